Source: an optimization exercise on an open RTL-to-GDS flow (aim: small area). Production flows keep margins and buffers that such runs may drop.
Where RTL was checked, it was by simulation tests only, not by an equivalence proof against the original.
The runs stand in the order in which they began. Some may have run side by side, so a run need not build on the results above it, and the first need not be the original design.
The series may have gaps, and a smaller design here may also do less where the tests do not look.
Function not checked in runs 3, 4, 9, 10, 12 and 13: the RTL went through the layout flow alone.
The clock port is modelled as an ideal driver, which makes a skipped or thinned clock tree look cheaper than it is; a real chip needs a root buffer or a tree.
Power figures rest on the tool's default switching activity, not on a simulated workload.

<file path="design/flow/run.sh">
#!/bin/bash
# synth_recipe.tcl (not shown) runs the flow's synth.tcl, then flattens the netlist and writes it again
# the make line also repeats each setting of config.mk as NAME=value (left out here)
make -C /OpenROAD-flow-scripts/flow DESIGN_CONFIG=/design/flow/config.mk WORK_HOME=/design/flow/orfs CLKGATE_MAP_FILE= SYNTH_SCRIPT=/design/flow/synth_recipe.tcl finish
</file>
<file path="design/flow/config.mk">
export PLATFORM = sky130hd
export DESIGN_NAME = HRALM4
export DESIGN_NICKNAME = HRALM4
export VERILOG_FILES = /design/flow/design.v
export SDC_FILE = /design/flow/constraint.sdc
export NUM_CORES = 4
export LEC_CHECK = 0
export CAP_MARGIN = 20
export CORE_MARGIN = 2
export CORE_UTILIZATION = 40
export PLACE_DENSITY_LB_ADDON = 0.2
export SLEW_MARGIN = 20
</file>
<file path="design/flow/constraint.sdc">
create_clock -name core_clock -period 12.0 [get_ports {clk}]
set_input_delay 2.4000 -clock core_clock [delete_from_list [all_inputs] [get_ports {clk}]]
set_output_delay 2.4000 -clock core_clock [all_outputs]
set_load 0.01 [all_outputs]
</file>
<file path="design/flow/design.v">
module HRALM4(
    input [15:0] x,
    input [15:0] y,
    input clk,
    input rst,
    output reg [31:0] p
    );
    wire  sign_factor;
    wire [16:0] PP_1;
    wire [29:0] PP_0;
    PP_1_gen High(
        .x1(x[15:13]),
        .y(y),
        .sign_factor(sign_factor),
        .PP(PP_1)
        );
    PP_0_gen Low(
        .x0(x[13:0]),
        .y0(y),
        .PP(PP_0)
        );
    wire [17:0] tmp1_add;
    wire [17:0] tmp2_add;
    wire [17:0] tmp_sum;
    assign tmp1_add = {PP_0[29],PP_0[29],PP_0[29:14]};
    assign tmp2_add = {PP_1[16],PP_1};
    wire [1:0] carry_adder;
    wire [1:0] sum_adder;
    FAd add0(tmp1_add[0],tmp2_add[0],sign_factor,carry_adder[0],tmp_sum[0]);
    FAd add1(tmp1_add[1],tmp2_add[1],carry_adder[0],carry_adder[1],tmp_sum[1]);
    adder16 ADDER(tmp1_add[17:2],tmp2_add[17:2],carry_adder[1],tmp_sum[17:2]);
    always @(posedge clk)
    begin
    if(rst)
      p = 32'd0;
    else
     p = {tmp_sum,PP_0[13:0]};
    end
endmodule
module PP_1_gen(
    input [2:0] x1,
    input [15:0] y,
    output sign_factor,
    output [16:0] PP
    );
    wire one, two, sign;
    code encode_block(
        .one(one),
        .two(two),
        .sign(sign),
        .y2(x1[2]),
        .y1(x1[1]),
        .y0(x1[0])
        );
    wire [16:0] tmp1_pp; 
    assign tmp1_pp = {y[15],y};  
    wire [17:0] out1;
    assign out1[0] = sign;
    genvar i;
    generate
        for ( i = 0; i < 17; i = i+1 )
            begin : pp_rad4_first 
            product pp_pr(tmp1_pp[i],out1[i],one,two,sign,PP[i],out1[i+1]);
            end
    endgenerate
    sgn_gen sign_gen(one,two,sign,sign_factor);
endmodule
module code(one,two,sign,y2,y1,y0);  
	input y2,y1,y0;                     
	output one,two,sign;                
	wire [1:0]k;                        
	xor x1(one,y0,y1);                  
	xor x2(k[1],y2,y1);                 
	not n1(k[0],one);                   
	and a1(two,k[0],k[1]);              
	assign sign=y2;                     
endmodule       
module product(x1,x0,one,two,sign,p,i);
	input x1,x0,sign,one,two;
	output p,i;
	wire [1:0] k;
	xor xo1(i,x1,sign);
	and a1(k[1],i,one);
	and a0(k[0],x0,two);
	or o1(p,k[1],k[0]);
endmodule
module sgn_gen(one,two,sign,sign_factor);
    input sign,one,two;
    output sign_factor;
    wire k;
    or o1(k,one,two);
    and a1(sign_factor,sign,k);
endmodule
module PP_0_gen(
    input signed [13:0] x0,
    input signed [15:0] y0,
    output signed [29:0] PP
    );
    wire [13:0] x0_abs;
    assign x0_abs = x0 ^ {14{x0[13]}};
    wire [15:0] k_x0;
    wire [15:0] tmp_abs;
    wire zero_x0;
    wire [3:0] k_x0_enc;
    assign tmp_abs = {2'b0,x0_abs};
    LOD16 lod_x0(
        .data_i(tmp_abs),
        .zero_o(zero_x0),
        .data_o(k_x0),
        .data_enc(k_x0_enc));
    wire [3:0] x_shift;
    wire [3:0] neg_kx;
    assign neg_kx = ~ k_x0_enc;
    LBarrel Lshift_x0(
        .data_i(tmp_abs),
        .shift_i(neg_kx),
        .data_o(x_shift));
    wire [15:0] y0_abs;
    assign y0_abs = y0 ^ {16{y0[15]}};
    wire [15:0] k_y0;
    wire zero_y0;
    wire [3:0] k_y0_enc;
    LOD16 lod_y0(
        .data_i(y0_abs),
        .zero_o(zero_y0),
        .data_o(k_y0),
        .data_enc(k_y0_enc));
    wire [3:0] y_shift;
    wire [3:0] neg_ky;
    assign neg_ky = ~ k_y0_enc;
    LBarrel Lshift_y0(
        .data_i(y0_abs),
        .shift_i(neg_ky),
        .data_o(y_shift));
    wire [8:0] x_log;
    wire [8:0] y_log;
    wire [8:0] p_log;
    assign x_log = {1'b0,k_x0_enc,x_shift};
    assign y_log = {1'b0,k_y0_enc,y_shift};
    assign p_log = x_log + y_log;
    wire [20:0] p_l1b;
    wire [4:0] l1_input;
    assign l1_input = {1'b1,p_log[3:0]};
    L1Barrel L1shift_plog(
        .data_i(l1_input),
        .shift_i(p_log[7:4]),
        .data_o(p_l1b));
    wire [29:0] PP_abs;
    assign PP_abs = p_log[8] ? p_l1b[20:4] << 16 :  p_l1b[20:4];
    wire p_sign;
    wire [29:0] PP_temp;
    assign p_sign = x0[13] ^ y0[15];
    assign PP_temp = PP_abs ^ {30{p_sign}};
    wire notZeroA, notZeroB, notZeroD;
    assign notZeroA = ~zero_x0;
    assign notZeroB = ~zero_y0;
    assign notZeroD = notZeroA & notZeroB;
    assign PP = notZeroD? PP_temp : 30'b0;
endmodule
module LOD16(
    input [15:0] data_i,
    output zero_o,
    output [15:0] data_o,
    output [3:0] data_enc
    );
    wire [15:0] z;
	wire [3:0] zdet;
	wire [3:0] select;
	assign zdet[3] = |(data_i[15:12]);
	assign zdet[2] = |(data_i[11:8]);
	assign zdet[1] = |(data_i[7:4]);
	assign zdet[0] = |(data_i[3:0]);
	assign zero_o =  ~(|zdet);
	LOD4 lod4_1 (
		.data_i(data_i[3:0]), 
		.data_o(z[3:0])
	);
    LOD4 lod4_2 (
        .data_i(data_i[7:4]), 
        .data_o(z[7:4])
        );
    LOD4 lod4_3 (
        .data_i(data_i[11:8]), 
        .data_o(z[11:8])
    );
    LOD4 lod2_4 (
        .data_i(data_i[15:12]), 
        .data_o(z[15:12])
    );
    LOD4 lod4_5 (
            .data_i(zdet), 
            .data_o(select)
        );
	wire [15:0] tmp_out;
	Muxes2in1Array4 Inst_MUX214_3 (
         .data_i(z[15:12]), 
         .select_i(select[3]), 
         .data_o(tmp_out[15:12])
     );
	Muxes2in1Array4 Inst_MUX214_2 (
        .data_i(z[11:8]), 
        .select_i(select[2]), 
        .data_o(tmp_out[11:8])
    );
	 Muxes2in1Array4 Inst_MUX214_1 (
        .data_i(z[7:4]), 
        .select_i(select[1]), 
        .data_o(tmp_out[7:4])
    );
	 Muxes2in1Array4 Inst_MUX214_0 (
		.data_i(z[3:0]), 
		.select_i(select[0]), 
		.data_o(tmp_out[3:0])
    );
    wire [2:0] low_enc; 
    assign low_enc = tmp_out[3:1] | tmp_out[7:5] | tmp_out[11:9] | tmp_out[15: 13];
    assign data_enc[3] = select[3] | select[2];
    assign data_enc[2] = select[3] | select[1];
    assign data_enc[1] = low_enc[2] | low_enc[1];
    assign data_enc[0] = low_enc[2] | low_enc[0];
    assign data_o = tmp_out;
endmodule
module LOD4(
    input [3:0] data_i,
    output [3:0] data_o
    );
	 wire mux0;
	 wire mux1;
	 wire mux2;
	 assign mux2 = (data_i[3]==1) ? 1'b0 : 1'b1;
	 assign mux1 = (data_i[2]==1) ? 1'b0 : mux2;
	 assign mux0 = (data_i[1]==1) ? 1'b0 : mux1;
	 assign data_o[3] = data_i[3];
	 assign data_o[2] =(mux2 & data_i[2]);
	 assign data_o[1] =(mux1 & data_i[1]);
	 assign data_o[0] =(mux0 & data_i[0]);
endmodule
module LOD2(
    input [1:0] data_i,
    output [1:0] data_o
    );
	 assign data_o[1] = data_i[1];
	 assign data_o[0] =(~data_i[1] & data_i[0]);
endmodule
module Muxes2in1Array4(
    input [3:0] data_i,
    input select_i,
    output [3:0] data_o
    );
	assign data_o[3] = select_i ? data_i[3] : 1'b0;
	assign data_o[2] = select_i ? data_i[2] : 1'b0;
	assign data_o[1] = select_i ? data_i[1] : 1'b0;
	assign data_o[0] = select_i ? data_i[0] : 1'b0;
endmodule
module Muxes2in1Array2(
    input [1:0] data_i,
    input select_i,
    output [1:0] data_o
    );
	assign data_o[1] = select_i ? data_i[1] : 1'b0;
	assign data_o[0] = select_i ? data_i[0] : 1'b0;
endmodule
module LBarrel(
    input [15:0] data_i,
    input [3:0] shift_i,
    output [3:0] data_o);
    reg [15:0] tmp;
    always @*
        case (shift_i)
           4'b0000: tmp = data_i;
           4'b0001: tmp = data_i << 1;
           4'b0010: tmp = data_i << 2;
           4'b0011: tmp = data_i << 3;
           4'b0100: tmp = data_i << 4;
           4'b0101: tmp = data_i << 5;
           4'b0110: tmp = data_i << 6;
           4'b0111: tmp = data_i << 7;
           4'b1000: tmp = data_i << 8;
           4'b1001: tmp = data_i << 9;
           4'b1010: tmp = data_i << 10;
           4'b1011: tmp = data_i << 11;
           4'b1100: tmp = data_i << 12;
           4'b1101: tmp = data_i << 13;
           4'b1110: tmp = data_i << 14;
           default: tmp = data_i << 15;
        endcase
    assign data_o[3:1] = tmp[14:12];
    assign data_o[0] = 1'b1;
endmodule
module L1Barrel(
    input [4:0] data_i,
    input [3:0] shift_i,
    output reg [20:0] data_o);
    always @*
        case (shift_i)
           4'b0000: data_o = data_i;
           4'b0001: data_o = data_i << 1;
           4'b0010: data_o = data_i << 2;
           4'b0011: data_o = data_i << 3;
           4'b0100: data_o = data_i << 4;
           4'b0101: data_o = data_i << 5;
           4'b0110: data_o = data_i << 6;
           4'b0111: data_o = data_i << 7;
           4'b1000: data_o = data_i << 8;
           4'b1001: data_o = data_i << 9;
           4'b1010: data_o = data_i << 10;
           4'b1011: data_o = data_i << 11;
           4'b1100: data_o = data_i << 12;
           4'b1101: data_o = data_i << 13;
           4'b1110: data_o = data_i << 14;
           default: data_o = data_i << 15;
        endcase
endmodule
module RBarell(
    input [1:0] data_i,
    input [1:0] shift_i,
    output [2:0] data_o);
    assign data_o[2] = ~(shift_i[0] | shift_i[1]);
    assign data_o[1] = ~shift_i[1] | (data_i[1] & ~shift_i[0]);
    assign data_o[0] = (~shift_i[0] & data_i[0]) | (~shift_i[0] & shift_i[1]) | (~shift_i[1] & shift_i[0] & data_i[1]);
endmodule
module FAd(a,b,c,cy,sm);
	input a,b,c;
	output cy,sm;
	wire x,y,z;
	xor x1(x,a,b);
	xor x2(sm,x,c);
	and a1(y,a,b);
	and a2(z,x,c);
	or o1(cy,y,z);
endmodule 
module HAd(a,b,cy,sm);
	input a,b;
	output cy,sm;
	assign cy = a & b;
	assign sm = a ^ b;
endmodule 
module adder16(X,Y,carry_in,Z);
	input [15:0]X;
	input [15:0]Y;
	input carry_in;
	output [15:0]Z;
	wire c[3:1];
	adder4 A1(Z[3:0],c[1],X[3:0],Y[3:0],carry_in);
	adder4 A2(Z[7:4],c[2],X[7:4],Y[7:4],c[1]);
	adder4 A3(Z[11:8],c[3],X[11:8],Y[11:8],c[2]);
	adder4 A4(Z[15:12],Carry,X[15:12],Y[15:12],c[3]);
endmodule
module adder4(Sum,Cout,A,B,Cin);
	input [3:0]A,B;
	input Cin;
	output [3:0]Sum;
	output Cout;
	wire c[3:1], p[3:0], g[3:0];
	assign p[0]=A[0]^B[0], p[1]=A[1]^B[1], p[2]=A[2]^B[2], p[3]=A[3]^B[3];
	assign g[0]=A[0]&B[0], g[1]=A[1]&B[1], g[2]=A[2]&B[2], g[3]=A[3]&B[3];
	assign c[1]=g[0] | (p[0]&Cin);
	assign c[2]=g[1] | (p[1]&g[0]) | (p[1]&p[0]&Cin);
	assign c[3]=g[2] | (p[2]&g[1]) | (p[2]&p[1]&g[0]) | (p[2]&p[1]&p[0]&Cin);
	assign Cout=g[3] | (p[3]&g[2]) | (p[3]&p[2]&g[1]) | (p[3]&p[2]&p[1]&g[0]) | (p[3]&p[2]&p[1]&p[0]&Cin);
	assign Sum[0]=p[0]^Cin, Sum[1]=p[1]^c[1], Sum[2]=p[2]^c[2], Sum[3]=p[3]^c[3];
endmodule
</file>
==> results.txt, run 1 <==
Most frequent cell after synthesis: nor2_1
Synth top area share: 13.2%
Final Core Density: 46.8%
Resize count post-CTS: 0
Area Growth Syn to Fin: 14.9%
Vias in the first global route: 4817
Vias/cell: 6.16
Worst Path Buf+Inv: 3
Setup crit end kind: flop
Pre-antenna DRT Iters: 7
Max Clk Rate: 0.0944 GHz
Vias: 5117
PD cells: 129 nW/µm²
Post-route minimum period: 10590 ps
IO Pins: 66
Die height: 114 µm
Post-Syn Nets: 730
Initial antenna violation count: 0
CP Max Fanout: 18
Final Hold Vio Count: 0
Synth unique cells: 85
Total gr overflow: 0
Hold path depth: 2
DRC viols: 0
Cell types with the highest counts after synthesis: nor2_1 (73), nand2_1 (52), clkbuf_1 (48)
Clock share of power: 15.0%
Max_slew headroom: 34.5%
Core area: 12000 µm²
Multiplexer share of the synthesized area: 7.48%
Final std cells w/o fill: 831
Hpwl dp: 11200 µm
Port bufs: 65
Synth area leaders: dfxtp_1 (13%), mux2i_1 (6.8%), nor2_1 (5.6%), ha_1 (5.1%), a21oi_1 (4.1%)
Startpoint types: input port
CP Data Required Time: 12130 ps
Met1 WL: 6430 µm
Slew Limit Fails: 0
Number of synthesized flops with an enable pin: 0
Largest family of logic cells by synthesized area: compound AO/OA/AOI/OAI gates
ANT cells: 0
DR iter-0 viols: 431
Setup bufs post-CTS: 0
Crit-path leading delay family: compound AO/OA/AOI/OAI gates
Longest Clk Path Bufs: 2
Placed insts: 825
Syn Std Cell Area: 4870 µm²
Logic pwr share: 65.3%
Instance count of the mapped netlist: 669
Top Layer Used: met4
Routability cong.: 0.896
WL met3: 741 µm
Sink of the worst hold path: p[18]
Post-route setup TNS: 0 ps
Die area: 13100 µm²
Htree depth: 2
Area share of fa/ha/maj cells after synthesis: 8.02%
First-pass GRT wire length: 23600 µm
Initial Utilization: 40.7%
Share of synthesized registers carrying an async set or reset: 0%
Peak supply drop: 0.0526 mV
Fill cells: 1222
CTS root buf: clkbuf_16
RSZ-0062 raised after global routing: no
Total GRT Usage: 21.9%
Clk sinks: 32
Chip width: 114 µm
Internal power: 0.000420 W
Proportion of layout cells with a drive suffix above 1: 6.73%
Number of synthesized register bits: 32
Seq pwr share: 19.7%
# rows: 40
Largest register FFs: 32
Count of maximum capacitance violations: 0
Psw: 0.000300 W
Avg Synthesized Cell Area: 7.27 µm²
Synth Area in Compound Gates: 31.9%
Sequential fraction of the synthesis area: 13.2%
Worst EP arrival: 10720 ps
Crit path top cell by count: a21oi_1
Final setup vio count: 0
Crit-path max cell delay: 740 ps
Worst slew pin tran: 979 ps
Cell taking the most area after synthesis: dfxtp_1
Number of buffers created by CTS: 5
Slowest CP cell: clkdlybuf4s50_1
Nets@finish: 747
Routed len/inst: 17.2 µm
Clock transition at path regs: 40 ps
Setup CP Type: in2reg
Total leakage power: 2.18 nW
Primary FF master, synth: dfxtp_1
Switching Fraction: 41.6%
Post-synthesis simple-gate area fraction: 25.1%
XOR/XNOR Fraction of Synth Area: 7.69%
DRT Wirelength: 14300 µm
HP Class: in2reg
Hold_buf cts: 0
Largest net degree at the start of global routing: 57
HP Start: rst
Met2 routed wirelength: 6850 µm
Final Cycle Share: 88.3%
CTS tree: yes
Status: no timing/DRC/antenna violations
Yosys warns: 7
Antenna Nets Post-Route: 0
## worst max path at each step
stage	startpoint	end	slack [ps]	cells after the start
floorplan	y[10]	p[29]	2760	36
global placement	y[10]	p[29]	1420	35
detailed placement	y[10]	p[29]	1180	35
CTS	y[10]	p[29]	1450	35
global route	y[10]	p[29]	680	35
finish	y[10]	p[29]	1410	35
## power by group through the flow
stage,Sequential [W],Clock (W),Combinational (W)
after global placement,0.000143,0,0.000461
after detailed placement,0.000144,0,0.000466
after global routing,0.000144,0.000115,0.000522
final,0.000142,0.000108,0.000470
after floorplan,0.000159,0,0.000312
after CTS,0.000142,0.000111,0.000468
## final cells by class
| cell class | instances | area, µm² | share of cell area, % |
|---|---|---|---|
| Tap cell | 147 | 184 | 3.29 |
| Multi-Input combinational cell | 560 | 3900 | 69.7 |
| Clock buffer | 5 | 125 | 2.24 |
| Timing Repair Buffer | 69 | 676 | 12.1 |
| Sequential cell | 32 | 641 | 11.5 |
| Inverter | 18 | 67.6 | 1.21 |
## per-stage QoR
stage | hold WS [ps] | setup slack, ps | cell area, µm² | power (W)
6_report | 3100 | 1410 | 5590 | 0.000720
5_1_grt | 3190 | 679 | 5590 | 0.000781
4_1_cts | 3120 | 1450 | 5590 | 0.000721
3_5_place_dp | 3130 | 1180 | 5460 | 0.000610
3_3_place_gp | 3140 | 1420 | 5460 | 0.000604
2_1_floorplan | 2600 | 2760 | 4870 | 0.000472
## routing by layer
layer | vias to the layer above | global-route usage, %
met1 | 2374 | 28.4
li1 | 2522 | -
met4 | 0 | 6.18
met3 | 22 | 1.85
met5 | - | 0
met2 | 199 | 38.8
## cells in the final DEF, fill, tap and decap left out, types with 8 or more instances in the layout
cell type / Yosys / final
nor2_1: 73 / 73
clkdlybuf4s50_1: 0 / 64
nand2_1: 52 / 52
a21oi_1: 40 / 40
o21ai_0: 35 / 35
mux2i_1: 33 / 33
dfxtp_1: 32 / 32
xnor2_1: 20 / 20
nor3_1: 20 / 20
xor2_1: 20 / 20
ha_1: 20 / 20
nand3_1: 18 / 18
o22ai_1: 18 / 18
inv_1: 17 / 17
a22oi_1: 15 / 15
nand2b_1: 11 / 11
a221oi_1: 11 / 11
nor2b_1: 11 / 11
o221ai_1: 10 / 10
and3_1: 9 / 9
or3_1: 8 / 8
a21o_1: 8 / 8
## kinds of logic after synthesis
group           Yosys count
compound gates          213
xor+xnor                 41
fa+ha+maj                27
buf+inv                  77
flops                    32
mux                      36
simple gates            243
==> inputs of run 2 (changes only) <==
==> design/flow/design.v (replaced) <==
module HRALM4(
    input  [15:0] x,
    input  [15:0] y,
    input         clk,
    input         rst,
    output reg [31:0] p
    );
    wire one = ~rst & (x[13] ^ x[14]);
    wire two = ~rst & ~(x[13] ^ x[14]) & (x[15] ^ x[14]);
    wire sf  = x[15] & (one | two);
    wire [16:0] mag = ({17{one}} & {y[15], y}) | ({17{two}} & {y, 1'b0});
    wire [16:0] pp1 = mag ^ {17{sf}};
    wire [15:0] ax = {3'b0, x[12:0] ^ {13{x[13]}}};
    wire zx8 = ~|ax[15:8];
    wire [15:0] bx = zx8 ? {ax[7:0], 8'd0} : ax;
    wire zx4 = ~|bx[15:12];
    wire [15:0] cx = zx4 ? {bx[11:0], 4'd0} : bx;
    wire zx2 = ~|cx[15:14];
    wire [15:0] dx = zx2 ? {cx[13:0], 2'd0} : cx;
    wire zx1 = ~dx[15];
    wire [2:0] fx = zx1 ? dx[13:11] : dx[14:12];
    wire [3:0] kx = ~{zx8, zx4, zx2, zx1};
    wire nzx = dx[15] | dx[14];
    wire [15:0] ay = {1'b0, y[14:0] ^ {15{y[15]}}};
    wire zy8 = ~|ay[15:8];
    wire [15:0] by = zy8 ? {ay[7:0], 8'd0} : ay;
    wire zy4 = ~|by[15:12];
    wire [15:0] cy = zy4 ? {by[11:0], 4'd0} : by;
    wire zy2 = ~|cy[15:14];
    wire [15:0] dy = zy2 ? {cy[13:0], 2'd0} : cy;
    wire zy1 = ~dy[15];
    wire [2:0] fy = zy1 ? dy[13:11] : dy[14:12];
    wire [3:0] ky = ~{zy8, zy4, zy2, zy1};
    wire nzy = dy[15] | dy[14];
    wire [7:0] L = {1'b0, kx, fx} + {1'b0, ky, fy} + 8'd1;
    wire [3:0]  t  = L[6:3];
    wire [3:0]  w0 = {1'b1, L[2:0]};
    wire [4:0]  u1 = t[0] ? {w0, 1'b0} : {1'b0, w0};
    wire [6:0]  u2 = t[1] ? {u1, 2'b0} : {2'b0, u1};
    wire [10:0] u3 = t[2] ? {u2, 4'b0} : {4'b0, u2};
    wire [18:0] u4 = t[3] ? {u3, 8'b0} : {8'b0, u3};
    wire [15:0] v  = u4[18:3];
    wire nz   = ~rst & nzx & nzy;
    wire s    = x[13] ^ y[15];
    wire h0   = nz & s;
    wire h1lo = nz & (s ^ ~L[7]);
    wire h1hi = nz & (s ^ L[7]);
    wire [29:0] pp0;
    genvar i;
    for (i = 0; i < 16; i = i + 1) begin : g_lo
        assign pp0[i] = v[i] ? h1lo : h0;
    end
    for (i = 0; i < 12; i = i + 1) begin : g_hi
        assign pp0[16+i] = v[i] ? h1hi : h0;
    end
    assign pp0[29:28] = {h0, h0};
    wire [17:0] hi = {pp0[29], pp0[29], pp0[29:14]} + {pp1[16], pp1} + {17'd0, sf};
    always @(posedge clk)
        p <= {hi, pp0[13:0]};
endmodule
==> design/flow/flow/run.sh (new file) <==
#!/bin/bash
# Own layout flow: the standard ORFS flow, with
#  - synthesis as synth_recipe.tcl, but ABC mapping with an area-oriented script
#    (flow/area.abc) instead of the ORFS one, without adder extraction;
#  - port buffers of the smallest buffer cell.
set -euo pipefail
W=$PWD
export MY_WORK=$W
export MY_ABC_SCRIPT=$W/flow/area.abc
SYN="SYNTH_SCRIPT=$W/flow/synth.tcl"
bash standard.sh "$SYN" ADDER_MAP_FILE= synth > $W/log_synth.txt 2>&1
bash standard.sh "$SYN" ADDER_MAP_FILE= "BUFFER_PORTS_ARGS=-buffer_cell sky130_fd_sc_hd__buf_1" finish > $W/log_layout.txt 2>&1
==> design/flow/flow/area.abc (new file) <==
strash; &get -n; &deepsyn -T 30; &put; &get -n; &dch -f; &nf -R 1000; &put
==> design/flow/flow/synth.tcl (new file) <==
# synth_recipe.tcl with ABC run on an area-oriented script, without the
# ORFS delay constraints (-D, -constr).
proc abc {args} {
  set out {}
  set i 0
  while {$i < [llength $args]} {
    set a [lindex $args $i]
    if {$a in {-script -constr -D}} { incr i 2; continue }
    lappend out $a
    incr i
  }
  yosys abc -script $::env(MY_ABC_SCRIPT) {*}$out
}
source $::env(MY_WORK)/synth_recipe.tcl
==> design/flow/standard.sh (new file) <==
#!/bin/bash
# synth_recipe.tcl (not shown) runs the flow's synth.tcl, then flattens the netlist and writes it again
# the make line also repeats each setting of config.mk as NAME=value (left out here)
make -C /OpenROAD-flow-scripts/flow DESIGN_CONFIG=/design/flow/config.mk WORK_HOME=/design/flow/orfs CLKGATE_MAP_FILE= SYNTH_SCRIPT=/design/flow/synth_recipe.tcl "${@:-finish}"
--- a/design/flow/config.mk
+++ b/design/flow/config.mk
@@ -7,6 +7,8 @@
 export LEC_CHECK = 0
 export CAP_MARGIN = 20
 export CORE_MARGIN = 2
-export CORE_UTILIZATION = 40
+export CORE_UTILIZATION = 60
+export CTS_BUF_LIST = sky130_fd_sc_hd__clkbuf_4
+export GPL_TIMING_DRIVEN = 0
 export PLACE_DENSITY_LB_ADDON = 0.2
 export SLEW_MARGIN = 20
removed: design/flow/run.sh
==> run 2 against run 1 <==
Effect of this change: global-route usage is 4.1 points higher; critical path depth is 7 higher; via count is 43% lower; routed wire length is 48% lower; clock power is 49% lower; utilization is 35 points higher; design area is 36% lower; first-iteration DRC count is 60% lower; critical endpoint is now p[31]; largest power group unchanged.
==> results.txt, run 2 <==
Largest register FFs: 32 (unchanged)
Primary FF master, synth: dfxtp_1 (unchanged)
Cell taking the most area after synthesis: dfxtp_1 (unchanged)
Worst EP arrival: 11930 ps (was 10720 ps)
Post-route setup TNS: 0 ps (unchanged)
Antenna Nets Post-Route: 0 (unchanged)
Slowest CP cell: o41a_1 (was clkdlybuf4s50_1)
Worst slew pin tran: 820 ps (was 979 ps)
CP Data Required Time: 12240 ps (was 12130 ps)
Core area: 4410 µm² (was 12000 µm²)
CTS tree: yes (unchanged)
Max Clk Rate: 0.0855 GHz (was 0.0944 GHz)
Most frequent cell after synthesis: xnor2_1 (was nor2_1)
Share of synthesized registers carrying an async set or reset: 0% (unchanged)
Most frequent cells in the layout: buf_1 (63), xnor2_1 (52), dfxtp_1 (32), nand2_1 (27), a21oi_1 (26) (was nor2_1 (73), clkdlybuf4s50_1 (64), nand2_1 (52), a21oi_1 (40), o21ai_0 (35))
Die height: 72.0 µm (was 114 µm)
CTS root buf: clkbuf_4 (was clkbuf_16)
Proportion of layout cells with a drive suffix above 1: 16.1% (was 6.73%)
Total GRT Usage: 26.0% (was 21.9%)
DRC viols: 0 (unchanged)
Yosys warns: 1 (was 7)
Port bufs: 65 (unchanged)
Post-route minimum period: 11690 ps (was 10590 ps)
Total gr overflow: 0 (unchanged)
Peak supply drop: 0.103 mV (was 0.0526 mV)
Avg Synthesized Cell Area: 7.95 µm² (was 7.27 µm²)
Synth area leaders: dfxtp_1 (23%), xnor2_1 (18%), mux2i_1 (7.9%), xor2_1 (7.3%), o21ai_0 (5.4%) (was dfxtp_1 (13%), mux2i_1 (6.8%), nor2_1 (5.6%), ha_1 (5.1%), a21oi_1 (4.1%))
Hold_buf cts: 0 (unchanged)
Final setup vio count: 0 (unchanged)
PD cells: 195 nW/µm² (was 129 nW/µm²)
Routed len/inst: 14.9 µm (was 17.2 µm)
Initial Utilization: 62.9% (was 40.7%)
Fill cells: 283 (was 1222)
Vias in the first global route: 2459 (was 4817)
First-pass GRT wire length: 10800 µm (was 23600 µm)
Largest net degree at the start of global routing: 24 (was 57)
Hpwl dp: 5010 µm (was 11200 µm)
Vias/cell: 5.88 (was 6.16)
Clock transition at path regs: 120 ps (was 40 ps)
Commonest non-fill, non-tap cell in the layout: buf_1 (was nor2_1)
Crit-path max cell delay: 400 ps (was 740 ps)
Instance count of the mapped netlist: 349 (was 669)
Sequential fraction of the synthesis area: 23.1% (was 13.2%)
Setup crit end kind: flop (unchanged)
Pre-antenna DRT Iters: 5 (was 7)
Number of buffers created by CTS: 5 (unchanged)
Slew Limit Fails: 0 (unchanged)
Routability cong.: 0.899 (was 0.896)
Area Growth Syn to Fin: 29.7% (was 14.9%)
Die area: 5190 µm² (was 13100 µm²)
Clk sinks: 32 (unchanged)
Status: no timing/DRC/antenna violations (unchanged)
IO Pins: 66 (unchanged)
HP Class: in2reg (unchanged)
Post-Syn Nets: 383 (was 730)
Number of synthesized register bits: 32 (unchanged)
Setup CP Type: in2reg (unchanged)
Syn Std Cell Area: 2780 µm² (was 4870 µm²)
CP Max Fanout: 15 (was 18)
DR iter-0 viols: 173 (was 431)
Vias: 2930 (was 5117)
Max_slew headroom: 45.4% (was 34.5%)
Htree depth: 2 (unchanged)
DRT Wirelength: 7440 µm (was 14300 µm)
Total leakage power: 1.30 nW (was 2.18 nW)
Final Hold Vio Count: 0 (unchanged)
# rows: 24 (was 40)
Final Cycle Share: 97.4% (was 88.3%)
Crit path top cell by count: maj3_1 (was a21oi_1)
Hold slack final: 2530 ps (was 3100 ps)
Synth top area share: 23.1% (was 13.2%)
ANT cells: 0 (unchanged)
Initial antenna violation count: 0 (unchanged)
Cell types with the highest counts after synthesis: xnor2_1 (56), dfxtp_1 (32), nand2_1 (32) (was nor2_1 (73), nand2_1 (52), clkbuf_1 (48))
Nets@finish: 480 (was 747)
Startpoint types: input port (unchanged)
Chip width: 72.0 µm (was 114 µm)
Count of maximum capacitance violations: 0 (unchanged)
Longest Clk Path Bufs: 2 (unchanged)
Number of synthesized flops with an enable pin: 0 (unchanged)
Synth unique cells: 33 (was 85)
-- run 2: stage by stage --
step | power, W | instance area, µm² | setup slack, ps | instances | utilization [%]
after floorplan | 0.000508 | 2850 | 19.1 | 349 | -
after global placement | 0.000590 | 3160 | -1470 | 466 | 71.6
after detailed placement | 0.000599 | 3170 | -1670 | 467 | 71.9
after CTS | 0.000666 | 3380 | 6.79 | 484 | 76.5
after global routing | 0.000757 | 3600 | -74.7 | 498 | 81.5
final | 0.000703 | 3600 | 308 | 498 | 81.5
-- run 2: power breakdown --
group	internal, W	leakage, nW	switching [W]
combinational	0.000200	1.01	0.000285
sequential	0.000153	0.267	0.00000995
clock	0.0000204	0.0261	0.0000347
total	0.000373	1.30	0.000330
-- run 2: repair_timing --
| action | in CTS | in global routing |
|---|---|---|
| resized for setup | 22 | 26 |
| setup endpoints to repair | 8 | 6 |
| pin swaps | 5 | 18 |
| buffers inserted | 10 | 14 |
| hold endpoints to repair | 0 | 0 |
-- run 2: path summary, 6_finish.rpt --
path,from,to,slack [ps],cells past startpoint
worst max-delay path,y[15],p[31],310,42
worst min-delay path,y[0],p[14],2530,3
-- run 2: cell type report --
class | instances | area, µm² | share of cell area [%]
well taps | 52 | 65.1 | 1.81
flip-flops and latches | 32 | 641 | 17.8
inverters | 14 | 52.6 | 1.46
clock buffers | 5 | 37.5 | 1.04
repair buffers | 90 | 447 | 12.4
multi-input cells | 303 | 2350 | 65.3
clock inverters | 2 | 7.51 | 0.209
-- run 2: critical path, delay by kind of cell --
family / cells / cell delay [ps]
compound gates: 11 / 1990
xor+xnor: 3 / 590
fa+ha+maj: 12 / 4550
buf+inv: 2 / 340
simple gates: 14 / 2040
-- run 2: kinds of logic (layout without fill, tap and decap cells) --
kind of cell / Yosys count / in the layout / share of synthesized area [%]
adders and majority gates: 12 / 12 / 4.33
and+or+nand+nor: 85 / 85 / 13.8
AOI/OAI and AO/OA: 98 / 98 / 21.1
muxes: 29 / 29 / 10.8
buffers and inverters: 14 / 111 / 1.89
xor gates and xnor gates: 79 / 79 / 24.9
DFF: 32 / 32 / 23.1
-- run 2: routing by layer --
layer | track usage (%) | wire [µm]
met1 | 30.8 | 2870
met2 | 48.5 | 3810
met3 | 3.61 | 557
met4 | 7.55 | 197
met5 | 0 | 0
==> inputs of run 3 (changes only) <==
==> design/flow/design.v (replaced) <==
module HRALM4(
    input  [15:0] x,
    input  [15:0] y,
    input         clk,
    input         rst,
    output [31:0] p
    );
    wire [15:0] ax = {3'b0, x[12:0] ^ {13{x[13]}}};
    wire zx8 = ~|ax[15:8];
    wire [15:0] bx = zx8 ? {ax[7:0], 8'd0} : ax;
    wire zx4 = ~|bx[15:12];
    wire [15:0] cx = zx4 ? {bx[11:0], 4'd0} : bx;
    wire zx2 = ~|cx[15:14];
    wire [15:0] dx = zx2 ? {cx[13:0], 2'd0} : cx;
    wire zx1 = ~dx[15];
    wire [2:0] fx = zx1 ? dx[13:11] : dx[14:12];
    wire [3:0] kx = ~{zx8, zx4, zx2, zx1};
    wire nzx = dx[15] | dx[14];
    wire [15:0] ay = {1'b0, y[14:0] ^ {15{y[15]}}};
    wire zy8 = ~|ay[15:8];
    wire [15:0] by = zy8 ? {ay[7:0], 8'd0} : ay;
    wire zy4 = ~|by[15:12];
    wire [15:0] cy = zy4 ? {by[11:0], 4'd0} : by;
    wire zy2 = ~|cy[15:14];
    wire [15:0] dy = zy2 ? {cy[13:0], 2'd0} : cy;
    wire zy1 = ~dy[15];
    wire [2:0] fy = zy1 ? dy[13:11] : dy[14:12];
    wire [3:0] ky = ~{zy8, zy4, zy2, zy1};
    wire nzy = dy[15] | dy[14];
    wire [7:0] lc;
    wire [7:0] ls;
    assign ls[0] = ~(fx[0] ^ fy[0]);
    assign lc[1] = fx[0] | fy[0];
    wire [6:1] la = {kx, fx[2:1]};
    wire [6:1] lb = {ky, fy[2:1]};
    genvar i;
    for (i = 1; i < 7; i = i + 1) begin : g_la
        FA la_fa(.a(la[i]), .b(lb[i]), .c(lc[i]), .s(ls[i]), .co(lc[i+1]));
    end
    assign ls[7] = lc[7];
    wire xo = x[13] ^ x[14];
    reg  [15:0] ry;
    reg         one, two, sf;
    reg  [7:0]  L;
    reg         s, nz;
    always @(posedge clk) begin
        ry  <= y;
        one <= ~rst & xo;
        two <= ~rst & ~xo & (x[15] ^ x[14]);
        sf  <= ~rst & x[15] & (xo | x[14] ^ x[15]);
        L   <= ls;
        s   <= x[13] ^ y[15];
        nz  <= ~rst & nzx & nzy;
    end
    wire [16:0] mag = ({17{one}} & {ry[15], ry}) | ({17{two}} & {ry, 1'b0});
    wire [16:0] pp1 = mag ^ {17{sf}};
    wire [3:0]  t  = L[6:3];
    wire [3:0]  w0 = {1'b1, L[2:0]};
    wire [4:0]  u1 = t[0] ? {w0, 1'b0} : {1'b0, w0};
    wire [6:0]  u2 = t[1] ? {u1, 2'b0} : {2'b0, u1};
    wire [10:0] u3 = t[2] ? {u2, 4'b0} : {4'b0, u2};
    wire [18:0] u4 = t[3] ? {u3, 8'b0} : {8'b0, u3};
    wire [15:0] v  = u4[18:3];
    wire h0   = nz & s;
    wire h1lo = nz & (s ^ ~L[7]);
    wire h1hi = nz & (s ^ L[7]);
    wire [29:0] pp0;
    for (i = 0; i < 16; i = i + 1) begin : g_lo
        assign pp0[i] = v[i] ? h1lo : h0;
    end
    for (i = 0; i < 12; i = i + 1) begin : g_hi
        assign pp0[16+i] = v[i] ? h1hi : h0;
    end
    assign pp0[29:28] = {h0, h0};
    wire [17:0] ha = {pp0[29], pp0[29], pp0[29:14]};
    wire [17:0] hb = {pp1[16], pp1};
    wire [17:0] hi;
    wire [17:0] hc;
    assign hc[0] = sf;
    for (i = 0; i < 17; i = i + 1) begin : g_ha
        FA ha_fa(.a(ha[i]), .b(hb[i]), .c(hc[i]), .s(hi[i]), .co(hc[i+1]));
    end
    assign hi[17] = ha[17] ^ hb[17] ^ hc[17];
    assign p = {hi, pp0[13:0]};
endmodule
module FA(
    input  a,
    input  b,
    input  c,
    output s,
    output co
    );
    assign s  = a ^ b ^ c;
    assign co = (a & b) | (c & (a ^ b));
endmodule
==> design/flow/flow/run.sh (replaced) <==
#!/bin/bash
# Own layout flow: the standard ORFS flow, with
#  - synthesis as synth_recipe.tcl, but module FA kept apart and mapped onto
#    the library's full-adder cell, and ABC mapping with an area-oriented
#    script (flow/area.abc) instead of the ORFS one, without adder extraction;
#  - port buffers of the smallest buffer cell.
# Each make run writes its output to a log file of its own here; ORFS keeps
# each tool's log under orfs/logs.
set -euo pipefail
W=$PWD
export MY_WORK=$W
export MY_ABC_SCRIPT=$W/flow/area.abc
export MY_FA_MAP=$W/flow/fa_map.v
ARGS=("SYNTH_SCRIPT=$W/flow/synth.tcl" "ADDER_MAP_FILE=" "SYNTH_KEEP_MODULES=FA"
      "BUFFER_PORTS_ARGS=-buffer_cell sky130_fd_sc_hd__buf_1")
bash standard.sh "${ARGS[@]}" synth > $W/log_synth.txt 2>&1
bash standard.sh "${ARGS[@]}" finish > $W/log_layout.txt 2>&1
==> design/flow/flow/fa_map.v (new file) <==
(* techmap_celltype = "FA" *)
module _map_FA(input a, input b, input c, output s, output co);
  sky130_fd_sc_hd__fa_1 _TECHMAP_REPLACE_ (.A(a), .B(b), .CIN(c), .SUM(s), .COUT(co));
endmodule
==> design/flow/flow/synth.tcl (replaced) <==
# synth_recipe.tcl, except that ABC maps with an area-oriented script and
# without the ORFS delay constraints (-D, -constr), and that instances of
# module FA become the library's full-adder cell before ABC runs.
proc abc {args} {
  set out {}
  set i 0
  while {$i < [llength $args]} {
    set a [lindex $args $i]
    if {$a in {-script -constr -D}} { incr i 2; continue }
    lappend out $a
    incr i
  }
  yosys techmap -map $::env(MY_FA_MAP)
  yosys delete FA
  yosys abc -script $::env(MY_ABC_SCRIPT) {*}$out
}
source $::env(MY_WORK)/synth_recipe.tcl
--- a/design/flow/config.mk
+++ b/design/flow/config.mk
@@ -7,8 +7,7 @@
 export LEC_CHECK = 0
 export CAP_MARGIN = 20
 export CORE_MARGIN = 2
-export CORE_UTILIZATION = 60
-export CTS_BUF_LIST = sky130_fd_sc_hd__clkbuf_4
+export CORE_UTILIZATION = 40
 export GPL_TIMING_DRIVEN = 0
 export PLACE_DENSITY_LB_ADDON = 0.2
 export SLEW_MARGIN = 20
==> run 3 against run 2 <==
Effect of this change: routed wire length shrank 25%; still clean on timing, DRC and antenna; power shrank 27%; global-route usage shrank 9.5 points; clock power grew 77%; cell count shrank 14%; setup slack gained 630 ps; highest routed layer unchanged.
==> results.txt, run 3 <==
Status: no timing/DRC/antenna violations (unchanged)
Primary FF master, synth: dfxtp_1 (unchanged)
Worst EP arrival: 8660 ps (was 11930 ps)
Slew Limit Fails: 0 (unchanged)
Instance count of the mapped netlist: 279 (was 349)
CTS tree: yes (unchanged)
Most frequent cells in the layout: buf_1 (65), xnor2_1 (33), o21ai_0 (33), dfxtp_1 (29), nand2_1 (28) (was buf_1 (63), xnor2_1 (52), dfxtp_1 (32), nand2_1 (27), a21oi_1 (26))
PD cells: 175 nW/µm² (was 195 nW/µm²)
Final std cells w/o fill: 427 (was 498)
Count of maximum capacitance violations: 0 (unchanged)
Slowest CP cell: dfxtp_1 (was o41a_1)
Area Growth Syn to Fin: 18.2% (was 29.7%)
Yosys warns: 1 (unchanged)
HP Class: in2reg (unchanged)
Pre-antenna DRT Iters: 4 (was 5)
Commonest non-fill, non-tap cell in the layout: buf_1 (unchanged)
DRC viols: 0 (unchanged)
ANT cells: 0 (unchanged)
Vias in the first global route: 2041 (was 2459)
Die area: 6880 µm² (was 5190 µm²)
Cell taking the most area after synthesis: dfxtp_1 (unchanged)
Resize count post-CTS: 0 (was 22)
Crit path top cell by count: fa_1 (was maj3_1)
Proportion of layout cells with a drive suffix above 1: 2.27% (was 16.1%)
Hold_buf cts: 0 (unchanged)
Nets@finish: 408 (was 480)
Final setup vio count: 0 (unchanged)
Synth top area share: 23.3% (was 23.1%)
Max_slew headroom: 39.3% (was 45.4%)
Die height: 83.0 µm (was 72.0 µm)
HP Start: y[14] (was y[0])
Longest Clk Path Bufs: 2 (unchanged)
Avg Synthesized Cell Area: 8.94 µm² (was 7.95 µm²)
Sink of the worst hold path: ry[14] (was p[14])
Sequential fraction of the synthesis area: 23.3% (was 23.1%)
DRT Wirelength: 5580 µm (was 7440 µm)
Synth area leaders: dfxtp_1 (23%), fa_1 (18%), xnor2_1 (12%), mux2i_1 (7.2%), o21ai_0 (6.6%) (was dfxtp_1 (23%), xnor2_1 (18%), mux2i_1 (7.9%), xor2_1 (7.3%), o21ai_0 (5.4%))
Initial Utilization: 41.6% (was 62.9%)
Hold slack final: 2260 ps (was 2530 ps)
Worst Path Buf+Inv: 1 (was 2)
Hold path depth: 1 (was 3)
Hpwl dp: 4690 µm (was 5010 µm)
Total GRT Usage: 16.5% (was 26.0%)
Core area: 5990 µm² (was 4410 µm²)
Total leakage power: 1.07 nW (was 1.30 nW)
Setup bufs post-CTS: 0 (was 10)
Worst slew pin tran: 909 ps (was 820 ps)
Final Cycle Share: 92.2% (was 97.4%)
DR iter-0 viols: 55 (was 173)
Chip width: 83.0 µm (was 72.0 µm)
Largest net degree at the start of global routing: 19 (was 24)
RSZ-0062 raised after global routing: no
Antenna Nets Post-Route: 0 (unchanged)
Syn Std Cell Area: 2490 µm² (was 2780 µm²)
CP Data Required Time: 9600 ps (was 12240 ps)
Cell types with the highest counts after synthesis: o21ai_0 (33), xnor2_1 (33), dfxtp_1 (29) (was xnor2_1 (56), dfxtp_1 (32), nand2_1 (32))
Initial antenna violation count: 0 (unchanged)
Post-route setup TNS: 0 ps (unchanged)
Peak supply drop: 0.0951 mV (was 0.103 mV)
Post-Syn Nets: 336 (was 383)
Number of buffers created by CTS: 5 (unchanged)
First-pass GRT wire length: 9480 µm (was 10800 µm)
Total gr overflow: 0 (unchanged)
Share of synthesized registers carrying an async set or reset: 0% (unchanged)
# rows: 28 (was 24)
CTS root buf: clkbuf_8 (was clkbuf_4)
Final Hold Vio Count: 0 (unchanged)
Port bufs: 65 (unchanged)
Crit path depth: 21 (was 42)
Post-route minimum period: 11060 ps (was 11690 ps)
Synth unique cells: 32 (was 33)
Clk sinks: 29 (was 32)
CP Max Fanout: 18 (was 15)
Largest register FFs: 16 (was 32)
IO Pins: 66 (unchanged)
Crit-path max cell delay: 910 ps (was 400 ps)
Startpoint types: flop (was input port)
Vias/cell: 5.12 (was 5.88)
Crit-path leading delay family: adder cells (unchanged)
Routed len/inst: 13.1 µm (was 14.9 µm)
Setup crit end kind: output port (was flop)
Routability cong.: 0.948 (was 0.899)
Setup CP Type: reg2out (was in2reg)
Critical-path cell list: xnor2_1 > fa_1 > fa_1 > fa_1 > fa_1 > fa_1 > fa_1 > fa_1 > fa_1 > fa_1 > fa_1 > fa_1 > fa_1 > fa_1 > fa_1 > fa_1 > fa_1 > fa_1 > xnor2_1 > xnor2_1 > buf_1
Placed insts: 419 (was 467)
Max Clk Rate: 0.0904 GHz (was 0.0855 GHz)
Clock transition at path regs: 70 ps (was 120 ps)
Htree depth: 2 (unchanged)
Number of synthesized flops with an enable pin: 0 (unchanged)
Vias: 2186 (was 2930)
Number of synthesized register bits: 29 (was 32)
run 3: final cells by class:
type	instances	area [µm²]
fillers	585	3040
multi-input cells	239	1870
flip-flops and latches	29	581
repair buffers	65	244
well taps	75	93.8
clock buffers	5	68.8
clock inverters	3	46.3
inverters	11	41.3
run 3: power by group:
part | switching, W | total (W) | leakage [nW] | internal [W]
sequential | 0.0000271 | 0.000141 | 0.244 | 0.000114
combinational | 0.000168 | 0.000277 | 0.775 | 0.000109
clock | 0.0000357 | 0.0000977 | 0.0543 | 0.0000620
run 3: logic make-up (layout without fill, tap and decap cells):
kind of cell	count (synthesis)	after routing	synth area share [%]
compound gates	91	91	22.5
simple gates	64	64	11.5
xor+xnor	40	40	14.0
flops	29	29	23.3
fa+ha+maj	23	23	18.5
mux	21	21	8.58
buf+inv	11	84	1.65
run 3: how the worst max path moves through the flow:
stage	start	endpoint	slack, ps
2_1_floorplan	sf	p[31]	1700
3_3_place_gp	sf	p[31]	1320
3_5_place_dp	sf	p[31]	1200
4_1_cts	sf	p[31]	900
5_1_grt	sf	p[31]	600
6_report	sf	p[31]	940
run 3: per-layer routing:
layer / wire [µm] / track usage, % / vias to the layer above
met2: 2440 / 25.7 / 69
met5: 0 / 0 / -
li1: - / - / 1141
met3: 288 / 2.58 / 8
met1: 2750 / 23.0 / 968
met4: 101 / 6.26 / 0
run 3: metrics by stage:
stage,setup slack [ps],area (µm²),power (W),util (%)
2_1_floorplan,1700,2490,0.000345,-
3_3_place_gp,1320,2830,0.000416,47.3
3_5_place_dp,1200,2830,0.000420,47.3
4_1_cts,904,2950,0.000520,49.2
5_1_grt,600,2950,0.000562,49.2
6_report,939,2950,0.000516,49.2
==> inputs of run 4 (changes only) <==
--- a/design/flow/design.v
+++ b/design/flow/design.v
@@ -3,8 +3,13 @@
     input  [15:0] y,
     input         clk,
     input         rst,
-    output [31:0] p
+    output reg [31:0] p
     );
+    wire one = ~rst & (x[13] ^ x[14]);
+    wire two = ~rst & ~(x[13] ^ x[14]) & (x[15] ^ x[14]);
+    wire sf  = x[15] & (one | two);
+    wire [16:0] mag = ({17{one}} & {y[15], y}) | ({17{two}} & {y, 1'b0});
+    wire [16:0] pp1 = mag ^ {17{sf}};
     wire [15:0] ax = {3'b0, x[12:0] ^ {13{x[13]}}};
     wire zx8 = ~|ax[15:8];
     wire [15:0] bx = zx8 ? {ax[7:0], 8'd0} : ax;
@@ -27,33 +32,17 @@
     wire [2:0] fy = zy1 ? dy[13:11] : dy[14:12];
     wire [3:0] ky = ~{zy8, zy4, zy2, zy1};
     wire nzy = dy[15] | dy[14];
+    wire [7:0] L;
     wire [7:0] lc;
-    wire [7:0] ls;
-    assign ls[0] = ~(fx[0] ^ fy[0]);
+    assign L[0]  = ~(fx[0] ^ fy[0]);
     assign lc[1] = fx[0] | fy[0];
     wire [6:1] la = {kx, fx[2:1]};
     wire [6:1] lb = {ky, fy[2:1]};
     genvar i;
     for (i = 1; i < 7; i = i + 1) begin : g_la
-        FA la_fa(.a(la[i]), .b(lb[i]), .c(lc[i]), .s(ls[i]), .co(lc[i+1]));
+        FA la_fa(.a(la[i]), .b(lb[i]), .c(lc[i]), .s(L[i]), .co(lc[i+1]));
     end
-    assign ls[7] = lc[7];
-    wire xo = x[13] ^ x[14];
-    reg  [15:0] ry;
-    reg         one, two, sf;
-    reg  [7:0]  L;
-    reg         s, nz;
-    always @(posedge clk) begin
-        ry  <= y;
-        one <= ~rst & xo;
-        two <= ~rst & ~xo & (x[15] ^ x[14]);
-        sf  <= ~rst & x[15] & (xo | x[14] ^ x[15]);
-        L   <= ls;
-        s   <= x[13] ^ y[15];
-        nz  <= ~rst & nzx & nzy;
-    end
-    wire [16:0] mag = ({17{one}} & {ry[15], ry}) | ({17{two}} & {ry, 1'b0});
-    wire [16:0] pp1 = mag ^ {17{sf}};
+    assign L[7] = lc[7];
     wire [3:0]  t  = L[6:3];
     wire [3:0]  w0 = {1'b1, L[2:0]};
     wire [4:0]  u1 = t[0] ? {w0, 1'b0} : {1'b0, w0};
@@ -61,6 +50,8 @@
     wire [10:0] u3 = t[2] ? {u2, 4'b0} : {4'b0, u2};
     wire [18:0] u4 = t[3] ? {u3, 8'b0} : {8'b0, u3};
     wire [15:0] v  = u4[18:3];
+    wire nz   = ~rst & nzx & nzy;
+    wire s    = x[13] ^ y[15];
     wire h0   = nz & s;
     wire h1lo = nz & (s ^ ~L[7]);
     wire h1hi = nz & (s ^ L[7]);
@@ -75,13 +66,14 @@
     wire [17:0] ha = {pp0[29], pp0[29], pp0[29:14]};
     wire [17:0] hb = {pp1[16], pp1};
     wire [17:0] hi;
-    wire [17:0] hc;
+    wire [18:0] hc;
     assign hc[0] = sf;
     for (i = 0; i < 17; i = i + 1) begin : g_ha
         FA ha_fa(.a(ha[i]), .b(hb[i]), .c(hc[i]), .s(hi[i]), .co(hc[i+1]));
     end
     assign hi[17] = ha[17] ^ hb[17] ^ hc[17];
-    assign p = {hi, pp0[13:0]};
+    always @(posedge clk)
+        p <= {hi, pp0[13:0]};
 endmodule
 module FA(
     input  a,
==> run 4 against run 3 <==
Effect of this change: sequential power rose by 14%; first-iteration DRC count rose by 67%; highest routed layer unchanged; cell count rose by 4.4%; largest power group unchanged; critical path type is now in2reg; count of clock-buffer cells in the layout rose by 2; the layout now fails its checks (setup timing).
==> results.txt, run 4 <==
Status: failed layout checks (was no timing/DRC/antenna violations)
SO Viols: setup timing
Psw: 0.000287 W (was 0.000231 W)
Commonest non-fill, non-tap cell in the layout: buf_1 (unchanged)
Total GRT Usage: 18.4% (was 16.5%)
Setup slack after layout: -1490 ps (was 939 ps)
Max_slew headroom: 35.7% (was 39.3%)
Antenna Nets Post-Route: 0 (unchanged)
Die height: 84.9 µm (was 83.0 µm)
Most frequent cells in the layout: buf_1 (59), mux2i_1 (34), dfxtp_1 (32), xnor2_1 (24), fa_2 (23) (was buf_1 (65), xnor2_1 (33), o21ai_0 (33), dfxtp_1 (29), nand2_1 (28))
Logic pwr share: 60.3% (was 53.7%)
Avg Synthesized Cell Area: 9.51 µm² (was 8.94 µm²)
Vias/cell: 5.17 (was 5.12)
Synth area leaders: dfxtp_1 (24%), fa_1 (18%), mux2i_1 (13%), xnor2_1 (9.4%), a22oi_1 (4.3%) (was dfxtp_1 (23%), fa_1 (18%), xnor2_1 (12%), mux2i_1 (7.2%), o21ai_0 (6.6%))
Synth unique cells: 34 (was 32)
Internal power: 0.000396 W (was 0.000285 W)
Clock transition at path regs: 70 ps (about the same)
Post-route setup TNS: -4510 ps (was 0 ps)
Setup crit end kind: flop (was output port)
ANT cells: 0 (unchanged)
Number of buffers created by CTS: 5 (unchanged)
Hpwl dp: 4910 µm (was 4690 µm)
Total leakage power: 1.37 nW (was 1.07 nW)
Final Hold Vio Count: 0 (unchanged)
Largest net degree at the start of global routing: 29 (was 19)
DRT Wirelength: 6310 µm (was 5580 µm)
Vias in the first global route: 2214 (was 2041)
Largest register FFs: 32 (was 16)
Pre-antenna DRT Iters: 4 (unchanged)
Primary FF master, synth: dfxtp_1 (unchanged)
Cell taking the most area after synthesis: dfxtp_1 (unchanged)
Crit path top cell by count: fa_2 (was fa_1)
Synth top area share: 24.5% (was 23.3%)
Worst Setup SP: y[15] (was sf)
Worst setup endpoint: p[31] (unchanged)
# rows: 29 (was 28)
DRC viols: 0 (unchanged)
Final Cycle Share: 112% (was 92.2%)
Cell types with the highest counts after synthesis: mux2i_1 (35), dfxtp_1 (32), xnor2_1 (28) (was o21ai_0 (33), xnor2_1 (33), dfxtp_1 (29))
Placed insts: 417 (was 419)
Switching Fraction: 42.0% (was 44.7%)
Post-Syn Nets: 332 (was 336)
Instance count of the mapped netlist: 275 (was 279)
Post-route minimum period: 13490 ps (was 11060 ps)
Worst EP arrival: 13660 ps (was 8660 ps)
Number of synthesized register bits: 32 (was 29)
Htree depth: 2 (unchanged)
RSZ-0062 raised after global routing: yes (was no)
Core area: 6350 µm² (was 5990 µm²)
Vias: 2306 (was 2186)
IO Pins: 66 (unchanged)
Yosys warns: 1 (unchanged)
Final Core Density: 56.4% (was 49.2%)
PD cells: 191 nW/µm² (was 175 nW/µm²)
Proportion of layout cells with a drive suffix above 1: 24.1% (was 2.27%)
Peak supply drop: 0.170 mV (was 0.0951 mV)
CP Max Fanout: 5 (was 18)
Nets@finish: 425 (was 408)
Max Clk Rate: 0.0741 GHz (was 0.0904 GHz)
Final setup vio count: 5 (was 0)
Slowest CP cell: fa_2 (was dfxtp_1)
Initial antenna violation count: 0 (unchanged)
Clock share of power: 16.1% (was 18.9%)
Hold_buf cts: 0 (unchanged)
Seq pwr share: 23.5% (was 27.3%)
First-pass GRT wire length: 10600 µm (was 9480 µm)
Total gr overflow: 0 (unchanged)
Count of maximum capacitance violations: 0 (unchanged)
CTS root buf: clkbuf_8 (unchanged)
Area Growth Syn to Fin: 36.9% (was 18.2%)
Startpoint types: input port (was flop)
Die area: 7200 µm² (was 6880 µm²)
Final std cells w/o fill: 446 (was 427)
DR iter-0 viols: 92 (was 55)
Chip width: 84.9 µm (was 83.0 µm)
HP Class: in2reg (unchanged)
Number of synthesized flops with an enable pin: 0 (unchanged)
Initial Utilization: 41.2% (was 41.6%)
Most frequent cell after synthesis: mux2i_1
Clk sinks: 32 (was 29)
Sequential fraction of the synthesis area: 24.5% (was 23.3%)
Port bufs: 65 (unchanged)
Slew Limit Fails: 0 (unchanged)
Worst slew pin tran: 962 ps (was 909 ps)
Routability cong.: 0.921 (was 0.948)
CP Data Required Time: 12170 ps (was 9600 ps)
Hold slack final: 2690 ps (was 2260 ps)
Longest Clk Path Bufs: 2 (unchanged)
Crit-path max cell delay: 560 ps (was 910 ps)
CTS tree: yes (unchanged)
Setup CP Type: in2reg (was reg2out)
Pre-CTS setup slack: -2640 ps (was 1200 ps)
Routed len/inst: 14.1 µm (was 13.1 µm)
Syn Std Cell Area: 2620 µm² (was 2490 µm²)
Share of synthesized registers carrying an async set or reset: 0% (unchanged)
## run 4: through the flow
stage	power, W	area, µm²
floorplan	0.000457	2800
global placement	0.000554	3140
detailed placement	0.000559	3150
CTS	0.000686	3530
global route	0.000741	3580
finish	0.000684	3580
## run 4: how the worst min path moves through the flow
| stage | depth (start not counted) | slack, ps | from | endpoint |
|---|---|---|---|---|
| 2_1_floorplan | 3 | 2700 | x[15] | p[31] |
| 3_3_place_gp | 1 | 2790 | p[6] | p[6] |
| 3_5_place_dp | 1 | 2790 | p[29] | p[29] |
| 4_1_cts | 4 | 2650 | x[15] | p[31] |
| 5_1_grt | 4 | 2780 | x[15] | p[31] |
| 6_report | 4 | 2690 | x[15] | p[31] |
## run 4: area by class of cell
| type | count | area, µm² |
|---|---|---|
| clock inverter | 1 | 30.0 |
| tap | 77 | 96.3 |
| fill | 564 | 2770 |
| sequential | 32 | 641 |
| multi-input combinational | 235 | 2210 |
| inverter | 8 | 37.5 |
| timing repair buffer | 86 | 469 |
| clock buffer | 7 | 96.3 |
## run 4: power by group through the flow
stage / Combinational (W) / Clock, W / Sequential, W
2_1_floorplan: 0.000269 / 0 / 0.000188
6_report: 0.000412 / 0.000110 / 0.000161
4_1_cts: 0.000412 / 0.000112 / 0.000162
3_5_place_dp: 0.000395 / 0 / 0.000164
5_1_grt: 0.000459 / 0.000117 / 0.000165
3_3_place_gp: 0.000392 / 0 / 0.000162
## run 4: routing by layer
layer  global-route usage (%)  part of all wire [%]
met5                        0                     0
met4                     6.06                   2.0
met3                     3.21                   4.7
met2                     29.7                    46
met1                     25.2                    47
## run 4: worst max-delay path: cells and delay by family
kind,cells,cell delay (ps)
AO/OA/AOI/OAI,3,430
XOR/XNOR,3,500
adder cells (fa/ha/maj),23,8270
buffers and inverters,2,320
multiplexers,2,490
AND/OR/NAND/NOR,6,1270
## run 4: cells by family (layout without fill, tap and decap cells)
kind of cell               count (synthesis)  count (layout)  share of synthesized area, %
xor gates and xnor gates                  39              39                          13.1
muxes                                     38              38                          14.7
buffers and inverters                      8             102                          1.15
DFF                                       32              32                          24.5
and+or+nand+nor                           60              60                          10.5
AOI/OAI and AO/OA                         75              75                          18.5
adders and majority gates                 23              23                          17.6
## run 4: timing repair
action	in CTS	in global routing
setup buffers	15	5
gates cloned	1	0
resized for setup	31	8
endpoints found under the setup margin	8	6
pin swaps	8	6
==> inputs of run 5 (changes only) <==
--- a/design/flow/design.v
+++ b/design/flow/design.v
@@ -3,13 +3,8 @@
     input  [15:0] y,
     input         clk,
     input         rst,
-    output reg [31:0] p
+    output [31:0] p
     );
-    wire one = ~rst & (x[13] ^ x[14]);
-    wire two = ~rst & ~(x[13] ^ x[14]) & (x[15] ^ x[14]);
-    wire sf  = x[15] & (one | two);
-    wire [16:0] mag = ({17{one}} & {y[15], y}) | ({17{two}} & {y, 1'b0});
-    wire [16:0] pp1 = mag ^ {17{sf}};
     wire [15:0] ax = {3'b0, x[12:0] ^ {13{x[13]}}};
     wire zx8 = ~|ax[15:8];
     wire [15:0] bx = zx8 ? {ax[7:0], 8'd0} : ax;
@@ -32,17 +27,33 @@
     wire [2:0] fy = zy1 ? dy[13:11] : dy[14:12];
     wire [3:0] ky = ~{zy8, zy4, zy2, zy1};
     wire nzy = dy[15] | dy[14];
-    wire [7:0] L;
     wire [7:0] lc;
-    assign L[0]  = ~(fx[0] ^ fy[0]);
+    wire [7:0] ls;
+    assign ls[0] = ~(fx[0] ^ fy[0]);
     assign lc[1] = fx[0] | fy[0];
     wire [6:1] la = {kx, fx[2:1]};
     wire [6:1] lb = {ky, fy[2:1]};
     genvar i;
     for (i = 1; i < 7; i = i + 1) begin : g_la
-        FA la_fa(.a(la[i]), .b(lb[i]), .c(lc[i]), .s(L[i]), .co(lc[i+1]));
+        FA la_fa(.a(la[i]), .b(lb[i]), .c(lc[i]), .s(ls[i]), .co(lc[i+1]));
     end
-    assign L[7] = lc[7];
+    assign ls[7] = lc[7];
+    wire xo  = x[13] ^ x[14];
+    wire one = ~rst & xo;
+    wire two = ~rst & ~xo & (x[15] ^ x[14]);
+    wire neg = x[15] & (one | two);
+    wire [16:0] mag = ({17{one}} & {y[15], y}) | ({17{two}} & {y, 1'b0});
+    reg  [16:0] pp1;
+    reg         sf;
+    reg  [7:0]  L;
+    reg         s, nz;
+    always @(posedge clk) begin
+        pp1 <= mag ^ {17{neg}};
+        sf  <= neg;
+        L   <= ls;
+        s   <= x[13] ^ y[15];
+        nz  <= ~rst & nzx & nzy;
+    end
     wire [3:0]  t  = L[6:3];
     wire [3:0]  w0 = {1'b1, L[2:0]};
     wire [4:0]  u1 = t[0] ? {w0, 1'b0} : {1'b0, w0};
@@ -50,8 +61,6 @@
     wire [10:0] u3 = t[2] ? {u2, 4'b0} : {4'b0, u2};
     wire [18:0] u4 = t[3] ? {u3, 8'b0} : {8'b0, u3};
     wire [15:0] v  = u4[18:3];
-    wire nz   = ~rst & nzx & nzy;
-    wire s    = x[13] ^ y[15];
     wire h0   = nz & s;
     wire h1lo = nz & (s ^ ~L[7]);
     wire h1hi = nz & (s ^ L[7]);
@@ -66,14 +75,13 @@
     wire [17:0] ha = {pp0[29], pp0[29], pp0[29:14]};
     wire [17:0] hb = {pp1[16], pp1};
     wire [17:0] hi;
-    wire [18:0] hc;
+    wire [17:0] hc;
     assign hc[0] = sf;
     for (i = 0; i < 17; i = i + 1) begin : g_ha
         FA ha_fa(.a(ha[i]), .b(hb[i]), .c(hc[i]), .s(hi[i]), .co(hc[i+1]));
     end
     assign hi[17] = ha[17] ^ hb[17] ^ hc[17];
-    always @(posedge clk)
-        p <= {hi, pp0[13:0]};
+    assign p = {hi, pp0[13:0]};
 endmodule
 module FA(
     input  a,
==> design/flow/flow/run.sh (replaced) <==
#!/bin/bash
# Own layout flow: the standard ORFS flow, with
#  - synthesis as synth_recipe.tcl, but module FA kept apart and mapped onto
#    the library's full-adder cell, and ABC mapping with an area-oriented
#    script (flow/area.abc) instead of the ORFS one, without adder extraction;
#  - port buffers of the smallest buffer cell;
#  - clock tree options from flow/cts_args (no dummy loads).
# Each make run writes its output to a log file of its own here; ORFS keeps
# each tool's log under orfs/logs.
set -euo pipefail
W=$PWD
export MY_WORK=$W
export MY_ABC_SCRIPT=$W/flow/area.abc
export MY_FA_MAP=$W/flow/fa_map.v
ARGS=("SYNTH_SCRIPT=$W/flow/synth.tcl" "ADDER_MAP_FILE=" "SYNTH_KEEP_MODULES=FA"
      "BUFFER_PORTS_ARGS=-buffer_cell sky130_fd_sc_hd__buf_1"
      "CTS_ARGS=$(cat $W/flow/cts_args)")
bash standard.sh "${ARGS[@]}" synth > $W/log_synth.txt 2>&1
bash standard.sh "${ARGS[@]}" finish > $W/log_layout.txt 2>&1
==> design/flow/flow/cts_args (new file) <==
-sink_clustering_enable -repair_clock_nets -dont_use_dummy_load -buf_list sky130_fd_sc_hd__clkbuf_4 -sink_clustering_size 10
==> run 5 against run 4 <==
Effect of this change: the run now finishes clean; via count decreased by 1.7%; area after synthesis decreased by 5.3%; sequential share of layout area is 1.8 points higher; combinational power decreased by 34%; clock power decreased by 69%; sequential power fell by 11%; synthesized cell count up 1.8%; first-iteration DRC count down 9.8%; critical path depth fell by 15; setup slack gained 2000 ps; cell count is 4.9% lower; largest cell class unchanged.
==> results.txt, run 5 <==
Slew Limit Fails: 0 (unchanged)
DR iter-0 viols: 83 (was 92)
Psw: 0.000218 W (was 0.000287 W)
Peak supply drop: 0.0733 mV (was 0.170 mV)
Die height: 82.7 µm (was 84.9 µm)
Total GRT Usage: 17.3% (was 18.4%)
Proportion of layout cells with a drive suffix above 1: 1.43% (was 24.1%)
Chip width: 82.7 µm (was 84.9 µm)
Count of maximum capacitance violations: 0 (unchanged)
Synth area leaders: dfxtp_1 (23%), fa_1 (19%), xnor2_1 (11%), mux2i_1 (7.7%), o21ai_0 (6.7%) (was dfxtp_1 (24%), fa_1 (18%), mux2i_1 (13%), xnor2_1 (9.4%), a22oi_1 (4.3%))
Longest Clk Path Bufs: 2 (unchanged)
Syn Std Cell Area: 2480 µm² (was 2620 µm²)
Final Cycle Share: 95.8% (was 112%)
DRC viols: 0 (unchanged)
Setup crit end kind: output port (was flop)
Worst EP arrival: 9090 ps (was 13660 ps)
Logic pwr share: 60.6% (was 60.3%)
Clock transition at path regs: 120 ps (was 70 ps)
CTS tree: yes (unchanged)
Initial Utilization: 41.6% (was 41.2%)
Setup bufs post-CTS: 0 (was 15)
Max_slew headroom: 41.6% (was 35.7%)
Yosys warns: 1 (unchanged)
ANT cells: 0 (unchanged)
Setup CP Type: reg2out (was in2reg)
Number of synthesized register bits: 28 (was 32)
Post-route setup TNS: 0 ps (was -4510 ps)
XOR/XNOR Fraction of Synth Area: 13.4% (was 13.1%)
Vias: 2266 (was 2306)
Synth top area share: 22.6% (was 24.5%)
CTS root buf: clkbuf_4 (was clkbuf_8)
Most frequent cell after synthesis: o21ai_0 (was mux2i_1)
Htree depth: 1 (was 2)
Cell types with the highest counts after synthesis: o21ai_0 (33), xnor2_1 (31), dfxtp_1 (28), nand2_1 (28), fa_1 (23) (was mux2i_1 (35), dfxtp_1 (32), xnor2_1 (28))
Largest net degree at the start of global routing: 21 (was 29)
Finished Cell Area: 2850 µm² (was 3580 µm²)
IO Pins: 66 (unchanged)
Area share of fa/ha/maj cells after synthesis: 18.6% (was 17.6%)
Synth unique cells: 31 (was 34)
Status: no timing/DRC/antenna violations (was failed layout checks)
Final Total Pwr: 0.000451 W (was 0.000684 W)
Final setup vio count: 0 (was 5)
Share of synthesized registers carrying an async set or reset: 0% (unchanged)
Core area: 5960 µm² (was 6350 µm²)
Largest register FFs: 17 (was 32)
Synth Area in Compound Gates: 22.3% (was 18.5%)
DRT Wirelength: 5690 µm (was 6310 µm)
Largest family of logic cells by synthesized area: compound AO/OA/AOI/OAI gates (unchanged)
Pre-antenna DRT Iters: 4 (unchanged)
Primary FF master, synth: dfxtp_1 (unchanged)
Total gr overflow: 0 (unchanged)
Most frequent cells in the layout: buf_1 (65), o21ai_0 (33), xnor2_1 (31), dfxtp_1 (28), nand2_1 (28) (was buf_1 (59), mux2i_1 (34), dfxtp_1 (32), xnor2_1 (24), fa_2 (23))
Post-synthesis simple-gate area fraction: 11.8% (was 10.5%)
Number of synthesized flops with an enable pin: 0 (unchanged)
Final Hold Vio Count: 0 (unchanged)
Antenna Nets Post-Route: 0 (unchanged)
PD cells: 158 nW/µm² (was 191 nW/µm²)
Routed len/inst: 13.4 µm (was 14.1 µm)
Hold slack final: 2370 ps (was 2690 ps)
Switching Fraction: 48.3% (was 42.0%)
Cell taking the most area after synthesis: dfxtp_1 (unchanged)
Vias/cell: 5.34 (was 5.17)
Post-Syn Nets: 337 (was 332)
Number of buffers created by CTS: 3 (was 5)
Avg Synthesized Cell Area: 8.84 µm² (was 9.51 µm²)
Hpwl dp: 4750 µm (was 4910 µm)
HP Class: in2reg (unchanged)
Multiplexer share of the synthesized area: 9.50% (was 14.7%)
RSZ-0062 raised after global routing: no (was yes)
Port bufs: 65 (unchanged)
Post-route minimum period: 11490 ps (was 13490 ps)
Initial antenna violation count: 0 (unchanged)
Max Clk Rate: 0.0870 GHz (was 0.0741 GHz)
Resize count post-CTS: 0 (was 31)
Internal power: 0.000233 W (was 0.000396 W)
Die area: 6840 µm² (was 7200 µm²)
Clock share of power: 7.5% (was 16.1%)
Area Growth Syn to Fin: 15.1% (was 36.9%)
Instance count of the mapped netlist: 280 (was 275)
# rows: 28 (was 29)
First-pass GRT wire length: 9250 µm (was 10600 µm)
Commonest non-fill, non-tap cell in the layout: buf_1 (unchanged)
Hold_buf cts: 0 (unchanged)
Worst slew pin tran: 875 ps (was 962 ps)
Hold path depth: 2 (was 4)
Routability cong.: 0.898 (was 0.921)
Nets@finish: 408 (was 425)
Total leakage power: 1.02 nW (was 1.37 nW)
Vias in the first global route: 1939 (was 2214)
Startpoint types: flop (was input port)
Placed Area: 2830 µm² (was 3150 µm²)
CP Data Required Time: 9600 ps (was 12170 ps)
Pre-CTS setup slack: 835 ps (was -2640 ps)
Sequential fraction of the synthesis area: 22.6% (was 24.5%)
Setup slack after layout: 507 ps (was -1490 ps)
Clk sinks: 28 (was 32)
Seq pwr share: 31.9% (was 23.5%)
CP Max Fanout: 13 (was 5)
## run 5: cell types whose count changed after synthesis, moves of 2 or more
cell / change
a211oi_1: +2
a21boi_0: -6
a21oi_1: +2
clkinv_1: +3
dfxtp_1: -4
mux2i_1: -16
nand2_1: +12
nand2b_1: -3
nor2_1: -7
nor2b_1: +3
o21ai_0: +20
o31ai_1: +3
xnor2_1: +3
xor2_1: -4
## run 5: logic make-up (layout without fill, tap and decap cells)
group,after synthesis,count (layout)
DFF,28,28
xor gates and xnor gates,38,38
muxes,23,23
buffers and inverters,11,80
and+or+nand+nor,65,65
adders and majority gates,23,23
AOI/OAI and AO/OA,92,92
## run 5: metal layers
layer	part of all wire (%)	vias to the layer above	track usage (%)
met3	5.6	8	0.870
li1	-	1147	-
met2	45	88	27.6
met4	1.0	0	3.44
met5	0	-	0
met1	49	1023	26.2
## run 5: cell type report
class                      instances  area, µm²
clock buffer                       3       22.5
fill                             611       3110
inverter                          11       41.3
multi-input combinational        241       1880
sequential                        28        561
tap                               75       93.8
timing repair buffer              66        251
## run 5: worst paths after layout
kind / start / end / slack (ps)
hold / removal: rst / nz / 2370
setup / recovery: nz / p[31] / 510
## run 5: critical path, cell delays in order, from the launching register on
cell	delay, ps
dfxtp_1	350
nand2_1	370
clkinv_1	540
o21ai_0	210
o31ai_1	120
fa_1	450
fa_1	410
fa_1	390
fa_1	390
fa_1	400
fa_1	390
fa_1	390
fa_1	420
fa_1	400
fa_1	390
fa_1	390
fa_1	390
fa_1	390
fa_1	380
fa_1	390
fa_1	380
fa_1	390
xor2_1	170
xnor2_1	130
buf_1	170
## run 5: stage by stage
| step | util, % | std cells |
|---|---|---|
| floorplan | - | 280 |
| global placement | 47.2 | 420 |
| detailed placement | 47.5 | 421 |
| CTS | 47.8 | 424 |
| global route | 47.8 | 424 |
| finish | 47.8 | 424 |
## run 5: power by group through the flow
stage	sequential [W]	combinational [W]	clock [W]
after global routing	0.000149	0.000317	0.0000395
after detailed placement	0.000146	0.000275	0
after global placement	0.000145	0.000272	0
after floorplan	0.000139	0.000207	0
after CTS	0.000144	0.000276	0.0000358
final	0.000144	0.000273	0.0000340
==> inputs of run 6 (changes only) <==
==> design/flow/flow/cts_args (replaced) <==
-sink_clustering_enable -repair_clock_nets -dont_use_dummy_load -buf_list sky130_fd_sc_hd__clkbuf_8 -sink_clustering_size 30 -sink_clustering_max_diameter 200
==> run 6 against run 5 <==
Effect of this change: still clean; worst hold slack improved by 54 ps; fmax increased by 0.23%; critical path depth stayed put; non-clock buffer count did not move; clock power is 35% higher; sequential share of layout area fell by 0.13 points; critical endpoint unchanged; largest cell class unchanged.
==> results.txt, run 6 <==
Status: no timing/DRC/antenna violations (unchanged)
DRC viols: 0 (unchanged)
Yosys warns: 1 (unchanged)
Placed insts: 421 (unchanged)
Area Growth Syn to Fin: 15.8% (was 15.1%)
Fill cells: 610 (was 611)
CP Max Fanout: 13 (unchanged)
Primary FF master, synth: dfxtp_1 (unchanged)
Hold slack final: 2420 ps (was 2370 ps)
Synth area leaders: dfxtp_1 (23%), fa_1 (19%), xnor2_1 (11%), mux2i_1 (7.7%), o21ai_0 (6.7%) (unchanged)
PD cells: 162 nW/µm² (was 158 nW/µm²)
Worst slew pin tran: 888 ps (was 875 ps)
DR iter-0 viols: 66 (was 83)
Synth top area share: 22.6% (unchanged)
Hold_buf cts: 0 (unchanged)
# rows: 28 (unchanged)
Finished Cell Area: 2870 µm² (was 2850 µm²)
Most frequent cell after synthesis: o21ai_0 (unchanged)
Slew Limit Fails: 0 (unchanged)
Antenna Nets Post-Route: 0 (unchanged)
Nets@finish: 408 (unchanged)
Longest Clk Path Bufs: 2 (unchanged)
Cell taking the most area after synthesis: dfxtp_1 (unchanged)
Vias: 2247 (was 2266)
Clock transition at path regs: 80 ps (was 120 ps)
Total GRT Usage: 17.3% (about the same)
Final Core Density: 48.2% (was 47.8%)
Multi-input logic area: 1880 µm² (unchanged)
Sequential fraction of the synthesis area: 22.6% (unchanged)
DRT Wirelength: 5720 µm (was 5690 µm)
Die area: 6840 µm² (unchanged)
Synth unique cells: 31 (unchanged)
ANT cells: 0 (unchanged)
Core area: 5960 µm² (unchanged)
CP Data Required Time: 9600 ps (about the same)
Chip width: 82.7 µm (unchanged)
Setup bufs post-CTS: 0 (unchanged)
Pre-antenna DRT Iters: 6 (was 4)
Vias in the first global route: 1945 (was 1939)
Number of synthesized flops with an enable pin: 0 (unchanged)
Htree depth: 1 (unchanged)
Worst EP arrival: 9070 ps (was 9090 ps)
Placed Area: 2830 µm² (unchanged)
Total leakage power: 1.03 nW (was 1.02 nW)
Vias/cell: 5.30 (was 5.34)
HP Class: in2reg (unchanged)
Port bufs: 65 (unchanged)
Count of maximum capacitance violations: 0 (unchanged)
IO Pins: 66 (unchanged)
Final Hold Vio Count: 0 (unchanged)
Final Cycle Share: 95.5% (was 95.8%)
Number of buffers created by CTS: 3 (unchanged)
Routed len/inst: 13.5 µm (was 13.4 µm)
Initial Utilization: 41.6% (unchanged)
Number of synthesized register bits: 28 (unchanged)
Clk sinks: 28 (unchanged)
Setup CP Type: reg2out (unchanged)
Die height: 82.7 µm (unchanged)
Post-route setup TNS: 0 ps (unchanged)
Hpwl dp: 4750 µm (unchanged)
Proportion of layout cells with a drive suffix above 1: 1.43% (unchanged)
Largest register FFs: 17 (unchanged)
Syn Std Cell Area: 2480 µm² (unchanged)
Routability cong.: 0.898 (unchanged)
RSZ-0062 raised after global routing: no (unchanged)
Share of synthesized registers carrying an async set or reset: 0% (unchanged)
Max_slew headroom: 40.8% (was 41.6%)
Most frequent cells in the layout: buf_1 (65), o21ai_0 (33), xnor2_1 (31), dfxtp_1 (28), nand2_1 (28) (unchanged)
Cell types with the highest counts after synthesis: o21ai_0 (33), xnor2_1 (31), dfxtp_1 (28), nand2_1 (28), fa_1 (23) (unchanged)
Avg Synthesized Cell Area: 8.84 µm² (unchanged)
Max Clk Rate: 0.0872 GHz (was 0.0870 GHz)
Post-Syn Nets: 337 (unchanged)
Peak supply drop: 0.0739 mV (was 0.0733 mV)
Reg area: 561 µm² (unchanged)
Initial antenna violation count: 0 (unchanged)
Startpoint types: flop (unchanged)
Resize count post-CTS: 0 (unchanged)
CTS tree: yes (unchanged)
Final setup vio count: 0 (unchanged)
Commonest non-fill, non-tap cell in the layout: buf_1 (unchanged)
Instance count of the mapped netlist: 280 (unchanged)
Final std cells w/o fill: 424 (unchanged)
Post-route minimum period: 11470 ps (was 11490 ps)
Setup crit end kind: output port (unchanged)
Largest net degree at the start of global routing: 21 (unchanged)
CTS root buf: clkbuf_8 (was clkbuf_4)
First-pass GRT wire length: 9220 µm (was 9250 µm)
Total gr overflow: 0 (unchanged)
==> run 6: cells by family (layout without fill, tap and decap cells) <==
group / after synthesis / after routing / synth area share (%)
and+or+nand+nor: 65 / 65 / 11.8
DFF: 28 / 28 / 22.6
AOI/OAI and AO/OA: 92 / 92 / 22.3
xor gates and xnor gates: 38 / 38 / 13.4
buffers and inverters: 11 / 80 / 1.67
adders and majority gates: 23 / 23 / 18.6
muxes: 23 / 23 / 9.50
==> run 6: critical path, cell delays in order, from the launching register on <==
cell and delay [ps]:
dfxtp_1 330, nand2_1 380, clkinv_1 540, o21ai_0 220
o31ai_1 120, fa_1 450, fa_1 420, fa_1 390
fa_1 390, fa_1 400, fa_1 390, fa_1 390
fa_1 420, fa_1 400, fa_1 390, fa_1 390
fa_1 390, fa_1 390, fa_1 380, fa_1 390
fa_1 380, fa_1 390, xor2_1 170, xnor2_1 130
buf_1 170
==> run 6: stage by stage <==
step	setup slack, ps	power, W
2_1_floorplan	1530	0.000345
3_3_place_gp	919	0.000417
3_5_place_dp	835	0.000422
4_1_cts	551	0.000468
5_1_grt	116	0.000517
6_report	534	0.000464
==> run 6: cell type report <==
| type | instances | area share [%] |
|---|---|---|
| multi-input cells | 241 | 65.5 |
| flip-flops and latches | 28 | 19.5 |
| repair buffers | 66 | 8.77 |
| well taps | 75 | 3.27 |
| clock buffers | 3 | 1.44 |
| inverters | 11 | 1.44 |
==> run 6: final timing paths <==
path	from	end	slack, ps	depth (start not counted)
max	nz	p[31]	530	24
min	rst	nz	2420	2
==> run 6: power by group <==
part,switching [W],leakage [nW],total [W],internal (W)
Sequential,0.0000297,0.235,0.000144,0.000114
Clock,0.0000236,0.0216,0.0000460,0.0000224
Combinational,0.000167,0.775,0.000274,0.000107
==> run 6: per-layer routing <==
layer  GRT usage (%)  up-vias  part of all wire (%)
met5               0        -                     0
met4            3.44        0                  0.84
met3           0.870        6                   6.3
met2            27.4       81                    44
met1            26.2     1013                    49
li1                -     1147                     -
==> inputs of run 7 (changes only) <==
==> design/flow/flow/cts_args (replaced) <==
-sink_clustering_enable -repair_clock_nets -dont_use_dummy_load -buf_list sky130_fd_sc_hd__clkbuf_8 -root_buf sky130_fd_sc_hd__clkbuf_8 -sink_clustering_size 50 -sink_clustering_max_diameter 500 -sink_clustering_levels 1
==> run 7 against run 6 <==
Effect of this change: still clean on timing, DRC and antenna; sequential share of layout area unchanged; global-route usage unchanged; first-iteration DRC count unchanged; worst hold slack unchanged; sequential cell count unchanged; combinational power about the same; count of clock-buffer cells in the layout unchanged; critical path depth unchanged; critical path type unchanged; critical endpoint unchanged; largest cell class unchanged.
==> results.txt, run 7 <==
Critical-path cell list: nand2_1 > clkinv_1 > o21ai_0 > o31ai_1 > fa_1 > fa_1 > fa_1 > fa_1 > fa_1 > fa_1 > fa_1 > fa_1 > fa_1 > fa_1 > fa_1 > fa_1 > fa_1 > fa_1 > fa_1 > fa_1 > fa_1 > xor2_1 > xnor2_1 > buf_1 (unchanged)
Initial antenna violation count: 0 (unchanged)
ANT cells: 0 (unchanged)
Worst Setup SP: nz (unchanged)
Total gr overflow: 0 (unchanged)
CTS tree: yes (unchanged)
Vias in the first global route: 1945 (unchanged)
Vias: 2247 (unchanged)
Resize count post-CTS: 0 (unchanged)
Routability cong.: 0.898 (unchanged)
First-pass GRT wire length: 9220 µm (unchanged)
Instance count of the mapped netlist: 280 (unchanged)
Final Cycle Share: 95.5% (unchanged)
Synth area leaders: dfxtp_1 (23%), fa_1 (19%), xnor2_1 (11%), mux2i_1 (7.7%), o21ai_0 (6.7%) (unchanged)
Post-route setup TNS: 0 ps (unchanged)
Worst Path Buf+Inv: 2 (unchanged)
Number of buffers created by CTS: 3 (unchanged)
Yosys warns: 1 (unchanged)
Slew Limit Fails: 0 (unchanged)
Number of synthesized flops with an enable pin: 0 (unchanged)
Vias/cell: 5.30 (unchanged)
Largest net degree at the start of global routing: 21 (unchanged)
Count of maximum capacitance violations: 0 (unchanged)
Worst setup endpoint: p[31] (unchanged)
Crit path depth: 24 (unchanged)
Worst EP arrival: 9070 ps (about the same)
Hpwl dp: 4750 µm (unchanged)
Nets@finish: 408 (unchanged)
Pre-antenna DRT Iters: 6 (unchanged)
Post-route minimum period: 11470 ps (unchanged)
Final setup vio count: 0 (unchanged)
Fill cells: 610 (unchanged)
# rows: 28 (unchanged)
Synth unique cells: 31 (unchanged)
Area share of fa/ha/maj cells after synthesis: 18.6% (unchanged)
Primary FF master, synth: dfxtp_1 (unchanged)
Core area: 5960 µm² (unchanged)
Final Hold Vio Count: 0 (unchanged)
PD cells: 162 nW/µm² (unchanged)
Synth Area in Compound Gates: 22.3% (unchanged)
Startpoint types: flop (unchanged)
Die area: 6840 µm² (unchanged)
Total leakage power: 1.03 nW (unchanged)
Slowest CP cell: clkinv_1 (unchanged)
DRT Wirelength: 5720 µm (unchanged)
DR iter-0 viols: 66 (unchanged)
Hold slack final: 2420 ps (unchanged)
Crit-path max cell delay: 540 ps (about the same)
Max Clk Rate: 0.0872 GHz (unchanged)
Commonest non-fill, non-tap cell in the layout: buf_1 (unchanged)
Port bufs: 65 (unchanged)
Proportion of layout cells with a drive suffix above 1: 1.43% (unchanged)
Longest Clk Path Bufs: 2 (unchanged)
Sequential fraction of the synthesis area: 22.6% (unchanged)
Setup crit end kind: output port (unchanged)
Cell taking the most area after synthesis: dfxtp_1 (unchanged)
Multiplexer share of the synthesized area: 9.50% (unchanged)
Peak supply drop: 0.0739 mV (unchanged)
Worst slew pin tran: 888 ps (unchanged)
Post-Syn Nets: 337 (unchanged)
Syn Std Cell Area: 2480 µm² (unchanged)
RSZ-0062 raised after global routing: no (unchanged)
Max_slew headroom: 40.8% (unchanged)
HP Class: in2reg (unchanged)
Avg Synthesized Cell Area: 8.84 µm² (unchanged)
Cell types with the highest counts after synthesis: o21ai_0 (33), xnor2_1 (31), dfxtp_1 (28), nand2_1 (28), fa_1 (23) (unchanged)
Most frequent cells in the layout: buf_1 (65), o21ai_0 (33), xnor2_1 (31), dfxtp_1 (28), nand2_1 (28) (unchanged)
IO Pins: 66 (unchanged)
Routed len/inst: 13.5 µm (unchanged)
Hold_buf cts: 0 (unchanged)
Largest register FFs: 17 (unchanged)
Most frequent cell after synthesis: o21ai_0 (unchanged)
Clock transition at path regs: 80 ps (about the same)
Clk sinks: 28 (unchanged)
Area Growth Syn to Fin: 15.8% (unchanged)
CTS root buf: clkbuf_8 (unchanged)
Crit path top cell by count: fa_1 (unchanged)
CP Data Required Time: 9600 ps (about the same)
Synth top area share: 22.6% (unchanged)
Post-synthesis simple-gate area fraction: 11.8% (unchanged)
Htree depth: 1 (unchanged)
Largest family of logic cells by synthesized area: compound AO/OA/AOI/OAI gates (unchanged)
Die height: 82.7 µm (unchanged)
Status: no timing/DRC/antenna violations (unchanged)
Setup CP Type: reg2out (unchanged)
Setup bufs post-CTS: 0 (unchanged)
Chip width: 82.7 µm (unchanged)
DRC viols: 0 (unchanged)
CP Max Fanout: 13 (unchanged)
Initial Utilization: 41.6% (unchanged)
Number of synthesized register bits: 28 (unchanged)
XOR/XNOR Fraction of Synth Area: 13.4% (unchanged)
Crit-path leading delay family: adder cells (unchanged)
Share of synthesized registers carrying an async set or reset: 0% (unchanged)
Antenna Nets Post-Route: 0 (unchanged)
Total GRT Usage: 17.3% (unchanged)
[run 7: cell counts after synthesis]
Identical to the previous run, type by type.
[run 7: stage by stage]
step | area [µm²] | utilization [%] | std cells | total power, W | worst slack [ps]
after global placement | 2810 | 47.2 | 420 | 0.000417 | 919
after floorplan | 2480 | - | 280 | 0.000345 | 1530
after detailed placement | 2830 | 47.5 | 421 | 0.000422 | 835
after CTS | 2870 | 48.2 | 424 | 0.000468 | 551
after global routing | 2870 | 48.2 | 424 | 0.000517 | 116
final | 2870 | 48.2 | 424 | 0.000464 | 534
[run 7: layout make-up]
cell class	instances	area, µm²	area share [%]
Tap cell	75	93.8	3.27
Multi-Input combinational cell	241	1880	65.5
Clock buffer	3	41.3	1.44
Inverter	11	41.3	1.44
Sequential cell	28	561	19.5
Timing Repair Buffer	66	251	8.77
[run 7: worst min path at each step]
stage	start	endpoint	slack (ps)	depth (start not counted)
2_1_floorplan	rst	nz	2480	1
3_3_place_gp	rst	nz	2680	2
3_5_place_dp	rst	nz	2700	2
4_1_cts	rst	nz	2420	2
5_1_grt	rst	nz	2450	2
6_report	rst	nz	2420	2
[run 7: logic make-up (layout without fill, tap and decap cells)]
kind of cell | Yosys count | in the layout
adders and majority gates | 23 | 23
muxes | 23 | 23
buffers and inverters | 11 | 80
AOI/OAI and AO/OA | 92 | 92
DFF | 28 | 28
xor gates and xnor gates | 38 | 38
and+or+nand+nor | 65 | 65
[run 7: power by group]
| group | leakage, nW | internal, W | switching, W |
|---|---|---|---|
| clock network | 0.0216 | 0.0000224 | 0.0000236 |
| logic | 0.775 | 0.000107 | 0.000167 |
| registers | 0.235 | 0.000114 | 0.0000297 |
| total | 1.03 | 0.000244 | 0.000220 |
[run 7: per-layer routing]
layer / GRT usage, % / part of all wire (%) / vias up
met5: 0 / 0 / -
met4: 3.44 / 0.84 / 0
met3: 0.870 / 6.3 / 6
met2: 27.4 / 44 / 81
met1: 26.2 / 49 / 1013
li1: - / - / 1147
==> inputs of run 8 (changes only) <==
==> design/flow/flow/cts_args (replaced) <==
-repair_clock_nets -dont_use_dummy_load -buf_list sky130_fd_sc_hd__clkbuf_16 -root_buf sky130_fd_sc_hd__clkbuf_16
==> run 8 against run 7 <==
Effect of this change: still clean on timing, DRC and antenna; power up 5.4%; cell count unchanged; die area unchanged; critical path depth unchanged; count of clock-buffer cells in the layout unchanged; first-iteration DRC count up 47%; fmax about the same; clock power up 55%; critical endpoint unchanged; largest power group unchanged.
==> results.txt, run 8 <==
Number of synthesized flops with an enable pin: 0 (unchanged)
Pre-CTS setup slack: 835 ps (unchanged)
Crit path top cell by count: fa_1 (unchanged)
Setup CP Type: reg2out (unchanged)
Vias in the first global route: 1960 (was 1945)
Pre-antenna DRT Iters: 5 (was 6)
Cell types with the highest counts after synthesis: o21ai_0 (33), xnor2_1 (31), dfxtp_1 (28), nand2_1 (28), fa_1 (23) (unchanged)
Slowest CP cell: clkinv_1 (unchanged)
Total gr overflow: 0 (unchanged)
Most frequent cell after synthesis: o21ai_0 (unchanged)
Setup crit end kind: output port (unchanged)
Port bufs: 65 (unchanged)
Final setup vio count: 0 (unchanged)
Fill cells: 603 (was 610)
Clock transition at path regs: 60 ps (was 80 ps)
Synth unique cells: 31 (unchanged)
IO Pins: 66 (unchanged)
Synth top area share: 22.6% (unchanged)
RSZ-0062 raised after global routing: no (unchanged)
Vias: 2255 (was 2247)
Final Cycle Share: 95.5% (about the same)
HP Class: in2reg (unchanged)
Vias/cell: 5.32 (was 5.30)
# rows: 28 (unchanged)
Setup bufs post-CTS: 0 (unchanged)
Sink of the worst hold path: nz (unchanged)
CTS tree: yes (unchanged)
Multi-input logic area: 1880 µm² (unchanged)
Hold path depth: 2 (unchanged)
Core area: 5960 µm² (unchanged)
PD cells: 169 nW/µm² (was 162 nW/µm²)
Number of synthesized register bits: 28 (unchanged)
Syn Std Cell Area: 2480 µm² (unchanged)
Initial antenna violation count: 0 (unchanged)
Area Growth Syn to Fin: 17.2% (was 15.8%)
Sequential fraction of the synthesis area: 22.6% (unchanged)
Share of synthesized registers carrying an async set or reset: 0% (unchanged)
Die area: 6840 µm² (unchanged)
Critical-path cell list: nand2_1 > clkinv_1 > o21ai_0 > o31ai_1 > fa_1 > fa_1 > fa_1 > fa_1 > fa_1 > fa_1 > fa_1 > fa_1 > fa_1 > fa_1 > fa_1 > fa_1 > fa_1 > fa_1 > fa_1 > fa_1 > fa_1 > xor2_1 > xnor2_1 > buf_1 (unchanged)
CP Data Required Time: 9600 ps (about the same)
DR iter-0 viols: 97 (was 66)
Total GRT Usage: 17.5% (was 17.3%)
Primary FF master, synth: dfxtp_1 (unchanged)
HP Start: rst (unchanged)
Avg Synthesized Cell Area: 8.84 µm² (unchanged)
Nets@finish: 408 (unchanged)
Worst EP arrival: 9060 ps (was 9070 ps)
Instance count of the mapped netlist: 280 (unchanged)
Largest net degree at the start of global routing: 21 (unchanged)
Htree depth: 1 (unchanged)
First-pass GRT wire length: 9310 µm (was 9220 µm)
Worst slew pin tran: 887 ps (was 888 ps)
DRC viols: 0 (unchanged)
Most frequent cells in the layout: buf_1 (65), o21ai_0 (33), xnor2_1 (31), dfxtp_1 (28), nand2_1 (28) (unchanged)
Startpoint types: flop (unchanged)
Hold_buf cts: 0 (unchanged)
Yosys warns: 1 (unchanged)
CTS root buf: clkbuf_16 (was clkbuf_8)
CP Max Fanout: 13 (unchanged)
Reg area: 561 µm² (unchanged)
Slew Limit Fails: 0 (unchanged)
Peak supply drop: 0.0901 mV (was 0.0739 mV)
Resize count post-CTS: 0 (unchanged)
DRT Wirelength: 5800 µm (was 5720 µm)
Setup slack after layout: 542 ps (was 534 ps)
Routability cong.: 0.898 (unchanged)
Number of buffers created by CTS: 3 (unchanged)
Status: no timing/DRC/antenna violations (unchanged)
Max_slew headroom: 40.9% (was 40.8%)
Max Clk Rate: 0.0873 GHz (was 0.0872 GHz)
Proportion of layout cells with a drive suffix above 1: 1.43% (unchanged)
Post-route setup TNS: 0 ps (unchanged)
Post-route minimum period: 11460 ps (was 11470 ps)
Hpwl dp: 4750 µm (unchanged)
Synth area leaders: dfxtp_1 (23%), fa_1 (19%), xnor2_1 (11%), mux2i_1 (7.7%), o21ai_0 (6.7%) (unchanged)
Chip width: 82.7 µm (unchanged)
ANT cells: 0 (unchanged)
Final Hold Vio Count: 0 (unchanged)
Crit-path max cell delay: 550 ps (was 540 ps)
Initial Utilization: 41.6% (unchanged)
Hold slack final: 2440 ps (was 2420 ps)
Post-Syn Nets: 337 (unchanged)
Final Total Pwr: 0.000490 W (was 0.000464 W)
Largest register FFs: 17 (unchanged)
Total leakage power: 1.05 nW (was 1.03 nW)
Cell taking the most area after synthesis: dfxtp_1 (unchanged)
Count of maximum capacitance violations: 0 (unchanged)
Clk sinks: 28 (unchanged)
Longest Clk Path Bufs: 2 (unchanged)
Routed len/inst: 13.7 µm (was 13.5 µm)
Die height: 82.7 µm (unchanged)
Antenna Nets Post-Route: 0 (unchanged)
Commonest non-fill, non-tap cell in the layout: buf_1 (unchanged)
[run 8: cell types whose count changed in the layout (fill, tap and decap cells not counted)]
cell       previous run  this run
clkbuf_16             0         3
clkbuf_8              3         0
[run 8: cells by family (layout without fill, tap and decap cells)]
| group | count (synthesis) | in the layout | share of synthesized area [%] |
|---|---|---|---|
| xor gates and xnor gates | 38 | 38 | 13.4 |
| muxes | 23 | 23 | 9.50 |
| DFF | 28 | 28 | 22.6 |
| buffers and inverters | 11 | 80 | 1.67 |
| AOI/OAI and AO/OA | 92 | 92 | 22.3 |
| adders and majority gates | 23 | 23 | 18.6 |
| and+or+nand+nor | 65 | 65 | 11.8 |
[run 8: critical path, delay by kind of cell (launching register included)]
kind	cells	cell delay (ps)
xor+xnor	2	300
simple gates	1	370
compound gates	2	330
buf+inv	2	720
flops	1	320
fa+ha+maj	17	6780
[run 8: per-layer routing]
layer	track usage, %	up-vias	share of wire (%)
met5	0	-	0
met4	4.43	0	1.2
met3	0.870	7	5.5
met2	27.6	80	44
met1	26.3	1024	50
li1	-	1144	-
[run 8: through the flow]
stage                     area (µm²)  std cells  util [%]
after floorplan                 2480        280         -
after global placement          2810        420      47.2
after detailed placement        2830        421      47.5
after CTS                       2900        424      48.7
after global routing            2900        424      48.7
final                           2900        424      48.7
[run 8: worst max path at each step]
stage          start     to
3_3_place_gp      nz  p[31]
5_1_grt           nz  p[31]
6_report          nz  p[31]
2_1_floorplan     nz  p[31]
3_5_place_dp      nz  p[31]
4_1_cts           nz  p[31]
[run 8: layout make-up]
class | count | area share (%)
multi-input cells | 241 | 64.8
flip-flops and latches | 28 | 19.3
repair buffers | 66 | 8.67
well taps | 75 | 3.23
clock buffers | 3 | 2.59
inverters | 11 | 1.42
[run 8: power by group]
part,switching (W),leakage [nW],internal [W]
Combinational,0.000167,0.775,0.000107
Clock,0.0000270,0.0370,0.0000441
Sequential,0.0000297,0.235,0.000115
==> inputs of run 9 (changes only) <==
--- a/design/flow/design.v
+++ b/design/flow/design.v
@@ -3,8 +3,13 @@
     input  [15:0] y,
     input         clk,
     input         rst,
-    output [31:0] p
+    output reg [31:0] p
     );
+    wire one = ~rst & (x[13] ^ x[14]);
+    wire two = ~rst & ~(x[13] ^ x[14]) & (x[15] ^ x[14]);
+    wire sf  = x[15] & (one | two);
+    wire [16:0] mag = ({17{one}} & {y[15], y}) | ({17{two}} & {y, 1'b0});
+    wire [16:0] pp1 = mag ^ {17{sf}};
     wire [15:0] ax = {3'b0, x[12:0] ^ {13{x[13]}}};
     wire zx8 = ~|ax[15:8];
     wire [15:0] bx = zx8 ? {ax[7:0], 8'd0} : ax;
@@ -27,33 +32,17 @@
     wire [2:0] fy = zy1 ? dy[13:11] : dy[14:12];
     wire [3:0] ky = ~{zy8, zy4, zy2, zy1};
     wire nzy = dy[15] | dy[14];
+    wire [7:0] L;
     wire [7:0] lc;
-    wire [7:0] ls;
-    assign ls[0] = ~(fx[0] ^ fy[0]);
+    assign L[0]  = ~(fx[0] ^ fy[0]);
     assign lc[1] = fx[0] | fy[0];
     wire [6:1] la = {kx, fx[2:1]};
     wire [6:1] lb = {ky, fy[2:1]};
     genvar i;
     for (i = 1; i < 7; i = i + 1) begin : g_la
-        FA la_fa(.a(la[i]), .b(lb[i]), .c(lc[i]), .s(ls[i]), .co(lc[i+1]));
+        FA la_fa(.a(la[i]), .b(lb[i]), .c(lc[i]), .s(L[i]), .co(lc[i+1]));
     end
-    assign ls[7] = lc[7];
-    wire xo  = x[13] ^ x[14];
-    wire one = ~rst & xo;
-    wire two = ~rst & ~xo & (x[15] ^ x[14]);
-    wire neg = x[15] & (one | two);
-    wire [16:0] mag = ({17{one}} & {y[15], y}) | ({17{two}} & {y, 1'b0});
-    reg  [16:0] pp1;
-    reg         sf;
-    reg  [7:0]  L;
-    reg         s, nz;
-    always @(posedge clk) begin
-        pp1 <= mag ^ {17{neg}};
-        sf  <= neg;
-        L   <= ls;
-        s   <= x[13] ^ y[15];
-        nz  <= ~rst & nzx & nzy;
-    end
+    assign L[7] = lc[7];
     wire [3:0]  t  = L[6:3];
     wire [3:0]  w0 = {1'b1, L[2:0]};
     wire [4:0]  u1 = t[0] ? {w0, 1'b0} : {1'b0, w0};
@@ -61,6 +50,8 @@
     wire [10:0] u3 = t[2] ? {u2, 4'b0} : {4'b0, u2};
     wire [18:0] u4 = t[3] ? {u3, 8'b0} : {8'b0, u3};
     wire [15:0] v  = u4[18:3];
+    wire nz   = ~rst & nzx & nzy;
+    wire s    = x[13] ^ y[15];
     wire h0   = nz & s;
     wire h1lo = nz & (s ^ ~L[7]);
     wire h1hi = nz & (s ^ L[7]);
@@ -81,7 +72,8 @@
         FA ha_fa(.a(ha[i]), .b(hb[i]), .c(hc[i]), .s(hi[i]), .co(hc[i+1]));
     end
     assign hi[17] = ha[17] ^ hb[17] ^ hc[17];
-    assign p = {hi, pp0[13:0]};
+    always @(posedge clk)
+        p <= {hi, pp0[13:0]};
 endmodule
 module FA(
     input  a,
==> design/flow/flow/cts_args (replaced) <==
-sink_clustering_enable -repair_clock_nets -dont_use_dummy_load -buf_list sky130_fd_sc_hd__clkbuf_8 -sink_clustering_size 30 -sink_clustering_max_diameter 200
--- a/design/flow/config.mk
+++ b/design/flow/config.mk
@@ -8,6 +8,5 @@
 export CAP_MARGIN = 20
 export CORE_MARGIN = 2
 export CORE_UTILIZATION = 40
-export GPL_TIMING_DRIVEN = 0
 export PLACE_DENSITY_LB_ADDON = 0.2
 export SLEW_MARGIN = 20
==> run 9 against run 8 <==
Effect of this change: now fails the layout checks on setup timing; global-route usage rose by 1.3 points; fmax fell by 14%; setup slack got worse by 1900 ps; routed wire length rose by 16%; non-clock buffer count rose by 97; count of clock-buffer cells in the layout rose by 2; worst hold slack improved by 240 ps; critical path type is now in2reg.
==> results.txt, run 9 <==
Primary FF master, synth: dfxtp_1 (unchanged)
Routability cong.: 0.909 (was 0.898)
Cell taking the most area after synthesis: dfxtp_1 (unchanged)
Hold slack final: 2680 ps (was 2440 ps)
Switching Fraction: 40.8% (was 45.7%)
Final Hold Vio Count: 0 (unchanged)
CP Data Required Time: 12160 ps (was 9600 ps)
Port bufs: 65 (unchanged)
Core area: 6350 µm² (was 5960 µm²)
Number of synthesized register bits: 32 (was 28)
Reg area: 641 µm² (was 561 µm²)
Final Cycle Share: 111% (was 95.5%)
Antenna Nets Post-Route: 0 (unchanged)
Crit path top cell by count: fa_2 (was fa_1)
DRT Wirelength: 6700 µm (was 5800 µm)
Instance count of the mapped netlist: 275 (was 280)
CTS root buf: clkbuf_8 (was clkbuf_16)
Syn Std Cell Area: 2620 µm² (was 2480 µm²)
Initial antenna violation count: 0 (unchanged)
Proportion of layout cells with a drive suffix above 1: 35.7% (was 1.43%)
Worst slew pin tran: 557 ps (was 887 ps)
Longest Clk Path Bufs: 2 (unchanged)
Synth area leaders: dfxtp_1 (24%), fa_1 (18%), mux2i_1 (13%), xnor2_1 (9.4%), a22oi_1 (4.3%) (was dfxtp_1 (23%), fa_1 (19%), xnor2_1 (11%), mux2i_1 (7.7%), o21ai_0 (6.7%))
Setup slack after layout: -1360 ps (was 542 ps)
Logic pwr share: 69.0% (was 56.0%)
RSZ-0062 raised after global routing: yes (was no)
IO Pins: 66 (unchanged)
# rows: 29 (was 28)
Hpwl dp: 5630 µm (was 4750 µm)
Total leakage power: 1.69 nW (was 1.05 nW)
Sink of the worst hold path: p[31] (was nz)
Slew Limit Fails: 0 (unchanged)
Hold path depth: 4 (was 2)
Clock share of power: 9.5% (was 14.5%)
Avg Synthesized Cell Area: 9.51 µm² (was 8.84 µm²)
Vias/cell: 4.86 (was 5.32)
Vias in the first global route: 2347 (was 1960)
Setup crit end kind: flop (was output port)
Most frequent cells in the layout: buf_4 (95), buf_1 (62), mux2i_1 (34), dfxtp_1 (32), xnor2_1 (24) (was buf_1 (65), o21ai_0 (33), xnor2_1 (31), dfxtp_1 (28), nand2_1 (28))
Chip width: 84.9 µm (was 82.7 µm)
Largest register FFs: 32 (was 17)
Commonest non-fill, non-tap cell in the layout: buf_4 (was buf_1)
Post-route setup TNS: -3870 ps (was 0 ps)
Die height: 84.9 µm (was 82.7 µm)
Post-route minimum period: 13360 ps (was 11460 ps)
DR iter-0 viols: 52 (was 97)
Crit-path max cell delay: 560 ps (was 550 ps)
Status: failed layout checks (was no timing/DRC/antenna violations)
Routed len/inst: 12.9 µm (was 13.7 µm)
Most frequent cell after synthesis: mux2i_1 (was o21ai_0)
Cell types with the highest counts after synthesis: mux2i_1 (35), dfxtp_1 (32), xnor2_1 (28) (was o21ai_0 (33), xnor2_1 (31), dfxtp_1 (28), nand2_1 (28), fa_1 (23))
Yosys warns: 1 (unchanged)
Post-Syn Nets: 332 (was 337)
Fill cells: 571 (was 603)
Clk sinks: 32 (was 28)
Startpoint types: input port (was flop)
CP Max Fanout: 6 (was 13)
Number of synthesized flops with an enable pin: 0 (unchanged)
Final setup vio count: 5 (was 0)
Sequential fraction of the synthesis area: 24.5% (was 22.6%)
Htree depth: 2 (was 1)
Die area: 7200 µm² (was 6840 µm²)
Pre-CTS setup slack: -1730 ps (was 835 ps)
Seq pwr share: 21.5% (was 29.5%)
Clock transition at path regs: 60 ps (about the same)
Slowest CP cell: fa_2 (was clkinv_1)
Pre-antenna DRT Iters: 4 (was 5)
Total GRT Usage: 18.9% (was 17.5%)
Initial Utilization: 41.2% (was 41.6%)
Vias: 2526 (was 2255)
Synth unique cells: 34 (was 31)
CTS tree: yes (unchanged)
HP Class: in2reg (unchanged)
Finished Cell Area: 4090 µm² (was 2900 µm²)
Internal power: 0.000443 W (was 0.000266 W)
Count of maximum capacitance violations: 0 (unchanged)
First-pass GRT wire length: 10900 µm (was 9310 µm)
Total gr overflow: 0 (unchanged)
Placed Area: 3830 µm² (was 2830 µm²)
Share of synthesized registers carrying an async set or reset: 0% (unchanged)
Synth top area share: 24.5% (was 22.6%)
Hold_buf cts: 0 (unchanged)
Peak supply drop: 0.130 mV (was 0.0901 mV)
HP Start: x[15] (was rst)
Largest net degree at the start of global routing: 28 (was 21)
ANT cells: 0 (unchanged)
Max_slew headroom: 62.9% (was 40.9%)
Nets@finish: 502 (was 408)
DRC viols: 0 (unchanged)
Area Growth Syn to Fin: 56.2% (was 17.2%)
Max Clk Rate: 0.0749 GHz (was 0.0873 GHz)
Setup CP Type: in2reg (was reg2out)
Worst EP arrival: 13520 ps (was 9060 ps)
Psw: 0.000305 W (was 0.000224 W)
Multi-input logic area: 2200 µm² (was 1880 µm²)
PD cells: 183 nW/µm² (was 169 nW/µm²)
SO Viols: setup timing
Number of buffers created by CTS: 5 (was 3)
[run 9: cell types whose count changed after synthesis, sizes merged, moves of 4 or more]
cell / change
nand2: -12
mux2i: +16
a21boi: +6
dfxtp: +4
xor2: +4
nor2: +7
o21ai: -20
[run 9: power by group through the flow]
stage | Clock [W] | Sequential, W | Combinational, W
global placement | 0 | 0.000162 | 0.000496
finish | 0.0000710 | 0.000161 | 0.000517
global route | 0.0000756 | 0.000164 | 0.000570
detailed placement | 0 | 0.000164 | 0.000505
floorplan | 0 | 0.000188 | 0.000269
CTS | 0.0000731 | 0.000161 | 0.000515
[run 9: worst max path at each step]
stage,from,endpoint,slack [ps],cells after the start
after floorplan,y[8],p[31],-1290,38
after global placement,y[15],p[31],-1610,40
after detailed placement,y[15],p[31],-1730,40
after CTS,y[15],p[31],-1320,40
after global routing,y[15],p[31],-1660,40
final,y[15],p[31],-1360,40
[run 9: final cells by class]
cell class,instances,share of cell area (%)
Multi-Input combinational cell,235,53.9
Timing Repair Buffer,163,25.4
Sequential cell,32,15.7
Tap cell,77,2.36
Clock buffer,5,1.68
Inverter,8,0.919
[run 9: kinds of logic (layout without fill, tap and decap cells)]
family	count (synthesis)	after routing	share of synthesized area [%]
XOR/XNOR	39	39	13.1
AND/OR/NAND/NOR	60	60	10.5
AO/OA/AOI/OAI	75	75	18.5
adder cells (fa/ha/maj)	23	23	17.6
flip-flops	32	32	24.5
multiplexers	38	38	14.7
buffers and inverters	8	176	1.15
[run 9: metrics by stage]
step / cells / utilization [%] / total power, W
after floorplan: 275 / - / 0.000457
after global placement: 505 / 60.3 / 0.000658
after detailed placement: 505 / 60.3 / 0.000668
after CTS: 516 / 63.4 / 0.000749
after global routing: 520 / 64.3 / 0.000809
final: 520 / 64.3 / 0.000748
[run 9: per-layer routing]
metal,vias up,part of all wire (%),GRT usage (%)
li1,1325,-,-
met1,1133,48,25.4
met2,61,48,32.1
met3,7,3.5,2.53
met4,0,1.4,4.91
met5,-,0,0
[run 9: timing repair]
| item | 4_1_cts | 5_1_grt |
|---|---|---|
| gates cloned | 1 | 0 |
| gates resized for setup | 13 | 7 |
| endpoints found under the setup margin | 5 | 6 |
| pin swaps | 2 | 0 |
| endpoints found under the hold margin | 0 | 0 |
| setup buffers | 5 | 4 |
[run 9: worst max-delay path: cells and delay by family]
family / cells / cell delay [ps]
AO/OA/AOI/OAI: 3 / 420
XOR/XNOR: 3 / 490
adder cells (fa/ha/maj): 23 / 8200
buffers and inverters: 3 / 410
multiplexers: 2 / 480
AND/OR/NAND/NOR: 6 / 1100
==> inputs of run 10 (changes only) <==
--- a/design/flow/design.v
+++ b/design/flow/design.v
@@ -3,13 +3,8 @@
     input  [15:0] y,
     input         clk,
     input         rst,
-    output reg [31:0] p
+    output [31:0] p
     );
-    wire one = ~rst & (x[13] ^ x[14]);
-    wire two = ~rst & ~(x[13] ^ x[14]) & (x[15] ^ x[14]);
-    wire sf  = x[15] & (one | two);
-    wire [16:0] mag = ({17{one}} & {y[15], y}) | ({17{two}} & {y, 1'b0});
-    wire [16:0] pp1 = mag ^ {17{sf}};
     wire [15:0] ax = {3'b0, x[12:0] ^ {13{x[13]}}};
     wire zx8 = ~|ax[15:8];
     wire [15:0] bx = zx8 ? {ax[7:0], 8'd0} : ax;
@@ -32,17 +27,33 @@
     wire [2:0] fy = zy1 ? dy[13:11] : dy[14:12];
     wire [3:0] ky = ~{zy8, zy4, zy2, zy1};
     wire nzy = dy[15] | dy[14];
-    wire [7:0] L;
     wire [7:0] lc;
-    assign L[0]  = ~(fx[0] ^ fy[0]);
+    wire [7:0] ls;
+    assign ls[0] = ~(fx[0] ^ fy[0]);
     assign lc[1] = fx[0] | fy[0];
     wire [6:1] la = {kx, fx[2:1]};
     wire [6:1] lb = {ky, fy[2:1]};
     genvar i;
     for (i = 1; i < 7; i = i + 1) begin : g_la
-        FA la_fa(.a(la[i]), .b(lb[i]), .c(lc[i]), .s(L[i]), .co(lc[i+1]));
+        FA la_fa(.a(la[i]), .b(lb[i]), .c(lc[i]), .s(ls[i]), .co(lc[i+1]));
     end
-    assign L[7] = lc[7];
+    assign ls[7] = lc[7];
+    wire xo  = x[13] ^ x[14];
+    wire one = ~rst & xo;
+    wire two = ~rst & ~xo & (x[15] ^ x[14]);
+    wire neg = x[15] & (one | two);
+    wire [16:0] mag = ({17{one}} & {y[15], y}) | ({17{two}} & {y, 1'b0});
+    reg  [16:0] pp1;
+    reg         sf;
+    reg  [7:0]  L;
+    reg         s, nz;
+    always @(posedge clk) begin
+        pp1 <= mag ^ {17{neg}};
+        sf  <= neg;
+        L   <= ls;
+        s   <= x[13] ^ y[15];
+        nz  <= ~rst & nzx & nzy;
+    end
     wire [3:0]  t  = L[6:3];
     wire [3:0]  w0 = {1'b1, L[2:0]};
     wire [4:0]  u1 = t[0] ? {w0, 1'b0} : {1'b0, w0};
@@ -50,8 +61,6 @@
     wire [10:0] u3 = t[2] ? {u2, 4'b0} : {4'b0, u2};
     wire [18:0] u4 = t[3] ? {u3, 8'b0} : {8'b0, u3};
     wire [15:0] v  = u4[18:3];
-    wire nz   = ~rst & nzx & nzy;
-    wire s    = x[13] ^ y[15];
     wire h0   = nz & s;
     wire h1lo = nz & (s ^ ~L[7]);
     wire h1hi = nz & (s ^ L[7]);
@@ -68,12 +77,13 @@
     wire [17:0] hi;
     wire [17:0] hc;
     assign hc[0] = sf;
-    for (i = 0; i < 17; i = i + 1) begin : g_ha
+    for (i = 0; i < 16; i = i + 1) begin : g_ha
         FA ha_fa(.a(ha[i]), .b(hb[i]), .c(hc[i]), .s(hi[i]), .co(hc[i+1]));
     end
-    assign hi[17] = ha[17] ^ hb[17] ^ hc[17];
-    always @(posedge clk)
-        p <= {hi, pp0[13:0]};
+    wire hx = ha[16] ^ hb[16];
+    assign hi[16] = hx ^ hc[16];
+    assign hi[17] = hx ? hi[16] : ha[16];
+    assign p = {hi, pp0[13:0]};
 endmodule
 module FA(
     input  a,
==> design/flow/flow/area.abc (replaced) <==
strash; &get -n; &deepsyn -T 30; &put; dch -f; amap; 
--- a/design/flow/config.mk
+++ b/design/flow/config.mk
@@ -8,5 +8,6 @@
 export CAP_MARGIN = 20
 export CORE_MARGIN = 2
 export CORE_UTILIZATION = 40
+export GPL_TIMING_DRIVEN = 0
 export PLACE_DENSITY_LB_ADDON = 0.2
 export SLEW_MARGIN = 20
==> run 10 against run 9 <==
Effect of this change: the run now finishes clean; routed wire length fell by 13%; fmax is 23% higher; worst hold slack worse by 220 ps; power decreased by 43%; largest power group unchanged.
==> results.txt, run 10 <==
ANT cells: 0 (unchanged)
Total GRT Usage: 17.8% (was 18.9%)
Vias in the first global route: 2046 (was 2347)
Peak supply drop: 0.0698 mV (was 0.130 mV)
HP Class: in2reg (unchanged)
Worst EP arrival: 8440 ps (was 13520 ps)
Final setup vio count: 0 (was 5)
Largest net degree at the start of global routing: 20 (was 28)
Met3 usage: 0.543% (was 2.53%)
Setup CP Type: reg2out (was in2reg)
PD cells: 149 nW/µm² (was 183 nW/µm²)
Vias: 2504 (was 2526)
Busiest layer in global routing: met2 (unchanged)
Hpwl dp: 4920 µm (was 5630 µm)
RSZ-0062 raised after global routing: no (was yes)
Chip width: 82.2 µm (was 84.9 µm)
Yosys warns: 1 (unchanged)
Count of maximum capacitance violations: 0 (unchanged)
Setup crit end kind: output port (was flop)
Clock transition at path regs: 70 ps (was 60 ps)
# rows: 28 (was 29)
Most frequent cells in the layout: buf_1 (65), nor2_1 (55), o22ai_1 (42), o21ai_0 (41), clkinv_1 (37) (was buf_4 (95), buf_1 (62), mux2i_1 (34), dfxtp_1 (32), xnor2_1 (24))
Post-synthesis simple-gate area fraction: 21.5% (was 10.5%)
Antenna Nets Post-Route: 0 (unchanged)
Post-route minimum period: 10840 ps (was 13360 ps)
Met2 usage in global routing: 28.1% (was 32.1%)
DRC viols: 0 (unchanged)
Port bufs: 65 (unchanged)
Startpoint types: flop (was input port)
Share of synthesized registers carrying an async set or reset: 0% (unchanged)
Largest family of logic cells by synthesized area: compound AO/OA/AOI/OAI gates (unchanged)
Crit path top cell by count: fa_1 (was fa_2)
Nets@finish: 467 (was 502)
Most frequent cell after synthesis: nor2_1 (was mux2i_1)
Syn Std Cell Area: 2450 µm² (was 2620 µm²)
Resize count post-CTS: 0 (was 13)
Max_slew headroom: 45.5% (was 62.9%)
CTS tree: yes (unchanged)
Area Growth Syn to Fin: 16.4% (was 56.2%)
Clk sinks: 28 (was 32)
First-pass GRT wire length: 9450 µm (was 10900 µm)
Worst slew pin tran: 813 ps (was 557 ps)
Synth top area share: 22.9% (was 24.5%)
Number of synthesized register bits: 28 (was 32)
CP Data Required Time: 9600 ps (was 12160 ps)
Initial Utilization: 41.4% (was 41.2%)
Area share of fa/ha/maj cells after synthesis: 18.0% (was 17.6%)
Final Core Density: 48.1% (was 64.3%)
Post-Syn Nets: 396 (was 332)
Vias/cell: 5.17 (was 4.86)
Sequential fraction of the synthesis area: 22.9% (was 24.5%)
Slowest CP cell: fa_1 (was fa_2)
Crit-path leading delay family: adder cells (unchanged)
Number of synthesized flops with an enable pin: 0 (unchanged)
DR iter-0 viols: 81 (was 52)
Die height: 82.2 µm (was 84.9 µm)
Final Hold Vio Count: 0 (unchanged)
CTS root buf: clkbuf_8 (unchanged)
Synth area leaders: dfxtp_1 (23%), fa_1 (18%), o22ai_1 (11%), nor2_1 (8.6%), o21ai_0 (8.4%) (was dfxtp_1 (24%), fa_1 (18%), mux2i_1 (13%), xnor2_1 (9.4%), a22oi_1 (4.3%))
Max Clk Rate: 0.0923 GHz (was 0.0749 GHz)
Crit-path max cell delay: 460 ps (was 560 ps)
Longest Clk Path Bufs: 2 (unchanged)
Total gr overflow: 0 (unchanged)
Cell taking the most area after synthesis: dfxtp_1 (unchanged)
Fill cells: 583 (was 571)
Final Total Pwr: 0.000424 W (was 0.000748 W)
Initial antenna violation count: 0 (unchanged)
Worst Path Buf+Inv: 2 (was 3)
DRT Wirelength: 5820 µm (was 6700 µm)
Status: no timing/DRC/antenna violations (was failed layout checks)
XOR/XNOR Fraction of Synth Area: 0% (was 13.1%)
GR Util met1: 27.0% (was 25.4%)
Cell types with the highest counts after synthesis: nor2_1 (56), o22ai_1 (42), o21ai_0 (41) (was mux2i_1 (35), dfxtp_1 (32), xnor2_1 (28))
Routability cong.: 0.857 (was 0.909)
Hold_buf cts: 0 (unchanged)
Primary FF master, synth: dfxtp_1 (unchanged)
Total leakage power: 1.01 nW (was 1.69 nW)
Synth unique cells: 25 (was 34)
Die area: 6760 µm² (was 7200 µm²)
Htree depth: 1 (was 2)
Routed len/inst: 12.0 µm (was 12.9 µm)
CP Max Fanout: 5 (was 6)
Setup bufs post-CTS: 0 (was 5)
Final Cycle Share: 90.3% (was 111%)
Slew Limit Fails: 0 (unchanged)
Synth Area in Compound Gates: 31.9% (was 18.5%)
Proportion of layout cells with a drive suffix above 1: 1.71% (was 35.7%)
Multiplexer share of the synthesized area: 0% (was 14.7%)
Core area: 5920 µm² (was 6350 µm²)
Post-route setup TNS: 0 ps (was -3870 ps)
Largest register FFs: 17 (was 32)
Commonest non-fill, non-tap cell in the layout: buf_1 (was buf_4)
IO Pins: 66 (unchanged)
Number of buffers created by CTS: 3 (was 5)
Avg Synthesized Cell Area: 7.20 µm² (was 9.51 µm²)
Pre-antenna DRT Iters: 4 (unchanged)
Instance count of the mapped netlist: 340 (was 275)
==> run 10: cell count changes after synthesis, sizes merged, moves of 28 or more <==
cell,delta
mux2i,-35
xnor2,-28
o22ai,+39
clkinv,+29
o21ai,+28
nor2,+33
==> run 10: per-layer routing <==
metal	up-vias	wire length [µm]
li1	1368	-
met1	1061	3010
met2	75	2490
met3	0	328
met4	0	0
met5	-	0
==> run 10: metrics by stage <==
step                      hold WS [ps]  std cells  setup WS, ps  area [µm²]
after floorplan                   2480        340          1980        2450
after detailed placement          2690        481          1500        2800
final                             2460        484          1160        2850
after global placement            2700        480          1580        2790
after CTS                         2430        484          1180        2840
after global routing              2470        484           657        2850
==> run 10: layout make-up <==
class                           count  area (µm²)  area share (%)
Clock buffer                        3        41.3            1.45
Inverter                           37         139            4.87
Multi-Input combinational cell    275        1760            61.9
Sequential cell                    28         561            19.7
Tap cell                           75        93.8            3.29
Timing Repair Buffer               66         251            8.83
==> run 10: path summary, 6_finish.rpt <==
path,from,to,depth (start not counted)
max,L[3],p[30],25
min,x[15],pp1[0],2
==> run 10: logic make-up after synthesis <==
| group | count (synthesis) |
|---|---|
| buffers and inverters | 37 |
| flip-flops | 28 |
| AND/OR/NAND/NOR | 121 |
| adder cells (fa/ha/maj) | 22 |
| AO/OA/AOI/OAI | 132 |
==> run 10: power breakdown <==
part / total (W) / switching, W / internal [W]
registers: 0.000129 / 0.0000166 / 0.000112
clock network: 0.0000456 / 0.0000232 / 0.0000224
logic: 0.000249 / 0.000158 / 0.0000918
total: 0.000424 / 0.000197 / 0.000226
==> inputs of run 11 (changes only) <==
==> design/flow/design.v (replaced) <==
module HRALM4(
    input  [15:0] x,
    input  [15:0] y,
    input         clk,
    input         rst,
    output reg [31:0] p
    );
    wire one = ~rst & (x[13] ^ x[14]);
    wire two = ~rst & ~(x[13] ^ x[14]) & (x[15] ^ x[14]);
    wire sf  = x[15] & (one | two);
    wire [16:0] mag = ({17{one}} & {y[15], y}) | ({17{two}} & {y, 1'b0});
    wire [16:0] pp1 = mag ^ {17{sf}};
    wire [15:0] ax = {3'b0, x[12:0] ^ {13{x[13]}}};
    wire zx8 = ~|ax[15:8];
    wire [15:0] bx = zx8 ? {ax[7:0], 8'd0} : ax;
    wire zx4 = ~|bx[15:12];
    wire [15:0] cx = zx4 ? {bx[11:0], 4'd0} : bx;
    wire zx2 = ~|cx[15:14];
    wire [15:0] dx = zx2 ? {cx[13:0], 2'd0} : cx;
    wire zx1 = ~dx[15];
    wire [2:0] fx = zx1 ? dx[13:11] : dx[14:12];
    wire [3:0] kx = ~{zx8, zx4, zx2, zx1};
    wire nzx = dx[15] | dx[14];
    wire [15:0] ay = {1'b0, y[14:0] ^ {15{y[15]}}};
    wire zy8 = ~|ay[15:8];
    wire [15:0] by = zy8 ? {ay[7:0], 8'd0} : ay;
    wire zy4 = ~|by[15:12];
    wire [15:0] cy = zy4 ? {by[11:0], 4'd0} : by;
    wire zy2 = ~|cy[15:14];
    wire [15:0] dy = zy2 ? {cy[13:0], 2'd0} : cy;
    wire zy1 = ~dy[15];
    wire [2:0] fy = zy1 ? dy[13:11] : dy[14:12];
    wire [3:0] ky = ~{zy8, zy4, zy2, zy1};
    wire nzy = dy[15] | dy[14];
    wire [7:0] L = {1'b0, kx, fx} + {1'b0, ky, fy} + 8'd1;
    wire [3:0]  t  = L[6:3];
    wire [3:0]  w0 = {1'b1, L[2:0]};
    wire [4:0]  u1 = t[0] ? {w0, 1'b0} : {1'b0, w0};
    wire [6:0]  u2 = t[1] ? {u1, 2'b0} : {2'b0, u1};
    wire [10:0] u3 = t[2] ? {u2, 4'b0} : {4'b0, u2};
    wire [18:0] u4 = t[3] ? {u3, 8'b0} : {8'b0, u3};
    wire [15:0] v  = u4[18:3];
    wire nz   = ~rst & nzx & nzy;
    wire s    = x[13] ^ y[15];
    wire h0   = nz & s;
    wire h1lo = nz & (s ^ ~L[7]);
    wire h1hi = nz & (s ^ L[7]);
    wire [29:0] pp0;
    genvar i;
    for (i = 0; i < 16; i = i + 1) begin : g_lo
        assign pp0[i] = v[i] ? h1lo : h0;
    end
    for (i = 0; i < 12; i = i + 1) begin : g_hi
        assign pp0[16+i] = v[i] ? h1hi : h0;
    end
    assign pp0[29:28] = {h0, h0};
    wire [17:0] hi = {pp0[29], pp0[29], pp0[29:14]} + {pp1[16], pp1} + {17'd0, sf};
    always @(posedge clk)
        p <= {hi, pp0[13:0]};
endmodule
==> design/flow/flow/run.sh (replaced) <==
#!/bin/bash
# Own layout flow: the standard ORFS flow, with
#  - synthesis as synth_recipe.tcl, but ABC mapping with an area-oriented script
#    (flow/area.abc) instead of the ORFS one, without adder extraction;
#  - port buffers of the smallest buffer cell.
set -euo pipefail
W=$PWD
export MY_WORK=$W
export MY_ABC_SCRIPT=$W/flow/area.abc
SYN="SYNTH_SCRIPT=$W/flow/synth.tcl"
bash standard.sh "$SYN" ADDER_MAP_FILE= synth > $W/log_synth.txt 2>&1
bash standard.sh "$SYN" ADDER_MAP_FILE= "BUFFER_PORTS_ARGS=-buffer_cell sky130_fd_sc_hd__buf_1" finish > $W/log_layout.txt 2>&1
==> design/flow/flow/area.abc (replaced) <==
strash; &get -n; &deepsyn -T 30; &put; &get -n; &dch -f; &nf -R 1000; &put
==> design/flow/flow/synth.tcl (replaced) <==
# synth_recipe.tcl with ABC run on an area-oriented script, without the
# ORFS delay constraints (-D, -constr).
proc abc {args} {
  set out {}
  set i 0
  while {$i < [llength $args]} {
    set a [lindex $args $i]
    if {$a in {-script -constr -D}} { incr i 2; continue }
    lappend out $a
    incr i
  }
  yosys abc -script $::env(MY_ABC_SCRIPT) {*}$out
}
source $::env(MY_WORK)/synth_recipe.tcl
removed: design/flow/flow/cts_args
removed: design/flow/flow/fa_map.v
==> run 11 against run 10 <==
Effect of this change: still clean; area after synthesis is 13% higher; clock power is 120% higher; power increased by 75%; first-iteration DRC count up 56%; sequential power rose by 26%; utilization increased by 5.9 points; count of clock-buffer cells in the layout grew 3; sequential cell count increased by 4; design area grew 28%; die area grew 13%; combinational power increased by 93%; fmax is 6.4% lower; highest routed layer is now met4.
==> results.txt, run 11 <==
Proportion of layout cells with a drive suffix above 1: 15.6% (was 1.71%)
Commonest non-fill, non-tap cell in the layout: buf_1 (unchanged)
Max_slew headroom: 39.1% (was 45.5%)
Crit-path max cell delay: 410 ps (was 460 ps)
Share of synthesized registers carrying an async set or reset: 0% (unchanged)
Die area: 7620 µm² (was 6760 µm²)
CP Data Required Time: 12170 ps (was 9600 ps)
Setup crit end kind: flop (was output port)
Primary FF master, synth: dfxtp_1 (unchanged)
Largest register FFs: 32 (was 17)
Nets@finish: 475 (was 467)
ANT cells: 0 (unchanged)
Final Total Pwr: 0.000742 W (was 0.000424 W)
Worst EP arrival: 11740 ps (was 8440 ps)
Logic pwr share: 64.6% (was 58.9%)
Cell types with the highest counts after synthesis: xnor2_1 (56), dfxtp_1 (32), nand2_1 (32) (was nor2_1 (56), o22ai_1 (42), o21ai_0 (41))
Slowest CP cell: maj3_2 (was fa_1)
HP Class: in2reg (unchanged)
Number of synthesized flops with an enable pin: 0 (unchanged)
Sink of the worst hold path: p[14] (was pp1[0])
Total leakage power: 1.30 nW (was 1.01 nW)
Initial antenna violation count: 0 (unchanged)
Final Core Density: 54.1% (was 48.1%)
Final Cycle Share: 96.5% (was 90.3%)
Internal power: 0.000411 W (was 0.000226 W)
Max Clk Rate: 0.0864 GHz (was 0.0923 GHz)
Most frequent cells in the layout: buf_1 (63), xnor2_1 (53), dfxtp_1 (32), nand2_1 (26), a21oi_1 (26) (was buf_1 (65), nor2_1 (55), o22ai_1 (42), o21ai_0 (41), clkinv_1 (37))
Seq pwr share: 22.0% (was 30.4%)
Count of maximum capacitance violations: 0 (unchanged)
DRC viols: 0 (unchanged)
Post-Syn Nets: 383 (was 396)
DR iter-0 viols: 126 (was 81)
Sequential fraction of the synthesis area: 23.1% (was 22.9%)
PD cells: 203 nW/µm² (was 149 nW/µm²)
Avg Synthesized Cell Area: 7.95 µm² (was 7.20 µm²)
IO Pins: 66 (unchanged)
Chip width: 87.3 µm (was 82.2 µm)
Syn Std Cell Area: 2780 µm² (was 2450 µm²)
Slew Limit Fails: 0 (unchanged)
Switching Fraction: 44.7% (was 46.6%)
Status: no timing/DRC/antenna violations (unchanged)
Pre-CTS setup slack: -1650 ps (was 1500 ps)
Longest Clk Path Bufs: 2 (unchanged)
Die height: 87.3 µm (was 82.2 µm)
Clk sinks: 32 (was 28)
Routability cong.: 0.877 (was 0.857)
HP Start: y[0] (was x[15])
Vias in the first global route: 2369 (was 2046)
Yosys warns: 1 (unchanged)
Most frequent cell after synthesis: xnor2_1 (was nor2_1)
CTS tree: yes (unchanged)
Core area: 6760 µm² (was 5920 µm²)
Total gr overflow: 0 (unchanged)
Worst slew pin tran: 907 ps (was 813 ps)
Cell taking the most area after synthesis: dfxtp_1 (unchanged)
Area Growth Syn to Fin: 31.6% (was 16.4%)
DRT Wirelength: 6930 µm (was 5820 µm)
Vias/cell: 5.23 (was 5.17)
Post-route minimum period: 11580 ps (was 10840 ps)
Hpwl dp: 5290 µm (was 4920 µm)
Pre-antenna DRT Iters: 4 (unchanged)
Instance count of the mapped netlist: 349 (was 340)
Port bufs: 65 (unchanged)
Synth top area share: 23.1% (was 22.9%)
Vias: 2728 (was 2504)
# rows: 30 (was 28)
Hold path depth: 3 (was 2)
Setup CP Type: in2reg (was reg2out)
Clock share of power: 13.4% (was 10.8%)
CP Max Fanout: 7 (was 5)
Synth unique cells: 33 (was 25)
Antenna Nets Post-Route: 0 (unchanged)
Final setup vio count: 0 (unchanged)
Clock transition at path regs: 60 ps (was 70 ps)
First-pass GRT wire length: 10900 µm (was 9450 µm)
Final Hold Vio Count: 0 (unchanged)
Routed len/inst: 13.3 µm (was 12.0 µm)
Startpoint types: input port (was flop)
Htree depth: 2 (was 1)
Number of synthesized register bits: 32 (was 28)
Initial Utilization: 41.1% (was 41.4%)
Synth area leaders: dfxtp_1 (23%), xnor2_1 (18%), mux2i_1 (7.9%), xor2_1 (7.3%), o21ai_0 (5.4%) (was dfxtp_1 (23%), fa_1 (18%), o22ai_1 (11%), nor2_1 (8.6%), o21ai_0 (8.4%))
Psw: 0.000332 W (was 0.000197 W)
Number of buffers created by CTS: 5 (was 3)
CTS root buf: clkbuf_8 (unchanged)
Total GRT Usage: 17.8% (about the same)
Largest net degree at the start of global routing: 24 (was 20)
Peak supply drop: 0.0553 mV (was 0.0698 mV)
Setup slack after layout: 420 ps (was 1160 ps)
-- run 11: what timing repair did --
action                                 in CTS  in global routing
pin swaps                                  10                 14
cloned                                      0                  0
setup endpoints to repair                   8                  5
gates resized for setup                    25                 23
hold buffers                                0                  0
endpoints found under the hold margin       0                  0
buffers inserted                           13                  6
-- run 11: how the worst max path moves through the flow --
stage,slack [ps],start,to
finish,420,y[9],p[31]
global route,-60,x[13],p[31]
CTS,10,y[15],p[31]
detailed placement,-1650,y[15],p[31]
global placement,-1540,y[15],p[31]
floorplan,20,y[15],p[31]
-- run 11: area by class of cell --
type | instances | area (µm²)
tap | 80 | 100
sequential | 32 | 641
clock buffer | 6 | 72.6
inverter | 14 | 52.6
fill | 664 | 3100
clock inverter | 2 | 35.0
timing repair buffer | 85 | 405
multi-input combinational | 303 | 2350
-- run 11: logic make-up (layout without fill, tap and decap cells) --
family | after synthesis | after routing | share of synthesized area, %
AOI/OAI and AO/OA | 98 | 98 | 21.1
buffers and inverters | 14 | 107 | 1.89
and+or+nand+nor | 85 | 85 | 13.8
DFF | 32 | 32 | 23.1
xor gates and xnor gates | 79 | 79 | 24.9
adders and majority gates | 12 | 12 | 4.33
muxes | 29 | 29 | 10.8
-- run 11: through the flow --
stage,cells,hold slack (ps),setup TNS (ps),area [µm²]
after floorplan,349,2610,0,2850
after global placement,494,2790,-7550,3200
after detailed placement,495,2780,-8490,3210
after CTS,516,2550,0,3520
after global routing,522,2590,-83.3,3650
final,522,2570,0,3650
-- run 11: worst max-delay path: cells and delay by family --
kind	cells	cell delay [ps]
XOR/XNOR	3	560
adder cells (fa/ha/maj)	12	4480
buffers and inverters	2	390
AO/OA/AOI/OAI	11	1940
AND/OR/NAND/NOR	15	1970
-- run 11: power groups by stage --
| stage | Clock, W | Sequential (W) | Combinational, W |
|---|---|---|---|
| after CTS | 0.000102 | 0.000164 | 0.000459 |
| after detailed placement | 0 | 0.000166 | 0.000442 |
| after global routing | 0.000107 | 0.000168 | 0.000530 |
| final | 0.0000996 | 0.000163 | 0.000480 |
| after global placement | 0 | 0.000166 | 0.000437 |
| after floorplan | 0 | 0.000192 | 0.000316 |
-- run 11: per-layer routing --
metal  wire length [µm]  track usage (%)  part of all wire, %  vias to the layer above
li1                   -                -                    -                     1411
met1               3020             22.9                   44                     1226
met2               3450             30.6                   50                       82
met3                375             3.22                  5.4                        9
met4                 91             4.48                  1.3                        0
met5                  0                0                    0                        -
==> inputs of run 12 (changes only) <==
==> design/flow/design.v: back to that of run 10 <==
==> design/flow/flow/run.sh (replaced) <==
#!/bin/bash
# Own layout flow: the standard ORFS flow, with
#  - synthesis as synth_recipe.tcl, but module FA kept apart and mapped onto
#    the library's full-adder cell, and ABC mapping with an area-oriented
#    script (flow/area.abc) instead of the ORFS one, without adder extraction;
#  - port buffers of the smallest buffer cell;
#  - clock tree options from flow/cts_args (no dummy loads), and the
#    clock tree's second level folded into its root buffer (clk_merge.tcl).
# Each make run writes its output to a log file of its own here; ORFS keeps
# each tool's log under orfs/logs.
set -euo pipefail
W=$PWD
export MY_WORK=$W
export MY_ABC_SCRIPT=$W/flow/area.abc
export MY_FA_MAP=$W/flow/fa_map.v
ARGS=("SYNTH_SCRIPT=$W/flow/synth.tcl" "ADDER_MAP_FILE=" "SYNTH_KEEP_MODULES=FA"
      "BUFFER_PORTS_ARGS=-buffer_cell sky130_fd_sc_hd__buf_1"
      "CTS_ARGS=$(cat $W/flow/cts_args)")
bash standard.sh "${ARGS[@]}" synth > $W/log_synth.txt 2>&1
bash standard.sh "${ARGS[@]}" cts > $W/log_cts.txt 2>&1
export MY_RES=$W/orfs/results/$FLOW_PLATFORM/HRALM4/base
openroad -no_init -exit $W/flow/clk_merge.tcl > $W/log_clk_merge.txt 2>&1
bash standard.sh "${ARGS[@]}" finish > $W/log_layout.txt 2>&1
==> design/flow/flow/area.abc (replaced) <==
strash; &get -n; &deepsyn -T 30; &put; dch -f; amap; 
==> design/flow/flow/clk_merge.tcl (new file) <==
# After clock tree synthesis: the design has no register-to-register path,
# so one buffer can drive every register clock pin. Fold the clock tree's
# second-level buffers into the root buffer: their sinks move to the root
# buffer's output net, the buffers and their nets are removed, and the root
# buffer becomes a clkbuf_16 to drive them all (then placed legally again).
read_db $::env(MY_RES)/4_cts.odb
set block [ord::get_db_block]
set clkport [$block findBTerm clk]
set cnet [$clkport getNet]
set roots {}
foreach it [$cnet getITerms] { lappend roots [$it getInst] }
if {[llength $roots] != 1} { error "clock port drives [llength $roots] cells" }
set root [lindex $roots 0]
set rootout {}
foreach it [$root getITerms] {
  if {[$it isOutputSignal]} { set rootout [$it getNet] }
}
set n 0
foreach it [$rootout getITerms] {
  set inst [$it getInst]
  if {$inst eq $root} { continue }
  set m [[$inst getMaster] getName]
  if {![string match "sky130_fd_sc_hd__clkbuf_*" $m]} { continue }
  set onet {}
  foreach jt [$inst getITerms] {
    if {[$jt isOutputSignal]} { set onet [$jt getNet] }
  }
  foreach jt [$onet getITerms] {
    if {[$jt getInst] eq $inst} { continue }
    $jt disconnect
    $jt connect $rootout
  }
  odb::dbInst_destroy $inst
  odb::dbNet_destroy $onet
  incr n
}
set db [ord::get_db]
if {$n > 0} { $root swapMaster [$db findMaster sky130_fd_sc_hd__clkbuf_16] }
puts "clk_merge: folded $n buffers into [$root getName] ([[$root getMaster] getName])"
detailed_placement
check_placement -verbose
write_db $::env(MY_RES)/4_cts.odb
==> design/flow/flow/cts_args (new file) <==
-sink_clustering_enable -repair_clock_nets -dont_use_dummy_load -buf_list sky130_fd_sc_hd__clkbuf_8 -sink_clustering_size 30 -sink_clustering_max_diameter 200
==> design/flow/flow/fa_map.v (new file) <==
(* techmap_celltype = "FA" *)
module _map_FA(input a, input b, input c, output s, output co);
  sky130_fd_sc_hd__fa_1 _TECHMAP_REPLACE_ (.A(a), .B(b), .CIN(c), .SUM(s), .COUT(co));
endmodule
==> design/flow/flow/synth.tcl (replaced) <==
# synth_recipe.tcl, except that ABC maps with an area-oriented script and
# without the ORFS delay constraints (-D, -constr), and that instances of
# module FA become the library's full-adder cell before ABC runs.
proc abc {args} {
  set out {}
  set i 0
  while {$i < [llength $args]} {
    set a [lindex $args $i]
    if {$a in {-script -constr -D}} { incr i 2; continue }
    lappend out $a
    incr i
  }
  yosys techmap -map $::env(MY_FA_MAP)
  yosys delete FA
  yosys abc -script $::env(MY_ABC_SCRIPT) {*}$out
}
source $::env(MY_WORK)/synth_recipe.tcl
==> run 12 against run 11 <==
Effect of this change: routed wire length down 16%; clock power down 64%; count of clock-buffer cells in the layout down 5; sequential share of layout area up 2.2 points; still clean on timing, DRC and antenna; setup slack better by 830 ps.
==> results.txt, run 12 <==
Clk sinks: 28 (was 32)
Vias in the first global route: 2024 (was 2369)
Core area: 5920 µm² (was 6760 µm²)
Fill cells: 583 (was 664)
Nets@finish: 465 (was 475)
RSZ-0062 raised after global routing: no
Cell taking the most area after synthesis: dfxtp_1 (unchanged)
Slowest CP cell: fa_1 (was maj3_2)
Proportion of layout cells with a drive suffix above 1: 1.23% (was 15.6%)
Antenna Nets Post-Route: 0 (unchanged)
Chip width: 82.2 µm (was 87.3 µm)
Peak supply drop: 0.0760 mV (was 0.0553 mV)
Die area: 6760 µm² (was 7620 µm²)
Max_slew headroom: 45.8% (was 39.1%)
Die height: 82.2 µm (was 87.3 µm)
Largest register FFs: 17 (was 32)
Total gr overflow: 0 (unchanged)
Number of synthesized flops with an enable pin: 0 (unchanged)
Instance count of the mapped netlist: 340 (was 349)
Hold_buf cts: 0 (unchanged)
Primary FF master, synth: dfxtp_1 (unchanged)
Yosys warns: 1 (unchanged)
HP Start: rst (was y[0])
DRC viols: 0 (unchanged)
Routed len/inst: 12.1 µm (was 13.3 µm)
DRT Wirelength: 5830 µm (was 6930 µm)
Clock transition at path regs: 90 ps (was 60 ps)
Setup bufs post-CTS: 0 (was 13)
Final Cycle Share: 89.6% (was 96.5%)
Pre-antenna DRT Iters: 7 (was 4)
DR iter-0 viols: 154 (was 126)
IO Pins: 66 (unchanged)
Placed Area: 2800 µm² (was 3210 µm²)
HP Class: in2reg (unchanged)
Post-route minimum period: 10750 ps (was 11580 ps)
Finished Cell Area: 2830 µm² (was 3650 µm²)
ANT cells: 0 (unchanged)
Resize count post-CTS: 0 (was 25)
Max Clk Rate: 0.0930 GHz (was 0.0864 GHz)
# rows: 28 (was 30)
Synth area leaders: dfxtp_1 (23%), fa_1 (18%), o22ai_1 (11%), nor2_1 (8.6%), o21ai_0 (8.4%) (was dfxtp_1 (23%), xnor2_1 (18%), mux2i_1 (7.9%), xor2_1 (7.3%), o21ai_0 (5.4%))
Routability cong.: 0.857 (was 0.877)
Area Growth Syn to Fin: 15.7% (was 31.6%)
Count of maximum capacitance violations: 0 (unchanged)
Hpwl dp: 4920 µm (was 5290 µm)
Vias/cell: 5.25 (was 5.23)
Final Core Density: 47.8% (was 54.1%)
Crit path top cell by count: fa_1
Port bufs: 65 (unchanged)
Most frequent cell after synthesis: nor2_1 (was xnor2_1)
Cell types with the highest counts after synthesis: nor2_1 (56), o22ai_1 (42), o21ai_0 (41) (was xnor2_1 (56), dfxtp_1 (32), nand2_1 (32))
Most frequent cells in the layout: buf_1 (65), nor2_1 (55), o22ai_1 (42), o21ai_0 (41), clkinv_1 (37) (was buf_1 (63), xnor2_1 (53), dfxtp_1 (32), nand2_1 (26), a21oi_1 (26))
Syn Std Cell Area: 2450 µm² (was 2780 µm²)
Status: no timing/DRC/antenna violations (unchanged)
Largest net degree at the start of global routing: 29 (was 24)
Final Total Pwr: 0.000414 W (was 0.000742 W)
Final Hold Vio Count: 0 (unchanged)
Worst slew pin tran: 809 ps (was 907 ps)
Crit-path leading delay family: adder cells (unchanged)
Commonest non-fill, non-tap cell in the layout: buf_1 (unchanged)
Crit-path max cell delay: 460 ps (was 410 ps)
Vias: 2532 (was 2728)
Initial antenna violation count: 0 (unchanged)
Final setup vio count: 0 (unchanged)
Total leakage power: 0.997 nW (was 1.30 nW)
PD cells: 146 nW/µm² (was 203 nW/µm²)
Worst Path Buf+Inv: 2 (unchanged)
Worst EP arrival: 8350 ps (was 11740 ps)
Share of synthesized registers carrying an async set or reset: 0% (unchanged)
Startpoint types: flop (was input port)
Avg Synthesized Cell Area: 7.20 µm² (was 7.95 µm²)
Total GRT Usage: 18.6% (was 17.8%)
Initial Utilization: 41.4% (was 41.1%)
Synth unique cells: 25 (was 33)
First-pass GRT wire length: 9450 µm (was 10900 µm)
Setup CP Type: reg2out (was in2reg)
CP Data Required Time: 9600 ps (was 12170 ps)
Worst Setup SP: L[3] (was y[9])
Slew Limit Fails: 0 (unchanged)
Post-route setup TNS: 0 ps (unchanged)
Synth top area share: 22.9% (was 23.1%)
Post-Syn Nets: 396 (was 383)
Sequential fraction of the synthesis area: 22.9% (was 23.1%)
Setup crit end kind: output port (was flop)
Number of synthesized register bits: 28 (was 32)
CP Max Fanout: 5 (was 7)
run 12: cell count changes in the layout (fill, tap and decap cells not counted), moves of 7 or more:
cell	change
xnor2_1	-53
a22oi_1	-15
or2_0	+14
xor2_1	-18
mux2i_1	-21
buf_4	-20
mux2_1	-7
o21ai_0	+18
fa_1	+22
nand2_1	+8
nor2_1	+33
clkinv_1	+23
o22ai_1	+41
run 12: power breakdown:
| group | internal, W | leakage, nW | total [W] | switching, W |
|---|---|---|---|---|
| registers | 0.000112 | 0.235 | 0.000129 | 0.0000166 |
| clock network | 0.0000153 | 0.0123 | 0.0000359 | 0.0000206 |
| logic | 0.0000919 | 0.750 | 0.000250 | 0.000158 |
run 12: through the flow:
| step | instances | hold WS, ps | setup WS (ps) |
|---|---|---|---|
| global placement | 480 | 2700 | 1580 |
| detailed placement | 481 | 2690 | 1500 |
| floorplan | 340 | 2480 | 1980 |
| global route | 482 | 2560 | 752 |
| finish | 482 | 2550 | 1250 |
| CTS | 484 | 2430 | 1180 |
run 12: worst paths after layout:
check | endpoint | slack (ps) | depth (start not counted)
max | p[30] | 1250 | 25
min | nz | 2550 | 2
run 12: area by class of cell:
cell class                      count  area [µm²]  area share, %
Multi-Input combinational cell    275        1760           62.2
Clock buffer                        1        25.0          0.883
Timing Repair Buffer               66         251           8.88
Tap cell                           75        93.8           3.31
Sequential cell                    28         561           19.8
Inverter                           37         139           4.90
run 12: cell families (layout without fill, tap and decap cells):
logic type | Yosys count | count (layout) | synth area share (%)
AND/OR/NAND/NOR | 121 | 121 | 21.5
AO/OA/AOI/OAI | 132 | 132 | 31.9
buffers and inverters | 37 | 104 | 5.67
adder cells (fa/ha/maj) | 22 | 22 | 18.0
flip-flops | 28 | 28 | 22.9
run 12: per-layer routing:
| metal | GRT usage (%) | wire (µm) | vias to the layer above |
|---|---|---|---|
| met5 | 0 | 0 | - |
| met4 | 2.00 | 36 | 0 |
| met3 | 0.543 | 423 | 2 |
| met2 | 29.7 | 2480 | 97 |
| met1 | 28.9 | 2900 | 1071 |
| li1 | - | - | 1362 |
==> inputs of run 13 (changes only) <==
--- a/design/flow/flow/run.sh
+++ b/design/flow/flow/run.sh
@@ -1,8 +1,9 @@
 #!/bin/bash
 # Own layout flow: the standard ORFS flow, with
 #  - synthesis as synth_recipe.tcl, but module FA kept apart and mapped onto
-#    the library's full-adder cell, and ABC mapping with an area-oriented
-#    script (flow/area.abc) instead of the ORFS one, without adder extraction;
+#    the library's full-adder cell, and ABC mapping with area-oriented
+#    scripts (flow/abc/*.abc, the smallest result kept) instead of the ORFS
+#    one, without adder extraction;
 #  - port buffers of the smallest buffer cell;
 #  - clock tree options from flow/cts_args (no dummy loads), and the
 #    clock tree's second level folded into its root buffer (clk_merge.tcl).
@@ -11,7 +12,7 @@
 set -euo pipefail
 W=$PWD
 export MY_WORK=$W
-export MY_ABC_SCRIPT=$W/flow/area.abc
+export MY_ABC_DIR=$W/flow/abc
 export MY_FA_MAP=$W/flow/fa_map.v
 ARGS=("SYNTH_SCRIPT=$W/flow/synth.tcl" "ADDER_MAP_FILE=" "SYNTH_KEEP_MODULES=FA"
       "BUFFER_PORTS_ARGS=-buffer_cell sky130_fd_sc_hd__buf_1"
==> design/flow/flow/abc/a1.abc (new file) <==
strash; &get -n; &deepsyn -T 30; &put; &get -n; &dch -f; &nf -R 1000; &put
==> design/flow/flow/abc/a2.abc (new file) <==
strash; &get -n; &deepsyn -T 30; &put; dch -f; amap; 
==> design/flow/flow/abc/a3.abc (new file) <==
strash; &get -n; &deepsyn -T 30; &put; dch -f; amap -m
==> design/flow/flow/abc/a4.abc (new file) <==
strash; &get -n; &deepsyn -T 30; &put; dch -f; amap -A 10 -F 3
==> design/flow/flow/synth.tcl (replaced) <==
# synth_recipe.tcl, except that instances of module FA become the library's
# full-adder cell before ABC runs, and that ABC maps with area-oriented
# scripts (flow/abc/*.abc) instead of the ORFS one, without the ORFS delay
# constraints (-D, -constr): each script maps the same netlist, and the
# mapping with the smallest cell area is kept.
proc abc {args} {
  set out {}
  set lib {}
  set i 0
  while {$i < [llength $args]} {
    set a [lindex $args $i]
    if {$a in {-script -constr -D}} { incr i 2; continue }
    if {$a eq "-liberty"} { set lib [lindex $args [expr {$i + 1}]] }
    lappend out $a
    incr i
  }
  yosys techmap -map $::env(MY_FA_MAP)
  yosys delete FA
  yosys design -save my_pre_abc
  set best {}
  set best_area 0
  set k 0
  foreach scr [lsort [glob $::env(MY_ABC_DIR)/*.abc]] {
    yosys design -load my_pre_abc
    yosys abc -script $scr {*}$out
    set f $::env(MY_WORK)/abc_stat_$k.txt
    yosys tee -q -o $f stat -liberty $lib
    set fh [open $f r]
    set txt [read $fh]
    close $fh
    if {![regexp {Chip area for module '\\HRALM4': ([0-9.]+)} $txt -> area]} {
      error "no area for ABC script $scr"
    }
    puts "ABC script [file tail $scr]: cell area $area"
    if {$best eq {} || $area < $best_area} {
      set best $scr
      set best_area $area
      yosys design -save my_best_abc
    }
    incr k
  }
  puts "ABC script kept: [file tail $best] (cell area $best_area)"
  yosys design -load my_best_abc
}
source $::env(MY_WORK)/synth_recipe.tcl
removed: design/flow/flow/area.abc
==> run 13 against run 12 <==
Effect of this change: still clean on timing, DRC and antenna; non-clock buffer count is 1 higher; worst hold slack worse by 62 ps; utilization unchanged; sequential share of layout area unchanged; critical endpoint unchanged; highest routed layer unchanged.
==> results.txt, run 13 <==
Status: no timing/DRC/antenna violations (unchanged)
Post-Syn Nets: 392 (was 396)
Total gr overflow: 0 (unchanged)
Count of maximum capacitance violations: 0 (unchanged)
Sink of the worst hold path: nz (unchanged)
Synth Area in Compound Gates: 34.3% (was 31.9%)
Fill cells: 601 (was 583)
Max Clk Rate: 0.0923 GHz (was 0.0930 GHz)
Startpoint types: flop (unchanged)
Routed len/inst: 12.8 µm (was 12.1 µm)
Post-synthesis simple-gate area fraction: 18.6% (was 21.5%)
Antenna Nets Post-Route: 0 (unchanged)
Number of synthesized register bits: 28 (unchanged)
HP Start: rst (unchanged)
Vias/cell: 5.37 (was 5.25)
Multiplexer share of the synthesized area: 0% (unchanged)
IO Pins: 66 (unchanged)
Peak supply drop: 0.0631 mV (was 0.0760 mV)
Avg Synthesized Cell Area: 7.27 µm² (was 7.20 µm²)
PD cells: 144 nW/µm² (was 146 nW/µm²)
Final Cycle Share: 90.2% (was 89.6%)
Commonest non-fill, non-tap cell in the layout: buf_1 (unchanged)
Sequential fraction of the synthesis area: 23.0% (was 22.9%)
ANT cells: 0 (unchanged)
Placed Area: 2800 µm² (about the same)
Vias in the first global route: 2273 (was 2024)
Share of synthesized registers carrying an async set or reset: 0% (unchanged)
Hold_buf cts: 0 (unchanged)
Largest register FFs: 17 (unchanged)
Most frequent cell after synthesis: nor2_1 (unchanged)
Clock transition at path regs: 100 ps (was 90 ps)
Slew Limit Fails: 0 (unchanged)
DRC viols: 0 (unchanged)
Primary FF master, synth: dfxtp_1 (unchanged)
Instance count of the mapped netlist: 336 (was 340)
Final setup vio count: 0 (unchanged)
Initial Utilization: 41.3% (was 41.4%)
Clk sinks: 28 (unchanged)
Resize count post-CTS: 0 (unchanged)
Crit path top cell by count: fa_1 (unchanged)
Cell types with the highest counts after synthesis: nor2_1 (49), o21ai_0 (45), o22ai_1 (41) (was nor2_1 (56), o22ai_1 (42), o21ai_0 (41))
Die area: 6750 µm² (was 6760 µm²)
Post-route setup TNS: 0 ps (unchanged)
Total leakage power: 0.981 nW (was 0.997 nW)
Hold path depth: 2 (unchanged)
# rows: 28 (unchanged)
Total GRT Usage: 19.3% (was 18.6%)
DRT Wirelength: 6110 µm (was 5830 µm)
Largest net degree at the start of global routing: 29 (unchanged)
Area Growth Syn to Fin: 16.0% (was 15.7%)
Proportion of layout cells with a drive suffix above 1: 1.49% (was 1.23%)
Worst slew pin tran: 862 ps (was 809 ps)
Finished Cell Area: 2830 µm² (unchanged)
First-pass GRT wire length: 9690 µm (was 9450 µm)
Hold slack final: 2490 ps (was 2550 ps)
Synth top area share: 23.0% (was 22.9%)
Final Hold Vio Count: 0 (unchanged)
Most frequent cells in the layout: buf_1 (65), nor2_1 (47), o21ai_0 (44), o22ai_1 (41), clkinv_1 (40) (was buf_1 (65), nor2_1 (55), o22ai_1 (42), o21ai_0 (41), clkinv_1 (37))
CP Max Fanout: 7 (was 5)
Setup crit end kind: output port (unchanged)
Port bufs: 65 (unchanged)
Worst EP arrival: 8430 ps (was 8350 ps)
Area share of fa/ha/maj cells after synthesis: 18.0% (about the same)
Hpwl dp: 5070 µm (was 4920 µm)
Syn Std Cell Area: 2440 µm² (was 2450 µm²)
Largest family of logic cells by synthesized area: compound AO/OA/AOI/OAI gates (unchanged)
Initial antenna violation count: 0 (unchanged)
Vias: 2573 (was 2532)
HP Class: in2reg (unchanged)
Core area: 5920 µm² (unchanged)
Max_slew headroom: 42.5% (was 45.8%)
Crit-path max cell delay: 480 ps (was 460 ps)
Nets@finish: 462 (was 465)
Cell taking the most area after synthesis: dfxtp_1 (unchanged)
Pre-antenna DRT Iters: 7 (unchanged)
XOR/XNOR Fraction of Synth Area: 0% (unchanged)
DR iter-0 viols: 272 (was 154)
Slowest CP cell: fa_1 (unchanged)
Post-route minimum period: 10830 ps (was 10750 ps)
Number of synthesized flops with an enable pin: 0 (unchanged)
RSZ-0062 raised after global routing: no (unchanged)
Chip width: 82.1 µm (was 82.2 µm)
CP Data Required Time: 9600 ps (about the same)
Setup bufs post-CTS: 0 (unchanged)
Die height: 82.1 µm (was 82.2 µm)
Yosys warns: 1 (unchanged)
Routability cong.: 0.949 (was 0.857)
Setup CP Type: reg2out (unchanged)
Synth area leaders: dfxtp_1 (23%), fa_1 (18%), o22ai_1 (11%), o21ai_0 (9.2%), nor2_1 (7.5%) (was dfxtp_1 (23%), fa_1 (18%), o22ai_1 (11%), nor2_1 (8.6%), o21ai_0 (8.4%))
Synth unique cells: 27 (was 25)
## run 13: per-layer routing
layer / vias to the layer above / part of all wire, % / track usage (%)
met5: - / 0 / 0
met4: 0 / 1.9 / 5.00
met3: 10 / 7.1 / 3.26
met2: 106 / 44 / 31.1
met1: 1104 / 47 / 27.0
li1: 1353 / - / -
## run 13: logic make-up (layout without fill, tap and decap cells)
logic type,count (synthesis),in the layout
AOI/OAI and AO/OA,141,141
and+or+nand+nor,105,105
buffers and inverters,40,108
DFF,28,28
adders and majority gates,22,22
## run 13: per-stage QoR
step                      power [W]  util [%]  setup WS, ps  cells
final                      0.000408      47.8          1170    479
after global routing       0.000454      47.8           855    479
after CTS                  0.000421      48.1          1090    481
after detailed placement   0.000374      47.4          1390    478
after global placement     0.000367      47.0          1570    476
after floorplan            0.000308         -          1980    336
## run 13: report_power, final
group,internal [W],leakage [nW],switching (W)
Sequential,0.000111,0.235,0.0000153
Combinational,0.0000870,0.734,0.000158
Clock,0.0000154,0.0123,0.0000213
## run 13: layout make-up
| class | instances | area (µm²) | share of cell area (%) |
|---|---|---|---|
| Multi-Input combinational cell | 268 | 1740 | 61.4 |
| Sequential cell | 28 | 561 | 19.8 |
| Timing Repair Buffer | 67 | 263 | 9.28 |
| Inverter | 40 | 150 | 5.30 |
| Tap cell | 75 | 93.8 | 3.31 |
| Clock buffer | 1 | 25.0 | 0.883 |
## run 13: worst max path at each step
stage	slack (ps)	depth (start not counted)	to	from
2_1_floorplan	1980	24	p[30]	L[3]
3_3_place_gp	1570	25	p[30]	L[3]
3_5_place_dp	1390	25	p[30]	L[3]
4_1_cts	1090	25	p[30]	L[3]
5_1_grt	850	25	p[30]	L[3]
6_report	1170	25	p[30]	L[3]
## run 13: critical path: cells and delay by family, from the launching register on
family / cells / cell delay [ps]
DFF: 1 / 390
AOI/OAI and AO/OA: 4 / 840
buffers and inverters: 2 / 350
adders and majority gates: 16 / 6390
and+or+nand+nor: 3 / 300
==> inputs of run 14 (changes only) <==
--- a/design/flow/design.v
+++ b/design/flow/design.v
@@ -41,7 +41,7 @@
     wire xo  = x[13] ^ x[14];
     wire one = ~rst & xo;
     wire two = ~rst & ~xo & (x[15] ^ x[14]);
-    wire neg = x[15] & (one | two);
+    wire neg = x[15];
     wire [16:0] mag = ({17{one}} & {y[15], y}) | ({17{two}} & {y, 1'b0});
     reg  [16:0] pp1;
     reg         sf;
==> design/flow/flow/abc/a5.abc (new file) <==
strash; &get -n; &deepsyn -T 30; &put; dch -f; amap -A 10 -F 3 -m
==> run 14 against run 13 <==
Effect of this change: still clean; first-iteration DRC count decreased by 58%; worst hold slack got worse by 32 ps; sequential cell count unchanged; global-route usage increased by 0.19 points; count of clock-buffer cells in the layout unchanged; fmax decreased by 1.1%; largest cell class unchanged; highest routed layer unchanged.
==> results.txt, run 14 <==
Startpoint types: flop (unchanged)
Total gr overflow: 0 (unchanged)
Commonest non-fill, non-tap cell in the layout: buf_1 (unchanged)
Status: no timing/DRC/antenna violations (unchanged)
Port bufs: 65 (unchanged)
Resize count post-CTS: 0 (unchanged)
Number of synthesized flops with an enable pin: 0 (unchanged)
ANT cells: 0 (unchanged)
Fill cells: 636 (was 601)
Crit-path max cell delay: 470 ps (was 480 ps)
Instance count of the mapped netlist: 333 (was 336)
DRT Wirelength: 6030 µm (was 6110 µm)
Synth unique cells: 28 (was 27)
Crit path top cell by count: fa_1 (unchanged)
Placed Area: 2780 µm² (was 2800 µm²)
Clock transition at path regs: 100 ps (about the same)
Vias in the first global route: 2177 (was 2273)
Cell types with the highest counts after synthesis: o21ai_0 (54), o22ai_1 (45), nand2_1 (40) (was nor2_1 (49), o21ai_0 (45), o22ai_1 (41))
Total leakage power: 0.936 nW (was 0.981 nW)
Initial Utilization: 41.2% (was 41.3%)
DRC viols: 0 (unchanged)
Peak supply drop: 0.0744 mV (was 0.0631 mV)
Critical-path cell list: clkinv_1 > nor2_1 > a31oi_1 > fa_1 > fa_1 > fa_1 > fa_1 > fa_1 > fa_1 > fa_1 > fa_1 > fa_1 > fa_1 > fa_1 > fa_1 > fa_1 > fa_1 > fa_1 > fa_1 > o21ai_0 > nand2_1 > o21ai_0 > buf_1
CP Data Required Time: 9600 ps (about the same)
Largest net degree at the start of global routing: 34 (was 29)
Post-route setup TNS: 0 ps (unchanged)
Routed len/inst: 12.7 µm (was 12.8 µm)
Total GRT Usage: 19.5% (was 19.3%)
Count of maximum capacitance violations: 0 (unchanged)
Hpwl dp: 5010 µm (was 5070 µm)
Setup crit end kind: output port (unchanged)
Post-Syn Nets: 389 (was 392)
Worst Path Buf+Inv: 2 (unchanged)
Pre-CTS setup slack: 1260 ps (was 1390 ps)
Setup slack after layout: 1050 ps (was 1170 ps)
Routability cong.: 0.896 (was 0.949)
Antenna Nets Post-Route: 0 (unchanged)
Chip width: 81.9 µm (was 82.1 µm)
Setup CP Type: reg2out (unchanged)
Finished Cell Area: 2810 µm² (was 2830 µm²)
PD cells: 147 nW/µm² (was 144 nW/µm²)
Yosys warns: 1 (unchanged)
Synth area leaders: dfxtp_1 (23%), fa_1 (18%), o22ai_1 (12%), o21ai_0 (11%), nand2_1 (6.2%) (was dfxtp_1 (23%), fa_1 (18%), o22ai_1 (11%), o21ai_0 (9.2%), nor2_1 (7.5%))
First-pass GRT wire length: 9720 µm (was 9690 µm)
CP Max Fanout: 8 (was 7)
Sequential fraction of the synthesis area: 23.1% (was 23.0%)
Primary FF master, synth: dfxtp_1 (unchanged)
Number of synthesized register bits: 28 (unchanged)
Largest register FFs: 17 (unchanged)
Crit-path leading delay family: adder cells (unchanged)
IO Pins: 66 (unchanged)
# rows: 28 (unchanged)
Max_slew headroom: 53.4% (was 42.5%)
Avg Synthesized Cell Area: 7.29 µm² (was 7.27 µm²)
Slowest CP cell: dfxtp_1 (was fa_1)
Most frequent cell after synthesis: o21ai_0 (was nor2_1)
Final Cycle Share: 91.3% (was 90.2%)
Vias: 2508 (was 2573)
Worst EP arrival: 8550 ps (was 8430 ps)
Pre-antenna DRT Iters: 5 (was 7)
Nets@finish: 458 (was 462)
HP Class: in2reg (unchanged)
Proportion of layout cells with a drive suffix above 1: 0.750% (was 1.49%)
Vias/cell: 5.28 (was 5.37)
Initial antenna violation count: 0 (unchanged)
Syn Std Cell Area: 2430 µm² (was 2440 µm²)
Worst slew pin tran: 695 ps (was 862 ps)
Hold slack final: 2460 ps (was 2490 ps)
Synth top area share: 23.1% (was 23.0%)
Hold_buf cts: 0 (unchanged)
Clk sinks: 28 (unchanged)
Setup bufs post-CTS: 0 (unchanged)
Core area: 5890 µm² (was 5920 µm²)
Final setup vio count: 0 (unchanged)
Cell taking the most area after synthesis: dfxtp_1 (unchanged)
Final Total Pwr: 0.000412 W (was 0.000408 W)
Max Clk Rate: 0.0913 GHz (was 0.0923 GHz)
Most frequent cells in the layout: buf_1 (65), o21ai_0 (54), o22ai_1 (45), nand2_1 (40), clkinv_1 (39) (was buf_1 (65), nor2_1 (47), o21ai_0 (44), o22ai_1 (41), clkinv_1 (40))
Die height: 81.9 µm (was 82.1 µm)
Final Hold Vio Count: 0 (unchanged)
Slew Limit Fails: 0 (unchanged)
Post-route minimum period: 10950 ps (was 10830 ps)
Share of synthesized registers carrying an async set or reset: 0% (unchanged)
RSZ-0062 raised after global routing: no (unchanged)
DR iter-0 viols: 113 (was 272)
Die area: 6710 µm² (was 6750 µm²)
Area Growth Syn to Fin: 15.7% (was 16.0%)
## run 14: power breakdown
group	switching (W)	internal [W]	total, W
clock	0.0000234	0.0000155	0.0000389
combinational	0.000160	0.0000880	0.000248
sequential	0.0000143	0.000111	0.000125
total	0.000198	0.000214	0.000412
## run 14: layer usage
metal	global-route usage [%]	vias to the layer above	routed length, µm
met5	0	-	0
met4	3.50	0	55
met3	1.54	4	414
met2	32.4	83	2780
met1	28.1	1069	2780
li1	-	1352	-
## run 14: worst paths after layout
path,from,end,slack (ps),cells after the start
max,L[5],p[30],1050,23
min,x[15],sf,2460,1
## run 14: cell families (layout without fill, tap and decap cells)
logic type,Yosys count,after routing,share of synthesized area (%)
AOI/OAI and AO/OA,141,141,34.3
adders and majority gates,22,22,18.1
buffers and inverters,39,106,6.03
DFF,28,28,23.1
and+or+nand+nor,103,103,18.4
## run 14: final cells by class
class / instances / area [µm²] / area share (%)
Sequential cell: 28 / 561 / 20.0
Multi-Input combinational cell: 266 / 1720 / 61.4
Clock buffer: 1 / 25.0 / 0.891
Tap cell: 75 / 93.8 / 3.34
Timing Repair Buffer: 66 / 259 / 9.22
Inverter: 39 / 146 / 5.21
## run 14: through the flow
| step | utilization, % | instances |
|---|---|---|
| finish | 47.7 | 475 |
| global route | 47.7 | 475 |
| CTS | 48.0 | 477 |
| detailed placement | 47.3 | 474 |
| global placement | 47.0 | 473 |
| floorplan | - | 333 |
==> inputs of run 15 (changes only) <==
--- a/design/flow/config.mk
+++ b/design/flow/config.mk
@@ -5,9 +5,9 @@
 export SDC_FILE = /design/flow/constraint.sdc
 export NUM_CORES = 4
 export LEC_CHECK = 0
-export CAP_MARGIN = 20
+export CAP_MARGIN = 0
 export CORE_MARGIN = 2
 export CORE_UTILIZATION = 40
 export GPL_TIMING_DRIVEN = 0
 export PLACE_DENSITY_LB_ADDON = 0.2
-export SLEW_MARGIN = 20
+export SLEW_MARGIN = 0
==> run 15 against run 14 <==
Effect of this change: routed wire length shrank 1.9%; global-route usage shrank 0.41 points; area after synthesis is the same; design area shrank 0.53%.
==> results.txt, run 15 <==
Nets@finish: 457 (was 458)
Proportion of layout cells with a drive suffix above 1: 0.501% (was 0.750%)
Pre-antenna DRT Iters: 6 (was 5)
Number of synthesized flops with an enable pin: 0 (unchanged)
Final Cycle Share: 90.8% (was 91.3%)
Synth unique cells: 28 (unchanged)
Setup crit end kind: output port (unchanged)
First-pass GRT wire length: 9540 µm (was 9720 µm)
Avg Synthesized Cell Area: 7.29 µm² (unchanged)
Status: no timing/DRC/antenna violations (unchanged)
Startpoint types: flop (unchanged)
Initial antenna violation count: 0 (unchanged)
Peak supply drop: 0.0808 mV (was 0.0744 mV)
Total gr overflow: 0 (unchanged)
Final Hold Vio Count: 0 (unchanged)
Core area: 5890 µm² (unchanged)
CP Max Fanout: 8 (unchanged)
Max Clk Rate: 0.0918 GHz (was 0.0913 GHz)
Logic pwr share: 60.3% (was 60.2%)
Area Growth Syn to Fin: 15.1% (was 15.7%)
Share of synthesized registers carrying an async set or reset: 0% (unchanged)
Placed insts: 473 (was 474)
HP Class: in2reg (unchanged)
Die area: 6710 µm² (unchanged)
Hold_buf cts: 0 (unchanged)
Vias/cell: 5.40 (was 5.28)
Primary FF master, synth: dfxtp_1 (unchanged)
Clock share of power: 9.3% (was 9.4%)
Psw: 0.000196 W (was 0.000198 W)
PD cells: 147 nW/µm² (about the same)
Clk sinks: 28 (unchanged)
Port bufs: 65 (unchanged)
Synth top area share: 23.1% (unchanged)
Largest net degree at the start of global routing: 34 (unchanged)
Worst Path Buf+Inv: 2 (unchanged)
Initial Utilization: 41.2% (unchanged)
Antenna Nets Post-Route: 0 (unchanged)
Final setup vio count: 0 (unchanged)
Routability cong.: 0.896 (unchanged)
Routed len/inst: 12.5 µm (was 12.7 µm)
Post-route minimum period: 10900 ps (was 10950 ps)
Total leakage power: 0.929 nW (was 0.936 nW)
Post-route setup TNS: 0 ps (unchanged)
Sequential fraction of the synthesis area: 23.1% (unchanged)
Chip width: 81.9 µm (unchanged)
Cell types with the highest counts after synthesis: o21ai_0 (54), o22ai_1 (45), nand2_1 (40) (unchanged)
Slew Limit Fails: 0 (unchanged)
Crit-path leading delay family: adder cells (unchanged)
Setup bufs post-CTS: 0 (unchanged)
Placed Area: 2770 µm² (was 2780 µm²)
Most frequent cell after synthesis: o21ai_0 (unchanged)
Finished Cell Area: 2790 µm² (was 2810 µm²)
IO Pins: 66 (unchanged)
ANT cells: 0 (unchanged)
Final std cells w/o fill: 474 (was 475)
Critical-path cell list: clkinv_1 > nor2_1 > a31oi_1 > fa_1 > fa_1 > fa_1 > fa_1 > fa_1 > fa_1 > fa_1 > fa_1 > fa_1 > fa_1 > fa_1 > fa_1 > fa_1 > fa_1 > fa_1 > fa_1 > o21ai_0 > nand2_1 > o21ai_0 > buf_1 (unchanged)
DRT Wirelength: 5920 µm (was 6030 µm)
CP Data Required Time: 9600 ps (about the same)
# rows: 28 (unchanged)
Clock transition at path regs: 100 ps (about the same)
Die height: 81.9 µm (unchanged)
DRC viols: 0 (unchanged)
Commonest non-fill, non-tap cell in the layout: buf_1 (unchanged)
Number of synthesized register bits: 28 (unchanged)
Setup CP Type: reg2out (unchanged)
Final Core Density: 47.4% (was 47.7%)
Total GRT Usage: 19.1% (was 19.5%)
Seq pwr share: 30.4% (was 30.3%)
Yosys warns: 1 (unchanged)
Cell taking the most area after synthesis: dfxtp_1 (unchanged)
Hpwl dp: 4970 µm (was 5010 µm)
Crit-path max cell delay: 460 ps (was 470 ps)
Slowest CP cell: dfxtp_1 (unchanged)
Switching Fraction: 48.0% (about the same)
Instance count of the mapped netlist: 333 (unchanged)
Most frequent cells in the layout: buf_1 (65), o21ai_0 (54), o22ai_1 (45), nand2_1 (40), clkinv_1 (39) (unchanged)
DR iter-0 viols: 117 (was 113)
Max_slew headroom: 38.7% (was 53.4%)
Worst EP arrival: 8500 ps (was 8550 ps)
Resize count post-CTS: 0 (unchanged)
RSZ-0062 raised after global routing: no (unchanged)
Post-Syn Nets: 389 (unchanged)
Worst slew pin tran: 919 ps (was 695 ps)
Synth area leaders: dfxtp_1 (23%), fa_1 (18%), o22ai_1 (12%), o21ai_0 (11%), nand2_1 (6.2%) (unchanged)
Count of maximum capacitance violations: 0 (unchanged)
Vias in the first global route: 2154 (was 2177)
Largest register FFs: 17 (unchanged)
Vias: 2559 (was 2508)
Syn Std Cell Area: 2430 µm² (unchanged)
Crit path top cell by count: fa_1 (unchanged)
Internal power: 0.000213 W (was 0.000214 W)
run 15: logic make-up (layout without fill, tap and decap cells):
logic type                 Yosys count  count (layout)  share of synthesized area, %
and+or+nand+nor                    103             103                          18.4
AOI/OAI and AO/OA                  141             141                          34.3
buffers and inverters               39             105                          6.03
DFF                                 28              28                          23.1
adders and majority gates           22              22                          18.1
run 15: worst paths after layout:
kind              startpoint  endpoint  slack (ps)  cells after the start
setup / recovery        L[5]     p[30]        1100                     23
hold / removal         x[15]        sf        2460                      1
run 15: stage by stage:
step / setup WS [ps] / power, W / hold WS, ps
after global placement: 1440 / 0.000369 / 2630
after floorplan: 1900 / 0.000308 / 2430
after detailed placement: 1310 / 0.000375 / 2630
after global routing: 690 / 0.000453 / 2450
after CTS: 1020 / 0.000424 / 2330
final: 1100 / 0.000409 / 2460
run 15: power groups by stage:
stage	registers, W	clock network (W)	logic, W
after floorplan	0.000124	0	0.000185
after global placement	0.000127	0	0.000243
after detailed placement	0.000127	0	0.000248
after CTS	0.000125	0.0000506	0.000249
after global routing	0.000127	0.0000422	0.000284
final	0.000125	0.0000379	0.000247
run 15: final cells by class:
cell class                      count  area, µm²
Inverter                           39        146
Clock buffer                        1       25.0
Sequential cell                    28        561
Fill cell                         645       3090
Tap cell                           75       93.8
Timing Repair Buffer               65        244
Multi-Input combinational cell    266       1720
run 15: layer usage:
| layer | share of wire [%] | global-route usage [%] | up-vias |
|---|---|---|---|
| li1 | - | - | 1356 |
| met1 | 46 | 26.8 | 1110 |
| met2 | 47 | 33.4 | 89 |
| met3 | 6.2 | 0.879 | 4 |
| met4 | 0.95 | 2.50 | 0 |
| met5 | 0 | 0 | - |

-- port drivers added, routing unchanged --
The results above use ideal ports. As a check the final layouts listed here were re-extracted and re-timed, cells and wires unchanged.
Step 1, drivers: a clkbuf_16 drives clk and a buf_2 each remaining input, both assumed.
Step 2, shift: input delay + t, output delay - t, t = (earliest + latest rising clock arrival at the registers) / 2. This alone moves slack from input paths to output paths.
a / b / c = ideal ports / drivers / drivers and shift; a / b = the first two.
| run | shift t [ns] | setup WS [ns] | worst setup path at the end | slew at the worst register clock pin (ns) | worst slew at a driven data input, ns |
|---|---|---|---|---|---|
| run 1 | 0.298 | 1.407 / 1.417 / 1.119 | input to register | 0.04 / 0.04 | 0.03 |
| run 2 | 0.351 | 0.308 / 0.300 / -0.051 | input to register | 0.12 / 0.12 | 0.04 |
| run 3 | 0.295 | 0.939 / 0.914 / 1.209 | register to output | 0.07 / 0.07 | 0.03 |
| run 4 | 0.306 | -1.490 / -1.561 / -1.867 | input to register | 0.07 / 0.07 | 0.15 |
| run 5 | 0.324 | 0.507 / 0.487 / 0.810 | register to output | 0.12 / 0.12 | 0.03 |
| run 6 | 0.281 | 0.534 / 0.511 / 0.791 | register to output | 0.08 / 0.08 | 0.03 |
| run 7 | 0.281 | 0.534 / 0.511 / 0.791 | register to output | 0.08 / 0.08 | 0.03 |
| run 8 | 0.282 | 0.542 / 0.513 / 0.795 | register to output | 0.06 / 0.06 | 0.03 |
| run 9 | 0.298 | -1.360 / -1.373 / -1.671 | input to register | 0.07 / 0.07 | 0.05 |
| run 10 | 0.278 | 1.162 / 1.140 / 1.418 | register to output | 0.08 / 0.08 | 0.04 |
| run 11 | 0.305 | 0.420 / 0.423 / 0.118 | input to register | 0.07 / 0.07 | 0.04 |
| run 12 | 0.183 | 1.250 / 1.222 / 1.405 | register to output | 0.09 / 0.09 | 0.04 |
| run 13 | 0.189 | 1.172 / 1.141 / 1.329 | register to output | 0.10 / 0.10 | 0.03 |
| run 14 | 0.197 | 1.049 / 1.015 / 1.212 | register to output | 0.10 / 0.10 | 0.04 |
| run 15 | 0.190 | 1.105 / 1.075 / 1.265 | register to output | 0.10 / 0.10 | 0.03 |
Met with ideal ports but missed after step 2: setup timing in run 2. For run 4, which loses most, drivers alone change the setup slack by -0.071 ns; drivers and shift together by -0.377 ns.
